This is an optimization exercise on Yosys and OpenROAD, whose aim is a short achievable clock period and few clock cycles, not a production implementation. The RTL was checked by simulation tests, not by an equivalence proof against the original design. Runs are listed by start time; runs that overlapped did not see each other's results, and the first one shown may already differ from the original design. Not every run is shown, and edits may drop behaviour that the tests do not exercise. Power is estimated from default activity; no workload was simulated.

==> flow/design.v <==
`timescale 1ns / 1ps
module ALU(input [31:0] ReadData1, ReadData2, inExt,
           input ALUSrcB,
           input [2:0] ALUOp,
           output wire zero,
           output reg [31:0] result);
    wire [31:0] B;
    assign B = ALUSrcB? inExt : ReadData2;
    assign zero = (result? 0 : 1);
    always @(*) begin
        case(ALUOp)
            3'b000: result = ReadData1 + B;   
            3'b001: result = ReadData1 - B;   
            3'b010: result = ReadData1 & B;   
            3'b011: result = ReadData1 | B;   
            3'b100: result = ~(ReadData1 | B);  
            3'b101: result = (ReadData1 < B ? 1 : 0);   
            default: result = 0;
        endcase
    end
endmodule
`timescale 1ns / 1ps
module DataLate(input [31:0] i_data,
                input clk,
                output reg [31:0] o_data);
    always @(posedge clk) begin
        o_data <= i_data;
    end
endmodule
`timescale 1ns / 1ps
module DataSelect_2(input [31:0] A, B,
                    input Sign,
                    output wire [31:0] Get);
    assign Get = Sign ? B : A;
endmodule
`timescale 1ns / 1ps
module Extend(input [15:0] in_num,
              output wire [31:0] out);
    assign out = {{16{in_num[15]}}, in_num[15:0]};  
endmodule
`timescale 1ns / 1ps
module InsMemory(input [31:0] ins_in,
                 input IRWre, clk, Reset,
                 output reg [31:0] ins);
    always @(posedge clk) begin
        if (Reset == 0) ins <= 32'd0;
        else if (IRWre) ins <= ins_in;
    end
endmodule
`timescale 1ns / 1ps
module PC(input clk, Reset, PCWre,
          input [1:0] PCSrc,
          input wire [31:0] imm, addr, RDout1,
          output reg [31:0] Address);
    always @(posedge clk) begin
        if (Reset == 0) begin
            Address <= 0;
        end else if (PCWre) begin
            if (PCSrc == 2'b00) begin
                Address <= Address+4;
            end else if (PCSrc == 2'b01) begin
                Address <= imm*4+Address+4;
            end else if (PCSrc == 2'b10) begin
                Address <= RDout1;
            end else if (PCSrc == 2'b11) begin
                Address <= addr;
            end
        end
    end
endmodule
`timescale 1ns / 1ps
module PCAddr(input [25:0] in_addr,
              input [31:0] PC0,
              output wire [31:0] addr);
    wire [27:0] mid;
    wire [31:0] PC4;
    assign mid = in_addr << 2;
    assign PC4 = PC0+4;
    assign addr = {PC4[31:28], mid[27:0]};
endmodule
`timescale 1ns / 1ps
module RegFile(input [4:0] rs, rt, rd,
               input clk, RegWre,
               input RegOut,
               input [31:0] wrData,
               output wire [31:0] data1, data2);
    reg [31:0] register [0:31];
    wire [4:0] temp;
    assign temp = RegOut ? rd : rt;
    assign data1 = register[rs];
    assign data2 = register[rt];
    always @(posedge clk) begin
        if (RegWre == 1) begin
            register[temp] <= wrData;
        end
    end
endmodule
`timescale 1ns / 1ps
module controlUnit(input [5:0] opcode,
                   input zero, clk, Reset,
                   output reg RegOut, PCWre, IRWre, RegWre, ALUSrcB, ALUM2Reg, DataMemRW, DataMemRd,
                   output reg [1:0]  PCSrc,
                   output reg [2:0] ALUOp, state_out);
    parameter [2:0] sif = 3'b000,    
                    sid = 3'b001,    
                    exe1 = 3'b110,   
                    exe2 = 3'b101,   
                    exe3 = 3'b010,   
                    smem = 3'b011,   
                    wb1 = 3'b111,    
                    wb2 = 3'b100;    
    parameter [5:0] add = 6'b000000,
                    sub = 6'b000001,
                    And = 6'b010001,
                    Or = 6'b010000,
                    Nor = 6'b100110,
                    slt = 6'b100111,
                    sw = 6'b110000,
                    lw = 6'b110001,
                    beq = 6'b110100,
                    j = 6'b111000;
    reg [2:0] state, next_state;
    always @(posedge clk) begin
        if (Reset == 0) begin
            state <= sif;
        end
        else begin
            state <= next_state;
        end
    end
    always @(*) begin
        state_out = state;
        case(state)
            sif: next_state = sid;
            sid: begin
                case (opcode[5:3])
                    3'b111: next_state = sif;  
                    3'b110: begin
                        if (opcode == 6'b110100) next_state = exe2;  
                        else next_state = exe3;  
                    end
                    default: next_state = exe1;  
                endcase
            end
            exe1: next_state = wb1;
            exe2: next_state = sif;
            exe3: next_state = smem;
            smem: begin
                if (opcode == 6'b110001) next_state = wb2;  
                else next_state = sif;  
            end
            wb1: next_state = sif;
            wb2: next_state = sif;
            default: next_state = sif;
        endcase
    end
    always @(*) begin
        PCWre = (state == sif);
        IRWre = (state == sif);
        RegWre = (state == wb1 || state == wb2);
        ALUSrcB = (opcode == sw || opcode == lw);
        DataMemRW = (state == smem && opcode == sw);
        DataMemRd = (state == smem && opcode == lw);
        ALUM2Reg = (state == wb2);
        RegOut = (opcode == lw) ? 1'b0 : 1'b1;
        case(opcode)
            j: PCSrc = 2'b11;
            beq: begin
                if (zero) PCSrc = 2'b01;
                else PCSrc = 2'b00;
            end
            default: PCSrc = 2'b00;
        endcase
        case(opcode)
            sub: ALUOp = 3'b001;
            And: ALUOp = 3'b010;
            Or:  ALUOp = 3'b011;
            Nor: ALUOp = 3'b100;
            slt: ALUOp = 3'b101;
            beq: ALUOp = 3'b001;
            default: ALUOp = 3'b000;
        endcase
    end
endmodule
`timescale 1ns / 1ps
module mcpu(input clk, Reset,
            output wire [31:0] imem_addr,
            input  wire [31:0] imem_rdata,
            output wire [31:0] dmem_addr,
            output wire [31:0] dmem_wdata,
            output wire        dmem_we,
            output wire        dmem_re,
            input  wire [31:0] dmem_rdata);
    wire [31:0] ins, pc0, ReadData1, ReadData2, result;
    wire [31:0] j_addr, out1, out2, result1, extendData, mdr, wrData;
    wire zero;
    wire [2:0] ALUOp, state_out;
    wire [1:0] PCSrc;
    wire RegOut, PCWre, IRWre, RegWre, ALUSrcB, DataMemRW, DataMemRd, ALUM2Reg;
    assign imem_addr  = pc0;
    assign dmem_addr  = result1;
    assign dmem_wdata = out2;
    assign dmem_we    = DataMemRW;
    assign dmem_re    = DataMemRd;
    PC pc(  .clk(clk),
            .Reset(Reset),
            .PCWre(PCWre),
            .PCSrc(PCSrc),
            .imm(extendData),
            .addr(j_addr),
            .RDout1(out1),
            .Address(pc0)  );
    InsMemory ir(   .ins_in(imem_rdata),
                    .IRWre(IRWre),
                    .clk(clk),
                    .Reset(Reset),
                    .ins(ins) );
    PCAddr pcaddr(.in_addr(ins[25:0]),
                  .PC0(pc0),
                  .addr(j_addr) );
    RegFile regfile(.rs(ins[25:21]),
                    .rt(ins[20:16]),
                    .rd(ins[15:11]),
                    .clk(clk),
                    .RegWre(RegWre),
                    .RegOut(RegOut),
                    .wrData(wrData),
                    .data1(ReadData1),
                    .data2(ReadData2)  );
    DataLate ADR(.i_data(ReadData1),
                 .clk(clk),
                 .o_data(out1) );
    DataLate BDR(.i_data(ReadData2),
                 .clk(clk),
                 .o_data(out2) );
    Extend extend(.in_num(ins[15:0]),
                  .out(extendData) );
    ALU alu(.ReadData1(out1),
            .ReadData2(out2),
            .inExt(extendData),
            .ALUSrcB(ALUSrcB),
            .ALUOp(ALUOp),
            .zero(zero),
            .result(result) );
    DataLate ALUout(.i_data(result),
                    .clk(clk),
                    .o_data(result1) );
    DataLate MemDR(.i_data(dmem_rdata),
                 .clk(clk),
                 .o_data(mdr) );
    DataSelect_2 dataselect_2(.A(result1),
                              .B(mdr),
                              .Sign(ALUM2Reg),
                              .Get(wrData) );
    controlUnit control(.opcode(ins[31:26]),
                        .zero(zero),
                        .clk(clk),
                        .Reset(Reset),
                        .RegOut(RegOut),
                        .PCWre(PCWre),
                        .IRWre(IRWre),
                        .RegWre(RegWre),
                        .ALUSrcB(ALUSrcB),
                        .ALUM2Reg(ALUM2Reg),
                        .DataMemRW(DataMemRW),
                        .DataMemRd(DataMemRd),
                        .PCSrc(PCSrc),
                        .ALUOp(ALUOp),
                        .state_out(state_out) );
endmodule
==> flow/run.sh <==
#!/bin/bash
# synth_recipe.tcl (not shown) runs the flow's synth.tcl, then flattens the netlist and writes it again
# the make line also repeats each setting of config.mk as NAME=value (left out here)
make -C /OpenROAD-flow-scripts/flow DESIGN_CONFIG=/design/flow/config.mk WORK_HOME=/design/flow/orfs CLKGATE_MAP_FILE= SYNTH_SCRIPT=/design/flow/synth_recipe.tcl finish
==> flow/config.mk <==
export PLATFORM = sky130hd
export DESIGN_NAME = mcpu
export DESIGN_NICKNAME = mcpu
export VERILOG_FILES = /design/flow/design.v
export SDC_FILE = /design/flow/constraint.sdc
export NUM_CORES = 4
export LEC_CHECK = 0
export CAP_MARGIN = 20
export CORE_MARGIN = 2
export CORE_UTILIZATION = 40
export PLACE_DENSITY = 0.6
export SLEW_MARGIN = 20
==> flow/constraint.sdc <==
create_clock -name core_clock -period 7.0 [get_ports {clk}]
set_input_delay 1.4000 -clock core_clock [delete_from_list [all_inputs] [get_ports {clk}]]
set_output_delay 1.4000 -clock core_clock [all_outputs]
set_load 0.01 [all_outputs]
==> run notes, run 1 <==
reg-to-reg setup timing slack=0.37 ns; post-route clock period utilization=0.9476; Layout Cells excl Fill=6087; worst hold-check path type=flip-flop to flip-flop; Root Driver=clkbuf_16; result of the run=timing/DRC/antenna clean; Std-Cell Rows=143; Final Worst Setup Slack=0.3669 ns; category of the worst setup path launch point=flip-flop; max-slew violation total from the final report=0; Arr. time, crit path=7.31 ns; clock insertion delay at the later pin of the skew report=0.78 ns; maximum number of pins on one net before global-route repair=123; Setup crit start=ir.ins[30]; RD Place Congestion=0.9536; global-route wire length before repair=275400 µm; CP max stage cell=o311ai_1; initial DRC count=4440; Hold Fails Final Rpt=0; # port buffers=163; multiplexer share of the synthesized area=0.2493; sequential share of the synthesized area=0.5643; number of clock buffers inserted by TritonCTS=131; cell area after layout=69870 µm²; Cell Area, Placed=65630 µm²; post-detailed-route via-to-cell ratio=6.291; total number of yosys warnings=6; maximum level of the CTS H-tree=4; startpoint-to-endpoint class of the critical path=flip-flop to flip-flop; maximum ir drop on the vdd rail=256.8 µV; synthesized flop and latch total=1219; number of enable-type register cells in the synthesized netlist=1024; number of global-route vias before repair=37940; total DRC errors in the routed layout=0; final critical delay including setup and external delays=6.633 ns; unrepaired setup endpoints after global routing=false; full die area=156700 µm²; main combinational cell family by area after synthesis=multiplexers; Layout area overhead=13.77%; Distinct cells, synth=96; via count=38290; cell leakage power=22.57 nW; instance count along the most critical hold path=1; R2R cell count=19; average size of a mapped cell=16.08 µm²; detailed placer's ending HPWL=115400 µm; synthesized area=61410 µm²; number of routed nets with antenna violations=0; startpoint of the tightest hold check path=pc.Address[0]; area fraction in compound gates after synthesis=0.06397; starting density of the core=0.4033; most common library cells after synthesis=edfxtp_1 (1024), mux4_2 (640), nand2_1 (254); Congestion Overflow GR=0; xor/xnor cell area share of the yosys netlist=0.006846; overall track demand over capacity in global routing=0.2443; wire length reported by the detailed router=192800 µm; simple-gate share of the synthesized area=0.05676; most common cell in the netlist=edfxtp_1; # resized after CTS=0; slew at the pin with the worst max-slew slack=1.116 ns; share of synthesized registers carrying an async set or reset=0; max capacitance violation total=0; minimum setup slack after placement=0.4618 ns; total placed cells including tap cells=5842; Total Nets Final=4183; Slew Limit Headroom=0.2558; clk sinks=1219; Placeable Area=152300 µm²; ys flop type=edfxtp_1; fill cell total of the finished layout=13100; worst slack on hold paths=0.4793 ns; Die Height=395.8 µm; kind of end point of the critical path=flip-flop; fraction of final layout cells with drive strength greater than 1=0.2707; fraction of post-synthesis cell area in the top cell type by area=0.5007; worst-path cell chain=nor4b_1, nand2_2, o21ai_0, inv_1, ha_1, buf_4, a21o_1, a211oi_1, nor4b_1, a211oi_1, o311ai_1, o21ai_0, a21oi_1, o32ai_1, or4_1, nor3_4, buf_4, a2111oi_0, a211o_1; adder-cell share of the synthesized area=0.03541; post-CTS clock slew at the launch and capture registers of the worst setup and hold paths=0.06 ns; hold buffers post-CTS=0; WP data required=7.68 ns; IO Count=164; highest attainable clock frequency=0.1508 GHz; critical path fanouts, max=36; top area cells in the synthesized netlist=edfxtp_1 (50%), mux4_2 (23%), dfxtp_1 (6.4%), ha_1 (3.4%), nand2_1 (1.6%); drt pass-1 iters=6; Clock Tree Buf Depth=3; number of setup buffers added after CTS=0; Mapped Cells=3819; width of the die=395.8 µm; worst flop-to-flop path startpoint=ir.ins[30]; power per cell area=328.6 nW/µm²; cell taking the most area after synthesis=edfxtp_1; number of antenna violations at the first check in global routing=7; CTS tree=done; Post-Route Setup TNS=0 ns; wire length per cell after detailed routing=31.68 µm; footprint of the flip-flops and latches=34690 µm²; Max Clock Skew=0.02982 ns; count of final setup violators=0; Largest stage delay, worst path=0.78 ns; multi-input combinational cell area=25590 µm²
[registers in the layout (all words and copies together) (netlist names)]
| register | count |
|---|---|
| ADR.o_data | 32 |
| ALUout.o_data | 32 |
| BDR.o_data | 32 |
| MemDR.o_data | 32 |
| control.state | 3 |
| ir.ins | 32 |
| pc.Address | 32 |
| regfile.register | 1024 |
[worst paths after layout]
kind,endpoint
worst min-delay path,pc.Address[0]
worst max register to register,pc.Address[11]
worst max-delay path,pc.Address[11]
worst min register to register,pc.Address[0]
[layer usage]
layer  GRT usage  up-vias  wire (µm)
met1      0.3345    20140      77380
met3     0.03847      339      16070
met4     0.09302        6       7224
met2      0.3937     1916      92120
met5           0        -         40
li1            -    15890          -
[cell usage in the layout, fill, tap and decap left out, drive strengths merged, types with 11 or more instances in the layout]
master	n
nor2	181
a221oi	31
clkdlybuf4s50	162
clkinv	40
nor3	53
mux2	76
inv	124
nor2b	18
clkbuf	181
edfxtp	1024
nand2b	26
o211ai	21
a21oi	113
or2	15
o21a	14
and3	21
ha	169
xor2	23
mux4	640
a2111oi	11
nand2	254
xnor2	25
nor4	13
or3	25
a211oi	34
a21boi	38
nand3	50
a221o	17
nand4	16
o21ai	118
a21o	40
o21bai	20
dfxtp	195
buf	88
[cell type report]
| type | count | area share |
|---|---|---|
| Sequential cell | 1219 | 0.4964 |
| Multi-Input combinational cell | 2229 | 0.3662 |
| Clock buffer | 181 | 0.05268 |
| Tap cell | 2030 | 0.03635 |
| Timing Repair Buffer | 250 | 0.03424 |
| Clock inverter | 63 | 0.007897 |
| Inverter | 114 | 0.006124 |
| Antenna cell | 1 | 0.00003582 |
[report_power, final]
| part | leakage (nW) | switching (mW) | internal [mW] |
|---|---|---|---|
| sequential | 10.8 | 0.574 | 9.09 |
| clock | 2.06 | 2.93 | 3.93 |
| combinational | 9.68 | 4.02 | 2.42 |
[stage by stage]
step	util	power, mW
floorplan	-	13.57
global placement	0.4309	16.19
detailed placement	0.4311	16.20
CTS	0.4589	23.03
global route	0.4589	23.85
finish	0.4589	22.96
[cell families (layout without fill, tap and decap cells)]
family,after synthesis,count (layout)
DFF,1219,1219
and+or+nand+nor,723,723
muxes,720,720
AOI/OAI and AO/OA,566,566
buffers and inverters,371,608
adders and majority gates,172,172
xor gates and xnor gates,48,48
other,0,1
[critical path: cells and delay by family (launching register included)]
family	cells	cell delay, ns
AOI/OAI and AO/OA	10	2.84
adders and majority gates	1	0.29
buffers and inverters	3	0.67
DFF	1	0.50
and+or+nand+nor	5	2.23
Testbench counts, summed over its fixed seeds: cycles 57,927.
==> run 2, diff against run 1 <==
==> flow/design.v (replaced) <==
`timescale 1ns / 1ps
module mcpu(input clk, Reset,
            output wire [31:0] imem_addr,
            input  wire [31:0] imem_rdata,
            output wire [31:0] dmem_addr,
            output wire [31:0] dmem_wdata,
            output wire        dmem_we,
            output wire        dmem_re,
            input  wire [31:0] dmem_rdata);
    reg  [31:0] pcF;
    reg         vD;
    reg  [31:0] irD;
    reg         vE, wrE, ldE, stE, jE, beqE, sameE;
    reg  [4:0]  dE;
    reg  [31:0] aE, bE, immE, btgtE;
    reg         fAM, fAW, fBM, fBW;         
    reg         opAdd, opSub, opAnd, opOr, opNor, opSlt;
    reg         vM, wrM, ldM;
    reg  [4:0]  dM;
    reg  [31:0] exM, addrM, wdM;
    reg         weM, reM;
    reg         vW, wrW;
    reg  [4:0]  dW;
    reg  [31:0] wbW;
    reg         fixup;
    reg  [31:0] fix_btgt, fix_jtgt;
    reg  [31:0] R [0:31];
    assign imem_addr  = pcF;
    assign dmem_addr  = addrM;
    assign dmem_wdata = wdM;
    assign dmem_we    = weM;
    assign dmem_re    = reM;
    wire [5:0]  opD  = irD[31:26];
    wire [4:0]  rsD  = irD[25:21];
    wire [4:0]  rtD  = irD[20:16];
    wire [4:0]  rdD  = irD[15:11];
    wire [31:0] sextD = {{16{irD[15]}}, irD[15:0]};
    wire aluD  = (opD[5:4] != 2'b11);
    wire lwD   = (opD == 6'b110001);
    wire swD   = (opD == 6'b110000);
    wire beqD  = (opD == 6'b110100);
    wire jD    = (opD == 6'b111000);
    wire sameD = (rsD == rtD);
    wire useRsD = aluD | lwD | swD | (beqD & ~sameD);
    wire useRtD = aluD | swD | (beqD & ~sameD);
    wire wrD    = aluD | lwD;
    wire [4:0] dD = lwD ? rtD : rdD;
    wire stall = vE & ldE & vD & ((useRsD & (rsD == dE)) | (useRtD & (rtD == dE)));
    wire [31:0] rA = (vW & wrW & (dW == rsD)) ? wbW : R[rsD];
    wire [31:0] rB = (vW & wrW & (dW == rtD)) ? wbW : R[rtD];
    wire [31:0] pcF4  = pcF + 32'd4;
    wire [31:0] btgtD = pcF4 + {sextD[29:0], 2'b00};
    wire [31:0] jtgtD = {pcF4[31:28], irD[25:0], 2'b00};
    wire [31:0] A = fAM ? exM : fAW ? wbW : aE;
    wire [31:0] B = fBM ? exM : fBW ? wbW : bE;
    wire [31:0] sum  = A + B;
    wire [32:0] diff = {1'b0, A} - {1'b0, B};
    wire [31:0] res  = ({32{opAdd}} & sum)
                     | ({32{opSub}} & diff[31:0])
                     | ({32{opAnd}} & (A & B))
                     | ({32{opOr}}  & (A | B))
                     | ({32{opNor}} & ~(A | B))
                     | {31'd0, opSlt & diff[32]};
    wire [31:0] addrE = A + immE;
    wire        eqE   = (A == B);
    wire mispred = vE & beqE & ~sameE & ~fixup & eqE;
    always @(posedge clk) begin
        if (Reset == 1'b0)
            pcF <= 32'd0;
        else if (mispred)
            pcF <= btgtE;
        else if (fixup)
            pcF <= (vE & jE) ? fix_jtgt :
                   (vE & beqE & (sameE | eqE)) ? fix_btgt : pcF4;
        else if (stall)
            pcF <= pcF;
        else if (vD & jD)
            pcF <= jtgtD;
        else if (vD & beqD & sameD)
            pcF <= btgtD;
        else
            pcF <= pcF4;
    end
    always @(posedge clk) begin
        if (Reset == 1'b0)
            fixup <= 1'b0;
        else
            fixup <= mispred;
    end
    wire [31:0] fixb4 = btgtE + 32'd4;
    always @(posedge clk) begin
        fix_btgt <= fixb4 + {sextD[29:0], 2'b00};
        fix_jtgt <= {fixb4[31:28], irD[25:0], 2'b00};
    end
    always @(posedge clk) begin
        if (Reset == 1'b0)
            vD <= 1'b0;
        else if (mispred)
            vD <= 1'b0;
        else if (!stall)
            vD <= 1'b1;
    end
    always @(posedge clk) begin
        if (!stall)
            irD <= imem_rdata;
    end
    always @(posedge clk) begin
        if (Reset == 1'b0)
            vE <= 1'b0;
        else
            vE <= vD & ~stall;
    end
    always @(posedge clk) begin
        wrE   <= wrD;
        ldE   <= lwD;
        stE   <= swD;
        jE    <= jD;
        beqE  <= beqD;
        sameE <= sameD;
        dE    <= dD;
        aE    <= rA;
        bE    <= rB;
        immE  <= sextD;
        btgtE <= btgtD;
        fAM   <= vE & wrE & (dE == rsD);
        fAW   <= vM & wrM & (dM == rsD) & ~(vE & wrE & (dE == rsD));
        fBM   <= vE & wrE & (dE == rtD);
        fBW   <= vM & wrM & (dM == rtD) & ~(vE & wrE & (dE == rtD));
        opSub <= aluD & (opD == 6'b000001);
        opAnd <= aluD & (opD == 6'b010001);
        opOr  <= aluD & (opD == 6'b010000);
        opNor <= aluD & (opD == 6'b100110);
        opSlt <= aluD & (opD == 6'b100111);
        opAdd <= aluD & (opD != 6'b000001) & (opD != 6'b010001) & (opD != 6'b010000)
                      & (opD != 6'b100110) & (opD != 6'b100111);
    end
    always @(posedge clk) begin
        if (Reset == 1'b0) begin
            vM  <= 1'b0;
            weM <= 1'b0;
            reM <= 1'b0;
        end else begin
            vM  <= vE;
            weM <= vE & stE;
            reM <= vE & ldE;
        end
    end
    always @(posedge clk) begin
        wrM   <= wrE;
        ldM   <= ldE;
        dM    <= dE;
        exM   <= res;
        addrM <= addrE;
        wdM   <= B;
    end
    always @(posedge clk) begin
        if (Reset == 1'b0)
            vW <= 1'b0;
        else
            vW <= vM;
    end
    always @(posedge clk) begin
        wrW <= wrM;
        dW  <= dM;
        wbW <= ldM ? dmem_rdata : exM;
    end
    always @(posedge clk) begin
        if (vW & wrW)
            R[dW] <= wbW;
    end
endmodule
--- a/flow/config.mk
+++ b/flow/config.mk
@@ -6,7 +6,9 @@
 export NUM_CORES = 4
 export LEC_CHECK = 0
+export ABC_CLOCK_PERIOD_IN_PS = 2500
 export CAP_MARGIN = 20
 export CORE_MARGIN = 2
 export CORE_UTILIZATION = 40
 export PLACE_DENSITY = 0.6
+export SETUP_SLACK_MARGIN = 4.2
 export SLEW_MARGIN = 20
==> run notes, run 2 <==
Hold Fails Final Rpt=0 (unchanged); worst flop-to-flop path startpoint=fix_jtgt[23]; Reg2Reg Capture Point=pcF[22]; endpoint of the worst hold path=fix_btgt[0]; wire length reported by the detailed router=238400 µm (+24%); clk sinks=1351 (+11%); number of clock buffers inserted by TritonCTS=146 (+11%); Most common cell on crit path=buf_6; main combinational cell family by area after synthesis=multiplexers; Clock Tree Buf Depth=3 (unchanged); register with the most flip-flops=R; initial DRC count=5951 (+34%); maximum level of the CTS H-tree=4 (unchanged); Post-Route Setup TNS=0 ns (unchanged); xor/xnor cell area share of the yosys netlist=0.02212 (+0.01528); Placeable Area=169700 µm² (+11%); Largest stage delay, worst path=0.50 ns (-0.28 ns); total DRC errors in the routed layout=0 (unchanged); clock insertion delay at the later pin of the skew report=0.82 ns (+0.04 ns); global-route wire length before repair=335500 µm (+22%); hold buffers post-CTS=0 (unchanged); drt pass-1 iters=8 (+2); count of final setup violators=0 (unchanged); reg-to-reg setup timing slack=1.66 ns (+1.30 ns); synthesized flop and latch total=1351 (+11%); buffers plus inverters on the worst setup path=10 (+7); number of flip-flops in the largest register=1024 (unchanged); R2R cell count=23 (+4); average size of a mapped cell=15.19 µm² (-5.5%); category of the worst setup path launch point=flip-flop; final critical delay including setup and external delays=5.335 ns (-1.298 ns); startpoint-to-endpoint class of the critical path=flip-flop to flip-flop; post-layout util=0.5217 (+0.06286); kind of end point of the critical path=flip-flop; multiplexer share of the synthesized area=0.2195 (-0.02975); post-CTS clock slew at the launch and capture registers of the worst setup and hold paths=0.06 ns (about the same); most common cell after layout, fill and taps aside=edfxtp_1; fraction of final layout cells with drive strength greater than 1=0.4436 (+0.1729); startpoint of the tightest hold check path=btgtE[0]; Max Clock Skew=0.02682 ns (-0.003000 ns); Slew Limit Headroom=0.2005 (-0.05530); overall track demand over capacity in global routing=0.2680 (+0.02373); Congestion Overflow GR=0 (unchanged); WP data required=7.73 ns (+0.05 ns); critical path fanouts, max=7 (-81%); post-detailed-route via-to-cell ratio=6.266 (-0.39%); simple-gate share of the synthesized area=0.06114 (+0.004381); instance count along the most critical hold path=0 (-1); top area cells in the synthesized netlist=edfxtp_1 (46%), mux4_2 (21%), dfxtp_1 (8.6%), ha_1 (3.6%), xnor2_1 (1.6%); wire length per cell after detailed routing=31.49 µm (-0.59%); number of antenna violations at the first check in global routing=7 (unchanged); starting density of the core=0.4037 (about the same); synthesized area=68490 µm² (+12%); result of the run=timing/DRC/antenna clean; area fraction in compound gates after synthesis=0.08569 (+0.02172); most common cell in the netlist=edfxtp_1; IO Count=164 (unchanged); power per cell area=255.0 nW/µm² (-22%); full die area=174600 µm² (+11%); Total Nets Final=5496 (+31%); worst hold-check path type=flip-flop to flip-flop; Root Driver=clkbuf_16; Std-Cell Rows=151 (+5.6%); CP max stage cell=mux4_2; number of routed nets with antenna violations=0 (unchanged); fraction of post-synthesis cell area in the top cell type by area=0.4630 (-0.03772); fill cell total of the finished layout=13690 (+4.5%); worst-path cell chain=buf_12, buf_16, buf_6, buf_8, mux4_2, mux4_2, nor2b_1, a211oi_2, o31a_1, buf_6, ha_4, or2_2, nor4_4, buf_4, and4_4, and4b_1, buf_6, nor2b_4, buf_6, clkbuf_16, buf_6, a221oi_2, a31oi_1; highest attainable clock frequency=0.1874 GHz (+24%); number of enable-type register cells in the synthesized netlist=1056 (+3.1%); max-slew violation total from the final report=0 (unchanged); # port buffers=163 (unchanged); adder-cell share of the synthesized area=0.03727 (+0.001857); Mapped Cells=4509 (+18%); maximum ir drop on the vdd rail=225.5 µV (-12%); sequential share of the synthesized area=0.5492 (-0.01506); CTS tree=done; number of global-route vias before repair=46380 (+22%); maximum number of pins on one net before global-route repair=52 (-58%); width of the die=417.8 µm (+5.6%); CP top delay family=simple AND/OR/NAND/NOR gates; worst slack on hold paths=0.3587 ns (-0.1206 ns); max capacitance violation total=0 (unchanged); cell leakage power=30.97 nW (+37%); slew at the pin with the worst max-slew slack=1.199 ns (+0.08295 ns); via count=47440 (+24%); total number of yosys warnings=1 (-5); most common library cells after synthesis=edfxtp_1 (1056), mux4_2 (640), dfxtp_1 (295); detailed placer's ending HPWL=136600 µm (+18%); Arr. time, crit path=6.06 ns (-1.25 ns); ys flop type=edfxtp_1; Die Height=417.8 µm (+5.6%); unrepaired setup endpoints after global routing=true; cell taking the most area after synthesis=edfxtp_1; Distinct cells, synth=89 (-7.3%); commonest non-fill, non-tap cells in the layout=edfxtp_1 (1056), mux4_2 (640), buf_4 (435), nand2_1 (210), dfxtp_1 (209); post-route clock period utilization=0.7622 (-0.1854); RD Place Congestion=0.9217 (-3.3%); Layout area overhead=29.24%; share of synthesized registers carrying an async set or reset=0 (unchanged)
[run 2: changes by cell type in the layout (fill, tap and decap cells not counted), sizes merged, moves of 29 or more]
cell	delta
nor2b	+139
nand2	-30
o31a	+63
a21boi	-33
mux2	-34
a21oi	+52
inv	+29
edfxtp	+32
clkdlybuf4s15	+49
xnor2	+99
a211oi	+52
clkdlybuf4s50	-97
dfxtp	+100
buf	+636
[run 2: through the flow]
stage	setup WS [ns]	total power [mW]	cells	cell area [µm²]
after floorplan	2.302	12.35	4509	69670
after global placement	0.9894	13.73	6773	74160
after detailed placement	1.028	13.76	6773	74170
after CTS	1.755	22.20	7399	85660
after global routing	1.637	23.25	7569	88510
final	1.665	22.57	7570	88520
[run 2: repair_timing]
action | 4_1_cts | 5_1_grt
gates cloned | 40 | 4
setup endpoints to repair | 369 | 182
buffers inserted | 318 | 163
resized for setup | 983 | 336
pin swaps | 160 | 251
[run 2: cell families after synthesis]
group / Yosys count
buffers and inverters: 425
multiplexers: 697
XOR/XNOR: 173
adder cells (fa/ha/maj): 201
AND/OR/NAND/NOR: 835
AO/OA/AOI/OAI: 827
flip-flops: 1351
[run 2: power by group]
part	leakage [nW]	total [mW]	switching, mW	internal (mW)
logic	16.5	4.31	2.24	2.07
registers	12.1	10.4	0.783	9.64
clock network	2.36	7.84	3.34	4.50
[run 2: per-layer routing]
| metal | vias up | routed length [µm] | GRT usage | part of all wire |
|---|---|---|---|---|
| met5 | - | 13 | 0 | 0.000055 |
| met4 | 2 | 10330 | 0.1060 | 0.043 |
| met3 | 479 | 23020 | 0.04882 | 0.097 |
| met2 | 2563 | 111100 | 0.4236 | 0.47 |
| met1 | 24700 | 93940 | 0.3675 | 0.39 |
| li1 | 19700 | - | - | - |
[run 2: cell type report]
| cell class | count | area, µm² | share of cell area |
|---|---|---|---|
| flip-flops and latches | 1351 | 37840 | 0.4275 |
| multi-input cells | 2733 | 33160 | 0.3746 |
| repair buffers | 853 | 9351 | 0.1056 |
| clock buffers | 177 | 3924 | 0.04433 |
| well taps | 2218 | 2775 | 0.03135 |
| clock inverters | 91 | 872.1 | 0.009852 |
| inverters | 144 | 589.3 | 0.006658 |
| diodes | 3 | 7.507 | 0.00008481 |
[run 2: worst max path at each step]
stage | startpoint | end | cells after the start
floorplan | fix_jtgt[18] | pcF[25] | 20
global placement | fix_jtgt[23] | pcF[23] | 13
detailed placement | fix_jtgt[23] | pcF[30] | 17
CTS | fix_jtgt[23] | exM[24] | 19
global route | fix_jtgt[23] | pcF[30] | 20
finish | fix_jtgt[23] | pcF[22] | 23
Testbench counts for the RTL of run 2, summed over its fixed seeds: cycles 14,741.
==> run 3, diff against run 2 <==
--- a/flow/design.v
+++ b/flow/design.v
@@ -25,5 +25,16 @@
     reg         fixup;
     reg  [31:0] fix_btgt, fix_jtgt;
-    reg  [31:0] R [0:31];
+    wire [1023:0] Rflat;
+    genvar g;
+    generate
+        for (g = 0; g < 32; g = g + 1) begin : rf
+            reg [31:0] r;
+            always @(posedge clk) begin
+                if (vW & wrW & (dW == g))
+                    r <= wbW;
+            end
+            assign Rflat[32*g +: 32] = r;
+        end
+    endgenerate
     assign imem_addr  = pcF;
     assign dmem_addr  = addrM;
@@ -31,4 +42,22 @@
     assign dmem_we    = weM;
     assign dmem_re    = reM;
+    function [32:0] ks_add(input [31:0] a, input [31:0] b, input cin);
+        reg [31:0] g, p, gn, pn;
+        integer i, k;
+        begin
+            g = a & b;
+            p = a | b;
+            g[0] = g[0] | (p[0] & cin);
+            for (k = 1; k < 32; k = k * 2) begin
+                gn = g; pn = p;
+                for (i = k; i < 32; i = i + 1) begin
+                    gn[i] = g[i] | (p[i] & g[i-k]);
+                    pn[i] = p[i] & p[i-k];
+                end
+                g = gn; p = pn;
+            end
+            ks_add = {g[31], (a ^ b) ^ {g[30:0], cin}};
+        end
+    endfunction
     wire [5:0]  opD  = irD[31:26];
     wire [4:0]  rsD  = irD[25:21];
@@ -47,6 +76,6 @@
     wire [4:0] dD = lwD ? rtD : rdD;
     wire stall = vE & ldE & vD & ((useRsD & (rsD == dE)) | (useRtD & (rtD == dE)));
-    wire [31:0] rA = (vW & wrW & (dW == rsD)) ? wbW : R[rsD];
-    wire [31:0] rB = (vW & wrW & (dW == rtD)) ? wbW : R[rtD];
+    wire [31:0] rA = (vW & wrW & (dW == rsD)) ? wbW : Rflat[32*rsD +: 32];
+    wire [31:0] rB = (vW & wrW & (dW == rtD)) ? wbW : Rflat[32*rtD +: 32];
     wire [31:0] pcF4  = pcF + 32'd4;
     wire [31:0] btgtD = pcF4 + {sextD[29:0], 2'b00};
@@ -54,6 +83,7 @@
     wire [31:0] A = fAM ? exM : fAW ? wbW : aE;
     wire [31:0] B = fBM ? exM : fBW ? wbW : bE;
-    wire [31:0] sum  = A + B;
-    wire [32:0] diff = {1'b0, A} - {1'b0, B};
+    wire [32:0] sum33  = ks_add(A, B, 1'b0);
+    wire [32:0] diff   = ks_add(A, ~B, 1'b1);    
+    wire [31:0] sum    = sum33[31:0];
     wire [31:0] res  = ({32{opAdd}} & sum)
                      | ({32{opSub}} & diff[31:0])
@@ -61,6 +91,7 @@
                      | ({32{opOr}}  & (A | B))
                      | ({32{opNor}} & ~(A | B))
-                     | {31'd0, opSlt & diff[32]};
-    wire [31:0] addrE = A + immE;
+                     | {31'd0, opSlt & ~diff[32]};
+    wire [32:0] addr33 = ks_add(A, immE, 1'b0);
+    wire [31:0] addrE  = addr33[31:0];
     wire        eqE   = (A == B);
     wire mispred = vE & beqE & ~sameE & ~fixup & eqE;
@@ -165,7 +196,3 @@
         wbW <= ldM ? dmem_rdata : exM;
     end
-    always @(posedge clk) begin
-        if (vW & wrW)
-            R[dW] <= wbW;
-    end
 endmodule
==> run notes, run 3 <==
Cell Area, Placed=76490 µm² (+3.1%); via count=48260 (+1.7%); worst hold-check path type=flip-flop to flip-flop; power per cell area=265.0 nW/µm² (+3.9%); count of final setup violators=0 (unchanged); M3 GR Usage=0.04623 (-0.002593); CTS tree=done; Mapped Cells=4775 (+5.9%); unrepaired setup endpoints after global routing=true; Layout area overhead=27.98%; simple-gate share of the synthesized area=0.05571 (-0.005435); overall track demand over capacity in global routing=0.2581 (-0.009952); cell taking the most area after synthesis=edfxtp_1; most common library cells after synthesis=edfxtp_1 (1056), mux4_2 (640), dfxtp_1 (359); Antenna Diode Count=0 (-3); critical path fanouts, max=5 (-2); total number of yosys warnings=1 (unchanged); number of routed nets with antenna violations=0 (unchanged); initial DRC count=6191 (+4.0%); Die Height=425.3 µm (+1.8%); fill cell total of the finished layout=14230 (+3.9%); full die area=180900 µm² (+3.6%); number of flip-flops in the largest register=1024 (unchanged); number of clock buffers inserted by TritonCTS=152 (+4.1%); hold buffers post-CTS=0 (unchanged); synthesized flop and latch total=1415 (+4.7%); synthesized area=71000 µm² (+3.7%); total DRC errors in the routed layout=0 (unchanged); Placeable Area=176300 µm² (+3.9%); ys flop type=edfxtp_1; Clock Tree Buf Depth=3 (unchanged); maximum ir drop on the vdd rail=252.5 µV (+12%); fraction of final layout cells with drive strength greater than 1=0.4142 (-0.02939); worst flop-to-flop path startpoint=pcF[2]; main combinational cell family by area after synthesis=multiplexers; commonest non-fill, non-tap cells in the layout=edfxtp_1 (1056), mux4_2 (640), buf_4 (343), dfxtp_1 (274), nand2_1 (236); number of global-route vias before repair=47420 (+2.2%); R2R cell count=18 (-22%); startpoint of the tightest hold check path=ldE; max capacitance violation total=0 (unchanged); post-CTS clock slew at the launch and capture registers of the worst setup and hold paths=0.06 ns (about the same); startpoint-to-endpoint class of the critical path=flip-flop to flip-flop; Root Driver=clkbuf_16; global-route wire length before repair=337600 µm (+0.63%); kind of end point of the critical path=flip-flop; Slew Limit Headroom=0.2942 (+0.09368); clk sinks=1415 (+4.7%); post-route clock period utilization=0.5467 (-0.2155); instance count along the most critical hold path=0 (unchanged); IO Count=164 (unchanged); # port buffers=163 (unchanged); Max Clock Skew=0.05230 ns (+0.02548 ns); xor/xnor cell area share of the yosys netlist=0.02159 (-0.0005338); sequential share of the synthesized area=0.5479 (-0.001331); WP data required=7.66 ns (-0.07 ns); footprint of the flip-flops and latches=39190 µm² (+3.6%); drt pass-1 iters=7 (-1); gr busiest metal=met2; post-detailed-route via-to-cell ratio=6.130 (-2.2%); number of enable-type register cells in the synthesized netlist=1056 (unchanged); multiplexer share of the synthesized area=0.2324 (+0.01282); width of the die=425.3 µm (+1.8%); maximum level of the CTS H-tree=4 (unchanged); highest attainable clock frequency=0.2613 GHz (+39%); detailed placer's ending HPWL=135800 µm (-0.56%); RD Place Congestion=0.9125 (-1.0%); reg-to-reg setup timing slack=3.17 ns (+1.51 ns); fraction of post-synthesis cell area in the top cell type by area=0.4466 (-0.01633); average size of a mapped cell=14.87 µm² (-2.1%); adder-cell share of the synthesized area=0.04582 (+0.008554); Distinct cells, synth=84 (-5.6%); routing usage on met1=0.3483 (-0.01928); most common cell in the netlist=edfxtp_1; number of antenna violations at the first check in global routing=13 (+6); wire length reported by the detailed router=244300 µm (+2.5%); register with the most flip-flops=rf.r; slew at the pin with the worst max-slew slack=1.058 ns (-0.1417 ns); result of the run=timing/DRC/antenna clean; wire length per cell after detailed routing=31.02 µm (-1.5%); final critical delay including setup and external delays=3.827 ns (-1.509 ns); Congestion Overflow GR=0 (unchanged); cell leakage power=31.91 nW (+3.0%); Std-Cell Rows=154 (+2.0%); maximum number of pins on one net before global-route repair=65 (+25%); Hold Fails Final Rpt=0 (unchanged); category of the worst setup path launch point=flip-flop; met2 track demand over resource=0.4188 (-0.004837); starting density of the core=0.4027 (-0.001011); share of synthesized registers carrying an async set or reset=0 (unchanged); cell area after layout=90860 µm² (+2.6%); Arr. time, crit path=4.49 ns (-1.57 ns); Post-Route Setup TNS=0 ns (unchanged); area fraction in compound gates after synthesis=0.07187 (-0.01383); endpoint of the worst hold path=ldM; clock insertion delay at the later pin of the skew report=0.81 ns (about the same); max-slew violation total from the final report=0 (unchanged); multi-input combinational cell area=34780 µm² (+4.9%); Total Nets Final=5728 (+4.2%); most common cell after layout, fill and taps aside=edfxtp_1; top area cells in the synthesized netlist=edfxtp_1 (45%), mux4_2 (20%), dfxtp_1 (10%), ha_1 (4.4%), mux2i_1 (2.3%); Reg2Reg Capture Point=pcF[31]
## run 3: changes by cell type after synthesis, sizes merged, moves of 65 or more
cell / previous run / this run
nor2b: 157 / 25
a211oi: 86 / 19
nor2: 187 / 286
a21oi: 165 / 233
o21a: 13 / 78
mux2i: 15 / 162
## run 3: layout make-up
class	instances	share of cell area
Timing Repair Buffer	746	0.08980
Clock inverter	92	0.01107
Sequential cell	1415	0.4313
Inverter	191	0.008097
Clock buffer	190	0.04467
Tap cell	2340	0.03222
Multi-Input combinational cell	2899	0.3828
## run 3: power breakdown
group / internal (mW) / leakage, nW / switching (mW)
Clock: 4.65 / 2.47 / 3.55
Sequential: 10.2 / 12.6 / 1.03
Combinational: 2.18 / 16.8 / 2.45
Total: 17.0 / 31.9 / 7.04
## run 3: worst max-delay path by stage
stage                  end   start  cells after the start
6_report           pcF[31]  pcF[2]                     18
5_1_grt            pcF[31]  pcF[2]                     18
4_1_cts            exM[24]     fAW                     16
3_5_place_dp       pcF[24]     fBW                     14
3_3_place_gp       pcF[31]     fBW                     15
2_1_floorplan  rf[19].r[0]   dW[1]                      3
## run 3: timing repair
action	4_1_cts	5_1_grt
pin swaps	214	232
cloned	33	17
buffers inserted	284	161
resized for setup	968	341
setup endpoints to repair	943	314
## run 3: cell families (layout without fill, tap and decap cells)
group / count (synthesis) / after routing
flops: 1415 / 1415
simple gates: 861 / 863
mux: 843 / 843
compound gates: 761 / 761
buf+inv: 463 / 1219
fa+ha+maj: 257 / 257
xor+xnor: 175 / 175
## run 3: metal layers
| layer | share of wire | up-vias |
|---|---|---|
| li1 | - | 20210 |
| met1 | 0.38 | 24860 |
| met4 | 0.042 | 16 |
| met2 | 0.47 | 2678 |
| met3 | 0.10 | 499 |
| met5 | 0.00045 | - |
## run 3: critical path, stage by stage (launching register included)
cell and delay (ns):
dfxtp_4 0.40, ha_4 0.16, nand3_4 0.09, nor2_4 0.20
and4_4 0.29, nor2b_4 0.25, nand2_2 0.10, xor2_2 0.20
inv_2 0.08, ha_4 0.24, buf_4 0.16, a21oi_1 0.26
o21ai_2 0.12, a31o_2 0.26, o41ai_4 0.27, xnor2_2 0.16
nand2_1 0.08, xnor2_1 0.22, a31oi_1 0.13
## run 3: metrics by stage
stage               worst slack, ns  hold WS, ns  std cells    util  total power [mW]
floorplan                     3.478       0.3298       4775       -             13.12
global placement              2.140       0.3386       7096  0.4339             14.64
detailed placement            2.093       0.3435       7096  0.4339             14.68
CTS                           3.304       0.3602       7695  0.4963             23.55
global route                  3.081       0.3700       7873  0.5154             24.84
finish                        3.173       0.3592       7873  0.5154             24.08
Testbench counts for the RTL of run 3, summed over its fixed seeds: cycles 14,741.
==> run 4, diff against run 3 <==
--- a/flow/design.v
+++ b/flow/design.v
@@ -1,2 +1,67 @@
+`timescale 1ns / 1ps
+module fwd3(input [31:0] r, m, w,
+            input selM, selW,
+            output [31:0] y);
+    assign y = selM ? m : (selW ? w : r);
+endmodule
+module pg32 #(parameter INV = 0)
+            (input [31:0] a, b,
+             input cin,
+             output [31:0] g, p);
+    wire [31:0] bb = INV ? ~b : b;
+    wire [31:0] g0 = a & bb;
+    wire [31:0] p0 = a | bb;
+    assign g = {g0[31:1], g0[0] | (p0[0] & cin)};
+    assign p = p0;
+endmodule
+module kslevel #(parameter K = 1)
+               (input [31:0] g, p,
+                output [31:0] go, po);
+    genvar i;
+    generate
+        for (i = 0; i < 32; i = i + 1) begin : b
+            if (i < K) begin : pass
+                assign go[i] = g[i];
+                assign po[i] = p[i];
+            end else begin : comb
+                assign go[i] = g[i] | (p[i] & g[i-K]);
+                assign po[i] = p[i] & p[i-K];
+            end
+        end
+    endgenerate
+endmodule
+module ks_carry #(parameter INV = 0)
+                (input [31:0] a, b,
+                 input cin,
+                 output [31:0] c);
+    wire [31:0] g0, p0, g1, p1, g2, p2, g3, p3, g4, p4, g5, p5;
+    pg32 #(.INV(INV)) u_pg(.a(a), .b(b), .cin(cin), .g(g0), .p(p0));
+    kslevel #(.K(1))  u_l1(.g(g0), .p(p0), .go(g1), .po(p1));
+    kslevel #(.K(2))  u_l2(.g(g1), .p(p1), .go(g2), .po(p2));
+    kslevel #(.K(4))  u_l3(.g(g2), .p(p2), .go(g3), .po(p3));
+    kslevel #(.K(8))  u_l4(.g(g3), .p(p3), .go(g4), .po(p4));
+    kslevel #(.K(16)) u_l5(.g(g4), .p(p4), .go(g5), .po(p5));
+    assign c = g5;
+endmodule
+module alu_out(input [31:0] a, b, cs, cd,
+               input opAdd, opSub, opAnd, opOr, opNor, opSlt,
+               output [31:0] y);
+    wire [31:0] sum  = a ^ b ^ {cs[30:0], 1'b0};
+    wire [31:0] diff = ~(a ^ b) ^ {cd[30:0], 1'b1};
+    wire        lt   = ~cd[31];
+    assign y = ({32{opAdd}} & sum)
+             | ({32{opSub}} & diff)
+             | ({32{opAnd}} & (a & b))
+             | ({32{opOr}}  & (a | b))
+             | ({32{opNor}} & ~(a | b))
+             | {31'd0, opSlt & lt};
+endmodule
+module addr_out(input [31:0] a, b, c,
+                output [31:0] y);
+    assign y = a ^ b ^ {c[30:0], 1'b0};
+endmodule
+module eq32(input [31:0] a, b, output eq);
+    assign eq = (a == b);
+endmodule
 `timescale 1ns / 1ps
 module mcpu(input clk, Reset,
@@ -42,22 +107,4 @@
     assign dmem_we    = weM;
     assign dmem_re    = reM;
-    function [32:0] ks_add(input [31:0] a, input [31:0] b, input cin);
-        reg [31:0] g, p, gn, pn;
-        integer i, k;
-        begin
-            g = a & b;
-            p = a | b;
-            g[0] = g[0] | (p[0] & cin);
-            for (k = 1; k < 32; k = k * 2) begin
-                gn = g; pn = p;
-                for (i = k; i < 32; i = i + 1) begin
-                    gn[i] = g[i] | (p[i] & g[i-k]);
-                    pn[i] = p[i] & p[i-k];
-                end
-                g = gn; p = pn;
-            end
-            ks_add = {g[31], (a ^ b) ^ {g[30:0], cin}};
-        end
-    endfunction
     wire [5:0]  opD  = irD[31:26];
     wire [4:0]  rsD  = irD[25:21];
@@ -81,18 +128,16 @@
     wire [31:0] btgtD = pcF4 + {sextD[29:0], 2'b00};
     wire [31:0] jtgtD = {pcF4[31:28], irD[25:0], 2'b00};
-    wire [31:0] A = fAM ? exM : fAW ? wbW : aE;
-    wire [31:0] B = fBM ? exM : fBW ? wbW : bE;
-    wire [32:0] sum33  = ks_add(A, B, 1'b0);
-    wire [32:0] diff   = ks_add(A, ~B, 1'b1);    
-    wire [31:0] sum    = sum33[31:0];
-    wire [31:0] res  = ({32{opAdd}} & sum)
-                     | ({32{opSub}} & diff[31:0])
-                     | ({32{opAnd}} & (A & B))
-                     | ({32{opOr}}  & (A | B))
-                     | ({32{opNor}} & ~(A | B))
-                     | {31'd0, opSlt & ~diff[32]};
-    wire [32:0] addr33 = ks_add(A, immE, 1'b0);
-    wire [31:0] addrE  = addr33[31:0];
-    wire        eqE   = (A == B);
+    wire [31:0] A, B, cS, cD, cA, res, addrE;
+    wire        eqE;
+    fwd3 u_fa(.r(aE), .m(exM), .w(wbW), .selM(fAM), .selW(fAW), .y(A));
+    fwd3 u_fb(.r(bE), .m(exM), .w(wbW), .selM(fBM), .selW(fBW), .y(B));
+    ks_carry #(.INV(0)) u_cs(.a(A), .b(B),    .cin(1'b0), .c(cS));
+    ks_carry #(.INV(1)) u_cd(.a(A), .b(B),    .cin(1'b1), .c(cD));
+    ks_carry #(.INV(0)) u_ca(.a(A), .b(immE), .cin(1'b0), .c(cA));
+    alu_out  u_res(.a(A), .b(B), .cs(cS), .cd(cD),
+                   .opAdd(opAdd), .opSub(opSub), .opAnd(opAnd), .opOr(opOr),
+                   .opNor(opNor), .opSlt(opSlt), .y(res));
+    addr_out u_addr(.a(A), .b(immE), .c(cA), .y(addrE));
+    eq32     u_eq(.a(A), .b(B), .eq(eqE));
     wire mispred = vE & beqE & ~sameE & ~fixup & eqE;
     always @(posedge clk) begin
--- a/flow/config.mk
+++ b/flow/config.mk
@@ -13,2 +13,4 @@
 export SETUP_SLACK_MARGIN = 4.2
 export SLEW_MARGIN = 20
+export SYNTH_HIERARCHICAL = 1
+export SYNTH_MINIMUM_KEEP_SIZE = 0
==> run notes, run 4 <==
result of the run=timing/DRC/antenna clean; synthesized area=74510 µm² (+5.0%); Clock Tree Buf Depth=3 (unchanged); number of routed nets with antenna violations=0 (unchanged); Placeable Area=185200 µm² (+5.1%); post-route clock period utilization=0.5201 (-0.02655); number of clock buffers inserted by TritonCTS=155 (+2.0%); final critical delay including setup and external delays=3.641 ns (-0.1858 ns); maximum ir drop on the vdd rail=268.8 µV (+6.5%); Mapped Cells=5189 (+8.7%); wire length reported by the detailed router=265800 µm (+8.8%); commonest non-fill, non-tap cells in the layout=edfxtp_1 (1056), mux4_2 (640), a21o_1 (370), and2_1 (311), buf_4 (279); footprint of the flip-flops and latches=39220 µm² (about the same); Layout area overhead=23.21%; Max Clock Skew=0.06604 ns (+0.01374 ns); Largest stage delay, worst path=0.43 ns (+0.03 ns); cell leakage power=33.64 nW (+5.4%); worst hold-check path type=flip-flop to flip-flop; Congestion Overflow GR=0 (unchanged); maximum level of the CTS H-tree=4 (unchanged); buffers plus inverters on the worst setup path=2 (unchanged); total number of yosys warnings=7 (+6); full die area=189800 µm² (+4.9%); highest attainable clock frequency=0.2746 GHz (+5.1%); worst slack on hold paths=0.3538 ns (-0.005352 ns); CP max stage cell=or3b_4; Total Nets Final=5812 (+1.5%); kind of end point of the critical path=flip-flop; Post-Route Setup TNS=0 ns (unchanged); Hold Fails Final Rpt=0 (unchanged); clock insertion delay at the later pin of the skew report=0.84 ns (+0.03 ns); max capacitance violation total=0 (unchanged); drt pass-1 iters=6 (-1); unrepaired setup endpoints after global routing=true; width of the die=435.6 µm (+2.4%); count of final setup violators=0 (unchanged); category of the worst setup path launch point=flip-flop; number of flip-flops in the largest register=1024 (unchanged); register with the most flip-flops=rf.r; startpoint-to-endpoint class of the critical path=flip-flop to flip-flop; Arr. time, crit path=4.39 ns (-0.10 ns); # port buffers=163 (unchanged); number of antenna violations at the first check in global routing=14 (+1); Std-Cell Rows=158 (+2.6%); Root Driver=clkbuf_16; post-detailed-route via-to-cell ratio=6.141 (+0.18%); starting density of the core=0.4023 (-0.0004296); worst-path cell chain=nand4_4, nor4_4, buf_6, nand4_1, xor2_2, inv_2, ha_4, and3_4, nand3_4, a211oi_4, o311a_1, nor3_1, or3b_4, xnor2_4, a21oi_2; post-layout util=0.4956 (-0.01973); via count=50530 (+4.7%); WP data required=7.75 ns (+0.09 ns); post-CTS clock slew at the launch and capture registers of the worst setup and hold paths=0.06 ns (about the same); slew at the pin with the worst max-slew slack=1.058 ns (+0.0004652 ns); average size of a mapped cell=14.36 µm² (-3.4%); Slew Limit Headroom=0.2947 (+0.0004660); critical path fanouts, max=7 (+2); CP top delay family=simple AND/OR/NAND/NOR gates; initial DRC count=6459 (+4.3%); number of global-route vias before repair=50120 (+5.7%); RD Place Congestion=0.9992 (+9.5%); total DRC errors in the routed layout=0 (unchanged); global-route wire length before repair=372200 µm (+10%); maximum number of pins on one net before global-route repair=65 (unchanged); clk sinks=1415 (unchanged); most common cell after layout, fill and taps aside=edfxtp_1; max-slew violation total from the final report=0 (unchanged); detailed placer's ending HPWL=159900 µm (+18%); fraction of final layout cells with drive strength greater than 1=0.3884 (-0.02585); CTS tree=done; Die Height=435.6 µm (+2.4%); power per cell area=272.1 nW/µm² (+2.7%); wire length per cell after detailed routing=32.30 µm (+4.1%); IO Count=164 (unchanged); multi-input combinational cell area=37290 µm² (+7.2%); overall track demand over capacity in global routing=0.2737 (+0.01559); fill cell total of the finished layout=15440 (+8.6%)
run 4: changes by cell type in the layout (fill, tap and decap cells not counted), moves of 35 or more:
cell	previous run	this run
a21o_1	28	370
and2_1	12	311
a21oi_1	184	119
buf_4	343	279
ha_1	165	101
nor2_1	230	171
nand2_1	236	182
o21ai_4	5	50
ha_4	64	23
or2_2	4	45
o21a_1	42	7
run 4: layer usage:
layer | global-route usage | up-vias | wire length (µm)
li1 | - | 21010 | -
met1 | 0.3564 | 26100 | 100500
met2 | 0.4376 | 2780 | 124700
met3 | 0.04986 | 640 | 24580
met4 | 0.1422 | 0 | 15970
met5 | 0 | - | 0
run 4: report_power, final:
group / total, mW / switching, mW / internal, mW
logic: 5.22 / 2.85 / 2.37
clock network: 8.29 / 3.59 / 4.70
registers: 11.5 / 1.19 / 10.3
total: 25.0 / 7.63 / 17.4
run 4: stage by stage:
step | cell area (µm²) | total power [mW] | setup slack, ns | std cells
2_1_floorplan | 75010 | 13.84 | 3.617 | 5190
3_3_place_gp | 78750 | 15.69 | 2.007 | 7554
3_5_place_dp | 78770 | 15.72 | 1.923 | 7555
4_1_cts | 90100 | 24.78 | 3.357 | 8154
5_1_grt | 91800 | 25.71 | 3.266 | 8227
6_report | 91810 | 24.98 | 3.359 | 8228
run 4: cell type report:
cell class,instances,share of cell area
Sequential cell,1415,0.4272
Multi-Input combinational cell,3261,0.4062
Timing Repair Buffer,622,0.07032
Clock buffer,206,0.04647
Tap cell,2480,0.03380
Clock inverter,77,0.009336
Inverter,158,0.006460
Antenna cell,9,0.0002453
run 4: worst paths after layout:
path | cells past startpoint | slack (ns) | end | from
worst max register to register | 15 | 3.36 | pcF[31] | pcF[4]
worst min register to register | 0 | 0.35 | wrM | wrE
worst min-delay path | 0 | 0.35 | wrM | wrE
worst max-delay path | 15 | 3.36 | pcF[31] | pcF[4]
run 4: what timing repair did:
action	in CTS	in global routing
resized for setup	1119	253
hold buffers	0	0
pin swaps	289	156
setup endpoints to repair	476	229
buffers inserted	291	61
gates cloned	25	4
Testbench counts for the RTL of run 4, summed over its fixed seeds: cycles 14,741.
==> run 5, diff against run 4 <==
--- a/flow/design.v
+++ b/flow/design.v
@@ -1,7 +1,32 @@
 `timescale 1ns / 1ps
-module fwd3(input [31:0] r, m, w,
-            input selM, selW,
+module fwd2(input [31:0] r, e,
+            input selE,
             output [31:0] y);
-    assign y = selM ? m : (selW ? w : r);
+    assign y = selE ? e : r;
+endmodule
+module mux32(input s,
+             input [31:0] a, b,
+             output [31:0] y);
+    assign y = s ? a : b;
+endmodule
+module inc30(input [31:0] a, output [31:0] y);
+    wire [29:0] x = a[31:2];
+    wire [29:0] c;    
+    genvar i;
+    generate
+        for (i = 0; i < 30; i = i + 1) begin : b
+            if (i == 0) begin : z
+                assign c[i] = 1'b1;
+            end else begin : nz
+                assign c[i] = &x[i-1:0];
+            end
+        end
+    endgenerate
+    assign y = {x ^ c, a[1:0]};
+endmodule
+module add32(input [31:0] a, b, output [31:0] y);
+    wire [31:0] c;
+    ks_carry #(.INV(0)) u_c(.a(a), .b(b), .cin(1'b0), .c(c));
+    addr_out u_s(.a(a), .b(b), .c(c), .y(y));
 endmodule
 module pg32 #(parameter INV = 0)
@@ -75,9 +100,13 @@
     reg  [31:0] pcF;
     reg         vD;
-    reg  [31:0] irD;
+    reg  [31:0] irD, aD, bD, off4D;
+    reg         aluD, lwD, swD, beqD, jD, sameD, wrD;
+    reg  [4:0]  dD;
+    reg         hAE, hAM, hAW, hBE, hBM, hBW;    
+    reg         ldmD;                             
+    reg         xSub, xAnd, xOr, xNor, xSlt, xAdd;
     reg         vE, wrE, ldE, stE, jE, beqE, sameE;
     reg  [4:0]  dE;
     reg  [31:0] aE, bE, immE, btgtE;
-    reg         fAM, fAW, fBM, fBW;         
     reg         opAdd, opSub, opAnd, opOr, opNor, opSlt;
     reg         vM, wrM, ldM;
@@ -90,4 +119,9 @@
     reg         fixup;
     reg  [31:0] fix_btgt, fix_jtgt;
+    assign imem_addr  = pcF;
+    assign dmem_addr  = addrM;
+    assign dmem_wdata = wdM;
+    assign dmem_we    = weM;
+    assign dmem_re    = reM;
     wire [1023:0] Rflat;
     genvar g;
@@ -102,59 +136,62 @@
         end
     endgenerate
-    assign imem_addr  = pcF;
-    assign dmem_addr  = addrM;
-    assign dmem_wdata = wdM;
-    assign dmem_we    = weM;
-    assign dmem_re    = reM;
-    wire [5:0]  opD  = irD[31:26];
-    wire [4:0]  rsD  = irD[25:21];
-    wire [4:0]  rtD  = irD[20:16];
-    wire [4:0]  rdD  = irD[15:11];
+    wire [4:0]  rsF = imem_rdata[25:21];
+    wire [4:0]  rtF = imem_rdata[20:16];
+    wire [31:0] rdAF = (vW & wrW & (dW == rsF)) ? wbW : Rflat[32*rsF +: 32];
+    wire [31:0] rdBF = (vW & wrW & (dW == rtF)) ? wbW : Rflat[32*rtF +: 32];
+    wire [31:0] off4F = {{14{imem_rdata[15]}}, imem_rdata[15:0], 2'b00} + 32'd4;
+    wire [5:0]  opF  = imem_rdata[31:26];
+    wire        aluF = (opF[5:4] != 2'b11);
+    wire        lwF  = (opF == 6'b110001);
+    wire        swF  = (opF == 6'b110000);
+    wire        beqF = (opF == 6'b110100);
+    wire        jF   = (opF == 6'b111000);
+    wire        sameF = (rsF == rtF);
+    wire        useRsF = aluF | lwF | swF | (beqF & ~sameF);
+    wire        useRtF = aluF | swF | (beqF & ~sameF);
+    wire        wrF  = aluF | lwF;
+    wire [4:0]  dF   = lwF ? rtF : imem_rdata[15:11];
+    wire hAEF = vD & wrD & (dD == rsF);
+    wire hAMF = vE & wrE & (dE == rsF);
+    wire hAWF = vM & wrM & (dM == rsF);
+    wire hBEF = vD & wrD & (dD == rtF);
+    wire hBMF = vE & wrE & (dE == rtF);
+    wire hBWF = vM & wrM & (dM == rtF);
+    wire ldmF = vD & lwD & ((useRsF & (dD == rsF)) | (useRtF & (dD == rtF)));
     wire [31:0] sextD = {{16{irD[15]}}, irD[15:0]};
-    wire aluD  = (opD[5:4] != 2'b11);
-    wire lwD   = (opD == 6'b110001);
-    wire swD   = (opD == 6'b110000);
-    wire beqD  = (opD == 6'b110100);
-    wire jD    = (opD == 6'b111000);
-    wire sameD = (rsD == rtD);
-    wire useRsD = aluD | lwD | swD | (beqD & ~sameD);
-    wire useRtD = aluD | swD | (beqD & ~sameD);
-    wire wrD    = aluD | lwD;
-    wire [4:0] dD = lwD ? rtD : rdD;
-    wire stall = vE & ldE & vD & ((useRsD & (rsD == dE)) | (useRtD & (rtD == dE)));
-    wire [31:0] rA = (vW & wrW & (dW == rsD)) ? wbW : Rflat[32*rsD +: 32];
-    wire [31:0] rB = (vW & wrW & (dW == rtD)) ? wbW : Rflat[32*rtD +: 32];
-    wire [31:0] pcF4  = pcF + 32'd4;
-    wire [31:0] btgtD = pcF4 + {sextD[29:0], 2'b00};
+    wire stall = vD & ldmD;
+    wire [31:0] res;                         
+    wire [31:0] wbM = ldM ? dmem_rdata : exM;    
+    wire [31:0] aOld = hAM ? wbM : hAW ? wbW : aD;
+    wire [31:0] bOld = hBM ? wbM : hBW ? wbW : bD;
+    wire [31:0] aNext, bNext;
+    fwd2 u_fa(.r(aOld), .e(res), .selE(hAE), .y(aNext));
+    fwd2 u_fb(.r(bOld), .e(res), .selE(hBE), .y(bNext));
+    wire [31:0] pcF4, btgtD;
+    inc30 u_pc4(.a(pcF), .y(pcF4));
+    add32 u_bt(.a(pcF), .b(off4D), .y(btgtD));
     wire [31:0] jtgtD = {pcF4[31:28], irD[25:0], 2'b00};
-    wire [31:0] A, B, cS, cD, cA, res, addrE;
+    wire [31:0] cS, cD, addrE;
     wire        eqE;
-    fwd3 u_fa(.r(aE), .m(exM), .w(wbW), .selM(fAM), .selW(fAW), .y(A));
-    fwd3 u_fb(.r(bE), .m(exM), .w(wbW), .selM(fBM), .selW(fBW), .y(B));
-    ks_carry #(.INV(0)) u_cs(.a(A), .b(B),    .cin(1'b0), .c(cS));
-    ks_carry #(.INV(1)) u_cd(.a(A), .b(B),    .cin(1'b1), .c(cD));
-    ks_carry #(.INV(0)) u_ca(.a(A), .b(immE), .cin(1'b0), .c(cA));
-    alu_out  u_res(.a(A), .b(B), .cs(cS), .cd(cD),
+    ks_carry #(.INV(0)) u_cs(.a(aE), .b(bE), .cin(1'b0), .c(cS));
+    ks_carry #(.INV(1)) u_cd(.a(aE), .b(bE), .cin(1'b1), .c(cD));
+    alu_out  u_res(.a(aE), .b(bE), .cs(cS), .cd(cD),
                    .opAdd(opAdd), .opSub(opSub), .opAnd(opAnd), .opOr(opOr),
                    .opNor(opNor), .opSlt(opSlt), .y(res));
-    addr_out u_addr(.a(A), .b(immE), .c(cA), .y(addrE));
-    eq32     u_eq(.a(A), .b(B), .eq(eqE));
+    add32    u_addr(.a(aE), .b(immE), .y(addrE));
+    eq32     u_eq(.a(aE), .b(bE), .eq(eqE));
     wire mispred = vE & beqE & ~sameE & ~fixup & eqE;
+    wire [31:0] nfix  = jE ? fix_jtgt : (beqE & (sameE | eqE)) ? fix_btgt : pcF4;
+    wire [31:0] nseq  = stall ? pcF : (vD & jD) ? jtgtD : pcF4;
+    wire        selBt = ~fixup & ~stall & vD & beqD & sameD;
+    wire [31:0] nrest = fixup ? nfix : nseq;
+    wire [31:0] nbt, npc;
+    mux32 u_nbt(.s(selBt), .a(btgtD), .b(nrest), .y(nbt));
+    mux32 u_npc(.s(mispred), .a(btgtE), .b(nbt), .y(npc));
     always @(posedge clk) begin
         if (Reset == 1'b0)
             pcF <= 32'd0;
-        else if (mispred)
-            pcF <= btgtE;
-        else if (fixup)
-            pcF <= (vE & jE) ? fix_jtgt :
-                   (vE & beqE & (sameE | eqE)) ? fix_btgt : pcF4;
-        else if (stall)
-            pcF <= pcF;
-        else if (vD & jD)
-            pcF <= jtgtD;
-        else if (vD & beqD & sameD)
-            pcF <= btgtD;
         else
-            pcF <= pcF4;
+            pcF <= npc;
     end
     always @(posedge clk) begin
@@ -164,7 +201,9 @@
             fixup <= mispred;
     end
-    wire [31:0] fixb4 = btgtE + 32'd4;
-    always @(posedge clk) begin
-        fix_btgt <= fixb4 + {sextD[29:0], 2'b00};
+    wire [31:0] fixb4, fixbt;
+    inc30 u_fb4(.a(btgtE), .y(fixb4));
+    add32 u_fbt(.a(btgtE), .b(off4D), .y(fixbt));
+    always @(posedge clk) begin
+        fix_btgt <= fixbt;
         fix_jtgt <= {fixb4[31:28], irD[25:0], 2'b00};
     end
@@ -178,6 +217,42 @@
     end
     always @(posedge clk) begin
-        if (!stall)
-            irD <= imem_rdata;
+        if (stall) begin
+            aD   <= aOld;
+            bD   <= bOld;
+            hAE  <= 1'b0;
+            hAM  <= hAE;
+            hAW  <= hAM;
+            hBE  <= 1'b0;
+            hBM  <= hBE;
+            hBW  <= hBM;
+            ldmD <= 1'b0;
+        end else begin
+            irD   <= imem_rdata;
+            aD    <= rdAF;
+            bD    <= rdBF;
+            off4D <= off4F;
+            aluD  <= aluF;
+            lwD   <= lwF;
+            swD   <= swF;
+            beqD  <= beqF;
+            jD    <= jF;
+            sameD <= sameF;
+            wrD   <= wrF;
+            dD    <= dF;
+            hAE   <= hAEF;
+            hAM   <= hAMF;
+            hAW   <= hAWF;
+            hBE   <= hBEF;
+            hBM   <= hBMF;
+            hBW   <= hBWF;
+            ldmD  <= ldmF;
+            xSub  <= aluF & (opF == 6'b000001);
+            xAnd  <= aluF & (opF == 6'b010001);
+            xOr   <= aluF & (opF == 6'b010000);
+            xNor  <= aluF & (opF == 6'b100110);
+            xSlt  <= aluF & (opF == 6'b100111);
+            xAdd  <= aluF & (opF != 6'b000001) & (opF != 6'b010001) & (opF != 6'b010000)
+                          & (opF != 6'b100110) & (opF != 6'b100111);
+        end
     end
     always @(posedge clk) begin
@@ -195,19 +270,14 @@
         sameE <= sameD;
         dE    <= dD;
-        aE    <= rA;
-        bE    <= rB;
+        aE    <= aNext;
+        bE    <= bNext;
         immE  <= sextD;
         btgtE <= btgtD;
-        fAM   <= vE & wrE & (dE == rsD);
-        fAW   <= vM & wrM & (dM == rsD) & ~(vE & wrE & (dE == rsD));
-        fBM   <= vE & wrE & (dE == rtD);
-        fBW   <= vM & wrM & (dM == rtD) & ~(vE & wrE & (dE == rtD));
-        opSub <= aluD & (opD == 6'b000001);
-        opAnd <= aluD & (opD == 6'b010001);
-        opOr  <= aluD & (opD == 6'b010000);
-        opNor <= aluD & (opD == 6'b100110);
-        opSlt <= aluD & (opD == 6'b100111);
-        opAdd <= aluD & (opD != 6'b000001) & (opD != 6'b010001) & (opD != 6'b010000)
-                      & (opD != 6'b100110) & (opD != 6'b100111);
+        opSub <= xSub;
+        opAnd <= xAnd;
+        opOr  <= xOr;
+        opNor <= xNor;
+        opSlt <= xSlt;
+        opAdd <= xAdd;
     end
     always @(posedge clk) begin
@@ -228,5 +298,5 @@
         exM   <= res;
         addrM <= addrE;
-        wdM   <= B;
+        wdM   <= bE;
     end
     always @(posedge clk) begin
@@ -239,5 +309,5 @@
         wrW <= wrM;
         dW  <= dM;
-        wbW <= ldM ? dmem_rdata : exM;
-    end
-endmodule
+        wbW <= wbM;
+    end
+endmodule
==> run notes, run 5 <==
wire length reported by the detailed router=262400 µm (-1.3%); total DRC errors in the routed layout=0 (unchanged); detailed placer's ending HPWL=162300 µm (+1.5%); number of global-route vias before repair=52020 (+3.8%); global-route wire length before repair=371400 µm (-0.22%); Total Nets Final=6047 (+4.0%); number of flip-flops in the largest register=1024 (unchanged); fill cell total of the finished layout=17730 (+15%); Slew Limit Headroom=0.2956 (+0.0009110); width of the die=455.5 µm (+4.6%); full die area=207400 µm² (+9.3%); startpoint-to-endpoint class of the critical path=flip-flop to flip-flop; cell leakage power=35.63 nW (+5.9%); footprint of the flip-flops and latches=41400 µm² (+5.6%); CTS tree=done; power per cell area=269.4 nW/µm² (-1.0%); max capacitance violation total=0 (unchanged); Post-Route Setup TNS=0 ns (unchanged); Layout area overhead=13.35%; number of routed nets with antenna violations=0 (unchanged); post-CTS clock slew at the launch and capture registers of the worst setup and hold paths=0.06 ns (about the same); clock insertion delay at the later pin of the skew report=0.84 ns (about the same); instance count along the most critical hold path=0 (unchanged); initial DRC count=6185 (-4.2%); RD Place Congestion=0.9287 (-7.1%); post-route clock period utilization=0.4534 (-0.06670); maximum level of the CTS H-tree=4 (unchanged); maximum number of pins on one net before global-route repair=81 (+25%); post-detailed-route via-to-cell ratio=6.038 (-1.7%); fraction of final layout cells with drive strength greater than 1=0.2836 (-0.1048); total number of yosys warnings=7 (unchanged); highest attainable clock frequency=0.3150 GHz (+15%); multi-input combinational cell area=37850 µm² (+1.5%); average size of a mapped cell=14.06 µm² (-2.1%); Die Height=455.5 µm (+4.6%); Mapped Cells=5800 (+12%); R2R cell count=15 (unchanged); hold buffers post-CTS=0 (unchanged); register with the most flip-flops=rf.r; Max Clock Skew=0.04963 ns (-0.01641 ns); slew at the pin with the worst max-slew slack=1.052 ns (-0.006128 ns); WP data required=7.69 ns (-0.06 ns); worst slack on hold paths=0.3436 ns (-0.01023 ns); post-layout util=0.4568 (-0.03887); total power consumption of the routed design=24.89 mW (-0.35%); wire length per cell after detailed routing=30.10 µm (-6.8%); Congestion Overflow GR=0 (unchanged); unrepaired setup endpoints after global routing=true; Root Driver=clkbuf_16; overall track demand over capacity in global routing=0.2453 (-0.02840); final critical delay including setup and external delays=3.174 ns (-0.4669 ns); Arr. time, crit path=3.86 ns (-0.53 ns); drt pass-1 iters=9 (+3); Hold Fails Final Rpt=0 (unchanged); most common cell after layout, fill and taps aside=edfxtp_1; Placeable Area=202300 µm² (+9.2%); Std-Cell Rows=165 (+4.4%); via count=52630 (+4.2%); maximum ir drop on the vdd rail=247.9 µV (-7.8%); clk sinks=1510 (+6.7%); kind of end point of the critical path=flip-flop; category of the worst setup path launch point=flip-flop; max-slew violation total from the final report=0 (unchanged); number of antenna violations at the first check in global routing=7 (-7); number of clock buffers inserted by TritonCTS=158 (+1.9%); count of final setup violators=0 (unchanged); result of the run=timing/DRC/antenna clean; worst hold-check path type=flip-flop to flip-flop; synthesized area=81520 µm² (+9.4%); Clock Tree Buf Depth=3 (unchanged); critical path fanouts, max=15 (+8); # port buffers=163 (unchanged); commonest non-fill, non-tap cells in the layout=edfxtp_1 (1084), and2_1 (615), a21o_1 (607), mux4_2 (574), dfxtp_1 (303); starting density of the core=0.4029 (+0.0006898); IO Count=164 (unchanged)
[run 5: changes by cell type in the layout (fill, tap and decap cells not counted), moves of 70 or more]
cell     before  now
mux2_4        0  127
buf_6       117   22
a22o_1        0  124
xor3_1       19   93
a22oi_1       3   73
a21o_1      370  607
nor2_1      171   69
or2_2        45  115
and2_1      311  615
buf_4       279  174
[run 5: critical path: stages (launching register included)]
cell and delay (ns):
dfxtp_1 0.30, buf_4 0.19, xor2_1 0.17, nor4_1 0.32, nand4_1 0.19, nor2_4 0.24
o21ai_4 0.08, buf_12 0.15, clkbuf_16 0.21, mux2i_1 0.17, o21ai_0 0.10, nand2_1 0.10
o21ai_0 0.10, mux2_4 0.31, mux2_4 0.26, and2_1 0.15
[run 5: area by class of cell]
| type | instances | area share |
|---|---|---|
| Antenna cell | 2 | 0.00005416 |
| Clock buffer | 214 | 0.04660 |
| Clock inverter | 79 | 0.009505 |
| Inverter | 191 | 0.007758 |
| Multi-Input combinational cell | 3653 | 0.4095 |
| Sequential cell | 1510 | 0.4480 |
| Tap cell | 2672 | 0.03618 |
| Timing Repair Buffer | 396 | 0.04237 |
[run 5: metrics by stage]
step                      setup WS [ns]  cell area [µm²]  instances
final                             3.826            92410       8717
after global routing              3.777            92410       8717
after CTS                         3.961            91420       8662
after detailed placement          2.629            85080       8302
after global placement            2.644            85070       8302
after floorplan                   3.804            82040       5810
[run 5: what timing repair did]
item	4_1_cts	5_1_grt
hold endpoints to repair	0	0
resized for setup	572	117
setup buffers	57	42
pin swaps	20	49
setup endpoints to repair	254	129
gates cloned	10	11
[run 5: worst paths after layout]
kind              startpoint  endpoint  slack (ns)
hold / removal       irD[11]  immE[11]        0.34
hold reg to reg      irD[11]  immE[11]        0.34
setup reg to reg      bE[24]   pcF[24]        3.83
setup / recovery      bE[24]   pcF[24]        3.83
[run 5: routing by layer]
layer  wire [µm]  track usage  vias up
li1            -            -    22370
met1      107300       0.3362    27160
met2      120900       0.3857     2579
met3       23110      0.04504      521
met4       11080      0.09872        2
met5          13            0        -
[run 5: where the power goes]
group / internal (mW) / leakage (nW) / switching [mW] / total, mW
logic: 2.08 / 19.6 / 2.55 / 4.63
registers: 10.8 / 13.5 / 1.00 / 11.8
clock network: 4.69 / 2.52 / 3.76 / 8.45
total: 17.6 / 35.6 / 7.32 / 24.9
Testbench counts for the RTL of run 5, summed over its fixed seeds: cycles 14,741.
==> run 6, diff against run 5 <==
--- a/flow/design.v
+++ b/flow/design.v
@@ -10,4 +10,9 @@
     assign y = s ? a : b;
 endmodule
+module mux32r(input rst_n, s,
+              input [31:0] a, b,
+              output [31:0] y);
+    assign y = {32{rst_n}} & (s ? a : b);
+endmodule
 module inc30(input [31:0] a, output [31:0] y);
     wire [29:0] x = a[31:2];
@@ -26,7 +31,11 @@
 endmodule
 module add32(input [31:0] a, b, output [31:0] y);
-    wire [31:0] c;
+    wire [31:0] c, x;
     ks_carry #(.INV(0)) u_c(.a(a), .b(b), .cin(1'b0), .c(c));
-    addr_out u_s(.a(a), .b(b), .c(c), .y(y));
+    xor32 u_x(.a(a), .b(b), .y(x));
+    xor32 u_s(.a(x), .b({c[30:0], 1'b0}), .y(y));
+endmodule
+module xor32(input [31:0] a, b, output [31:0] y);
+    assign y = a ^ b;
 endmodule
 module pg32 #(parameter INV = 0)
@@ -69,20 +78,30 @@
     assign c = g5;
 endmodule
-module alu_out(input [31:0] a, b, cs, cd,
-               input opAdd, opSub, opAnd, opOr, opNor, opSlt,
-               output [31:0] y);
-    wire [31:0] sum  = a ^ b ^ {cs[30:0], 1'b0};
-    wire [31:0] diff = ~(a ^ b) ^ {cd[30:0], 1'b1};
+module alu_pre(input [31:0] a, b,
+               input opAnd, opOr, opNor,
+               output [31:0] x, l);
+    assign x = a ^ b;
+    assign l = ({32{opAnd}} & (a & b))
+             | ({32{opOr}}  & (a | b))
+             | ({32{opNor}} & ~(a | b));
+endmodule
+module alu_post(input [31:0] x, l, cs, cd,
+                input opAdd, opSub, opSlt,
+                output [31:0] y);
+    wire [31:0] sum  = x ^ {cs[30:0], 1'b0};
+    wire [31:0] diff = ~x ^ {cd[30:0], 1'b1};
     wire        lt   = ~cd[31];
     assign y = ({32{opAdd}} & sum)
              | ({32{opSub}} & diff)
-             | ({32{opAnd}} & (a & b))
-             | ({32{opOr}}  & (a | b))
-             | ({32{opNor}} & ~(a | b))
+             | l
              | {31'd0, opSlt & lt};
 endmodule
-module addr_out(input [31:0] a, b, c,
-                output [31:0] y);
-    assign y = a ^ b ^ {c[30:0], 1'b0};
+module alu_out(input [31:0] a, b, cs, cd,
+               input opAdd, opSub, opAnd, opOr, opNor, opSlt,
+               output [31:0] y);
+    wire [31:0] x, l;
+    alu_pre  u_pre(.a(a), .b(b), .opAnd(opAnd), .opOr(opOr), .opNor(opNor), .x(x), .l(l));
+    alu_post u_post(.x(x), .l(l), .cs(cs), .cd(cd), .opAdd(opAdd), .opSub(opSub),
+                    .opSlt(opSlt), .y(y));
 endmodule
 module eq32(input [31:0] a, b, output eq);
@@ -181,17 +200,16 @@
     add32    u_addr(.a(aE), .b(immE), .y(addrE));
     eq32     u_eq(.a(aE), .b(bE), .eq(eqE));
-    wire mispred = vE & beqE & ~sameE & ~fixup & eqE;
-    wire [31:0] nfix  = jE ? fix_jtgt : (beqE & (sameE | eqE)) ? fix_btgt : pcF4;
+    wire takeE   = vE & beqE & ~sameE & eqE;
+    wire mispred = takeE & ~fixup;
+    wire [31:0] nfix  = jE ? fix_jtgt : (beqE & sameE) ? fix_btgt : pcF4;
     wire [31:0] nseq  = stall ? pcF : (vD & jD) ? jtgtD : pcF4;
     wire        selBt = ~fixup & ~stall & vD & beqD & sameD;
     wire [31:0] nrest = fixup ? nfix : nseq;
+    wire [31:0] tgtE  = fixup ? fix_btgt : btgtE;
     wire [31:0] nbt, npc;
     mux32 u_nbt(.s(selBt), .a(btgtD), .b(nrest), .y(nbt));
-    mux32 u_npc(.s(mispred), .a(btgtE), .b(nbt), .y(npc));
+    mux32r u_npc(.rst_n(Reset), .s(takeE), .a(tgtE), .b(nbt), .y(npc));
     always @(posedge clk) begin
-        if (Reset == 1'b0)
-            pcF <= 32'd0;
-        else
-            pcF <= npc;
+        pcF <= npc;
     end
     always @(posedge clk) begin
==> run notes, run 6 <==
Congestion Overflow GR=0 (unchanged); post-detailed-route via-to-cell ratio=6.067 (+0.48%); power per cell area=274.3 nW/µm² (+1.8%); commonest non-fill, non-tap cells in the layout=edfxtp_1 (1084), a21o_1 (643), and2_1 (596), mux4_2 (567), dfxtp_1 (294); maximum level of the CTS H-tree=4 (unchanged); most common cell after layout, fill and taps aside=edfxtp_1; part of the power in the clock network=0.356 (+0.017); Placeable Area=201500 µm² (-0.41%); Internal=17.79 mW (+1.3%); starting density of the core=0.4013 (-0.001640); drt pass-1 iters=7 (-2); max capacitance violation total=0 (unchanged); Slew Limit Headroom=0.1395 (-0.1561); post-layout util=0.4539 (-0.002816); startpoint-to-endpoint class of the critical path=input pin to flip-flop; Final Worst Setup Slack=4.154 ns (+0.3282 ns); number of clock buffers inserted by TritonCTS=160 (+1.3%); count of final setup violators=0 (unchanged); worst hold-check path type=flip-flop to flip-flop; result of the run=timing/DRC/antenna clean; critical path fanouts, max=3 (-12); IO Count=164 (unchanged); Post-Route Setup TNS=0 ns (unchanged); total DRC errors in the routed layout=0 (unchanged); global-route wire length before repair=381400 µm (+2.7%); Layout Cells excl Fill=8776 (+0.68%); Arr. time, crit path=3.57 ns (-0.29 ns); synthesized area=80860 µm² (-0.81%); Total Nets Final=6103 (+0.93%); Layout area overhead=13.11%; kind of end point of the critical path=flip-flop; Std-Cell Rows=165 (unchanged); number of antenna violations at the first check in global routing=16 (+9); minimum setup slack after placement=2.416 ns (-0.2130 ns); final critical delay including setup and external delays=2.846 ns (-0.3282 ns); overall track demand over capacity in global routing=0.2594 (+0.01409); number of routed nets with antenna violations=0 (unchanged); part of the power in combinational logic=0.166 (-0.020); maximum ir drop on the vdd rail=171.8 µV (-31%); total placed cells including tap cells=8372 (+0.84%); detailed placer's ending HPWL=164800 µm (+1.5%); CTS tree=done; # port buffers=163 (unchanged); fraction of final layout cells with drive strength greater than 1=0.2702 (-0.01339); Sw Share=0.2909 (-0.003258); total power consumption of the routed design=25.09 mW (+0.81%); Die Height=453.6 µm (-0.40%); full die area=205800 µm² (-0.81%); unrepaired setup endpoints after global routing=true; number of flip-flops in the largest register=1024 (unchanged); post-route clock period utilization=0.4066 (-0.04689); total number of yosys warnings=7 (unchanged); power share of the sequential group=0.478 (+0.003); highest attainable clock frequency=0.3514 GHz (+12%); clk sinks=1510 (unchanged); Clock Tree Buf Depth=3 (unchanged); startpoint of the tightest hold check path=swD; initial DRC count=6564 (+6.1%); post-CTS clock slew at the launch and capture registers of the worst setup and hold paths=0.06 ns (about the same); category of the worst setup path launch point=input pin; Root Driver=clkbuf_16; cell leakage power=35.14 nW (-1.4%); via count=53240 (+1.2%); wire length reported by the detailed router=273400 µm (+4.2%); number of global-route vias before repair=52490 (+0.89%); maximum number of pins on one net before global-route repair=94 (+16%); worst flop-to-flop path startpoint=dW[1]; Max Clock Skew=0.06952 ns (+0.01989 ns); width of the die=453.6 µm (-0.40%); WP data required=7.73 ns (+0.04 ns); hold buffers post-CTS=0 (unchanged); max-slew violation total from the final report=0 (unchanged); Setup crit start=dmem_rdata[21]; Mapped Cells=5872 (+1.2%); Hold Fails Final Rpt=0 (unchanged); clock insertion delay at the later pin of the skew report=0.84 ns (about the same); switching power of the nets=7.298 mW (-0.31%); wire length per cell after detailed routing=31.16 µm (+3.5%); register with the most flip-flops=rf.r; slew at the pin with the worst max-slew slack=1.277 ns (+0.2253 ns); average size of a mapped cell=13.77 µm² (-2.0%); RD Place Congestion=0.9453 (+1.8%)
run 6: worst paths after layout:
kind / end / slack [ns] / depth (start not counted)
worst max register to register: rf[30].r[16] / 4.19 / 3
worst min register to register: stE / 0.34 / 0
worst max-delay path: bD[21] / 4.15 / 6
worst min-delay path: stE / 0.34 / 0
run 6: power by group through the flow:
stage                     logic [mW]  clock network, mW  registers, mW
after detailed placement        3.98                  0           12.2
final                           4.16               8.94           12.0
after floorplan                 2.89                  0           11.7
after CTS                       4.03               9.04           12.0
after global routing            4.39               9.38           12.1
after global placement          3.96                  0           12.1
run 6: cell type report:
cell class / instances / area [µm²]
Clock inverter: 84 / 1135
Timing Repair Buffer: 371 / 3583
Tap cell: 2672 / 3343
Antenna cell: 2 / 5.005
Clock buffer: 214 / 4412
Multi-Input combinational cell: 3846 / 37330
Sequential cell: 1510 / 41360
Inverter: 77 / 291.5
Fill cell: 17840 / 110000
run 6: critical path, stage by stage:
cell	delay (ns)
clkdlybuf4s50_1	0.55
mux2_2	0.45
nand2_1	0.11
o21ai_0	0.46
a22o_1	0.37
a211o_1	0.23
run 6: metal layers:
layer	track usage	up-vias	wire length [µm]
met5	0	-	40
met4	0.1137	6	13350
met3	0.05666	548	25940
met2	0.4163	2777	127500
met1	0.3378	27400	106600
li1	-	22510	-
run 6: timing repair:
action / 4_1_cts / 5_1_grt
gates resized for setup: 586 / 87
buffers inserted: 57 / 27
endpoints found under the hold margin: 0 / 0
cloned: 14 / 5
setup endpoints to repair: 410 / 145
pin swaps: 20 / 22
run 6: through the flow:
step,area (µm²),hold slack (ns)
5_1_grt,91460,0.3495
6_report,91470,0.3446
3_3_place_gp,84320,0.3256
2_1_floorplan,81390,0.3233
4_1_cts,90910,0.3435
3_5_place_dp,84340,0.3285
Testbench counts for the RTL of run 6, summed over its fixed seeds: cycles 14,741.
==> run 7, diff against run 6 <==
--- a/flow/design.v
+++ b/flow/design.v
@@ -105,4 +105,22 @@
                     .opSlt(opSlt), .y(y));
 endmodule
+module dec5(input [4:0] a, output [31:0] y);
+    genvar i;
+    generate
+        for (i = 0; i < 32; i = i + 1) begin : d
+            assign y[i] = (a == i);
+        end
+    endgenerate
+endmodule
+module rfread(input [1023:0] r, input [31:0] sel, output [31:0] y);
+    integer i;
+    reg [31:0] acc;
+    always @(*) begin
+        acc = 32'd0;
+        for (i = 0; i < 32; i = i + 1)
+            acc = acc | ({32{sel[i]}} & r[32*i +: 32]);
+    end
+    assign y = acc;
+endmodule
 module eq32(input [31:0] a, b, output eq);
     assign eq = (a == b);
@@ -157,6 +175,11 @@
     wire [4:0]  rsF = imem_rdata[25:21];
     wire [4:0]  rtF = imem_rdata[20:16];
-    wire [31:0] rdAF = (vW & wrW & (dW == rsF)) ? wbW : Rflat[32*rsF +: 32];
-    wire [31:0] rdBF = (vW & wrW & (dW == rtF)) ? wbW : Rflat[32*rtF +: 32];
+    wire [31:0] selAF, selBF, rfAF, rfBF;
+    dec5   u_dsa(.a(rsF), .y(selAF));
+    dec5   u_dsb(.a(rtF), .y(selBF));
+    rfread u_rfa(.r(Rflat), .sel(selAF), .y(rfAF));
+    rfread u_rfb(.r(Rflat), .sel(selBF), .y(rfBF));
+    wire [31:0] rdAF = (vW & wrW & (dW == rsF)) ? wbW : rfAF;
+    wire [31:0] rdBF = (vW & wrW & (dW == rtF)) ? wbW : rfBF;
     wire [31:0] off4F = {{14{imem_rdata[15]}}, imem_rdata[15:0], 2'b00} + 32'd4;
     wire [5:0]  opF  = imem_rdata[31:26];
==> run notes, run 7 <==
Most common cell on crit path=buf_12; count of final setup violators=0 (unchanged); post-layout util=0.4897 (+0.03574); Slew Limit Headroom=0.1189 (-0.02065); total DRC errors in the routed layout=0 (unchanged); Clock Tree Buf Depth=3 (unchanged); Cell Area, Placed=82970 µm² (-1.6%); M3 GR Usage=0.07614 (+0.01948); detailed placer's ending HPWL=191700 µm (+16%); number of routed nets with antenna violations=0 (unchanged); maximum number of pins on one net before global-route repair=129 (+37%); number of clock buffers inserted by TritonCTS=158 (-1.3%); max capacitance violation total=0 (unchanged); WP data required=7.67 ns (-0.06 ns); CTS tree=done; most common cell after layout, fill and taps aside=edfxtp_1; worst-path cell chain=buf_12, buf_12, or3b_4, buf_8, nor2_4, a22oi_1, nand4_1, or4_1, mux2i_1, o21ai_1; startpoint-to-endpoint class of the critical path=input pin to flip-flop; wire length per cell after detailed routing=31.98 µm (+2.6%); number of antenna violations at the first check in global routing=28 (+12); IO Count=164 (unchanged); drt pass-1 iters=7 (unchanged); post-CTS clock slew at the launch and capture registers of the worst setup and hold paths=0.06 ns (about the same); buffers plus inverters on the worst setup path=3 (+2); Reg2Reg Capture Point=aE[29]; register with the most flip-flops=rf.r; final critical delay including setup and external delays=3.142 ns (+0.2957 ns); wire length reported by the detailed router=307500 µm (+12%); slew at the pin with the worst max-slew slack=1.308 ns (+0.03065 ns); worst hold-check path type=flip-flop to flip-flop; Post-Route Setup TNS=0 ns (unchanged); CP max stage cell=or4_1; synthesized area=77020 µm² (-4.8%); fraction of final layout cells with drive strength greater than 1=0.2823 (+0.01209); cell area after layout=94010 µm² (+2.8%); worst flop-to-flop path startpoint=bE[23]; Std-Cell Rows=161 (-2.4%); max-slew violation total from the final report=0 (unchanged); maximum level of the CTS H-tree=4 (unchanged); overall track demand over capacity in global routing=0.2981 (+0.03870); number of flip-flops in the largest register=1024 (unchanged); highest attainable clock frequency=0.3183 GHz (-9.4%); unrepaired setup endpoints after global routing=true; Congestion Overflow GR=0 (unchanged); Internal=18.45 mW (+3.7%); power share of the sequential group=0.442 (-0.036); endpoint of the worst hold path=opNor; average size of a mapped cell=11.72 µm² (-15%); met2 track demand over resource=0.4630 (+0.04665); clock insertion delay at the later pin of the skew report=0.84 ns (about the same); instance count along the most critical hold path=0 (unchanged); hold buffers post-CTS=0 (unchanged); part of the power in the clock network=0.342 (-0.014); Layout area overhead=22.06%; Sw Share=0.3042 (+0.01330); power per cell area=282.1 nW/µm² (+2.8%); commonest non-fill, non-tap cells in the layout=edfxtp_1 (1084), a21o_1 (606), and2_1 (588), a22oi_2 (532), a22oi_1 (511); Total Nets Final=7088 (+16%); width of the die=442.8 µm (-2.4%); category of the worst setup path launch point=input pin; part of the power in combinational logic=0.215 (+0.049); maximum ir drop on the vdd rail=180.0 µV (+4.8%); total number of yosys warnings=8 (+1); kind of end point of the critical path=flip-flop; full die area=196100 µm² (-4.7%); gr busiest metal=met2; initial DRC count=8263 (+26%); via count=60470 (+14%); startpoint of the tightest hold check path=xNor; critical path fanouts, max=12 (+9); number of global-route vias before repair=57280 (+9.1%); CP top delay family=simple AND/OR/NAND/NOR gates; starting density of the core=0.4012 (about the same); Largest stage delay, worst path=0.60 ns (+0.05 ns); Die Height=442.8 µm (-2.4%); Hold Fails Final Rpt=0 (unchanged); global-route wire length before repair=424200 µm (+11%); R2R cell count=10 (+7); reg-to-reg setup timing slack=4.22 ns (+0.03 ns); Arr. time, crit path=3.81 ns (+0.24 ns); post-detailed-route via-to-cell ratio=6.288 (+3.7%); Setup crit start=imem_rdata[19]; # port buffers=163 (unchanged); RD Place Congestion=0.9512 (+0.62%); Mapped Cells=6570 (+12%); cell leakage power=35.85 nW (+2.0%); switching power of the nets=8.065 mW (+11%); Placeable Area=192000 µm² (-4.7%); Max Clock Skew=0.04285 ns (-0.02668 ns); result of the run=timing/DRC/antenna clean; Root Driver=clkbuf_16; clk sinks=1510 (unchanged); routing usage on met1=0.3945 (+0.05667); post-route clock period utilization=0.4488 (+0.04224)
[run 7: power by group through the flow]
stage	Sequential (mW)	Combinational, mW	Clock [mW]
floorplan	11.9	3.08	0
global placement	11.9	5.15	0
detailed placement	11.9	5.20	0
CTS	11.7	5.40	9.13
global route	11.8	5.99	9.47
finish	11.7	5.71	9.08
[run 7: metrics by stage]
stage	worst slack, ns	cells	total power, mW	hold slack, ns
after floorplan	3.866	6583	15.01	0.3233
after detailed placement	1.830	8952	17.08	0.3269
after global placement	1.920	8952	17.01	0.3248
after CTS	4.099	9494	26.23	0.3230
final	3.858	9616	26.52	0.3224
after global routing	3.908	9611	27.24	0.3461
[run 7: layout make-up]
cell class	count	area (µm²)
Clock inverter	90	1266
Fill cell	16680	97970
Inverter	76	285.3
Sequential cell	1510	41360
Multi-Input combinational cell	4520	36600
Timing Repair Buffer	685	7022
Antenna cell	6	15.01
Clock buffer	203	4299
Tap cell	2526	3161
[run 7: worst max-delay path by stage]
stage,cells past startpoint,endpoint
3_3_place_gp,9,aD[22]
2_1_floorplan,10,pcF[31]
5_1_grt,10,bD[10]
3_5_place_dp,9,aD[18]
4_1_cts,10,bD[8]
6_report,10,bD[0]
[run 7: layer usage]
| layer | share of wire | up-vias |
|---|---|---|
| li1 | - | 25700 |
| met1 | 0.39 | 29930 |
| met3 | 0.11 | 876 |
| met4 | 0.053 | 22 |
| met2 | 0.45 | 3933 |
| met5 | 0.00051 | - |
[run 7: what timing repair did]
action / in CTS / in global routing
gates resized for setup: 753 / 228
pin swaps: 208 / 187
gates cloned: 24 / 13
buffers inserted: 225 / 103
setup endpoints to repair: 250 / 130
[run 7: worst reg2reg max path, delay by kind of cell, from the launching register on]
| family | cells | cell delay, ns |
|---|---|---|
| muxes | 1 | 0.29 |
| buffers and inverters | 1 | 0.14 |
| DFF | 1 | 0.34 |
| AOI/OAI and AO/OA | 5 | 1.22 |
| and+or+nand+nor | 2 | 0.48 |
| xor gates and xnor gates | 1 | 0.18 |
Testbench counts for the RTL of run 7, summed over its fixed seeds: cycles 14,741.
==> run 8, diff against run 7 <==
--- a/flow/design.v
+++ b/flow/design.v
@@ -105,22 +105,4 @@
                     .opSlt(opSlt), .y(y));
 endmodule
-module dec5(input [4:0] a, output [31:0] y);
-    genvar i;
-    generate
-        for (i = 0; i < 32; i = i + 1) begin : d
-            assign y[i] = (a == i);
-        end
-    endgenerate
-endmodule
-module rfread(input [1023:0] r, input [31:0] sel, output [31:0] y);
-    integer i;
-    reg [31:0] acc;
-    always @(*) begin
-        acc = 32'd0;
-        for (i = 0; i < 32; i = i + 1)
-            acc = acc | ({32{sel[i]}} & r[32*i +: 32]);
-    end
-    assign y = acc;
-endmodule
 module eq32(input [31:0] a, b, output eq);
     assign eq = (a == b);
@@ -137,5 +119,5 @@
     reg  [31:0] pcF;
     reg         vD;
-    reg  [31:0] irD, aD, bD, off4D;
+    reg  [31:0] irD, aD, bD;
     reg         aluD, lwD, swD, beqD, jD, sameD, wrD;
     reg  [4:0]  dD;
@@ -154,4 +136,5 @@
     reg  [4:0]  dW;
     reg  [31:0] wbW;
+    reg  [31:0] weW;         
     reg         fixup;
     reg  [31:0] fix_btgt, fix_jtgt;
@@ -167,5 +150,5 @@
             reg [31:0] r;
             always @(posedge clk) begin
-                if (vW & wrW & (dW == g))
+                if (weW[g])
                     r <= wbW;
             end
@@ -175,12 +158,6 @@
     wire [4:0]  rsF = imem_rdata[25:21];
     wire [4:0]  rtF = imem_rdata[20:16];
-    wire [31:0] selAF, selBF, rfAF, rfBF;
-    dec5   u_dsa(.a(rsF), .y(selAF));
-    dec5   u_dsb(.a(rtF), .y(selBF));
-    rfread u_rfa(.r(Rflat), .sel(selAF), .y(rfAF));
-    rfread u_rfb(.r(Rflat), .sel(selBF), .y(rfBF));
-    wire [31:0] rdAF = (vW & wrW & (dW == rsF)) ? wbW : rfAF;
-    wire [31:0] rdBF = (vW & wrW & (dW == rtF)) ? wbW : rfBF;
-    wire [31:0] off4F = {{14{imem_rdata[15]}}, imem_rdata[15:0], 2'b00} + 32'd4;
+    wire [31:0] rdAF = (vW & wrW & (dW == rsF)) ? wbW : Rflat[32*rsF +: 32];
+    wire [31:0] rdBF = (vW & wrW & (dW == rtF)) ? wbW : Rflat[32*rtF +: 32];
     wire [5:0]  opF  = imem_rdata[31:26];
     wire        aluF = (opF[5:4] != 2'b11);
@@ -212,5 +189,6 @@
     wire [31:0] pcF4, btgtD;
     inc30 u_pc4(.a(pcF), .y(pcF4));
-    add32 u_bt(.a(pcF), .b(off4D), .y(btgtD));
+    wire [31:0] offD = {{14{irD[15]}}, irD[15:0], 2'b01};
+    add32 u_bt(.a({pcF[31:2], 2'b11}), .b(offD), .y(btgtD));
     wire [31:0] jtgtD = {pcF4[31:28], irD[25:0], 2'b00};
     wire [31:0] cS, cD, addrE;
@@ -244,5 +222,5 @@
     wire [31:0] fixb4, fixbt;
     inc30 u_fb4(.a(btgtE), .y(fixb4));
-    add32 u_fbt(.a(btgtE), .b(off4D), .y(fixbt));
+    add32 u_fbt(.a({btgtE[31:2], 2'b11}), .b(offD), .y(fixbt));
     always @(posedge clk) begin
         fix_btgt <= fixbt;
@@ -272,5 +250,4 @@
             aD    <= rdAF;
             bD    <= rdBF;
-            off4D <= off4F;
             aluD  <= aluF;
             lwD   <= lwF;
@@ -352,3 +329,9 @@
         wbW <= wbM;
     end
+    always @(posedge clk) begin
+        if (Reset == 1'b0)
+            weW <= 32'd0;
+        else
+            weW <= (vM & wrM) ? (32'd1 << dM) : 32'd0;
+    end
 endmodule
==> run notes, run 8 <==
result of the run=timing/DRC/antenna clean; number of routed nets with antenna violations=0 (unchanged); detailed placer's ending HPWL=162100 µm (-15%); RD Place Congestion=0.9262 (-2.6%); Hold Fails Final Rpt=0 (unchanged); overall track demand over capacity in global routing=0.2549 (-0.04317); max-slew violation total from the final report=0 (unchanged); fraction of final layout cells with drive strength greater than 1=0.2773 (-0.004985); via count=52530 (-13%); Layout Cells excl Fill=8768 (-8.8%); average size of a mapped cell=13.80 µm² (+18%); Final Worst Setup Slack=4.190 ns (+0.3313 ns); Mapped Cells=5857 (-11%); maximum level of the CTS H-tree=4 (unchanged); Total Nets Final=6110 (-14%); wire length reported by the detailed router=265600 µm (-14%); width of the die=453.4 µm (+2.4%); Congestion Overflow GR=0 (unchanged); count of final setup violators=0 (unchanged); final critical delay including setup and external delays=2.810 ns (-0.3313 ns); post-detailed-route via-to-cell ratio=5.991 (-4.7%); Layout area overhead=13.05%; power per cell area=275.0 nW/µm² (-2.5%); starting density of the core=0.4034 (+0.002254); synthesized area=80800 µm² (+4.9%); startpoint-to-endpoint class of the critical path=input pin to flip-flop; most common cell after layout, fill and taps aside=edfxtp_1; kind of end point of the critical path=flip-flop; hold buffers post-CTS=0 (unchanged); wire length per cell after detailed routing=30.29 µm (-5.3%); worst hold-check path type=flip-flop to flip-flop; register with the most flip-flops=rf.r; number of antenna violations at the first check in global routing=10 (-64%); Std-Cell Rows=164 (+1.9%); Post-Route Setup TNS=0 ns (unchanged); # port buffers=163 (unchanged); minimum setup slack after placement=2.574 ns (+0.7435 ns); IO Count=164 (unchanged); global-route wire length before repair=376500 µm (-11%); total number of yosys warnings=7 (-1); commonest non-fill, non-tap cells in the layout=edfxtp_1 (1067), a21o_1 (606), mux4_2 (574), and2_1 (549), dfxtp_1 (296); number of flip-flops in the largest register=1024 (unchanged); number of clock buffers inserted by TritonCTS=161 (+1.9%); drt pass-1 iters=5 (-2); initial DRC count=5793 (-30%); slew at the pin with the worst max-slew slack=1.216 ns (-0.09232 ns); Slew Limit Headroom=0.1811 (+0.06220); Placeable Area=200300 µm² (+4.3%); unrepaired setup endpoints after global routing=true; CTS tree=done; Clock Tree Buf Depth=3 (unchanged); post-route clock period utilization=0.4015 (-0.04733); clk sinks=1525 (+0.99%); cell leakage power=35.20 nW (-1.8%); clock insertion delay at the later pin of the skew report=0.87 ns (+0.03 ns); maximum number of pins on one net before global-route repair=82 (-36%); Max Clock Skew=0.06011 ns (+0.01726 ns); category of the worst setup path launch point=input pin; Arr. time, crit path=3.48 ns (-0.33 ns); critical path fanouts, max=38 (+26); total DRC errors in the routed layout=0 (unchanged); total placed cells including tap cells=8342 (-6.8%); max capacitance violation total=0 (unchanged); maximum ir drop on the vdd rail=242.3 µV (+35%); post-CTS clock slew at the launch and capture registers of the worst setup and hold paths=0.06 ns (about the same); Die Height=453.4 µm (+2.4%); number of global-route vias before repair=52100 (-9.0%); Root Driver=clkbuf_16; WP data required=7.67 ns (about the same); full die area=205600 µm² (+4.9%); highest attainable clock frequency=0.3558 GHz (+12%)
-- run 8: report_power, final --
group	total (mW)	leakage, nW	switching, mW	internal, mW
Combinational	4.30	18.9	2.38	1.93
Clock	8.83	2.66	3.75	5.08
Sequential	12.0	13.7	1.10	10.9
-- run 8: layer usage --
layer,global-route usage,wire length (µm),vias to the layer above
met5,0,41,-
met3,0.04735,24200,565
met1,0.3369,104800,26850
met2,0.4093,123600,2666
met4,0.1134,12890,6
li1,-,-,22440
-- run 8: path summary, 6_finish.rpt --
| check | start | end | slack [ns] | cells after the start |
|---|---|---|---|---|
| max | imem_rdata[24] | aD[28] | 4.19 | 7 |
| min | irD[25] | fix_jtgt[27] | 0.35 | 0 |
| max reg2reg | bE[0] | aE[30] | 4.20 | 10 |
| min reg2reg | irD[25] | fix_jtgt[27] | 0.35 | 0 |
-- run 8: area by class of cell --
cell class	count	area, µm²
diodes	4	10.01
clock buffers	216	4463
clock inverters	81	1011
fillers	17760	108900
inverters	139	524.3
multi-input cells	3764	36800
flip-flops and latches	1525	41590
well taps	2656	3323
repair buffers	383	3617
-- run 8: per-stage QoR --
stage	cell area [µm²]	hold WS, ns	power, mW	utilization
floorplan	81350	0.3233	14.63	-
global placement	84130	0.3270	16.16	0.4201
detailed placement	84140	0.3343	16.22	0.4201
CTS	90800	0.3459	25.09	0.4534
global route	91340	0.3645	25.94	0.4561
finish	91350	0.3544	25.12	0.4561
-- run 8: worst max-delay path, cell delays in order --
cell	delay, ns
buf_4	0.14
buf_6	0.59
nor2b_4	0.06
buf_4	0.43
a22o_1	0.35
nor2_1	0.30
o221ai_1	0.18
-- run 8: repair_timing --
item | 4_1_cts | 5_1_grt
endpoints found under the hold margin | 0 | 0
setup buffers | 71 | 42
endpoints found under the setup margin | 253 | 101
pin swaps | 19 | 26
cloned | 11 | 1
resized for setup | 547 | 80
Testbench counts for the RTL of run 8, summed over its fixed seeds: cycles 14,741.
==> run 9, diff against run 8 <==
--- a/flow/design.v
+++ b/flow/design.v
@@ -1,8 +1,3 @@
 `timescale 1ns / 1ps
-module fwd2(input [31:0] r, e,
-            input selE,
-            output [31:0] y);
-    assign y = selE ? e : r;
-endmodule
 module mux32(input s,
              input [31:0] a, b,
@@ -10,4 +5,10 @@
     assign y = s ? a : b;
 endmodule
+module npcsel(input rst_n, takeE, selB, selP, selO,
+              input [31:0] tgtE, btgtD, pcF4, other,
+              output [31:0] y);
+    wire [31:0] n = ({32{selB}} & btgtD) | ({32{selP}} & pcF4) | ({32{selO}} & other);
+    assign y = {32{rst_n}} & (takeE ? tgtE : n);
+endmodule
 module mux32r(input rst_n, s,
               input [31:0] a, b,
@@ -31,8 +32,11 @@
 endmodule
 module add32(input [31:0] a, b, output [31:0] y);
-    wire [31:0] c, x;
-    ks_carry #(.INV(0)) u_c(.a(a), .b(b), .cin(1'b0), .c(c));
+    wire [31:0] cn, x;
+    ks_carry #(.INV(0)) u_c(.a(a), .b(b), .cin(1'b0), .cn(cn));
     xor32 u_x(.a(a), .b(b), .y(x));
-    xor32 u_s(.a(x), .b({c[30:0], 1'b0}), .y(y));
+    xnor32 u_s(.a(x), .b({cn[30:0], 1'b1}), .y(y));
+endmodule
+module xnor32(input [31:0] a, b, output [31:0] y);
+    assign y = ~(a ^ b);
 endmodule
 module xor32(input [31:0] a, b, output [31:0] y);
@@ -49,16 +53,32 @@
     assign p = p0;
 endmodule
-module kslevel #(parameter K = 1)
+module ksl_inv #(parameter K = 1)
                (input [31:0] g, p,
-                output [31:0] go, po);
+                output [31:0] gn, pn);
+    genvar i;
+    generate
+        for (i = 0; i < 32; i = i + 1) begin : b
+            if (i < K) begin : pass
+                assign gn[i] = ~g[i];
+                assign pn[i] = ~p[i];
+            end else begin : comb
+                assign gn[i] = ~(g[i] | (p[i] & g[i-K]));
+                assign pn[i] = ~(p[i] & p[i-K]);
+            end
+        end
+    endgenerate
+endmodule
+module ksl_pos #(parameter K = 1)
+               (input [31:0] gn, pn,
+                output [31:0] g, p);
     genvar i;
     generate
         for (i = 0; i < 32; i = i + 1) begin : b
             if (i < K) begin : pass
-                assign go[i] = g[i];
-                assign po[i] = p[i];
+                assign g[i] = ~gn[i];
+                assign p[i] = ~pn[i];
             end else begin : comb
-                assign go[i] = g[i] | (p[i] & g[i-K]);
-                assign po[i] = p[i] & p[i-K];
+                assign g[i] = ~(gn[i] & (pn[i] | gn[i-K]));
+                assign p[i] = ~(pn[i] | pn[i-K]);
             end
         end
@@ -68,13 +88,13 @@
                 (input [31:0] a, b,
                  input cin,
-                 output [31:0] c);
+                 output [31:0] cn);
     wire [31:0] g0, p0, g1, p1, g2, p2, g3, p3, g4, p4, g5, p5;
     pg32 #(.INV(INV)) u_pg(.a(a), .b(b), .cin(cin), .g(g0), .p(p0));
-    kslevel #(.K(1))  u_l1(.g(g0), .p(p0), .go(g1), .po(p1));
-    kslevel #(.K(2))  u_l2(.g(g1), .p(p1), .go(g2), .po(p2));
-    kslevel #(.K(4))  u_l3(.g(g2), .p(p2), .go(g3), .po(p3));
-    kslevel #(.K(8))  u_l4(.g(g3), .p(p3), .go(g4), .po(p4));
-    kslevel #(.K(16)) u_l5(.g(g4), .p(p4), .go(g5), .po(p5));
-    assign c = g5;
+    ksl_inv #(.K(1))  u_l1(.g(g0),  .p(p0),  .gn(g1), .pn(p1));
+    ksl_pos #(.K(2))  u_l2(.gn(g1), .pn(p1), .g(g2),  .p(p2));
+    ksl_inv #(.K(4))  u_l3(.g(g2),  .p(p2),  .gn(g3), .pn(p3));
+    ksl_pos #(.K(8))  u_l4(.gn(g3), .pn(p3), .g(g4),  .p(p4));
+    ksl_inv #(.K(16)) u_l5(.g(g4),  .p(p4),  .gn(g5), .pn(p5));
+    assign cn = g5;
 endmodule
 module alu_pre(input [31:0] a, b,
@@ -86,22 +106,18 @@
              | ({32{opNor}} & ~(a | b));
 endmodule
-module alu_post(input [31:0] x, l, cs, cd,
-                input opAdd, opSub, opSlt,
-                output [31:0] y);
-    wire [31:0] sum  = x ^ {cs[30:0], 1'b0};
-    wire [31:0] diff = ~x ^ {cd[30:0], 1'b1};
-    wire        lt   = ~cd[31];
+module alu_fwd(input [31:0] x, l, csn, cdn,
+               input opAdd, opSub, opSlt,
+               input hAE, hBE,
+               input [31:0] aOld, bOld,
+               output [31:0] y, aNext, bNext);
+    wire [31:0] sum  = ~(x ^ {csn[30:0], 1'b1});
+    wire [31:0] diff = x ^ {cdn[30:0], 1'b0};
+    wire        lt   = cdn[31];
     assign y = ({32{opAdd}} & sum)
              | ({32{opSub}} & diff)
              | l
              | {31'd0, opSlt & lt};
-endmodule
-module alu_out(input [31:0] a, b, cs, cd,
-               input opAdd, opSub, opAnd, opOr, opNor, opSlt,
-               output [31:0] y);
-    wire [31:0] x, l;
-    alu_pre  u_pre(.a(a), .b(b), .opAnd(opAnd), .opOr(opOr), .opNor(opNor), .x(x), .l(l));
-    alu_post u_post(.x(x), .l(l), .cs(cs), .cd(cd), .opAdd(opAdd), .opSub(opSub),
-                    .opSlt(opSlt), .y(y));
+    assign aNext = hAE ? y : aOld;
+    assign bNext = hBE ? y : bOld;
 endmodule
 module eq32(input [31:0] a, b, output eq);
@@ -119,5 +135,6 @@
     reg  [31:0] pcF;
     reg         vD;
-    reg  [31:0] irD, aD, bD;
+    reg  [31:0] irD, aD0, aD1, bD0, bD1, wbP;
+    reg         hWA, hWB;    
     reg         aluD, lwD, swD, beqD, jD, sameD, wrD;
     reg  [4:0]  dD;
@@ -158,6 +175,10 @@
     wire [4:0]  rsF = imem_rdata[25:21];
     wire [4:0]  rtF = imem_rdata[20:16];
-    wire [31:0] rdAF = (vW & wrW & (dW == rsF)) ? wbW : Rflat[32*rsF +: 32];
-    wire [31:0] rdBF = (vW & wrW & (dW == rtF)) ? wbW : Rflat[32*rtF +: 32];
+    wire [31:0] rdA0F = Rflat[32*{1'b0, rsF[3:0]} +: 32];
+    wire [31:0] rdA1F = Rflat[32*{1'b1, rsF[3:0]} +: 32];
+    wire [31:0] rdB0F = Rflat[32*{1'b0, rtF[3:0]} +: 32];
+    wire [31:0] rdB1F = Rflat[32*{1'b1, rtF[3:0]} +: 32];
+    wire        hWAF  = vW & wrW & (dW == rsF);
+    wire        hWBF  = vW & wrW & (dW == rtF);
     wire [5:0]  opF  = imem_rdata[31:26];
     wire        aluF = (opF[5:4] != 2'b11);
@@ -182,9 +203,9 @@
     wire [31:0] res;                         
     wire [31:0] wbM = ldM ? dmem_rdata : exM;    
+    wire [31:0] aD   = hWA ? wbP : (irD[25] ? aD1 : aD0);
+    wire [31:0] bD   = hWB ? wbP : (irD[20] ? bD1 : bD0);
     wire [31:0] aOld = hAM ? wbM : hAW ? wbW : aD;
     wire [31:0] bOld = hBM ? wbM : hBW ? wbW : bD;
-    wire [31:0] aNext, bNext;
-    fwd2 u_fa(.r(aOld), .e(res), .selE(hAE), .y(aNext));
-    fwd2 u_fb(.r(bOld), .e(res), .selE(hBE), .y(bNext));
+    wire [31:0] aNext, bNext;                
     wire [31:0] pcF4, btgtD;
     inc30 u_pc4(.a(pcF), .y(pcF4));
@@ -192,23 +213,26 @@
     add32 u_bt(.a({pcF[31:2], 2'b11}), .b(offD), .y(btgtD));
     wire [31:0] jtgtD = {pcF4[31:28], irD[25:0], 2'b00};
-    wire [31:0] cS, cD, addrE;
+    wire [31:0] cSn, cDn, addrE, xE, lE;
     wire        eqE;
-    ks_carry #(.INV(0)) u_cs(.a(aE), .b(bE), .cin(1'b0), .c(cS));
-    ks_carry #(.INV(1)) u_cd(.a(aE), .b(bE), .cin(1'b1), .c(cD));
-    alu_out  u_res(.a(aE), .b(bE), .cs(cS), .cd(cD),
-                   .opAdd(opAdd), .opSub(opSub), .opAnd(opAnd), .opOr(opOr),
-                   .opNor(opNor), .opSlt(opSlt), .y(res));
+    ks_carry #(.INV(0)) u_cs(.a(aE), .b(bE), .cin(1'b0), .cn(cSn));
+    ks_carry #(.INV(1)) u_cd(.a(aE), .b(bE), .cin(1'b1), .cn(cDn));
+    alu_pre  u_pre(.a(aE), .b(bE), .opAnd(opAnd), .opOr(opOr), .opNor(opNor),
+                   .x(xE), .l(lE));
+    alu_fwd  u_res(.x(xE), .l(lE), .csn(cSn), .cdn(cDn),
+                   .opAdd(opAdd), .opSub(opSub), .opSlt(opSlt),
+                   .hAE(hAE), .hBE(hBE), .aOld(aOld), .bOld(bOld),
+                   .y(res), .aNext(aNext), .bNext(bNext));
     add32    u_addr(.a(aE), .b(immE), .y(addrE));
     eq32     u_eq(.a(aE), .b(bE), .eq(eqE));
     wire takeE   = vE & beqE & ~sameE & eqE;
     wire mispred = takeE & ~fixup;
-    wire [31:0] nfix  = jE ? fix_jtgt : (beqE & sameE) ? fix_btgt : pcF4;
-    wire [31:0] nseq  = stall ? pcF : (vD & jD) ? jtgtD : pcF4;
-    wire        selBt = ~fixup & ~stall & vD & beqD & sameD;
-    wire [31:0] nrest = fixup ? nfix : nseq;
+    wire        selB  = ~fixup & ~stall & vD & beqD & sameD;
+    wire        selP  = ~selB & (fixup ? (~jE & ~(beqE & sameE)) : (~stall & ~(vD & jD)));
+    wire        selO  = ~selB & ~selP;
+    wire [31:0] other = fixup ? (jE ? fix_jtgt : fix_btgt) : (stall ? pcF : jtgtD);
     wire [31:0] tgtE  = fixup ? fix_btgt : btgtE;
-    wire [31:0] nbt, npc;
-    mux32 u_nbt(.s(selBt), .a(btgtD), .b(nrest), .y(nbt));
-    mux32r u_npc(.rst_n(Reset), .s(takeE), .a(tgtE), .b(nbt), .y(npc));
+    wire [31:0] npc;
+    npcsel u_npc(.rst_n(Reset), .takeE(takeE), .tgtE(tgtE), .selB(selB), .btgtD(btgtD),
+                 .selP(selP), .pcF4(pcF4), .selO(selO), .other(other), .y(npc));
     always @(posedge clk) begin
         pcF <= npc;
@@ -237,6 +261,10 @@
     always @(posedge clk) begin
         if (stall) begin
-            aD   <= aOld;
-            bD   <= bOld;
+            aD0  <= aOld;
+            aD1  <= aOld;
+            bD0  <= bOld;
+            bD1  <= bOld;
+            hWA  <= 1'b0;
+            hWB  <= 1'b0;
             hAE  <= 1'b0;
             hAM  <= hAE;
@@ -248,6 +276,10 @@
         end else begin
             irD   <= imem_rdata;
-            aD    <= rdAF;
-            bD    <= rdBF;
+            aD0   <= rdA0F;
+            aD1   <= rdA1F;
+            bD0   <= rdB0F;
+            bD1   <= rdB1F;
+            hWA   <= hWAF;
+            hWB   <= hWBF;
             aluD  <= aluF;
             lwD   <= lwF;
@@ -325,4 +357,7 @@
     end
     always @(posedge clk) begin
+        wbP <= wbW;
+    end
+    always @(posedge clk) begin
         wrW <= wrM;
         dW  <= dM;
--- a/flow/config.mk
+++ b/flow/config.mk
@@ -9,7 +9,7 @@
 export CAP_MARGIN = 20
 export CORE_MARGIN = 2
-export CORE_UTILIZATION = 40
-export PLACE_DENSITY = 0.6
-export SETUP_SLACK_MARGIN = 4.2
+export CORE_UTILIZATION = 55
+export PLACE_DENSITY = 0.7
+export SETUP_SLACK_MARGIN = 4.4
 export SLEW_MARGIN = 20
 export SYNTH_HIERARCHICAL = 1
==> run notes, run 9 <==
result of the run=timing/DRC/antenna clean; hold buffers post-CTS=0 (unchanged); maximum ir drop on the vdd rail=204.1 µV (-16%); wire length reported by the detailed router=292400 µm (+10%); category of the worst setup path launch point=flip-flop; max-slew violation total from the final report=0 (unchanged); total DRC errors in the routed layout=0 (unchanged); via count=62290 (+19%); full die area=151200 µm² (-26%); Slew Limit Headroom=0.2387 (+0.05764); fraction of final layout cells with drive strength greater than 1=0.2095 (-0.06781); Sw Share=0.3081 (+0.02042); post-route clock period utilization=0.3850 (-0.01650); clk sinks=1623 (+6.4%); worst-path cell chain=buf_6; Hold Fails Final Rpt=0 (unchanged); Root Driver=clkbuf_16; width of the die=388.9 µm (-14%); Clock Tree Buf Depth=3 (unchanged); global-route wire length before repair=414900 µm (+10%); drt pass-1 iters=6 (+1); part of the power in combinational logic=0.179 (+0.008); worst hold-check path type=flip-flop to flip-flop; number of flip-flops in the largest register=1024 (unchanged); CP top delay family=flip-flops; Die Height=388.9 µm (-14%); part of the power in the clock network=0.333 (-0.019); switching power of the nets=8.214 mW (+14%); Arr. time, crit path=1.29 ns (-2.19 ns); kind of end point of the critical path=primary output; highest attainable clock frequency=0.3711 GHz (+4.3%); Internal=18.45 mW (+3.1%); fill cell total of the finished layout=11270 (-37%); CTS tree=done; clock insertion delay at the later pin of the skew report=0.83 ns (-0.04 ns); detailed placer's ending HPWL=172200 µm (+6.3%); RD Place Congestion=1.009 (+9.0%); CP max stage cell=dfxtp_4; total placed cells including tap cells=8778 (+5.2%); wire length per cell after detailed routing=31.75 µm (+4.8%); count of final setup violators=0 (unchanged); WP data required=5.60 ns (-2.07 ns); commonest non-fill, non-tap cells in the layout=edfxtp_1 (1067), mux2i_1 (631), a21oi_1 (565), dfxtp_1 (359), nor2_1 (352); Layout Cells excl Fill=9210 (+5.0%); Largest stage delay, worst path=0.36 ns (-0.23 ns); footprint of the flip-flops and latches=43540 µm² (+4.7%); starting density of the core=0.5524 (+0.1490); average size of a mapped cell=11.74 µm² (-15%); post-CTS clock slew at the launch and capture registers of the worst setup and hold paths=0.06 ns (about the same); maximum number of pins on one net before global-route repair=71 (-13%); # port buffers=163 (unchanged); number of clock buffers inserted by TritonCTS=169 (+5.0%); multi-input combinational cell area=36130 µm² (-1.8%); IO Count=164 (unchanged); number of routed nets with antenna violations=0 (unchanged); max capacitance violation total=0 (unchanged); unrepaired setup endpoints after global routing=true; register with the most flip-flops=rf.r; cell leakage power=35.32 nW (+0.34%); post-detailed-route via-to-cell ratio=6.763 (+13%); Mapped Cells=6941 (+19%); Std-Cell Rows=141 (-14%); power share of the sequential group=0.488 (+0.011); buffers plus inverters on the worst setup path=1 (-2); Total Nets Final=7270 (+19%); slew at the pin with the worst max-slew slack=1.110 ns (-0.1054 ns); maximum level of the CTS H-tree=4 (unchanged); synthesized area=81470 µm² (+0.83%); critical path fanouts, max=2 (-95%); initial DRC count=8417 (+45%); Max Clock Skew=0.05068 ns (-0.009432 ns); final critical delay including setup and external delays=2.695 ns (-0.1155 ns); total number of yosys warnings=7 (unchanged); number of antenna violations at the first check in global routing=9 (-1); Layout area overhead=13.95%; Post-Route Setup TNS=0 ns (unchanged); number of global-route vias before repair=60870 (+17%); startpoint-to-endpoint class of the critical path=flip-flop to primary output; Placeable Area=147500 µm² (-26%); post-layout util=0.6295 (+0.1734); power per cell area=287.2 nW/µm² (+4.4%); overall track demand over capacity in global routing=0.3788 (+0.1239); most common cell after layout, fill and taps aside=edfxtp_1; Congestion Overflow GR=0 (unchanged)
## run 9: what timing repair did
item                       4_1_cts  5_1_grt
setup buffers                   72       29
cloned                          13        1
gates resized for setup        696      164
setup endpoints to repair      360      264
pin swaps                        8       28
## run 9: final timing paths
| check | startpoint | end | slack, ns | depth (start not counted) |
|---|---|---|---|---|
| worst max register to register | irD[20] | bE[3] | 4.36 | 8 |
| worst min register to register | xAnd | opAnd | 0.35 | 0 |
| worst min-delay path | xAnd | opAnd | 0.35 | 0 |
| worst max-delay path | pcF[10] | imem_addr[10] | 4.31 | 1 |
## run 9: final cells by class
type,instances,area share
antenna,2,0.00005391
clock buffer,240,0.05063
clock inverter,75,0.007952
inverter,329,0.01357
multi-input combinational,4630,0.3892
sequential,1623,0.4690
tap,1930,0.02601
timing repair buffer,381,0.04360
## run 9: stage by stage
step           setup WS, ns  area, µm²  power [mW]  hold WS, ns
6_report              4.305      92840       26.66       0.3454
5_1_grt               4.273      92830       27.45       0.3526
2_1_floorplan         3.909      82110       15.56       0.3233
3_3_place_gp          2.720      85040       17.48       0.3268
4_1_cts               4.277      91950       26.37       0.3444
3_5_place_dp          2.632      85040       17.59       0.3287
## run 9: power by group through the flow
stage	clock network (mW)	registers, mW	logic, mW
2_1_floorplan	0	12.7	2.91
3_3_place_gp	0	13.1	4.39
3_5_place_dp	0	13.2	4.43
4_1_cts	8.90	13.0	4.51
5_1_grt	9.29	13.1	5.03
6_report	8.89	13.0	4.76
## run 9: layer usage
layer,vias up,routed length (µm),GRT usage
met5,-,231,0
met4,12,21260,0.2390
met3,1110,36400,0.1093
met2,4276,132600,0.5958
met1,30580,101900,0.4598
li1,26310,-,-
Testbench counts for the RTL of run 9, summed over its fixed seeds: cycles 14,741.
==> run 10, diff against run 9 <==
--- a/flow/config.mk
+++ b/flow/config.mk
@@ -9,6 +9,6 @@
 export CAP_MARGIN = 20
 export CORE_MARGIN = 2
-export CORE_UTILIZATION = 55
-export PLACE_DENSITY = 0.7
+export CORE_UTILIZATION = 40
+export PLACE_DENSITY = 0.6
 export SETUP_SLACK_MARGIN = 4.4
 export SLEW_MARGIN = 20
==> run notes, run 10 <==
highest attainable clock frequency=0.3655 GHz (-1.5%); number of flip-flops in the largest register=1024 (unchanged); Slew Limit Headroom=0.2059 (-0.03279); average size of a mapped cell=11.74 µm² (unchanged); minimum setup slack after placement=2.517 ns (-0.1153 ns); fraction of final layout cells with drive strength greater than 1=0.2195 (+0.009943); Congestion Overflow GR=0 (unchanged); Layout area overhead=16.29%; Clock Tree Buf Depth=3 (unchanged); Cell Area, Placed=86240 µm² (+1.4%); CTS tree=done; max-slew violation total from the final report=0 (unchanged); initial DRC count=7503 (-11%); Max Clock Skew=0.05721 ns (+0.006530 ns); post-CTS clock slew at the launch and capture registers of the worst setup and hold paths=0.06 ns (about the same); number of antenna violations at the first check in global routing=18 (+9); post-route clock period utilization=0.3908 (+0.005874); commonest non-fill, non-tap cells in the layout=edfxtp_1 (1067), mux2i_1 (630), a21oi_1 (541), dfxtp_1 (394), nor2_1 (344); worst-path cell chain=buf_6; Root Driver=clkbuf_16; footprint of the flip-flops and latches=43510 µm² (about the same); overall track demand over capacity in global routing=0.2863 (-0.09249); result of the run=timing/DRC/antenna clean; buffers plus inverters on the worst setup path=1 (unchanged); global-route wire length before repair=426000 µm (+2.7%); total number of yosys warnings=7 (unchanged); Post-Route Setup TNS=0 ns (unchanged); starting density of the core=0.4027 (-0.1497); register with the most flip-flops=rf.r; width of the die=455.3 µm (+17%); fill cell total of the finished layout=18100 (+61%); M3 GR Usage=0.05878 (-0.05050); startpoint-to-endpoint class of the critical path=flip-flop to primary output; cell leakage power=35.72 nW (+1.1%); RD Place Congestion=0.9450 (-6.4%); final critical delay including setup and external delays=2.736 ns (+0.04112 ns); met2 track demand over resource=0.4621 (-0.1337); CP max stage cell=dfxtp_4; IO Count=164 (unchanged); max capacitance violation total=0 (unchanged); total DRC errors in the routed layout=0 (unchanged); number of routed nets with antenna violations=0 (unchanged); maximum number of pins on one net before global-route repair=117 (+65%); category of the worst setup path launch point=flip-flop; drt pass-1 iters=6 (unchanged); wire length per cell after detailed routing=30.61 µm (-3.6%); routing usage on met1=0.3683 (-0.09155); maximum ir drop on the vdd rail=268.2 µV (+31%); CP top delay family=flip-flops; most common cell after layout, fill and taps aside=edfxtp_1; wire length reported by the detailed router=306200 µm (+4.7%); Mapped Cells=6941 (unchanged); via count=61400 (-1.4%); number of clock buffers inserted by TritonCTS=170 (+0.59%); detailed placer's ending HPWL=182000 µm (+5.7%); Largest stage delay, worst path=0.39 ns (+0.03 ns); full die area=207300 µm² (+37%); synthesized area=81470 µm² (unchanged); gr busiest metal=met2; multi-input combinational cell area=36540 µm² (+1.1%); clock insertion delay at the later pin of the skew report=0.86 ns (+0.03 ns); critical path fanouts, max=2 (unchanged); Hold Fails Final Rpt=0 (unchanged); Std-Cell Rows=165 (+17%); count of final setup violators=0 (unchanged); power per cell area=288.0 nW/µm² (+0.27%); # port buffers=163 (unchanged); Total Nets Final=7319 (+0.67%); cell area after layout=94750 µm² (+2.1%); unrepaired setup endpoints after global routing=true; maximum level of the CTS H-tree=4 (unchanged); number of global-route vias before repair=59460 (-2.3%); Placeable Area=202300 µm² (+37%); total power consumption of the routed design=27.28 mW (+2.3%); WP data required=5.60 ns (about the same); Die Height=455.3 µm (+17%); Arr. time, crit path=1.34 ns (+0.05 ns); worst hold-check path type=flip-flop to flip-flop; post-detailed-route via-to-cell ratio=6.137 (-9.3%); kind of end point of the critical path=primary output; slew at the pin with the worst max-slew slack=1.158 ns (+0.04782 ns); Final Worst Setup Slack=4.264 ns (-0.04112 ns); clk sinks=1623 (unchanged)
==> run 10: what timing repair did <==
action,4_1_cts,5_1_grt
gates cloned,10,4
buffers inserted,99,18
pin swaps,26,45
resized for setup,664,222
hold buffers,0,0
endpoints found under the hold margin,0,0
setup endpoints to repair,376,269
==> run 10: power by group <==
part / switching [mW] / internal, mW
Sequential: 1.26 / 11.7
Combinational: 3.21 / 1.86
Clock: 3.98 / 5.27
Total: 8.45 / 18.8
==> run 10: area by class of cell <==
cell class,count,area share
clock buffers,243,0.05113
diodes,1,0.00002641
inverters,329,0.01331
multi-input cells,4631,0.3857
repair buffers,428,0.04618
flip-flops and latches,1623,0.4592
well taps,2672,0.03529
clock inverters,77,0.009165
==> run 10: worst register-to-register path, stage by stage, from the launching register on <==
cell and delay, ns:
dfxtp_4 0.45, buf_4 0.28, inv_2 0.09, buf_6 0.47, a211oi_1 0.22, nor2_1 0.68
a21oi_1 0.10, nor2_1 0.16, a21oi_1 0.05
==> run 10: final timing paths <==
kind              slack [ns]  cells past startpoint    start             to
setup / recovery        4.26                      1  pcF[19]  imem_addr[19]
hold / removal          0.35                      0     xAnd          opAnd
setup reg to reg        4.38                      8      hWA          aE[1]
hold reg to reg         0.35                      0     xAnd          opAnd
==> run 10: per-stage QoR <==
| stage | util | instances | hold WS, ns |
|---|---|---|---|
| floorplan | - | 6961 | 0.3233 |
| global placement | 0.4261 | 9551 | 0.3315 |
| detailed placement | 0.4263 | 9552 | 0.3406 |
| CTS | 0.4624 | 9981 | 0.3546 |
| global route | 0.4683 | 10000 | 0.3637 |
| finish | 0.4683 | 10000 | 0.3521 |
==> run 10: layer usage <==
metal / wire length (µm) / vias to the layer above
met1: 118100 / 30730
met3: 29640 / 771
met4: 15630 / 10
met5: 61 / -
li1: - / 26400
met2: 142800 / 3476
==> run 11, diff against run 10 <==
--- a/flow/config.mk
+++ b/flow/config.mk
@@ -9,6 +9,8 @@
 export CAP_MARGIN = 20
 export CORE_MARGIN = 2
-export CORE_UTILIZATION = 40
-export PLACE_DENSITY = 0.6
+export CORE_UTILIZATION = 55
+export CTS_CLUSTER_DIAMETER = 120
+export CTS_CLUSTER_SIZE = 20
+export PLACE_DENSITY = 0.7
 export SETUP_SLACK_MARGIN = 4.4
 export SLEW_MARGIN = 20
==> run notes, run 11 <==
result of the run=timing/DRC/antenna clean; category of the worst setup path launch point=input pin; gr busiest metal=met2; Sw Share=0.3195 (+0.009937); post-CTS clock slew at the launch and capture registers of the worst setup and hold paths=0.09 ns (+0.03 ns); Clock Tree Buf Depth=3 (unchanged); post-detailed-route via-to-cell ratio=6.793 (+11%); routing usage on met1=0.4616 (+0.09334); worst-path cell chain=buf_12, buf_16, and2_2, buf_4, a22oi_1, nand3_1, nand3_1; register with the most flip-flops=rf.r; IO Count=164 (unchanged); full die area=151200 µm² (-27%); Hold Fails Final Rpt=0 (unchanged); power per cell area=261.2 nW/µm² (-9.3%); Placeable Area=147500 µm² (-27%); detailed placer's ending HPWL=172200 µm (-5.4%); startpoint-to-endpoint class of the critical path=input pin to flip-flop; starting density of the core=0.5524 (+0.1497); width of the die=388.9 µm (-15%); Std-Cell Rows=141 (-15%); maximum number of pins on one net before global-route repair=71 (-39%); drt pass-1 iters=7 (+1); CP max stage cell=and2_2; Arr. time, crit path=3.27 ns (+1.93 ns); Max Clock Skew=0.04679 ns (-0.01042 ns); RD Place Congestion=1.009 (+6.8%); WP data required=7.57 ns (+1.97 ns); instance count along the most critical hold path=0 (unchanged); Layout area overhead=10.71%; met2 track demand over resource=0.5952 (+0.1332); Slew Limit Headroom=0.2032 (-0.002715); part of the power in combinational logic=0.203 (+0.017); R2R cell count=8 (unchanged); Post-Route Setup TNS=0 ns (unchanged); Congestion Overflow GR=0 (unchanged); via count=61620 (+0.37%); maximum ir drop on the vdd rail=244.3 µV (-8.9%); kind of end point of the critical path=flip-flop; max capacitance violation total=0 (unchanged); most common cell after layout, fill and taps aside=edfxtp_1; part of the power in the clock network=0.246 (-0.093); clk sinks=1623 (unchanged); wire length reported by the detailed router=290500 µm (-5.1%); power share of the sequential group=0.551 (+0.075); global-route wire length before repair=411600 µm (-3.4%); critical path fanouts, max=44 (+42); average size of a mapped cell=11.74 µm² (unchanged); wire length per cell after detailed routing=32.03 µm (+4.7%); final critical delay including setup and external delays=2.698 ns (-0.03761 ns); total number of yosys warnings=7 (unchanged); worst hold-check path type=flip-flop to flip-flop; maximum level of the CTS H-tree=3 (-1); Root Driver=clkbuf_16; number of routed nets with antenna violations=0 (unchanged); Total Nets Final=7199 (-1.6%); Internal=16.03 mW (-15%); fraction of final layout cells with drive strength greater than 1=0.1944 (-0.02505); commonest non-fill, non-tap cells in the layout=edfxtp_1 (1067), mux2i_1 (630), a21oi_1 (565), dfxtp_1 (359), nor2_1 (354); Mapped Cells=6941 (unchanged); initial DRC count=8248 (+9.9%); switching power of the nets=7.528 mW (-11%); Die Height=388.9 µm (-15%); M3 GR Usage=0.09920 (+0.04041); post-route clock period utilization=0.3855 (-0.005373); number of antenna violations at the first check in global routing=9 (-9); count of final setup violators=0 (unchanged); # port buffers=163 (unchanged); number of clock buffers inserted by TritonCTS=92 (-46%); max-slew violation total from the final report=0 (unchanged); Most common cell on crit path=nand3_1; Largest stage delay, worst path=0.40 ns (about the same); synthesized area=81470 µm² (unchanged); highest attainable clock frequency=0.3706 GHz (+1.4%); unrepaired setup endpoints after global routing=true; total power consumption of the routed design=23.56 mW (-14%); cell leakage power=34.01 nW (-4.8%); number of flip-flops in the largest register=1024 (unchanged); total DRC errors in the routed layout=0 (unchanged); slew at the pin with the worst max-slew slack=1.162 ns (+0.003959 ns); overall track demand over capacity in global routing=0.3753 (+0.08897); clock insertion delay at the later pin of the skew report=0.76 ns (-0.10 ns); CTS tree=done; number of global-route vias before repair=59910 (+0.76%)
==> run 11: metal layers <==
metal	part of all wire	vias up
li1	-	26080
met1	0.35	30370
met2	0.46	4119
met3	0.12	1043
met4	0.073	12
met5	0.00026	-
==> run 11: power groups by stage <==
stage	clock network [mW]	logic [mW]	registers, mW
finish	5.80	4.77	13.0
global route	6.16	5.05	13.1
CTS	5.82	4.52	12.9
detailed placement	0	4.43	13.2
global placement	0	4.39	13.1
floorplan	0	2.91	12.7
==> run 11: per-stage QoR <==
stage                     std cells    util  hold slack [ns]  instance area, µm²  setup slack [ns]
after floorplan                6961       -           0.3233               82110             3.909
after global placement         8778  0.5766           0.3268               85040             2.720
after detailed placement       8778  0.5766           0.3287               85040             2.632
after CTS                      9037  0.6058           0.3504               89340             4.329
after global routing           9069  0.6115           0.3549               90190             4.323
final                          9071  0.6116           0.3490               90200             4.302
==> run 11: what timing repair did <==
item	in CTS	in global routing
pin swaps	8	29
hold buffers	0	0
setup buffers	76	28
gates resized for setup	720	143
setup endpoints to repair	360	274
gates cloned	13	3
hold endpoints to repair	0	0
==> run 11: final timing paths <==
path,start,slack [ns],end
hold / removal,xAdd,0.35,opAdd
setup / recovery,imem_rdata[18],4.30,bD1[12]
hold reg to reg,xAdd,0.35,opAdd
setup reg to reg,irD[20],4.35,bE[3]
==> run 11: cell type report <==
type	instances	area, µm²
diodes	2	5.005
clock buffers	162	2608
clock inverters	8	140.1
fillers	11590	57290
inverters	329	1260
multi-input cells	4630	36090
flip-flops and latches	1623	43540
well taps	1930	2415
repair buffers	387	4140
==> run 11: critical path: cells and delay by family <==
family	cells	cell delay, ns
compound gates	1	0.11
buf+inv	3	1.00
simple gates	3	0.64
==> run 12, diff against run 11 <==
--- a/flow/config.mk
+++ b/flow/config.mk
@@ -10,8 +10,6 @@
 export CORE_MARGIN = 2
 export CORE_UTILIZATION = 55
-export CTS_CLUSTER_DIAMETER = 120
-export CTS_CLUSTER_SIZE = 20
 export PLACE_DENSITY = 0.7
-export SETUP_SLACK_MARGIN = 4.4
+export SETUP_SLACK_MARGIN = 4.6
 export SLEW_MARGIN = 20
 export SYNTH_HIERARCHICAL = 1
==> run notes, run 12 <==
result of the run=timing/DRC/antenna clean; worst slack on hold paths=0.3393 ns (-0.009698 ns); # port buffers=163 (unchanged); commonest non-fill, non-tap cells in the layout=edfxtp_1 (1067), mux2i_1 (622), a21oi_1 (444), dfxtp_1 (353), a22oi_1 (326); number of flip-flops in the largest register=1024 (unchanged); post-layout util=0.6554 (+0.04386); wire length per cell after detailed routing=33.10 µm (+3.3%); total power consumption of the routed design=27.60 mW (+17%); count of final setup violators=0 (unchanged); Setup crit start=pcF[31]; full die area=151200 µm² (unchanged); WP data required=5.60 ns (-1.97 ns); Arr. time, crit path=1.31 ns (-1.96 ns); total placed cells including tap cells=8776 (-0.023%); reg-to-reg setup timing slack=4.44 ns (+0.09 ns); number of clock buffers inserted by TritonCTS=169 (+84%); highest attainable clock frequency=0.3693 GHz (-0.35%); Layout area overhead=18.65%; buffers plus inverters on the worst setup path=1 (-2); worst flop-to-flop path startpoint=aE[31]; number of global-route vias before repair=61140 (+2.0%); post-detailed-route via-to-cell ratio=6.883 (+1.3%); Hold Fails Final Rpt=0 (unchanged); power per cell area=285.5 nW/µm² (+9.3%); clock insertion delay at the later pin of the skew report=0.83 ns (+0.07 ns); CP max stage cell=dfxtp_4; detailed placer's ending HPWL=173900 µm (+0.97%); Std-Cell Rows=141 (unchanged); cell area after layout=96670 µm² (+7.2%); CP top delay family=flip-flops; kind of end point of the critical path=primary output; Largest stage delay, worst path=0.39 ns (about the same); cell leakage power=36.71 nW (+7.9%); RD Place Congestion=0.9636 (-4.5%); Critical path destination=imem_addr[31]; final critical delay including setup and external delays=2.708 ns (+0.009390 ns); clk sinks=1623 (unchanged); overall track demand over capacity in global routing=0.3924 (+0.01710); Reg2Reg Capture Point=pcF[21]; Die Height=388.9 µm (unchanged); width of the die=388.9 µm (unchanged); total number of yosys warnings=7 (unchanged); drt pass-1 iters=6 (-1); Final Worst Setup Slack=4.292 ns (-0.009390 ns); post-CTS clock slew at the launch and capture registers of the worst setup and hold paths=0.06 ns (-0.03 ns); Slew Limit Headroom=0.2300 (+0.02677); footprint of the flip-flops and latches=43630 µm² (+0.20%); startpoint-to-endpoint class of the critical path=flip-flop to primary output; Total Nets Final=7364 (+2.3%); most common cell after layout, fill and taps aside=edfxtp_1; Post-Route Setup TNS=0 ns (unchanged); wire length reported by the detailed router=308300 µm (+6.1%); slew at the pin with the worst max-slew slack=1.153 ns (-0.008497 ns); number of antenna violations at the first check in global routing=15 (+6); Cell Area, Placed=85070 µm² (about the same); starting density of the core=0.5524 (unchanged); Max Clock Skew=0.02901 ns (-0.01778 ns); fill cell total of the finished layout=10760 (-7.2%); Mapped Cells=6941 (unchanged); multi-input combinational cell area=38180 µm² (+5.8%); Layout Cells excl Fill=9313 (+2.7%); maximum level of the CTS H-tree=4 (+1); fraction of final layout cells with drive strength greater than 1=0.2679 (+0.07344); Crit path depth=1 (-6); maximum ir drop on the vdd rail=302.1 µV (+24%); Root Driver=clkbuf_16; initial DRC count=8838 (+7.2%); critical path fanouts, max=2 (-95%); Placeable Area=147500 µm² (unchanged); worst-path cell chain=buf_6; category of the worst setup path launch point=flip-flop; R2R cell count=9 (+1); total DRC errors in the routed layout=0 (unchanged); max capacitance violation total=0 (unchanged); unrepaired setup endpoints after global routing=true; register with the most flip-flops=rf.r; synthesized area=81470 µm² (unchanged); CTS tree=done; global-route wire length before repair=427100 µm (+3.8%); Congestion Overflow GR=0 (unchanged); instance count along the most critical hold path=0 (unchanged); Clock Tree Buf Depth=3 (unchanged); average size of a mapped cell=11.74 µm² (unchanged); post-route clock period utilization=0.3868 (+0.001341); IO Count=164 (unchanged); maximum number of pins on one net before global-route repair=98 (+38%); minimum setup slack after placement=2.710 ns (+0.07776 ns); via count=64110 (+4.0%); worst hold-check path type=flip-flop to flip-flop; max-slew violation total from the final report=0 (unchanged); number of routed nets with antenna violations=0 (unchanged)
-- run 12: cell types whose count changed in the layout (fill, tap and decap cells not counted), sizes merged, moves of 2 or more --
cell,change
clkinv,+23
clkinvlp,+6
and2,+2
clkbuf,+112
inv,+2
bufbuf,+2
clkdlybuf4s50,-4
buf,+73
dlymetal6s2s,+3
diode,+8
bufinv,+12
-- run 12: power by group --
part           internal, mW  switching, mW
combinational          2.02           3.32
sequential             11.7           1.28
clock                  5.41           3.85
-- run 12: area by class of cell --
class / count / share of cell area
timing repair inverter: 1 / 0.0001165
multi-input combinational: 4634 / 0.3950
inverter: 329 / 0.01319
clock buffer: 266 / 0.05229
clock inverter: 50 / 0.006575
sequential: 1623 / 0.4513
tap: 1930 / 0.02498
antenna: 10 / 0.0002589
timing repair buffer: 470 / 0.05633
-- run 12: worst min path at each step --
stage                     startpoint     to  slack (ns)
after floorplan                 xAdd  opAdd        0.32
after global placement          xNor  opNor        0.33
after detailed placement        xSub  opSub        0.33
after CTS                       xSub  opSub        0.34
after global routing            xNor  opNor        0.35
final                           xSub  opSub        0.34
-- run 12: per-layer routing --
layer	track usage	share of wire	vias to the layer above	wire [µm]
li1	-	-	26570	-
met1	0.4802	0.34	31360	105100
met2	0.6139	0.45	4861	139100
met3	0.1091	0.13	1303	40090
met4	0.2520	0.078	16	23970
met5	0	0.00030	-	94
-- run 12: timing repair --
item,4_1_cts,5_1_grt
hold endpoints to repair,0,0
hold buffers,0,0
cloned,23,16
resized for setup,885,535
setup endpoints to repair,416,347
pin swaps,65,172
buffers inserted,120,51
==> run 13, diff against run 12 <==
--- a/flow/config.mk
+++ b/flow/config.mk
@@ -9,7 +9,7 @@
 export CAP_MARGIN = 20
 export CORE_MARGIN = 2
-export CORE_UTILIZATION = 55
-export PLACE_DENSITY = 0.7
-export SETUP_SLACK_MARGIN = 4.6
+export CORE_UTILIZATION = 65
+export PLACE_DENSITY = 0.8
+export SETUP_SLACK_MARGIN = 4.4
 export SLEW_MARGIN = 20
 export SYNTH_HIERARCHICAL = 1
==> run notes, run 13 <==
result of the run=timing/DRC/antenna clean; drt pass-1 iters=11 (+5); full die area=128200 µm² (-15%); RD Place Congestion=1.032 (+7.1%); number of clock buffers inserted by TritonCTS=164 (-3.0%); Max Clock Skew=0.05908 ns (+0.03007 ns); synthesized area=81470 µm² (unchanged); Post-Route Setup TNS=0 ns (unchanged); width of the die=358.0 µm (-7.9%); commonest non-fill, non-tap cells in the layout=edfxtp_1 (1067), mux2i_1 (628), a21oi_1 (549), dfxtp_1 (367), nor2_1 (358); maximum ir drop on the vdd rail=264.9 µV (-12%); final critical delay including setup and external delays=2.841 ns (+0.1333 ns); post-route clock period utilization=0.4059 (+0.01905); total power consumption of the routed design=26.83 mW (-2.8%); count of final setup violators=0 (unchanged); hold buffers post-CTS=0 (unchanged); Root Driver=clkbuf_16; Die Height=358.0 µm (-7.9%); starting density of the core=0.6572 (+0.1048); slew at the pin with the worst max-slew slack=1.160 ns (+0.006798 ns); power per cell area=290.1 nW/µm² (+1.6%); Total Nets Final=7271 (-1.3%); number of routed nets with antenna violations=0 (unchanged); via count=64830 (+1.1%); max-slew violation total from the final report=0 (unchanged); critical path fanouts, max=86 (+84); maximum number of pins on one net before global-route repair=94 (-4.1%); total DRC errors in the routed layout=0 (unchanged); post-detailed-route via-to-cell ratio=7.266 (+5.6%); kind of end point of the critical path=flip-flop; Layout area overhead=13.54%; total number of yosys warnings=7 (unchanged); number of global-route vias before repair=63450 (+3.8%); # port buffers=163 (unchanged); Clock Tree Buf Depth=3 (unchanged); worst hold-check path type=flip-flop to flip-flop; fraction of final layout cells with drive strength greater than 1=0.2128 (-0.05506); wire length per cell after detailed routing=33.26 µm (+0.48%); maximum level of the CTS H-tree=4 (unchanged); highest attainable clock frequency=0.3520 GHz (-4.7%); wire length reported by the detailed router=296800 µm (-3.7%); number of flip-flops in the largest register=1024 (unchanged); global-route wire length before repair=419100 µm (-1.9%); Std-Cell Rows=129 (-8.5%); cell leakage power=35.33 nW (-3.7%); total placed cells including tap cells=8472 (-3.5%); most common cell after layout, fill and taps aside=edfxtp_1; max capacitance violation total=0 (unchanged); post-CTS clock slew at the launch and capture registers of the worst setup and hold paths=0.06 ns (about the same); Arr. time, crit path=3.55 ns (+2.24 ns); IO Count=164 (unchanged); Cell Area, Placed=84630 µm² (-0.52%); Mapped Cells=6941 (unchanged); register with the most flip-flops=rf.r; unrepaired setup endpoints after global routing=true; startpoint-to-endpoint class of the critical path=input pin to flip-flop; clk sinks=1623 (unchanged); number of antenna violations at the first check in global routing=16 (+1); cell area after layout=92510 µm² (-4.3%); CTS tree=done; overall track demand over capacity in global routing=0.4540 (+0.06162); Placeable Area=124000 µm² (-16%); initial DRC count=10820 (+22%); category of the worst setup path launch point=input pin; clock insertion delay at the later pin of the skew report=0.82 ns (about the same); average size of a mapped cell=11.74 µm² (unchanged); detailed placer's ending HPWL=170200 µm (-2.1%); Slew Limit Headroom=0.2254 (-0.004538); Hold Fails Final Rpt=0 (unchanged); Congestion Overflow GR=0 (unchanged); Layout Cells excl Fill=8923 (-4.2%); WP data required=7.71 ns (+2.11 ns)
==> run 13: changes by cell type in the layout (fill, tap and decap cells not counted), moves of 29 or more <==
cell / change
a21oi_2: -32
a21oi_1: +105
o21ai_1: +61
o21ai_2: -48
dfxtp_4: -29
a21oi_4: -73
nor2_1: +58
nor2_2: -47
==> run 13: cell type report <==
| cell class | instances | area, µm² |
|---|---|---|
| repair buffers | 382 | 3973 |
| clock buffers | 221 | 4603 |
| inverters | 329 | 1265 |
| flip-flops and latches | 1623 | 43540 |
| diodes | 12 | 30.03 |
| fillers | 7970 | 31450 |
| well taps | 1637 | 2048 |
| clock inverters | 84 | 860.8 |
| multi-input cells | 4635 | 36190 |
==> run 13: repair_timing <==
| item | in CTS | in global routing |
|---|---|---|
| cloned | 15 | 5 |
| gates resized for setup | 663 | 161 |
| pin swaps | 14 | 19 |
| setup buffers | 85 | 29 |
| endpoints found under the setup margin | 356 | 303 |
==> run 13: path summary, 6_finish.rpt <==
| path | from | to | slack (ns) | depth (start not counted) |
|---|---|---|---|---|
| min | xSlt | opSlt | 0.34 | 0 |
| min reg2reg | xSlt | opSlt | 0.34 | 0 |
| max | imem_rdata[22] | aD0[23] | 4.16 | 6 |
| max reg2reg | hWB | bE[28] | 4.23 | 7 |
==> run 13: metal layers <==
metal | GRT usage | part of all wire
met5 | 0.005926 | 0.0010
met4 | 0.3247 | 0.089
met2 | 0.6786 | 0.43
met3 | 0.1622 | 0.15
met1 | 0.5473 | 0.32
==> run 13: report_power, final <==
part           internal, mW  total [mW]  switching [mW]
sequential             11.7        13.0            1.29
combinational          1.77        4.86            3.09
clock                  5.09        8.97            3.88
total                  18.6        26.8            8.26
==> run 13: through the flow <==
stage               utilization  hold WS [ns]  setup WS (ns)
floorplan                     -        0.3233          3.909
global placement         0.6825        0.3280          2.680
detailed placement       0.6827        0.3269          2.704
CTS                      0.7385        0.3346          4.278
global route             0.7461        0.3459          4.289
finish                   0.7463        0.3394          4.159
==> run 13: worst max-delay path, stage by stage <==
cell and delay, ns:
buf_12 0.15, nor2_4 0.82, buf_4 0.54, a21oi_1 0.18
nand3_1 0.13, nand3_1 0.08
==> run 14, diff against run 13 <==
--- a/flow/config.mk
+++ b/flow/config.mk
@@ -9,7 +9,7 @@
 export CAP_MARGIN = 20
 export CORE_MARGIN = 2
-export CORE_UTILIZATION = 65
-export PLACE_DENSITY = 0.8
-export SETUP_SLACK_MARGIN = 4.4
+export CORE_UTILIZATION = 55
+export PLACE_DENSITY = 0.7
+export SETUP_SLACK_MARGIN = 4.8
 export SLEW_MARGIN = 20
 export SYNTH_HIERARCHICAL = 1
==> run notes, run 14 <==
result of the run=timing/DRC/antenna clean; kind of end point of the critical path=primary output; Std-Cell Rows=141 (+9.3%); Total Nets Final=7518 (+3.4%); total power consumption of the routed design=28.38 mW (+5.8%); CP max stage cell=dfxtp_4; slew at the pin with the worst max-slew slack=1.201 ns (+0.04054 ns); Slew Limit Headroom=0.1984 (-0.02707); Post-Route Setup TNS=0 ns (unchanged); post-detailed-route via-to-cell ratio=6.892 (-5.1%); average size of a mapped cell=11.74 µm² (unchanged); width of the die=388.9 µm (+8.6%); post-CTS clock slew at the launch and capture registers of the worst setup and hold paths=0.06 ns (about the same); number of global-route vias before repair=62690 (-1.2%); wire length reported by the detailed router=319600 µm (+7.7%); IO Count=164 (unchanged); clock insertion delay at the later pin of the skew report=0.84 ns (+0.02 ns); Layout area overhead=22.57%; maximum number of pins on one net before global-route repair=71 (-24%); commonest non-fill, non-tap cells in the layout=edfxtp_1 (1067), mux2i_1 (615), a21oi_1 (387), dfxtp_1 (359), a22oi_1 (330); reg-to-reg setup timing slack=4.41 ns (+0.18 ns); number of clock buffers inserted by TritonCTS=167 (+1.8%); # port buffers=163 (unchanged); RD Place Congestion=1.034 (+0.18%); maximum ir drop on the vdd rail=256.2 µV (-3.3%); WP data required=5.60 ns (-2.11 ns); power per cell area=284.2 nW/µm² (-2.0%); Clock Tree Buf Depth=3 (unchanged); max-slew violation total from the final report=0 (unchanged); worst hold-check path type=flip-flop to flip-flop; Max Clock Skew=0.05112 ns (-0.007954 ns); total DRC errors in the routed layout=0 (unchanged); unrepaired setup endpoints after global routing=true; multi-input combinational cell area=39360 µm² (+8.8%); wire length per cell after detailed routing=33.78 µm (+1.6%); detailed placer's ending HPWL=174400 µm (+2.4%); clk sinks=1623 (unchanged); initial DRC count=9211 (-15%); number of routed nets with antenna violations=0 (unchanged); most common cell after layout, fill and taps aside=edfxtp_1; CTS tree=done; fraction of final layout cells with drive strength greater than 1=0.3094 (+0.09661); fill cell total of the finished layout=10350 (+30%); number of flip-flops in the largest register=1024 (unchanged); global-route wire length before repair=440800 µm (+5.2%); Arr. time, crit path=1.32 ns (-2.23 ns); startpoint-to-endpoint class of the critical path=flip-flop to primary output; worst-path cell chain=buf_6; Mapped Cells=6941 (unchanged); total number of yosys warnings=7 (unchanged); Hold Fails Final Rpt=0 (unchanged); register with the most flip-flops=rf.r; count of final setup violators=0 (unchanged); overall track demand over capacity in global routing=0.4058 (-0.04820); buffers plus inverters on the worst setup path=1 (-1); Cell Area, Placed=85110 µm² (+0.58%); Root Driver=clkbuf_16; final critical delay including setup and external delays=2.721 ns (-0.1196 ns); Congestion Overflow GR=0 (unchanged); drt pass-1 iters=9 (-2); maximum level of the CTS H-tree=4 (unchanged); full die area=151200 µm² (+18%); cell leakage power=38.01 nW (+7.6%); max capacitance violation total=0 (unchanged); critical path fanouts, max=5 (-94%); Die Height=388.9 µm (+8.6%); synthesized area=81470 µm² (unchanged); highest attainable clock frequency=0.3675 GHz (+4.4%); post-route clock period utilization=0.3888 (-0.01708); Placeable Area=147500 µm² (+19%); starting density of the core=0.5524 (-0.1048); category of the worst setup path launch point=flip-flop; cell area after layout=99860 µm² (+7.9%); hold buffers post-CTS=0 (unchanged); via count=65200 (+0.57%); Largest stage delay, worst path=0.39 ns (-0.43 ns); post-layout util=0.6771 (-0.06920); footprint of the flip-flops and latches=43650 µm² (+0.27%); number of antenna violations at the first check in global routing=17 (+1); CP top delay family=flip-flops
[run 14: cell count changes in the layout (fill, tap and decap cells not counted), sizes merged, moves of 5 or more]
cell / before / now
buf: 314 / 550
clkinv: 60 / 72
bufbuf: 5 / 15
clkbuf: 225 / 235
clkdlybuf4s50: 58 / 48
diode: 12 / 4
dlygate4sd2: 0 / 6
clkinvlp: 7 / 2
[run 14: path summary, 6_finish.rpt]
check	start	to	depth (start not counted)
max	pcF[9]	imem_addr[9]	1
min	xSub	opSub	0
max reg2reg	irD[8]	pcF[25]	12
min reg2reg	xSub	opSub	0
[run 14: final cells by class]
type | count | share of cell area
sequential | 1623 | 0.4372
clock inverter | 90 | 0.009247
clock buffer | 224 | 0.04697
timing repair inverter | 1 | 0.0001629
multi-input combinational | 4629 | 0.3942
inverter | 329 | 0.01322
antenna | 4 | 0.0001002
timing repair buffer | 631 | 0.07480
tap | 1930 | 0.02418
[run 14: worst reg2reg max path: cells and delay by family (launching register included)]
kind / cells / cell delay, ns
flops: 1 / 0.55
xor+xnor: 1 / 0.15
compound gates: 7 / 1.09
simple gates: 1 / 0.20
buf+inv: 3 / 0.49
[run 14: timing repair]
item	in CTS	in global routing
gates resized for setup	1422	439
setup buffers	230	76
endpoints found under the hold margin	0	0
pin swaps	235	247
cloned	41	7
setup endpoints to repair	471	387
[run 14: metal layers]
metal | track usage | wire length [µm] | vias to the layer above
met3 | 0.1200 | 41900 | 1449
met4 | 0.2726 | 28040 | 18
met1 | 0.4890 | 108100 | 31920
met2 | 0.6326 | 141400 | 4970
li1 | - | - | 26840
met5 | 0 | 105 | -
[run 14: per-stage QoR]
step | hold WS, ns | worst slack [ns] | instances
finish | 0.3412 | 4.279 | 9461
global route | 0.3454 | 4.260 | 9457
CTS | 0.3433 | 4.238 | 9373
detailed placement | 0.3292 | 2.527 | 8788
global placement | 0.3275 | 2.604 | 8787
floorplan | 0.3233 | 3.909 | 6961
[run 14: report_power, final]
part           internal (mW)  total [mW]  switching (mW)
sequential              11.7        13.0            1.28
clock                   5.28        9.18            3.91
combinational           2.45        6.19            3.74
total                   19.5        28.4            8.93

[afterwards: timing with drivers on the ports]
The results above use ideal ports. As a check the final layouts listed here were re-extracted and re-timed, cells and wires unchanged.
Step 1, drivers: a clkbuf_16 drives clk and a buf_2 each remaining input, both assumed.
Step 2 moves the port delays by t, midway between the first and last clock arrival at a register: inputs arrive t later, outputs are due t later. That takes back most of the time a late clock gives input paths.
Three values: ideal, step 1, step 2; two values: the first two.
run	shift t [ns]	setup WS [ns]	slew at the worst register clock pin (ns)
run 1	0.854	0.367 / 0.367 / 0.367	0.07 / 0.07
run 2	0.893	1.665 / 1.665 / 1.665	0.07 / 0.07
run 3	0.875	3.173 / 3.173 / 3.173	0.07 / 0.07
run 4	0.889	3.359 / 3.359 / 3.359	0.08 / 0.08
run 5	0.893	3.826 / 3.826 / 3.116	0.07 / 0.07
run 6	0.905	4.154 / 4.067 / 3.162	0.07 / 0.07
run 7	0.908	3.858 / 3.898 / 2.990	0.07 / 0.07
run 8	0.917	4.190 / 4.098 / 3.181	0.07 / 0.07
run 9	0.889	4.305 / 4.228 / 3.492	0.07 / 0.07
run 10	0.927	4.264 / 4.164 / 3.429	0.07 / 0.07
run 11	0.824	4.302 / 4.277 / 3.498	0.10 / 0.10
run 12	0.891	4.292 / 4.213 / 3.531	0.07 / 0.07
run 13	0.881	4.159 / 4.177 / 3.297	0.07 / 0.07
run 14	0.907	4.279 / 4.187 / 3.728	0.07 / 0.07
After both steps setup and hold are still met in every run listed. The setup slack of run 8, which loses most, moves by -0.092 ns with the drivers and by -1.009 ns with both steps.
